This is an optimization exercise on Yosys and OpenROAD, whose aim is small area, not a production implementation. Where RTL was checked, it was by simulation tests only, not by an equivalence proof against the original. The runs stand in the order in which they began. Some may have run side by side, so a run need not build on the results above it, and the first need not be the original design. Not every run is shown, and edits may drop behaviour that the tests do not exercise. Function not checked in runs 7 and 8: the RTL went through the layout flow alone. No driver is modelled on the clock port, so clock power and skew are understated where the tree is cut down; a real chip needs a root buffer or a tree.

===== flow/config.mk =====
export PLATFORM = sky130hd
export DESIGN_NAME = filt_ppd
export DESIGN_NICKNAME = filt_ppd
export VERILOG_FILES = /design/flow/design.v
export SDC_FILE = /design/flow/constraint.sdc
export NUM_CORES = 4
export LEC_CHECK = 0
export CAP_MARGIN = 20
export CORE_MARGIN = 2
export CORE_UTILIZATION = 40
export SLEW_MARGIN = 20

===== flow/run.sh =====
#!/bin/bash
# synth_recipe.tcl (not shown) runs the flow's synth.tcl, then flattens the netlist and writes it again
# the make line also repeats each setting of config.mk as NAME=value (left out here)
make -C /OpenROAD-flow-scripts/flow DESIGN_CONFIG=/design/flow/config.mk WORK_HOME=/design/flow/orfs CLKGATE_MAP_FILE= SYNTH_SCRIPT=/design/flow/synth_recipe.tcl finish

===== flow/constraint.sdc =====
create_clock -name core_clock -period 25.0 [get_ports {i_clk}]
set_input_delay 5.0000 -clock core_clock [delete_from_list [all_inputs] [get_ports {i_clk}]]
set_output_delay 5.0000 -clock core_clock [all_outputs]
set_load 0.01 [all_outputs]

===== flow/design.v =====
module dff #(
  parameter gp_data_width = 8                   
) 
(
  input  wire                     i_rst_an,     
  input  wire                     i_ena,        
  input  wire                     i_clk,        
  input  wire [gp_data_width-1:0] i_data,       
  output wire [gp_data_width-1:0] o_data        
);
  reg [gp_data_width-1:0] r_data;
  always @(posedge i_clk or negedge i_rst_an)
    begin: p_dff
      if (!i_rst_an)
        r_data <= 'd0;
      else if (i_ena)
        r_data <= i_data;  
    end
  assign o_data = r_data;
endmodule
module commutator #(
  parameter gp_ccw               = 1,                                      
  parameter gp_idata_width       = 8,                                      
  parameter gp_decimation_factor = 4,                                      
  parameter gp_reg_oup           = 1,                                      
  parameter gp_phase             = 0                                       
  )                              
(
  input  wire                                                  i_rst_an,   
  input  wire                                                  i_ena,      
  input  wire                                                  i_clk,      
  input  wire signed [gp_idata_width-1:0]                      i_data,     
  output wire signed [gp_decimation_factor*gp_idata_width-1:0] o_data,     
  output wire                                                  o_clk       
);
  localparam c_cnt_width = gp_decimation_factor;
  reg  [c_cnt_width-1:0]                         r_ring_cnt;
  reg                                            r_done;    
  wire [c_cnt_width-1:0]                         w_phase_to_idx;  
  wire [gp_decimation_factor*gp_idata_width-1:0] w_data; 
  wire                                           w_ena; 
  wire                                           w_done;
  wire signed [gp_idata_width-1:0]               d_data;
  genvar x;
  generate
    if (!gp_ccw)
      begin: g_commutator_cw
        always @(posedge i_clk or negedge i_rst_an)
          begin: p_ring_counter_cw
            if (!i_rst_an)
              begin
                r_ring_cnt <= 'd0;
		r_done     <= 1'b0;
              end
            else if (i_ena)
              begin
                if (r_ring_cnt == 'd0)
                  begin
                    r_ring_cnt[c_cnt_width-1] <= 1'b1;
                  end
                else
                  begin
                    r_ring_cnt[c_cnt_width-1]   <= r_ring_cnt[0];
                    r_ring_cnt[c_cnt_width-2:0] <= r_ring_cnt[c_cnt_width-1:1];  
                  end
		r_done <= w_done;
              end
          end 
	if (gp_phase==0)
	  begin: SR_PHASE_EQ_0
	    assign d_data = i_data;
	  end
	else	  
	  begin: g_phase_alignment
            shift_register #(
	      .gp_data_width (gp_idata_width),
	      .gp_nr_stages  (gp_phase)
	    ) SR_PHASE_LT_0 (
	      .i_rst_an (i_rst_an),
	      .i_ena    (i_ena),  
	      .i_clk    (i_clk),  
	      .i_data   (i_data), 
	      .o_data   (d_data),
	      .o_shift_done (w_ena)  
	    );
	  end
        for (x=gp_decimation_factor; x>0; x=x-1)
          begin: g_reg_comm_inp
            dff #(
              .gp_data_width (gp_idata_width)
              ) REG_COMMUTATOR_INP_DATA  (
              .i_rst_an (i_rst_an),
              .i_ena    (i_ena & r_ring_cnt[x-1]),
              .i_clk    (i_clk),
              .i_data   (d_data),
              .o_data   (w_data[x*gp_idata_width-1 -: gp_idata_width])
            );
          end
	if (gp_reg_oup)
	  begin: g_reg_comm_oup
            for (x=gp_decimation_factor; x>0; x=x-1)
              begin: g_dff
                dff #(
                  .gp_data_width (gp_idata_width)
                  ) REG_COMMUTATOR_OUP_DATA  (
                  .i_rst_an (i_rst_an),
                  .i_ena    (i_ena & r_done),
                  .i_clk    (i_clk),
                  .i_data   (w_data[x*gp_idata_width-1 -: gp_idata_width]),
                  .o_data   (o_data[x*gp_idata_width-1 -: gp_idata_width])
                );
              end	  
	  end
	else
	  begin
	    assign o_data = w_data;
	  end
        assign w_done = (r_ring_cnt[0]) ? 1'b1 : 1'b0;
      end 
    else
      begin: g_commutator_ccw
        always @(posedge i_clk or negedge i_rst_an)
          begin: p_ring_counter_ccw
            if (!i_rst_an)
              begin
                r_ring_cnt <= 'd0;
		r_done     <= 1'b0;
              end
            else if (i_ena)
              begin
                if (r_ring_cnt == 'd0)
                  begin
                    r_ring_cnt[0] <= 1'b1;
                  end
                else
                  begin
                    r_ring_cnt[0]               <= r_ring_cnt[c_cnt_width-1];
                    r_ring_cnt[c_cnt_width-1:1] <= r_ring_cnt[c_cnt_width-2:0];
                  end
		r_done     <= w_done;
              end
          end 
	if (gp_phase==0)
	  begin: SR_PHASE_EQ_0
	    assign d_data = i_data;
	  end
	else	  
	  begin: g_phase_alignment
            shift_register #(
	      .gp_data_width (gp_idata_width),
	      .gp_nr_stages  (gp_phase)
	    ) SR_PHASE_LT_0 (
	      .i_rst_an (i_rst_an),
	      .i_ena    (i_ena),  
	      .i_clk    (i_clk),  
	      .i_data   (i_data), 
	      .o_data   (d_data),
	      .o_shift_done (w_ena)  
	    );
	  end
        for (x=0; x<gp_decimation_factor; x=x+1)
          begin: g_reg_comm_inp
            dff #(
              .gp_data_width (gp_idata_width)
              ) REG_COMMUTATOR_INP_DATA  (
              .i_rst_an (i_rst_an),
              .i_ena    (i_ena & r_ring_cnt[x]),
              .i_clk    (i_clk),
              .i_data   (d_data),
              .o_data   (w_data[(x+1)*gp_idata_width-1:x*gp_idata_width])
            );
          end
	if (gp_reg_oup)
	  begin: g_reg_comm_oup
            for (x=0; x<gp_decimation_factor; x=x+1)
              begin: g_dff
                dff #(
                  .gp_data_width (gp_idata_width)
                  ) REG_COMMUTATOR_OUP_DATA  (
                  .i_rst_an (i_rst_an),
                  .i_ena    (i_ena & r_done),
                  .i_clk    (i_clk),
                  .i_data   (w_data[(x+1)*gp_idata_width-1:x*gp_idata_width]),
                  .o_data   (o_data[(x+1)*gp_idata_width-1:x*gp_idata_width])
                );
              end	  
	  end
	else
	  begin
	    assign o_data = w_data;
	  end
        assign w_done = (r_ring_cnt[c_cnt_width-1]) ? 1'b1 : 1'b0;
      end 
  endgenerate
assign o_clk  = i_ena & r_done;                  
endmodule
module mul_add #(
  parameter gp_idata_width       = 6,                                     
  parameter gp_decimation_factor = 31,                                     
  parameter gp_coeff_length      = 53,                                    
  parameter gp_coeff_width       = 16,                                    
  parameter gp_tf_df             = 1,                                     
  parameter gp_ccw               = 1,                                     
  parameter gp_odata_width       = gp_idata_width+gp_coeff_width+$clog2(gp_decimation_factor)+$clog2((gp_coeff_length%gp_decimation_factor==0) ? (gp_coeff_length/gp_decimation_factor) : (gp_coeff_length/gp_decimation_factor+1))
) (
  input  wire                                                  i_rst_an,  
  input  wire                                                  i_ena,	  
  input  wire                                                  i_clk,	  
  input  wire signed [gp_decimation_factor*gp_idata_width-1:0] i_data,	  
  output wire signed [gp_odata_width-1:0]                      o_data	  
);
  localparam c_coeff_2          = (gp_coeff_length%2==0) ? (gp_coeff_length/2) : (gp_coeff_length/2+1);
  localparam c_col              = (gp_coeff_length%gp_decimation_factor==0) ? (gp_coeff_length/gp_decimation_factor) : (gp_coeff_length/gp_decimation_factor+1);
  localparam c_row_x_col        = gp_decimation_factor * c_col;
  localparam c_mul_out_width    = gp_idata_width       + gp_coeff_width;
  localparam c_add_out_width    = $clog2(gp_decimation_factor) + c_mul_out_width;
  localparam c_sum_out_width    = c_add_out_width      + $clog2(c_col);
  localparam c_commutator_width = gp_decimation_factor * gp_idata_width;
  localparam c_msb_filler_width = c_sum_out_width      - c_add_out_width;
  wire signed [gp_coeff_width-1:0]                      c_coeff [0:c_coeff_2-1]; 
  wire signed [c_mul_out_width*c_row_x_col-1:0]         w_mul;
  wire signed [c_add_out_width*(c_row_x_col-c_col)-1:0] w_add_tree;
  wire signed [c_row_x_col*gp_idata_width-1:0]          w_mul_inp_tf;
  wire signed [c_row_x_col*gp_idata_width-1:0]          w_mul_inp_df;
  wire signed [c_row_x_col*gp_idata_width-1:0]          w_mul_inp;
  wire signed [c_sum_out_width*c_col-1:0]               w_sum;
  wire signed [c_sum_out_width*(c_col-1)-1:0]           d_sum;
  wire signed [gp_decimation_factor*gp_idata_width-1:0] w_byte_reverse;
  genvar i, j, k, l, m, n, o;
  assign c_coeff[0] =  16'sd483;
  assign c_coeff[1] =  16'sd616;
  assign c_coeff[2] =  16'sd819;
  assign c_coeff[3] =  16'sd1120;
  assign c_coeff[4] =  16'sd1542;
  assign c_coeff[5] =  16'sd2109;
  assign c_coeff[6] =  16'sd2840;
  assign c_coeff[7] =  16'sd3750;
  assign c_coeff[8] =  16'sd4846;
  assign c_coeff[9] =  16'sd6133;
  assign c_coeff[10] =  16'sd7606;
  assign c_coeff[11] =  16'sd9255;
  assign c_coeff[12] =  16'sd11062;
  assign c_coeff[13] =  16'sd13002;
  assign c_coeff[14] =  16'sd15045;
  assign c_coeff[15] =  16'sd17156;
  assign c_coeff[16] =  16'sd19293;
  assign c_coeff[17] =  16'sd21414;
  assign c_coeff[18] =  16'sd23473;
  assign c_coeff[19] =  16'sd25425;
  assign c_coeff[20] =  16'sd27224;
  assign c_coeff[21] =  16'sd28827;
  assign c_coeff[22] =  16'sd30197;
  assign c_coeff[23] =  16'sd31300;
  assign c_coeff[24] =  16'sd32108;
  assign c_coeff[25] =  16'sd32601;
  assign c_coeff[26] =  16'sd32767;
  generate
    if (gp_tf_df)
      begin: g_mul_tf
	if (gp_ccw)
	  begin: g_mul_tf_ccw
	    for (i=0; i<c_row_x_col; i=i+1)
	      begin: g_mul_coeff
	        if (i<c_coeff_2)
                  assign w_mul[(i+1)*c_mul_out_width-1 -: c_mul_out_width] = $signed(w_mul_inp[(i+1)*gp_idata_width-1 -: gp_idata_width]) * c_coeff[i];
                else if (i<gp_coeff_length)
                  assign w_mul[(i+1)*c_mul_out_width-1 -: c_mul_out_width] = $signed(w_mul_inp[(i+1)*gp_idata_width-1 -: gp_idata_width]) * c_coeff[gp_coeff_length-i-1];
                else
                  assign w_mul[(i+1)*c_mul_out_width-1 -: c_mul_out_width] = 'd0;
	      end
	  end
	else
	  begin: g_mul_tf_cw
	    for (i=0; i<c_row_x_col; i=i+1)
	      begin: g_mul_coeff
	        if (i<c_coeff_2)
                  assign w_mul[(i+1)*c_mul_out_width-1 -: c_mul_out_width] = $signed(w_mul_inp[(c_row_x_col-i)*gp_idata_width-1 -: gp_idata_width]) * c_coeff[i];
                else if (i<gp_coeff_length)
                  assign w_mul[(i+1)*c_mul_out_width-1 -: c_mul_out_width] = $signed(w_mul_inp[(c_row_x_col-i)*gp_idata_width-1 -: gp_idata_width]) * c_coeff[gp_coeff_length-i-1];
                else
                  assign w_mul[(i+1)*c_mul_out_width-1 -: c_mul_out_width] = 'd0;
	      end	  
	  end
      end
    else
      begin: g_mul_df
	if (gp_ccw)
	  begin: g_mul_df_ccw
	    for (i=0; i<c_row_x_col; i=i+1)
	      begin: g_mul_coeff
	        if (i<c_coeff_2)
                  assign w_mul[(i+1)*c_mul_out_width-1 -: c_mul_out_width] = $signed(w_mul_inp[ (c_row_x_col-(gp_decimation_factor-1-i%gp_decimation_factor)-((i/gp_decimation_factor)*gp_decimation_factor))*gp_idata_width-1 -: gp_idata_width]) * c_coeff[i];
                else if (i<gp_coeff_length)
                  assign w_mul[(i+1)*c_mul_out_width-1 -: c_mul_out_width] = $signed(w_mul_inp[ (c_row_x_col-(gp_decimation_factor-1-i%gp_decimation_factor)-((i/gp_decimation_factor)*gp_decimation_factor))*gp_idata_width-1 -: gp_idata_width]) * c_coeff[gp_coeff_length-i-1];
                else
                  assign w_mul[(i+1)*c_mul_out_width-1 -: c_mul_out_width] = 'd0;	      
	      end
	  end
	else
	  begin: g_mul_df_cw
	    for (i=0; i<c_row_x_col; i=i+1)
	      begin: g_mul_coeff
	        if (i<c_coeff_2)
                  assign w_mul[(c_row_x_col-i)*c_mul_out_width-1 -: c_mul_out_width] = $signed(w_mul_inp[(c_row_x_col-i)*gp_idata_width-1 -: gp_idata_width]) * c_coeff[i];
                else if (i<gp_coeff_length)
                  assign w_mul[(c_row_x_col-i)*c_mul_out_width-1 -: c_mul_out_width] = $signed(w_mul_inp[(c_row_x_col-i)*gp_idata_width-1 -: gp_idata_width]) * c_coeff[gp_coeff_length-i-1];
                else
                  assign w_mul[(c_row_x_col-i)*c_mul_out_width-1 -: c_mul_out_width] = 'd0;
	      end	  
	  end
      end
  endgenerate
  generate
    for (j=0; j<(c_row_x_col-c_col); j=j+1)
      begin: g_add_tree
        if (j%(gp_decimation_factor-1)==0)
          assign w_add_tree[(j+1)*c_add_out_width-1:j*c_add_out_width] = $signed(w_mul[(j+1+j/(gp_decimation_factor-1))*c_mul_out_width-1:(j+j/(gp_decimation_factor-1))*c_mul_out_width]) + $signed(w_mul[(j+2+j/(gp_decimation_factor-1))*c_mul_out_width-1:(j+1+j/(gp_decimation_factor-1))*c_mul_out_width]);
        else
          assign w_add_tree[(j+1)*c_add_out_width-1:j*c_add_out_width] = $signed(w_add_tree[j*c_add_out_width-1:(j-1)*c_add_out_width])                                                  + $signed(w_mul[(j+2+j/(gp_decimation_factor-1))*c_mul_out_width-1:(j+1+j/(gp_decimation_factor-1))*c_mul_out_width]);
      end
  endgenerate
  generate
    if (gp_tf_df)
      begin: g_mul_inp_tf
        for (k=0; k<c_col; k=k+1)
          begin: g_mul_inp_tf_loop
            assign w_mul_inp_tf[(1+k)*gp_decimation_factor*gp_idata_width-1 -: gp_decimation_factor*gp_idata_width] = i_data;
          end 
      end
    else
      begin: g_mul_inp_df
        for (k=c_row_x_col-1; k>=0; k=k-1)
	  begin: g_mul_inp_df_loop
	    if (k/gp_decimation_factor==c_col-1)
	      begin: g_mul_inp_df_inp_col
	        assign w_mul_inp_df[(k+1)*gp_idata_width-1 -: gp_idata_width] = i_data[((k%gp_decimation_factor)+1)*gp_idata_width-1 -: gp_idata_width];
	      end
	    else
	      begin: g_mul_inp_df_remain_cols
	        dff #(
                  .gp_data_width (gp_idata_width)
                ) CCW_DF_DFF (
                  .i_rst_an (i_rst_an),
		  .i_ena    (i_ena),
		  .i_clk    (i_clk),
                  .i_data   (w_mul_inp_df[(k+gp_decimation_factor+1)*gp_idata_width-1 -: gp_idata_width]),
                  .o_data   (w_mul_inp_df[(k+1)*gp_idata_width-1 -: gp_idata_width])
                );
	      end
	  end
      end
  endgenerate
  generate
    if (gp_tf_df)
      begin: g_sel_inp_tf
        assign w_mul_inp = w_mul_inp_tf;
      end
    else
      begin: g_sel_inp_df
        assign w_mul_inp = w_mul_inp_df;
      end
  endgenerate
  generate
    if (gp_tf_df)
      begin: g_dly_line_tf
        for (n=c_col; n>0; n=n-1)
          begin: g_dly_line_tf_loop
            if (n==c_col)
              begin: g_sum_tf_col_n               
                assign w_sum[n*c_sum_out_width-1-:c_sum_out_width] = $signed(w_add_tree[(gp_decimation_factor-1)*(n)*c_add_out_width-1-:c_add_out_width]);
              end 
            else
              begin: g_sum_tf_col_n_0                
                dff #(
                  .gp_data_width (c_sum_out_width)
                ) SUM_TF_DFF (
                  .i_rst_an (i_rst_an),
		  .i_ena    (i_ena),
		  .i_clk    (i_clk),
                  .i_data   (w_sum[(n+1)*c_sum_out_width-1 -: c_sum_out_width]),
                  .o_data   (d_sum[(n)*c_sum_out_width-1 -: c_sum_out_width])
                );
		assign w_sum[n*c_sum_out_width-1-:c_sum_out_width] = $signed(w_add_tree[(gp_decimation_factor-1)*(n)*c_add_out_width-1-:c_add_out_width]) + $signed(d_sum[n*c_sum_out_width-1 -: c_sum_out_width]);
              end 
          end 
      end 
    else
      begin: g_dly_line_df
        for (n=0; n<c_col; n=n+1)
          begin: g_dly_line_df_loop
            if (n == 0)
              assign w_sum[(n+1)*c_sum_out_width-1-:c_sum_out_width] = $signed(w_add_tree[(gp_decimation_factor-1)*(n+1)*c_add_out_width-1-:c_add_out_width]);
	    else
	      assign w_sum[(n+1)*c_sum_out_width-1-:c_sum_out_width] = $signed(w_add_tree[(gp_decimation_factor-1)*(n+1)*c_add_out_width-1-:c_add_out_width]) + $signed(w_sum[n*c_sum_out_width-1-:c_sum_out_width]);
          end
      end
  endgenerate
  generate
    if (gp_tf_df)
      begin: g_oup_assignment_tf
        assign o_data = w_sum[c_sum_out_width-1:0]; 
      end
    else
      begin: g_oup_assignment_df
        assign o_data = w_sum[c_sum_out_width*c_col-1 -: c_sum_out_width]; 
      end
  endgenerate
endmodule
module filt_ppd #(  
  parameter gp_idata_width       = 6,                               
  parameter gp_decimation_factor = 31,                               
  parameter gp_coeff_length      = 53,                              
  parameter gp_coeff_width       = 16,                               
  parameter gp_tf_df             = 0,                               
  parameter gp_comm_reg_oup      = 1,                               
  parameter gp_comm_ccw          = 1,                               
  parameter gp_mul_ccw           = 0,                               
  parameter gp_comm_phase        = 0,                               
  parameter gp_odata_width       = gp_idata_width+gp_coeff_width+$clog2(gp_decimation_factor)+$clog2((gp_coeff_length%gp_decimation_factor==0) ? (gp_coeff_length/gp_decimation_factor) : (gp_coeff_length/gp_decimation_factor+1))
) (
  input  wire                             i_rst_an,                 
  input  wire                             i_ena,                    
  input  wire                             i_clk,                    
  input  wire signed [gp_idata_width-1:0] i_data,                   
  output wire signed [gp_odata_width-1:0] o_data,                   
  output wire                             o_sclk                    
);
  wire                                           s_clk;
  wire [gp_decimation_factor*gp_idata_width-1:0] comm_data;
  commutator #(
    .gp_ccw               (gp_comm_ccw         ),
    .gp_idata_width       (gp_idata_width      ),
    .gp_decimation_factor (gp_decimation_factor),
    .gp_reg_oup           (gp_comm_reg_oup     ),                     
    .gp_phase             (gp_comm_phase       )
  ) ppd_commutator                             
  (
    .i_rst_an (i_rst_an ),
    .i_ena    (i_ena    ),
    .i_clk    (i_clk    ),
    .i_data   (i_data   ),
    .o_data   (comm_data),     
    .o_clk    (s_clk    ) 
  );
  mul_add #(
    .gp_idata_width       (gp_idata_width      ),   
    .gp_decimation_factor (gp_decimation_factor),
    .gp_coeff_length      (gp_coeff_length     ),
    .gp_coeff_width       (gp_coeff_width      ),
    .gp_tf_df	          (gp_tf_df            ),
    .gp_ccw	          (gp_mul_ccw          ),
    .gp_odata_width       (gp_odata_width      )
  ) ppd_mul_add (
    .i_rst_an (i_rst_an ),
    .i_ena    (s_clk    ),
    .i_clk    (i_clk    ),
    .i_data   (comm_data),
    .o_data   (o_data   )
  );
  reg r_sclk;
  always @(posedge i_clk or negedge i_rst_an)
    begin: p_sclk
      if (!i_rst_an)
        r_sclk <= 1'b0;
      else
        r_sclk <= s_clk;
    end
  assign o_sclk = r_sclk;
endmodule

==> notes.md, run 1 <==
- Clock buffer depth: 3
- CP Launch Type: register
- Yosys warning count: 4
- Area leader, netlist: fa_1
- Final period util: 0.898
- Worst slew pin tran: 1.08 ns
- Synth Flop Type: dfrtp_1
- Nets: 14,459
- Setup Buffers After CTS: 0
- Skew-Pair Late Insertion Delay: 0.72 ns
- Vias: 69,903
- Post-Synth Simple-Gate Area: 0.0455
- Post-synth top area share: 0.358
- Detailed Route Iter0 Violations: 4,447
- TritonRoute pass-1 iters: 5
- Resize count post-CTS: 0
- GR Layer Usage met2: 0.406
- Instance count of the mapped netlist: 10,276
- Clk sinks: 537
- Fmax: 44.5 MHz
- Critical path arrival: 17.45 ns
- Reg clk slew, reported paths: 0.06 ns
- DP HPWL: 285 mm
- Layout cells sized above 1: 0.0476
- Worst path most repeated cell: fa_1
- Combinational family with the most area after synthesis: adder cells
- Grt total ovfl: 0
- GRT Overall Usage: 0.241
- Syn avg cell area: 10.5 um^2
- XOR/XNOR Fraction of Synth Area: 0.0345
- Synthesized area: 108,000 um^2
- Seq cells post-synth: 537
- Delay of the slowest critical-path stage: 0.75 ns
- CP max FO: 7
- Setup violators final: 0
- Outcome: complete, no violations
- Vias/cell: 5.02
- ANT nets after route: 0
- CTS tree: built
- Fill cell count: 25,503
- Max-cap violations: 0
- Post-synth EDFFs: 0
- Async set-reset flop share out of synthesis: 1.00
- Worst clock skew: 0.0391 ns
- Slew margin rel.: 0.272
- Core area: 268,000 um^2
- Initial antenna violation count: 22
- HP Class: reg2reg
- Ranking of synthesized cells by area: fa_1, ha_1, dfrtp_1
- Post-Synth Adder-Cell Area: 0.613
- I/O pin cnt: 38
- CP required: 20.00 ns
- Drt drc: 0
- Pin count of the biggest net entering global routing: 152
- Compound-gate portion of the synthesized area: 0.0540
- Die width: 524 um
- Routed wire length: 321 mm
- Final worst path period need: 22.45 ns
- Number of CTS-inserted buffers: 73
- Input/output buffers: 37
- FP Rows: 190
- Area Overhead vs Synth: 6.65%
- Syn_nets: 14,418
- CP max-delay cell: xor2_1
- CP Capture Type: output pin
- H-tree depth: 3
- Finished Layout Cells: 13,935
- GRT Max-Usage Layer: met2
- Initial Utilization: 0.403
- Hold-fix buffers, CTS: 0
- Setup TNS: 0 ns
- Critical path class: reg2out
- Dpl cells: 13,794
- Met1 usage in global routing: 0.319
- Die extent in y: 524 um
- R2r setup slk: 20.90 ns
- DR WL/cell: 23.0 um
- Post-synthesis mux area share: 0.0284
- Max Transition Viols Final: 0
- CTS Root Cell: clkbuf_16
- RSZ-0062 raised after global routing: false
- Sequential-to-total area share from yosys stat: 0.124
- Die area: 274,000 um^2
- Distinct cells, synth: 70
- Met3 usage: 0.0278
- First-pass GRT wire length: 487 mm
- Routability congestion estimate: 0.983
- Fin. Hold Viols: 0
- Number of global-route vias before repair: 76,835
==> cells by family after synthesis <==
| group | Yosys count |
|---|---|
| muxes | 273 |
| AOI/OAI and AO/OA | 943 |
| adders and majority gates | 4133 |
| buffers and inverters | 2899 |
| xor gates and xnor gates | 426 |
| and+or+nand+nor | 1065 |
| DFF | 537 |
==> stage by stage <==
| step | util | hold WS (ns) | cell area (um^2) | worst slack (ns) |
|---|---|---|---|---|
| floorplan | - | 0.433 | 108000 | 5.40 |
| finish | 0.430 | 0.453 | 115000 | 2.55 |
| detailed placement | 0.420 | 0.461 | 113000 | 3.40 |
| global route | 0.429 | 0.486 | 115000 | 1.81 |
| CTS | 0.429 | 0.454 | 115000 | 2.59 |
| global placement | 0.420 | 0.453 | 113000 | 3.54 |
==> worst paths after layout <==
kind | startpoint | to | depth (start not counted)
max in group asynchronous | i_rst_an | async pin | 4
min | register | register | 2
min reg2reg | register | register | 2
max | register | o_data[27] | 60
max reg2reg | ppd_commutator.r_done | register | 6
min in group asynchronous | i_rst_an | async pin | 1
==> critical path: cells and delay by family, from the launching register on <==
| kind | cells | cell delay, ns |
|---|---|---|
| adders and majority gates | 24 | 9.92 |
| AOI/OAI and AO/OA | 14 | 3.08 |
| buffers and inverters | 11 | 1.30 |
| xor gates and xnor gates | 3 | 0.99 |
| and+or+nand+nor | 8 | 0.93 |
| DFF | 1 | 0.54 |
==> cells in the mapped netlist (7+ instances only) <==
| cell | instances |
|---|---|
| o31ai_1 | 18 |
| ha_1 | 2201 |
| a21boi_0 | 17 |
| mux2_2 | 271 |
| o2111ai_1 | 16 |
| a31o_2 | 9 |
| o31a_1 | 7 |
| nor3_1 | 67 |
| a211oi_1 | 16 |
| and2_1 | 16 |
| nand2_1 | 458 |
| nand3_1 | 86 |
| or4_1 | 8 |
| o21ai_1 | 9 |
| o21bai_1 | 51 |
| a21oi_1 | 224 |
| inv_1 | 2809 |
| dfrtp_1 | 537 |
| or2_2 | 44 |
| nand2b_1 | 32 |
| o21a_1 | 32 |
| nor2b_1 | 47 |
| nor4_1 | 11 |
| a211o_1 | 9 |
| and3_1 | 42 |
| fa_1 | 1932 |
| o21ai_0 | 336 |
| or3_1 | 29 |
| nor2_1 | 192 |
| clkbuf_1 | 86 |
| nand4_1 | 11 |
| xnor2_1 | 298 |
| o311ai_0 | 8 |
| a21o_1 | 88 |
| a31oi_1 | 41 |
| xor2_1 | 128 |
| o41ai_2 | 7 |
==> routing by layer <==
layer | up-vias | routed length, um
li1 | 32134 | -
met1 | 35906 | 139000
met2 | 1518 | 154000
met3 | 339 | 15200
met4 | 6 | 13200
met5 | - | 40
==> layout make-up <==
| cell class | count | area [um^2] | share of cell area |
|---|---|---|---|
| diodes | 11 | 27.5 | 0.000239 |
| clock buffers | 93 | 2050 | 0.0177 |
| clock inverters | 37 | 467 | 0.00405 |
| inverters | 2810 | 10600 | 0.0916 |
| multi-input cells | 6840 | 83800 | 0.727 |
| flip-flops and latches | 537 | 13400 | 0.117 |
| well taps | 3552 | 4440 | 0.0385 |
| repair buffers | 55 | 518 | 0.00449 |
==> cells in the final DEF, fill, tap and decap left out, types with 128 or more instances in the layout <==
cell type     n
nand2_1     457
mux2_2      271
fa_1       1932
nor2_1      192
o21ai_0     335
xor2_1      128
xnor2_1     298
ha_1       2201
a21oi_1     224
inv_1      2809
dfrtp_1     537
Power of run 1 is not shown: default switching activity piles up to over one toggle a cycle in this logic, so the estimate is an artifact.
==> run 2: changes to the inputs <==
==> flow/design.v (replaced) <==
module mac_a (
  input  wire [4:0]  i_k,
  input  wire [2:0]  i_one,
  input  wire [2:0]  i_two,
  input  wire [2:0]  i_neg,
  input  wire [2:0]  i_nneg,
  input  wire [25:0] i_base,
  output wire [25:0] o_acc
);
  reg [14:0] h;
  always @(*)
    case (i_k)
      5'd0: h = 15'd483;
      5'd1: h = 15'd616;
      5'd2: h = 15'd819;
      5'd3: h = 15'd1120;
      5'd4: h = 15'd1542;
      5'd5: h = 15'd2109;
      5'd6: h = 15'd2840;
      5'd7: h = 15'd3750;
      5'd8: h = 15'd4846;
      5'd9: h = 15'd6133;
      5'd10: h = 15'd7606;
      5'd11: h = 15'd9255;
      5'd12: h = 15'd11062;
      5'd13: h = 15'd13002;
      5'd14: h = 15'd15045;
      5'd15: h = 15'd17156;
      5'd16: h = 15'd19293;
      5'd17: h = 15'd21414;
      5'd18: h = 15'd23473;
      5'd19: h = 15'd25425;
      5'd20: h = 15'd27224;
      5'd21: h = 15'd28827;
      5'd22: h = 15'd30197;
      5'd23: h = 15'd31300;
      5'd24: h = 15'd32108;
      5'd25: h = 15'd32601;
      5'd26: h = 15'd32767;
      5'd27: h = 15'd32601;
      5'd28: h = 15'd32108;
      5'd29: h = 15'd31300;
      5'd30: h = 15'd30197;
      5'd31: h = 15'd0;
    endcase
  wire pp0_0 = ((i_one[0] & h[0])) ^ i_neg[0];
  wire pp0_1 = ((i_one[0] & h[1]) | (i_two[0] & h[0])) ^ i_neg[0];
  wire pp0_2 = ((i_one[0] & h[2]) | (i_two[0] & h[1])) ^ i_neg[0];
  wire pp0_3 = ((i_one[0] & h[3]) | (i_two[0] & h[2])) ^ i_neg[0];
  wire pp0_4 = ((i_one[0] & h[4]) | (i_two[0] & h[3])) ^ i_neg[0];
  wire pp0_5 = ((i_one[0] & h[5]) | (i_two[0] & h[4])) ^ i_neg[0];
  wire pp0_6 = ((i_one[0] & h[6]) | (i_two[0] & h[5])) ^ i_neg[0];
  wire pp0_7 = ((i_one[0] & h[7]) | (i_two[0] & h[6])) ^ i_neg[0];
  wire pp0_8 = ((i_one[0] & h[8]) | (i_two[0] & h[7])) ^ i_neg[0];
  wire pp0_9 = ((i_one[0] & h[9]) | (i_two[0] & h[8])) ^ i_neg[0];
  wire pp0_10 = ((i_one[0] & h[10]) | (i_two[0] & h[9])) ^ i_neg[0];
  wire pp0_11 = ((i_one[0] & h[11]) | (i_two[0] & h[10])) ^ i_neg[0];
  wire pp0_12 = ((i_one[0] & h[12]) | (i_two[0] & h[11])) ^ i_neg[0];
  wire pp0_13 = ((i_one[0] & h[13]) | (i_two[0] & h[12])) ^ i_neg[0];
  wire pp0_14 = ((i_one[0] & h[14]) | (i_two[0] & h[13])) ^ i_neg[0];
  wire pp0_15 = ((i_two[0] & h[14])) ^ i_neg[0];
  wire pp1_0 = ((i_one[1] & h[0])) ^ i_neg[1];
  wire pp1_1 = ((i_one[1] & h[1]) | (i_two[1] & h[0])) ^ i_neg[1];
  wire pp1_2 = ((i_one[1] & h[2]) | (i_two[1] & h[1])) ^ i_neg[1];
  wire pp1_3 = ((i_one[1] & h[3]) | (i_two[1] & h[2])) ^ i_neg[1];
  wire pp1_4 = ((i_one[1] & h[4]) | (i_two[1] & h[3])) ^ i_neg[1];
  wire pp1_5 = ((i_one[1] & h[5]) | (i_two[1] & h[4])) ^ i_neg[1];
  wire pp1_6 = ((i_one[1] & h[6]) | (i_two[1] & h[5])) ^ i_neg[1];
  wire pp1_7 = ((i_one[1] & h[7]) | (i_two[1] & h[6])) ^ i_neg[1];
  wire pp1_8 = ((i_one[1] & h[8]) | (i_two[1] & h[7])) ^ i_neg[1];
  wire pp1_9 = ((i_one[1] & h[9]) | (i_two[1] & h[8])) ^ i_neg[1];
  wire pp1_10 = ((i_one[1] & h[10]) | (i_two[1] & h[9])) ^ i_neg[1];
  wire pp1_11 = ((i_one[1] & h[11]) | (i_two[1] & h[10])) ^ i_neg[1];
  wire pp1_12 = ((i_one[1] & h[12]) | (i_two[1] & h[11])) ^ i_neg[1];
  wire pp1_13 = ((i_one[1] & h[13]) | (i_two[1] & h[12])) ^ i_neg[1];
  wire pp1_14 = ((i_one[1] & h[14]) | (i_two[1] & h[13])) ^ i_neg[1];
  wire pp1_15 = ((i_two[1] & h[14])) ^ i_neg[1];
  wire pp2_0 = ((i_one[2] & h[0])) ^ i_neg[2];
  wire pp2_1 = ((i_one[2] & h[1]) | (i_two[2] & h[0])) ^ i_neg[2];
  wire pp2_2 = ((i_one[2] & h[2]) | (i_two[2] & h[1])) ^ i_neg[2];
  wire pp2_3 = ((i_one[2] & h[3]) | (i_two[2] & h[2])) ^ i_neg[2];
  wire pp2_4 = ((i_one[2] & h[4]) | (i_two[2] & h[3])) ^ i_neg[2];
  wire pp2_5 = ((i_one[2] & h[5]) | (i_two[2] & h[4])) ^ i_neg[2];
  wire pp2_6 = ((i_one[2] & h[6]) | (i_two[2] & h[5])) ^ i_neg[2];
  wire pp2_7 = ((i_one[2] & h[7]) | (i_two[2] & h[6])) ^ i_neg[2];
  wire pp2_8 = ((i_one[2] & h[8]) | (i_two[2] & h[7])) ^ i_neg[2];
  wire pp2_9 = ((i_one[2] & h[9]) | (i_two[2] & h[8])) ^ i_neg[2];
  wire pp2_10 = ((i_one[2] & h[10]) | (i_two[2] & h[9])) ^ i_neg[2];
  wire pp2_11 = ((i_one[2] & h[11]) | (i_two[2] & h[10])) ^ i_neg[2];
  wire pp2_12 = ((i_one[2] & h[12]) | (i_two[2] & h[11])) ^ i_neg[2];
  wire pp2_13 = ((i_one[2] & h[13]) | (i_two[2] & h[12])) ^ i_neg[2];
  wire pp2_14 = ((i_one[2] & h[14]) | (i_two[2] & h[13])) ^ i_neg[2];
  wire pp2_15 = ((i_two[2] & h[14])) ^ i_neg[2];
  wire mac_a_w1 = i_base[0] ^ i_neg[0] ^ pp0_0;
  wire mac_a_w2 = (i_base[0] & i_neg[0]) | (pp0_0 & (i_base[0] ^ i_neg[0]));
  wire mac_a_w3 = i_base[1] ^ pp0_1 ^ mac_a_w2;
  wire mac_a_w4 = (i_base[1] & pp0_1) | (mac_a_w2 & (i_base[1] ^ pp0_1));
  wire mac_a_w5 = i_base[2] ^ i_neg[1] ^ pp0_2;
  wire mac_a_w6 = (i_base[2] & i_neg[1]) | (pp0_2 & (i_base[2] ^ i_neg[1]));
  wire mac_a_w7 = pp1_0 ^ mac_a_w5 ^ mac_a_w4;
  wire mac_a_w8 = (pp1_0 & mac_a_w5) | (mac_a_w4 & (pp1_0 ^ mac_a_w5));
  wire mac_a_w9 = i_base[3] ^ pp0_3 ^ pp1_1;
  wire mac_a_w10 = (i_base[3] & pp0_3) | (pp1_1 & (i_base[3] ^ pp0_3));
  wire mac_a_w11 = mac_a_w6 ^ mac_a_w9 ^ mac_a_w8;
  wire mac_a_w12 = (mac_a_w6 & mac_a_w9) | (mac_a_w8 & (mac_a_w6 ^ mac_a_w9));
  wire mac_a_w13 = i_base[4] ^ i_neg[2] ^ pp0_4;
  wire mac_a_w14 = (i_base[4] & i_neg[2]) | (pp0_4 & (i_base[4] ^ i_neg[2]));
  wire mac_a_w15 = pp1_2 ^ pp2_0 ^ mac_a_w10;
  wire mac_a_w16 = (pp1_2 & pp2_0) | (mac_a_w10 & (pp1_2 ^ pp2_0));
  wire mac_a_w17 = mac_a_w13 ^ mac_a_w15 ^ mac_a_w12;
  wire mac_a_w18 = (mac_a_w13 & mac_a_w15) | (mac_a_w12 & (mac_a_w13 ^ mac_a_w15));
  wire mac_a_w19 = i_base[5] ^ pp0_5 ^ pp1_3;
  wire mac_a_w20 = (i_base[5] & pp0_5) | (pp1_3 & (i_base[5] ^ pp0_5));
  wire mac_a_w21 = pp2_1 ^ mac_a_w14 ^ mac_a_w19;
  wire mac_a_w22 = (pp2_1 & mac_a_w14) | (mac_a_w19 & (pp2_1 ^ mac_a_w14));
  wire mac_a_w23 = mac_a_w16 ^ mac_a_w21 ^ mac_a_w18;
  wire mac_a_w24 = (mac_a_w16 & mac_a_w21) | (mac_a_w18 & (mac_a_w16 ^ mac_a_w21));
  wire mac_a_w25 = i_base[6] ^ pp0_6 ^ pp1_4;
  wire mac_a_w26 = (i_base[6] & pp0_6) | (pp1_4 & (i_base[6] ^ pp0_6));
  wire mac_a_w27 = pp2_2 ^ mac_a_w20 ^ mac_a_w25;
  wire mac_a_w28 = (pp2_2 & mac_a_w20) | (mac_a_w25 & (pp2_2 ^ mac_a_w20));
  wire mac_a_w29 = mac_a_w22 ^ mac_a_w27 ^ mac_a_w24;
  wire mac_a_w30 = (mac_a_w22 & mac_a_w27) | (mac_a_w24 & (mac_a_w22 ^ mac_a_w27));
  wire mac_a_w31 = i_base[7] ^ pp0_7 ^ pp1_5;
  wire mac_a_w32 = (i_base[7] & pp0_7) | (pp1_5 & (i_base[7] ^ pp0_7));
  wire mac_a_w33 = pp2_3 ^ mac_a_w26 ^ mac_a_w31;
  wire mac_a_w34 = (pp2_3 & mac_a_w26) | (mac_a_w31 & (pp2_3 ^ mac_a_w26));
  wire mac_a_w35 = mac_a_w28 ^ mac_a_w33 ^ mac_a_w30;
  wire mac_a_w36 = (mac_a_w28 & mac_a_w33) | (mac_a_w30 & (mac_a_w28 ^ mac_a_w33));
  wire mac_a_w37 = i_base[8] ^ pp0_8 ^ pp1_6;
  wire mac_a_w38 = (i_base[8] & pp0_8) | (pp1_6 & (i_base[8] ^ pp0_8));
  wire mac_a_w39 = pp2_4 ^ mac_a_w32 ^ mac_a_w37;
  wire mac_a_w40 = (pp2_4 & mac_a_w32) | (mac_a_w37 & (pp2_4 ^ mac_a_w32));
  wire mac_a_w41 = mac_a_w34 ^ mac_a_w39 ^ mac_a_w36;
  wire mac_a_w42 = (mac_a_w34 & mac_a_w39) | (mac_a_w36 & (mac_a_w34 ^ mac_a_w39));
  wire mac_a_w43 = i_base[9] ^ pp0_9 ^ pp1_7;
  wire mac_a_w44 = (i_base[9] & pp0_9) | (pp1_7 & (i_base[9] ^ pp0_9));
  wire mac_a_w45 = pp2_5 ^ mac_a_w38 ^ mac_a_w43;
  wire mac_a_w46 = (pp2_5 & mac_a_w38) | (mac_a_w43 & (pp2_5 ^ mac_a_w38));
  wire mac_a_w47 = mac_a_w40 ^ mac_a_w45 ^ mac_a_w42;
  wire mac_a_w48 = (mac_a_w40 & mac_a_w45) | (mac_a_w42 & (mac_a_w40 ^ mac_a_w45));
  wire mac_a_w49 = i_base[10] ^ pp0_10 ^ pp1_8;
  wire mac_a_w50 = (i_base[10] & pp0_10) | (pp1_8 & (i_base[10] ^ pp0_10));
  wire mac_a_w51 = pp2_6 ^ mac_a_w44 ^ mac_a_w49;
  wire mac_a_w52 = (pp2_6 & mac_a_w44) | (mac_a_w49 & (pp2_6 ^ mac_a_w44));
  wire mac_a_w53 = mac_a_w46 ^ mac_a_w51 ^ mac_a_w48;
  wire mac_a_w54 = (mac_a_w46 & mac_a_w51) | (mac_a_w48 & (mac_a_w46 ^ mac_a_w51));
  wire mac_a_w55 = i_base[11] ^ pp0_11 ^ pp1_9;
  wire mac_a_w56 = (i_base[11] & pp0_11) | (pp1_9 & (i_base[11] ^ pp0_11));
  wire mac_a_w57 = pp2_7 ^ mac_a_w50 ^ mac_a_w55;
  wire mac_a_w58 = (pp2_7 & mac_a_w50) | (mac_a_w55 & (pp2_7 ^ mac_a_w50));
  wire mac_a_w59 = mac_a_w52 ^ mac_a_w57 ^ mac_a_w54;
  wire mac_a_w60 = (mac_a_w52 & mac_a_w57) | (mac_a_w54 & (mac_a_w52 ^ mac_a_w57));
  wire mac_a_w61 = i_base[12] ^ pp0_12 ^ pp1_10;
  wire mac_a_w62 = (i_base[12] & pp0_12) | (pp1_10 & (i_base[12] ^ pp0_12));
  wire mac_a_w63 = pp2_8 ^ mac_a_w56 ^ mac_a_w61;
  wire mac_a_w64 = (pp2_8 & mac_a_w56) | (mac_a_w61 & (pp2_8 ^ mac_a_w56));
  wire mac_a_w65 = mac_a_w58 ^ mac_a_w63 ^ mac_a_w60;
  wire mac_a_w66 = (mac_a_w58 & mac_a_w63) | (mac_a_w60 & (mac_a_w58 ^ mac_a_w63));
  wire mac_a_w67 = i_base[13] ^ pp0_13 ^ pp1_11;
  wire mac_a_w68 = (i_base[13] & pp0_13) | (pp1_11 & (i_base[13] ^ pp0_13));
  wire mac_a_w69 = pp2_9 ^ mac_a_w62 ^ mac_a_w67;
  wire mac_a_w70 = (pp2_9 & mac_a_w62) | (mac_a_w67 & (pp2_9 ^ mac_a_w62));
  wire mac_a_w71 = mac_a_w64 ^ mac_a_w69 ^ mac_a_w66;
  wire mac_a_w72 = (mac_a_w64 & mac_a_w69) | (mac_a_w66 & (mac_a_w64 ^ mac_a_w69));
  wire mac_a_w73 = i_base[14] ^ pp0_14 ^ pp1_12;
  wire mac_a_w74 = (i_base[14] & pp0_14) | (pp1_12 & (i_base[14] ^ pp0_14));
  wire mac_a_w75 = pp2_10 ^ mac_a_w68 ^ mac_a_w73;
  wire mac_a_w76 = (pp2_10 & mac_a_w68) | (mac_a_w73 & (pp2_10 ^ mac_a_w68));
  wire mac_a_w77 = mac_a_w70 ^ mac_a_w75 ^ mac_a_w72;
  wire mac_a_w78 = (mac_a_w70 & mac_a_w75) | (mac_a_w72 & (mac_a_w70 ^ mac_a_w75));
  wire mac_a_w79 = i_base[15] ^ pp0_15 ^ pp1_13;
  wire mac_a_w80 = (i_base[15] & pp0_15) | (pp1_13 & (i_base[15] ^ pp0_15));
  wire mac_a_w81 = pp2_11 ^ mac_a_w74 ^ mac_a_w79;
  wire mac_a_w82 = (pp2_11 & mac_a_w74) | (mac_a_w79 & (pp2_11 ^ mac_a_w74));
  wire mac_a_w83 = mac_a_w76 ^ mac_a_w81 ^ mac_a_w78;
  wire mac_a_w84 = (mac_a_w76 & mac_a_w81) | (mac_a_w78 & (mac_a_w76 ^ mac_a_w81));
  wire mac_a_w85 = i_base[16] ^ i_nneg[0] ^ pp1_14;
  wire mac_a_w86 = (i_base[16] & i_nneg[0]) | (pp1_14 & (i_base[16] ^ i_nneg[0]));
  wire mac_a_w87 = pp2_12 ^ mac_a_w80 ^ mac_a_w85;
  wire mac_a_w88 = (pp2_12 & mac_a_w80) | (mac_a_w85 & (pp2_12 ^ mac_a_w80));
  wire mac_a_w89 = mac_a_w82 ^ mac_a_w87 ^ mac_a_w84;
  wire mac_a_w90 = (mac_a_w82 & mac_a_w87) | (mac_a_w84 & (mac_a_w82 ^ mac_a_w87));
  wire mac_a_w91 = i_base[17] ^ pp1_15 ^ pp2_13;
  wire mac_a_w92 = (i_base[17] & pp1_15) | (pp2_13 & (i_base[17] ^ pp1_15));
  wire mac_a_w93 = mac_a_w86 ^ mac_a_w91 ^ mac_a_w88;
  wire mac_a_w94 = (mac_a_w86 & mac_a_w91) | (mac_a_w88 & (mac_a_w86 ^ mac_a_w91));
  wire mac_a_w95 = mac_a_w93 ^ mac_a_w90;
  wire mac_a_w96 = mac_a_w93 & mac_a_w90;
  wire mac_a_w97 = i_base[18] ^ i_nneg[1] ^ pp2_14;
  wire mac_a_w98 = (i_base[18] & i_nneg[1]) | (pp2_14 & (i_base[18] ^ i_nneg[1]));
  wire mac_a_w99 = mac_a_w92 ^ mac_a_w97 ^ mac_a_w94;
  wire mac_a_w100 = (mac_a_w92 & mac_a_w97) | (mac_a_w94 & (mac_a_w92 ^ mac_a_w97));
  wire mac_a_w101 = mac_a_w99 ^ mac_a_w96;
  wire mac_a_w102 = mac_a_w99 & mac_a_w96;
  wire mac_a_w103 = i_base[19] ^ pp2_15 ^ mac_a_w98;
  wire mac_a_w104 = (i_base[19] & pp2_15) | (mac_a_w98 & (i_base[19] ^ pp2_15));
  wire mac_a_w105 = mac_a_w103 ^ mac_a_w100 ^ mac_a_w102;
  wire mac_a_w106 = (mac_a_w103 & mac_a_w100) | (mac_a_w102 & (mac_a_w103 ^ mac_a_w100));
  wire mac_a_w107 = i_base[20] ^ i_nneg[2] ^ mac_a_w104;
  wire mac_a_w108 = (i_base[20] & i_nneg[2]) | (mac_a_w104 & (i_base[20] ^ i_nneg[2]));
  wire mac_a_w109 = mac_a_w107 ^ mac_a_w106;
  wire mac_a_w110 = mac_a_w107 & mac_a_w106;
  wire mac_a_w111 = i_base[21] ^ mac_a_w108 ^ mac_a_w110;
  wire mac_a_w112 = (i_base[21] & mac_a_w108) | (mac_a_w110 & (i_base[21] ^ mac_a_w108));
  wire mac_a_w113 = i_base[22] ^ mac_a_w112;
  wire mac_a_w114 = i_base[22] & mac_a_w112;
  wire mac_a_w115 = i_base[23] ^ mac_a_w114;
  wire mac_a_w116 = i_base[23] & mac_a_w114;
  wire mac_a_w117 = i_base[24] ^ mac_a_w116;
  wire mac_a_w118 = i_base[24] & mac_a_w116;
  wire mac_a_w119 = i_base[25] ^ mac_a_w118;
  assign o_acc = {mac_a_w119, mac_a_w117, mac_a_w115, mac_a_w113, mac_a_w111, mac_a_w109, mac_a_w105, mac_a_w101, mac_a_w95, mac_a_w89, mac_a_w83, mac_a_w77, mac_a_w71, mac_a_w65, mac_a_w59, mac_a_w53, mac_a_w47, mac_a_w41, mac_a_w35, mac_a_w29, mac_a_w23, mac_a_w17, mac_a_w11, mac_a_w7, mac_a_w3, mac_a_w1};
endmodule
module mac_b (
  input  wire [4:0]  i_k,
  input  wire [2:0]  i_one,
  input  wire [2:0]  i_two,
  input  wire [2:0]  i_neg,
  input  wire [2:0]  i_nneg,
  input  wire [25:0] i_base,
  output wire [25:0] o_acc
);
  reg [14:0] h;
  always @(*)
    case (i_k)
      5'd0: h = 15'd28827;
      5'd1: h = 15'd27224;
      5'd2: h = 15'd25425;
      5'd3: h = 15'd23473;
      5'd4: h = 15'd21414;
      5'd5: h = 15'd19293;
      5'd6: h = 15'd17156;
      5'd7: h = 15'd15045;
      5'd8: h = 15'd13002;
      5'd9: h = 15'd11062;
      5'd10: h = 15'd9255;
      5'd11: h = 15'd7606;
      5'd12: h = 15'd6133;
      5'd13: h = 15'd4846;
      5'd14: h = 15'd3750;
      5'd15: h = 15'd2840;
      5'd16: h = 15'd2109;
      5'd17: h = 15'd1542;
      5'd18: h = 15'd1120;
      5'd19: h = 15'd819;
      5'd20: h = 15'd616;
      5'd21: h = 15'd483;
      5'd22: h = 15'd0;
      5'd23: h = 15'd0;
      5'd24: h = 15'd0;
      5'd25: h = 15'd0;
      5'd26: h = 15'd0;
      5'd27: h = 15'd0;
      5'd28: h = 15'd0;
      5'd29: h = 15'd0;
      5'd30: h = 15'd0;
      5'd31: h = 15'd0;
    endcase
  wire pp0_0 = ((i_one[0] & h[0])) ^ i_neg[0];
  wire pp0_1 = ((i_one[0] & h[1]) | (i_two[0] & h[0])) ^ i_neg[0];
  wire pp0_2 = ((i_one[0] & h[2]) | (i_two[0] & h[1])) ^ i_neg[0];
  wire pp0_3 = ((i_one[0] & h[3]) | (i_two[0] & h[2])) ^ i_neg[0];
  wire pp0_4 = ((i_one[0] & h[4]) | (i_two[0] & h[3])) ^ i_neg[0];
  wire pp0_5 = ((i_one[0] & h[5]) | (i_two[0] & h[4])) ^ i_neg[0];
  wire pp0_6 = ((i_one[0] & h[6]) | (i_two[0] & h[5])) ^ i_neg[0];
  wire pp0_7 = ((i_one[0] & h[7]) | (i_two[0] & h[6])) ^ i_neg[0];
  wire pp0_8 = ((i_one[0] & h[8]) | (i_two[0] & h[7])) ^ i_neg[0];
  wire pp0_9 = ((i_one[0] & h[9]) | (i_two[0] & h[8])) ^ i_neg[0];
  wire pp0_10 = ((i_one[0] & h[10]) | (i_two[0] & h[9])) ^ i_neg[0];
  wire pp0_11 = ((i_one[0] & h[11]) | (i_two[0] & h[10])) ^ i_neg[0];
  wire pp0_12 = ((i_one[0] & h[12]) | (i_two[0] & h[11])) ^ i_neg[0];
  wire pp0_13 = ((i_one[0] & h[13]) | (i_two[0] & h[12])) ^ i_neg[0];
  wire pp0_14 = ((i_one[0] & h[14]) | (i_two[0] & h[13])) ^ i_neg[0];
  wire pp0_15 = ((i_two[0] & h[14])) ^ i_neg[0];
  wire pp1_0 = ((i_one[1] & h[0])) ^ i_neg[1];
  wire pp1_1 = ((i_one[1] & h[1]) | (i_two[1] & h[0])) ^ i_neg[1];
  wire pp1_2 = ((i_one[1] & h[2]) | (i_two[1] & h[1])) ^ i_neg[1];
  wire pp1_3 = ((i_one[1] & h[3]) | (i_two[1] & h[2])) ^ i_neg[1];
  wire pp1_4 = ((i_one[1] & h[4]) | (i_two[1] & h[3])) ^ i_neg[1];
  wire pp1_5 = ((i_one[1] & h[5]) | (i_two[1] & h[4])) ^ i_neg[1];
  wire pp1_6 = ((i_one[1] & h[6]) | (i_two[1] & h[5])) ^ i_neg[1];
  wire pp1_7 = ((i_one[1] & h[7]) | (i_two[1] & h[6])) ^ i_neg[1];
  wire pp1_8 = ((i_one[1] & h[8]) | (i_two[1] & h[7])) ^ i_neg[1];
  wire pp1_9 = ((i_one[1] & h[9]) | (i_two[1] & h[8])) ^ i_neg[1];
  wire pp1_10 = ((i_one[1] & h[10]) | (i_two[1] & h[9])) ^ i_neg[1];
  wire pp1_11 = ((i_one[1] & h[11]) | (i_two[1] & h[10])) ^ i_neg[1];
  wire pp1_12 = ((i_one[1] & h[12]) | (i_two[1] & h[11])) ^ i_neg[1];
  wire pp1_13 = ((i_one[1] & h[13]) | (i_two[1] & h[12])) ^ i_neg[1];
  wire pp1_14 = ((i_one[1] & h[14]) | (i_two[1] & h[13])) ^ i_neg[1];
  wire pp1_15 = ((i_two[1] & h[14])) ^ i_neg[1];
  wire pp2_0 = ((i_one[2] & h[0])) ^ i_neg[2];
  wire pp2_1 = ((i_one[2] & h[1]) | (i_two[2] & h[0])) ^ i_neg[2];
  wire pp2_2 = ((i_one[2] & h[2]) | (i_two[2] & h[1])) ^ i_neg[2];
  wire pp2_3 = ((i_one[2] & h[3]) | (i_two[2] & h[2])) ^ i_neg[2];
  wire pp2_4 = ((i_one[2] & h[4]) | (i_two[2] & h[3])) ^ i_neg[2];
  wire pp2_5 = ((i_one[2] & h[5]) | (i_two[2] & h[4])) ^ i_neg[2];
  wire pp2_6 = ((i_one[2] & h[6]) | (i_two[2] & h[5])) ^ i_neg[2];
  wire pp2_7 = ((i_one[2] & h[7]) | (i_two[2] & h[6])) ^ i_neg[2];
  wire pp2_8 = ((i_one[2] & h[8]) | (i_two[2] & h[7])) ^ i_neg[2];
  wire pp2_9 = ((i_one[2] & h[9]) | (i_two[2] & h[8])) ^ i_neg[2];
  wire pp2_10 = ((i_one[2] & h[10]) | (i_two[2] & h[9])) ^ i_neg[2];
  wire pp2_11 = ((i_one[2] & h[11]) | (i_two[2] & h[10])) ^ i_neg[2];
  wire pp2_12 = ((i_one[2] & h[12]) | (i_two[2] & h[11])) ^ i_neg[2];
  wire pp2_13 = ((i_one[2] & h[13]) | (i_two[2] & h[12])) ^ i_neg[2];
  wire pp2_14 = ((i_one[2] & h[14]) | (i_two[2] & h[13])) ^ i_neg[2];
  wire pp2_15 = ((i_two[2] & h[14])) ^ i_neg[2];
  wire mac_b_w1 = i_base[0] ^ i_neg[0] ^ pp0_0;
  wire mac_b_w2 = (i_base[0] & i_neg[0]) | (pp0_0 & (i_base[0] ^ i_neg[0]));
  wire mac_b_w3 = i_base[1] ^ pp0_1 ^ mac_b_w2;
  wire mac_b_w4 = (i_base[1] & pp0_1) | (mac_b_w2 & (i_base[1] ^ pp0_1));
  wire mac_b_w5 = i_base[2] ^ i_neg[1] ^ pp0_2;
  wire mac_b_w6 = (i_base[2] & i_neg[1]) | (pp0_2 & (i_base[2] ^ i_neg[1]));
  wire mac_b_w7 = pp1_0 ^ mac_b_w5 ^ mac_b_w4;
  wire mac_b_w8 = (pp1_0 & mac_b_w5) | (mac_b_w4 & (pp1_0 ^ mac_b_w5));
  wire mac_b_w9 = i_base[3] ^ pp0_3 ^ pp1_1;
  wire mac_b_w10 = (i_base[3] & pp0_3) | (pp1_1 & (i_base[3] ^ pp0_3));
  wire mac_b_w11 = mac_b_w6 ^ mac_b_w9 ^ mac_b_w8;
  wire mac_b_w12 = (mac_b_w6 & mac_b_w9) | (mac_b_w8 & (mac_b_w6 ^ mac_b_w9));
  wire mac_b_w13 = i_base[4] ^ i_neg[2] ^ pp0_4;
  wire mac_b_w14 = (i_base[4] & i_neg[2]) | (pp0_4 & (i_base[4] ^ i_neg[2]));
  wire mac_b_w15 = pp1_2 ^ pp2_0 ^ mac_b_w10;
  wire mac_b_w16 = (pp1_2 & pp2_0) | (mac_b_w10 & (pp1_2 ^ pp2_0));
  wire mac_b_w17 = mac_b_w13 ^ mac_b_w15 ^ mac_b_w12;
  wire mac_b_w18 = (mac_b_w13 & mac_b_w15) | (mac_b_w12 & (mac_b_w13 ^ mac_b_w15));
  wire mac_b_w19 = i_base[5] ^ pp0_5 ^ pp1_3;
  wire mac_b_w20 = (i_base[5] & pp0_5) | (pp1_3 & (i_base[5] ^ pp0_5));
  wire mac_b_w21 = pp2_1 ^ mac_b_w14 ^ mac_b_w19;
  wire mac_b_w22 = (pp2_1 & mac_b_w14) | (mac_b_w19 & (pp2_1 ^ mac_b_w14));
  wire mac_b_w23 = mac_b_w16 ^ mac_b_w21 ^ mac_b_w18;
  wire mac_b_w24 = (mac_b_w16 & mac_b_w21) | (mac_b_w18 & (mac_b_w16 ^ mac_b_w21));
  wire mac_b_w25 = i_base[6] ^ pp0_6 ^ pp1_4;
  wire mac_b_w26 = (i_base[6] & pp0_6) | (pp1_4 & (i_base[6] ^ pp0_6));
  wire mac_b_w27 = pp2_2 ^ mac_b_w20 ^ mac_b_w25;
  wire mac_b_w28 = (pp2_2 & mac_b_w20) | (mac_b_w25 & (pp2_2 ^ mac_b_w20));
  wire mac_b_w29 = mac_b_w22 ^ mac_b_w27 ^ mac_b_w24;
  wire mac_b_w30 = (mac_b_w22 & mac_b_w27) | (mac_b_w24 & (mac_b_w22 ^ mac_b_w27));
  wire mac_b_w31 = i_base[7] ^ pp0_7 ^ pp1_5;
  wire mac_b_w32 = (i_base[7] & pp0_7) | (pp1_5 & (i_base[7] ^ pp0_7));
  wire mac_b_w33 = pp2_3 ^ mac_b_w26 ^ mac_b_w31;
  wire mac_b_w34 = (pp2_3 & mac_b_w26) | (mac_b_w31 & (pp2_3 ^ mac_b_w26));
  wire mac_b_w35 = mac_b_w28 ^ mac_b_w33 ^ mac_b_w30;
  wire mac_b_w36 = (mac_b_w28 & mac_b_w33) | (mac_b_w30 & (mac_b_w28 ^ mac_b_w33));
  wire mac_b_w37 = i_base[8] ^ pp0_8 ^ pp1_6;
  wire mac_b_w38 = (i_base[8] & pp0_8) | (pp1_6 & (i_base[8] ^ pp0_8));
  wire mac_b_w39 = pp2_4 ^ mac_b_w32 ^ mac_b_w37;
  wire mac_b_w40 = (pp2_4 & mac_b_w32) | (mac_b_w37 & (pp2_4 ^ mac_b_w32));
  wire mac_b_w41 = mac_b_w34 ^ mac_b_w39 ^ mac_b_w36;
  wire mac_b_w42 = (mac_b_w34 & mac_b_w39) | (mac_b_w36 & (mac_b_w34 ^ mac_b_w39));
  wire mac_b_w43 = i_base[9] ^ pp0_9 ^ pp1_7;
  wire mac_b_w44 = (i_base[9] & pp0_9) | (pp1_7 & (i_base[9] ^ pp0_9));
  wire mac_b_w45 = pp2_5 ^ mac_b_w38 ^ mac_b_w43;
  wire mac_b_w46 = (pp2_5 & mac_b_w38) | (mac_b_w43 & (pp2_5 ^ mac_b_w38));
  wire mac_b_w47 = mac_b_w40 ^ mac_b_w45 ^ mac_b_w42;
  wire mac_b_w48 = (mac_b_w40 & mac_b_w45) | (mac_b_w42 & (mac_b_w40 ^ mac_b_w45));
  wire mac_b_w49 = i_base[10] ^ pp0_10 ^ pp1_8;
  wire mac_b_w50 = (i_base[10] & pp0_10) | (pp1_8 & (i_base[10] ^ pp0_10));
  wire mac_b_w51 = pp2_6 ^ mac_b_w44 ^ mac_b_w49;
  wire mac_b_w52 = (pp2_6 & mac_b_w44) | (mac_b_w49 & (pp2_6 ^ mac_b_w44));
  wire mac_b_w53 = mac_b_w46 ^ mac_b_w51 ^ mac_b_w48;
  wire mac_b_w54 = (mac_b_w46 & mac_b_w51) | (mac_b_w48 & (mac_b_w46 ^ mac_b_w51));
  wire mac_b_w55 = i_base[11] ^ pp0_11 ^ pp1_9;
  wire mac_b_w56 = (i_base[11] & pp0_11) | (pp1_9 & (i_base[11] ^ pp0_11));
  wire mac_b_w57 = pp2_7 ^ mac_b_w50 ^ mac_b_w55;
  wire mac_b_w58 = (pp2_7 & mac_b_w50) | (mac_b_w55 & (pp2_7 ^ mac_b_w50));
  wire mac_b_w59 = mac_b_w52 ^ mac_b_w57 ^ mac_b_w54;
  wire mac_b_w60 = (mac_b_w52 & mac_b_w57) | (mac_b_w54 & (mac_b_w52 ^ mac_b_w57));
  wire mac_b_w61 = i_base[12] ^ pp0_12 ^ pp1_10;
  wire mac_b_w62 = (i_base[12] & pp0_12) | (pp1_10 & (i_base[12] ^ pp0_12));
  wire mac_b_w63 = pp2_8 ^ mac_b_w56 ^ mac_b_w61;
  wire mac_b_w64 = (pp2_8 & mac_b_w56) | (mac_b_w61 & (pp2_8 ^ mac_b_w56));
  wire mac_b_w65 = mac_b_w58 ^ mac_b_w63 ^ mac_b_w60;
  wire mac_b_w66 = (mac_b_w58 & mac_b_w63) | (mac_b_w60 & (mac_b_w58 ^ mac_b_w63));
  wire mac_b_w67 = i_base[13] ^ pp0_13 ^ pp1_11;
  wire mac_b_w68 = (i_base[13] & pp0_13) | (pp1_11 & (i_base[13] ^ pp0_13));
  wire mac_b_w69 = pp2_9 ^ mac_b_w62 ^ mac_b_w67;
  wire mac_b_w70 = (pp2_9 & mac_b_w62) | (mac_b_w67 & (pp2_9 ^ mac_b_w62));
  wire mac_b_w71 = mac_b_w64 ^ mac_b_w69 ^ mac_b_w66;
  wire mac_b_w72 = (mac_b_w64 & mac_b_w69) | (mac_b_w66 & (mac_b_w64 ^ mac_b_w69));
  wire mac_b_w73 = i_base[14] ^ pp0_14 ^ pp1_12;
  wire mac_b_w74 = (i_base[14] & pp0_14) | (pp1_12 & (i_base[14] ^ pp0_14));
  wire mac_b_w75 = pp2_10 ^ mac_b_w68 ^ mac_b_w73;
  wire mac_b_w76 = (pp2_10 & mac_b_w68) | (mac_b_w73 & (pp2_10 ^ mac_b_w68));
  wire mac_b_w77 = mac_b_w70 ^ mac_b_w75 ^ mac_b_w72;
  wire mac_b_w78 = (mac_b_w70 & mac_b_w75) | (mac_b_w72 & (mac_b_w70 ^ mac_b_w75));
  wire mac_b_w79 = i_base[15] ^ pp0_15 ^ pp1_13;
  wire mac_b_w80 = (i_base[15] & pp0_15) | (pp1_13 & (i_base[15] ^ pp0_15));
  wire mac_b_w81 = pp2_11 ^ mac_b_w74 ^ mac_b_w79;
  wire mac_b_w82 = (pp2_11 & mac_b_w74) | (mac_b_w79 & (pp2_11 ^ mac_b_w74));
  wire mac_b_w83 = mac_b_w76 ^ mac_b_w81 ^ mac_b_w78;
  wire mac_b_w84 = (mac_b_w76 & mac_b_w81) | (mac_b_w78 & (mac_b_w76 ^ mac_b_w81));
  wire mac_b_w85 = i_base[16] ^ i_nneg[0] ^ pp1_14;
  wire mac_b_w86 = (i_base[16] & i_nneg[0]) | (pp1_14 & (i_base[16] ^ i_nneg[0]));
  wire mac_b_w87 = pp2_12 ^ mac_b_w80 ^ mac_b_w85;
  wire mac_b_w88 = (pp2_12 & mac_b_w80) | (mac_b_w85 & (pp2_12 ^ mac_b_w80));
  wire mac_b_w89 = mac_b_w82 ^ mac_b_w87 ^ mac_b_w84;
  wire mac_b_w90 = (mac_b_w82 & mac_b_w87) | (mac_b_w84 & (mac_b_w82 ^ mac_b_w87));
  wire mac_b_w91 = i_base[17] ^ pp1_15 ^ pp2_13;
  wire mac_b_w92 = (i_base[17] & pp1_15) | (pp2_13 & (i_base[17] ^ pp1_15));
  wire mac_b_w93 = mac_b_w86 ^ mac_b_w91 ^ mac_b_w88;
  wire mac_b_w94 = (mac_b_w86 & mac_b_w91) | (mac_b_w88 & (mac_b_w86 ^ mac_b_w91));
  wire mac_b_w95 = mac_b_w93 ^ mac_b_w90;
  wire mac_b_w96 = mac_b_w93 & mac_b_w90;
  wire mac_b_w97 = i_base[18] ^ i_nneg[1] ^ pp2_14;
  wire mac_b_w98 = (i_base[18] & i_nneg[1]) | (pp2_14 & (i_base[18] ^ i_nneg[1]));
  wire mac_b_w99 = mac_b_w92 ^ mac_b_w97 ^ mac_b_w94;
  wire mac_b_w100 = (mac_b_w92 & mac_b_w97) | (mac_b_w94 & (mac_b_w92 ^ mac_b_w97));
  wire mac_b_w101 = mac_b_w99 ^ mac_b_w96;
  wire mac_b_w102 = mac_b_w99 & mac_b_w96;
  wire mac_b_w103 = i_base[19] ^ pp2_15 ^ mac_b_w98;
  wire mac_b_w104 = (i_base[19] & pp2_15) | (mac_b_w98 & (i_base[19] ^ pp2_15));
  wire mac_b_w105 = mac_b_w103 ^ mac_b_w100 ^ mac_b_w102;
  wire mac_b_w106 = (mac_b_w103 & mac_b_w100) | (mac_b_w102 & (mac_b_w103 ^ mac_b_w100));
  wire mac_b_w107 = i_base[20] ^ i_nneg[2] ^ mac_b_w104;
  wire mac_b_w108 = (i_base[20] & i_nneg[2]) | (mac_b_w104 & (i_base[20] ^ i_nneg[2]));
  wire mac_b_w109 = mac_b_w107 ^ mac_b_w106;
  wire mac_b_w110 = mac_b_w107 & mac_b_w106;
  wire mac_b_w111 = i_base[21] ^ mac_b_w108 ^ mac_b_w110;
  wire mac_b_w112 = (i_base[21] & mac_b_w108) | (mac_b_w110 & (i_base[21] ^ mac_b_w108));
  wire mac_b_w113 = i_base[22] ^ mac_b_w112;
  wire mac_b_w114 = i_base[22] & mac_b_w112;
  wire mac_b_w115 = i_base[23] ^ mac_b_w114;
  wire mac_b_w116 = i_base[23] & mac_b_w114;
  wire mac_b_w117 = i_base[24] ^ mac_b_w116;
  wire mac_b_w118 = i_base[24] & mac_b_w116;
  wire mac_b_w119 = i_base[25] ^ mac_b_w118;
  assign o_acc = {mac_b_w119, mac_b_w117, mac_b_w115, mac_b_w113, mac_b_w111, mac_b_w109, mac_b_w105, mac_b_w101, mac_b_w95, mac_b_w89, mac_b_w83, mac_b_w77, mac_b_w71, mac_b_w65, mac_b_w59, mac_b_w53, mac_b_w47, mac_b_w41, mac_b_w35, mac_b_w29, mac_b_w23, mac_b_w17, mac_b_w11, mac_b_w7, mac_b_w3, mac_b_w1};
endmodule
module filt_ppd (
  input  wire               i_rst_an,    
  input  wire               i_ena,       
  input  wire               i_clk,       
  input  wire signed [5:0]  i_data,      
  output wire signed [27:0] o_data,      
  output wire               o_sclk       
);
  localparam [25:0] c_k30 = 26'h2ea0000;
  localparam [25:0] c_k31 = 26'h1600000;
  reg  [4:0]  r_k;
  reg         r_sclk;
  reg  [25:0] r_acc_a;
  reg  [25:0] r_acc_b;
  wire [5:0] w_x = i_data & {6{i_ena}};
  wire [6:0] w_xe = {w_x, 1'b0};
  wire [2:0] w_one, w_two, w_neg, w_nneg;
  genvar i;
  generate
    for (i = 0; i < 3; i = i + 1) begin: g_booth
      assign w_one[i]  = w_xe[2*i+1] ^ w_xe[2*i];
      assign w_two[i]  = (w_xe[2*i+2] & ~w_xe[2*i+1] & ~w_xe[2*i]) |
                         (~w_xe[2*i+2] & w_xe[2*i+1] & w_xe[2*i]);
      assign w_neg[i]  = w_xe[2*i+2];
      assign w_nneg[i] = i_ena & ~w_xe[2*i+2];
    end
  endgenerate
  wire        w_sel    = i_ena & (&r_k[4:1]);
  wire [25:0] w_base_a = w_sel ? r_acc_b : r_acc_a;
  wire [25:0] w_base_b = w_sel ? (r_k[0] ? c_k31 : c_k30) : r_acc_b;
  wire [25:0] w_acc_a, w_acc_b;
  mac_a u_mac_a (.i_k(r_k), .i_one(w_one), .i_two(w_two), .i_neg(w_neg), .i_nneg(w_nneg),
                 .i_base(w_base_a), .o_acc(w_acc_a));
  mac_b u_mac_b (.i_k(r_k), .i_one(w_one), .i_two(w_two), .i_neg(w_neg), .i_nneg(w_nneg),
                 .i_base(w_base_b), .o_acc(w_acc_b));
  always @(posedge i_clk or negedge i_rst_an)
    if (!i_rst_an) begin
      r_k    <= 5'd31;
      r_sclk <= 1'b0;
    end else begin
      if (i_ena)
        r_k <= (r_k == 5'd0) ? 5'd30 : r_k - 5'd1;
      r_sclk <= i_ena & (r_k == 5'd0);
    end
  always @(posedge i_clk) begin
    r_acc_a <= w_acc_a;
    r_acc_b <= w_acc_b;
  end
  assign o_data = {{2{r_acc_a[25]}}, r_acc_a};
  assign o_sclk = r_sclk;
endmodule
==> run 2 against run 1 <==
  * Die area shrank 92%
  * Still clean
  * Wire length is 94% lower
  * Utilization up 1.5 points
  * Non-clock buffer count down 8
  * Largest cell class unchanged
  * Worst setup slack gained 7.1 ns
  * First-iteration DRC count shrank 87%
  * Critical path depth down 28
  * Cell count decreased by 92%
  * Highest routed layer is now met4
  * Via count shrank 91%
  * Register-to-register slack worse by 7.8 ns
  * Synthesized cell count is 92% lower
==> notes.md, run 2 <==
- Initial antenna violation count: 1
- CP Launch Type: primary input
- ANT nets after route: 0
- Syn_nets: 957
- H-tree depth: 3
- Pin count of the biggest net entering global routing: 66
- Slew margin rel.: 0.381
- Fill cell count: 1,867
- R2R Path Start: r_k[1]
- CP max-delay cell: nor2_1
- Resize count post-CTS: 0
- Fmax: 64.9 MHz
- Outcome: complete, no violations
- Setup Buffers After CTS: 0
- Post-synth EDFFs: 0
- Worst slew pin tran: 0.925 ns
- Clock buffer depth: 2
- Most common cell in the netlist: fa_1
- TritonRoute pass-1 iters: 6
- Dpl cells: 1,066
- Finished Layout Cells: 1,083
- Critical path class: in2reg
- Area leader, netlist: fa_1
- Vias: 5,993
- HP Class: reg2reg
- Fin. Hold Viols: 0
- Final worst path period need: 15.40 ns
- DP HPWL: 15.2 mm
- I/O pin cnt: 38
- Clk sinks: 58
- Ranking of synthesized cells by area: fa_1, dfxtp_1, xnor2_1
- Hold path start: r_acc_b[0]
- Detailed Route Iter0 Violations: 595
- FP Rows: 51
- Setup violators final: 0
- Sequential-to-total area share from yosys stat: 0.153
- Largest registers: r_acc_a x26, r_acc_b x26, r_k x5
- Yosys warning count: 3
- Async set-reset flop share out of synthesis: 0.103
- Distinct cells, synth: 88
- Worst Hold End: r_acc_b[0]
- Hold-fix buffers, CTS: 0
- GRT Overall Usage: 0.210
- Hold Path Cell Cnt: 2
- Die area: 20,700 um^2
- DR WL/cell: 18.9 um
- R2R cell count: 32
- Syn avg cell area: 9.59 um^2
- Max Transition Viols Final: 0
- Routability congestion estimate: 0.909
- Die width: 144 um
- Skew-Pair Late Insertion Delay: 0.35 ns
- Instance count of the mapped netlist: 816
- Most frequent cells in the layout: fa_1, inv_1, dfxtp_1
- Number of global-route vias before repair: 5,826
- RSZ-0062 raised after global routing: false
- Critical path arrival: 15.63 ns
- Max-cap violations: 0
- Reg clk slew, reported paths: 0.06 ns
- Synth cell count leaders: fa_1, inv_1, dfxtp_1
- CP Capture Type: register
- R2r setup slk: 13.14 ns
- Core area: 19,300 um^2
- Post-synth top area share: 0.266
- Number of CTS-inserted buffers: 9
- Routed wire length: 20.5 mm
- Grt total ovfl: 0
- Worst clock skew: 0.00680 ns
- Vias/cell: 5.53
- Input/output buffers: 37
- Final period util: 0.616
- CP required: 25.23 ns
- First-pass GRT wire length: 33.2 mm
- CP max FO: 37
- Worst path most repeated cell: fa_1
- Nets: 953
- Layout cells sized above 1: 0.0967
- Setup TNS: 0 ns
- Seq cells post-synth: 58
- Delay of the slowest critical-path stage: 0.74 ns
- Reg2reg end: r_acc_a[25]
- CTS Root Cell: clkbuf_16
- Drt drc: 0
- Synthesized area: 7830 um^2
- Initial Utilization: 0.405
- Commonest non-fill, non-tap cell in the layout: fa_1
- Die extent in y: 144 um
- Area Overhead vs Synth: 9.72%
- Synth Flop Type: dfxtp_1
- CTS tree: built
## run 2: cell count changes after synthesis, moves of 69 or more
cell,previous run,this run
fa_1,1932,104
nand3_1,86,11
ha_1,2201,28
xnor2_1,298,49
o21ai_0,336,21
nor2_1,192,37
dfrtp_1,537,1
xor2_1,128,19
clkbuf_1,86,17
a21oi_1,224,18
mux2_2,271,9
nand2_1,458,51
inv_1,2809,78
a21o_1,88,5
## run 2: how the worst max path moves through the flow
stage	slack [ns]	from	endpoint	depth (start not counted)
2_1_floorplan	10.73	i_data[0]	r_acc_b[25]	30
3_3_place_gp	9.42	i_ena	r_acc_a[25]	32
3_5_place_dp	9.24	i_ena	r_acc_b[25]	32
4_1_cts	9.63	i_ena	r_acc_b[25]	32
5_1_grt	9.13	i_ena	r_acc_b[25]	32
6_report	9.60	i_ena	r_acc_b[25]	32
## run 2: metal layers
metal | wire length [um] | GRT usage | share of wire | up-vias
met5 | 0 | 0 | 0 | -
met4 | 522 | 0.0635 | 0.026 | 0
met3 | 1030 | 0.0357 | 0.050 | 26
met2 | 9720 | 0.339 | 0.47 | 181
met1 | 9190 | 0.289 | 0.45 | 2978
li1 | - | - | - | 2808
## run 2: area by class of cell
| type | instances | area (um^2) | share of cell area |
|---|---|---|---|
| flip-flops and latches | 58 | 1200 | 0.139 |
| inverters | 82 | 308 | 0.0358 |
| clock buffers | 9 | 225 | 0.0262 |
| clock inverters | 7 | 101 | 0.0118 |
| multi-input cells | 614 | 5980 | 0.696 |
| repair buffers | 47 | 445 | 0.0519 |
| well taps | 265 | 332 | 0.0386 |
| diodes | 1 | 2.50 | 0.000291 |
## run 2: cells by family (layout without fill, tap and decap cells)
logic type               after synthesis  after routing  synth area share
XOR/XNOR                              68             68            0.0761
AO/OA/AOI/OAI                        203            203             0.205
multiplexers                          49             49            0.0681
other                                  0              1                 0
flip-flops                            58             58             0.153
buffers and inverters                144            145            0.0838
adder cells (fa/ha/maj)              132            132             0.311
AND/OR/NAND/NOR                      162            162             0.103
## run 2: through the flow
step | instance area (um^2) | setup slack (ns) | util | hold slack, ns
finish | 8590 | 9.60 | 0.444 | 0.508
floorplan | 7830 | 10.73 | - | 0.471
CTS | 8580 | 9.63 | 0.444 | 0.508
global placement | 8260 | 9.42 | 0.427 | 0.501
global route | 8590 | 9.13 | 0.444 | 0.568
detailed placement | 8260 | 9.24 | 0.427 | 0.500
## run 2: worst max-delay path: cells and delay by family
kind	cells	cell delay, ns
AO/OA/AOI/OAI	3	0.76
XOR/XNOR	1	0.13
adder cells (fa/ha/maj)	23	7.99
buffers and inverters	4	1.02
AND/OR/NAND/NOR	1	0.74
Power of run 2 is not shown: the default activity estimate is doubtful for this run.
==> run 3: changes to the inputs <==
==> flow/design.v (replaced) <==
module add_fa (input wire i_a, input wire i_b, input wire i_c, output wire o_s, output wire o_c);
  assign o_s = i_a ^ i_b ^ i_c;
  assign o_c = (i_a & i_b) | (i_c & (i_a ^ i_b));
endmodule
module add_ha (input wire i_a, input wire i_b, output wire o_s, output wire o_c);
  assign o_s = i_a ^ i_b;
  assign o_c = i_a & i_b;
endmodule
module filt_ppd (
  input  wire               i_rst_an,    
  input  wire               i_ena,       
  input  wire               i_clk,       
  input  wire signed [5:0]  i_data,      
  output wire signed [27:0] o_data,      
  output wire               o_sclk       
);
  localparam [25:0] c_k30 = 26'h2ea0000;
  localparam [25:0] c_k31 = 26'h1600000;
  reg  [4:0]  r_k;
  reg         r_sclk;
  reg  [25:0] r_acc_a;
  reg  [25:0] r_acc_b;
  wire [5:0] w_x = i_data & {6{i_ena}};
  wire [6:0] w_xe = {w_x, 1'b0};
  wire [2:0] w_one, w_two, w_neg, w_nneg;
  genvar i;
  generate
    for (i = 0; i < 3; i = i + 1) begin: g_booth
      assign w_one[i]  = w_xe[2*i+1] ^ w_xe[2*i];
      assign w_two[i]  = (w_xe[2*i+2] & ~w_xe[2*i+1] & ~w_xe[2*i]) |
                         (~w_xe[2*i+2] & w_xe[2*i+1] & w_xe[2*i]);
      assign w_neg[i]  = w_xe[2*i+2];
      assign w_nneg[i] = i_ena & ~w_xe[2*i+2];
    end
  endgenerate
  reg  [4:0] w_k_nxt;
  reg        w_first, w_last, w_rst_st;
  always @(*) begin
    w_k_nxt  = 5'd0;
    w_first  = 1'b0;    
    w_last   = 1'b0;    
    w_rst_st = 1'b0;    
    case (r_k)
      5'd0: begin w_k_nxt = 5'd30; w_last = 1'b1; end
      5'd1: begin w_k_nxt = 5'd0; end
      5'd2: begin w_k_nxt = 5'd1; end
      5'd3: begin w_k_nxt = 5'd2; end
      5'd4: begin w_k_nxt = 5'd3; end
      5'd5: begin w_k_nxt = 5'd4; end
      5'd6: begin w_k_nxt = 5'd5; end
      5'd7: begin w_k_nxt = 5'd6; end
      5'd8: begin w_k_nxt = 5'd7; end
      5'd9: begin w_k_nxt = 5'd8; end
      5'd10: begin w_k_nxt = 5'd9; end
      5'd11: begin w_k_nxt = 5'd10; end
      5'd12: begin w_k_nxt = 5'd11; end
      5'd13: begin w_k_nxt = 5'd12; end
      5'd14: begin w_k_nxt = 5'd13; end
      5'd15: begin w_k_nxt = 5'd14; end
      5'd16: begin w_k_nxt = 5'd15; end
      5'd17: begin w_k_nxt = 5'd16; end
      5'd18: begin w_k_nxt = 5'd17; end
      5'd19: begin w_k_nxt = 5'd18; end
      5'd20: begin w_k_nxt = 5'd19; end
      5'd21: begin w_k_nxt = 5'd20; end
      5'd22: begin w_k_nxt = 5'd21; end
      5'd23: begin w_k_nxt = 5'd22; end
      5'd24: begin w_k_nxt = 5'd23; end
      5'd25: begin w_k_nxt = 5'd24; end
      5'd26: begin w_k_nxt = 5'd25; end
      5'd27: begin w_k_nxt = 5'd26; end
      5'd28: begin w_k_nxt = 5'd27; end
      5'd29: begin w_k_nxt = 5'd28; end
      5'd30: begin w_k_nxt = 5'd29; w_first = 1'b1; end
      5'd31: begin w_k_nxt = 5'd30; w_first = 1'b1; w_rst_st = 1'b1; end
      default: ;
    endcase
  end
  wire        w_sel    = i_ena & w_first;
  wire [25:0] w_base_a = w_sel ? r_acc_b : r_acc_a;
  wire [25:0] w_base_b = w_sel ? (w_rst_st ? c_k31 : c_k30) : r_acc_b;
  wire [25:0] w_acc_a, w_acc_b;
  reg [14:0] ma_h;
  always @(*)
    case (r_k)
      5'd0: ma_h = 15'd483;
      5'd1: ma_h = 15'd616;
      5'd2: ma_h = 15'd819;
      5'd3: ma_h = 15'd1120;
      5'd4: ma_h = 15'd1542;
      5'd5: ma_h = 15'd2109;
      5'd6: ma_h = 15'd2840;
      5'd7: ma_h = 15'd3750;
      5'd8: ma_h = 15'd4846;
      5'd9: ma_h = 15'd6133;
      5'd10: ma_h = 15'd7606;
      5'd11: ma_h = 15'd9255;
      5'd12: ma_h = 15'd11062;
      5'd13: ma_h = 15'd13002;
      5'd14: ma_h = 15'd15045;
      5'd15: ma_h = 15'd17156;
      5'd16: ma_h = 15'd19293;
      5'd17: ma_h = 15'd21414;
      5'd18: ma_h = 15'd23473;
      5'd19: ma_h = 15'd25425;
      5'd20: ma_h = 15'd27224;
      5'd21: ma_h = 15'd28827;
      5'd22: ma_h = 15'd30197;
      5'd23: ma_h = 15'd31300;
      5'd24: ma_h = 15'd32108;
      5'd25: ma_h = 15'd32601;
      5'd26: ma_h = 15'd32767;
      5'd27: ma_h = 15'd32601;
      5'd28: ma_h = 15'd32108;
      5'd29: ma_h = 15'd31300;
      5'd30: ma_h = 15'd30197;
      5'd31: ma_h = 15'd0;
      default: ma_h = 15'd0;
    endcase
  wire ma_pp0_0 = ((w_one[0] & ma_h[0])) ^ w_neg[0];
  wire ma_pp0_1 = ((w_one[0] & ma_h[1]) | (w_two[0] & ma_h[0])) ^ w_neg[0];
  wire ma_pp0_2 = ((w_one[0] & ma_h[2]) | (w_two[0] & ma_h[1])) ^ w_neg[0];
  wire ma_pp0_3 = ((w_one[0] & ma_h[3]) | (w_two[0] & ma_h[2])) ^ w_neg[0];
  wire ma_pp0_4 = ((w_one[0] & ma_h[4]) | (w_two[0] & ma_h[3])) ^ w_neg[0];
  wire ma_pp0_5 = ((w_one[0] & ma_h[5]) | (w_two[0] & ma_h[4])) ^ w_neg[0];
  wire ma_pp0_6 = ((w_one[0] & ma_h[6]) | (w_two[0] & ma_h[5])) ^ w_neg[0];
  wire ma_pp0_7 = ((w_one[0] & ma_h[7]) | (w_two[0] & ma_h[6])) ^ w_neg[0];
  wire ma_pp0_8 = ((w_one[0] & ma_h[8]) | (w_two[0] & ma_h[7])) ^ w_neg[0];
  wire ma_pp0_9 = ((w_one[0] & ma_h[9]) | (w_two[0] & ma_h[8])) ^ w_neg[0];
  wire ma_pp0_10 = ((w_one[0] & ma_h[10]) | (w_two[0] & ma_h[9])) ^ w_neg[0];
  wire ma_pp0_11 = ((w_one[0] & ma_h[11]) | (w_two[0] & ma_h[10])) ^ w_neg[0];
  wire ma_pp0_12 = ((w_one[0] & ma_h[12]) | (w_two[0] & ma_h[11])) ^ w_neg[0];
  wire ma_pp0_13 = ((w_one[0] & ma_h[13]) | (w_two[0] & ma_h[12])) ^ w_neg[0];
  wire ma_pp0_14 = ((w_one[0] & ma_h[14]) | (w_two[0] & ma_h[13])) ^ w_neg[0];
  wire ma_pp0_15 = ((w_two[0] & ma_h[14])) ^ w_neg[0];
  wire ma_pp1_0 = ((w_one[1] & ma_h[0])) ^ w_neg[1];
  wire ma_pp1_1 = ((w_one[1] & ma_h[1]) | (w_two[1] & ma_h[0])) ^ w_neg[1];
  wire ma_pp1_2 = ((w_one[1] & ma_h[2]) | (w_two[1] & ma_h[1])) ^ w_neg[1];
  wire ma_pp1_3 = ((w_one[1] & ma_h[3]) | (w_two[1] & ma_h[2])) ^ w_neg[1];
  wire ma_pp1_4 = ((w_one[1] & ma_h[4]) | (w_two[1] & ma_h[3])) ^ w_neg[1];
  wire ma_pp1_5 = ((w_one[1] & ma_h[5]) | (w_two[1] & ma_h[4])) ^ w_neg[1];
  wire ma_pp1_6 = ((w_one[1] & ma_h[6]) | (w_two[1] & ma_h[5])) ^ w_neg[1];
  wire ma_pp1_7 = ((w_one[1] & ma_h[7]) | (w_two[1] & ma_h[6])) ^ w_neg[1];
  wire ma_pp1_8 = ((w_one[1] & ma_h[8]) | (w_two[1] & ma_h[7])) ^ w_neg[1];
  wire ma_pp1_9 = ((w_one[1] & ma_h[9]) | (w_two[1] & ma_h[8])) ^ w_neg[1];
  wire ma_pp1_10 = ((w_one[1] & ma_h[10]) | (w_two[1] & ma_h[9])) ^ w_neg[1];
  wire ma_pp1_11 = ((w_one[1] & ma_h[11]) | (w_two[1] & ma_h[10])) ^ w_neg[1];
  wire ma_pp1_12 = ((w_one[1] & ma_h[12]) | (w_two[1] & ma_h[11])) ^ w_neg[1];
  wire ma_pp1_13 = ((w_one[1] & ma_h[13]) | (w_two[1] & ma_h[12])) ^ w_neg[1];
  wire ma_pp1_14 = ((w_one[1] & ma_h[14]) | (w_two[1] & ma_h[13])) ^ w_neg[1];
  wire ma_pp1_15 = ((w_two[1] & ma_h[14])) ^ w_neg[1];
  wire ma_pp2_0 = ((w_one[2] & ma_h[0])) ^ w_neg[2];
  wire ma_pp2_1 = ((w_one[2] & ma_h[1]) | (w_two[2] & ma_h[0])) ^ w_neg[2];
  wire ma_pp2_2 = ((w_one[2] & ma_h[2]) | (w_two[2] & ma_h[1])) ^ w_neg[2];
  wire ma_pp2_3 = ((w_one[2] & ma_h[3]) | (w_two[2] & ma_h[2])) ^ w_neg[2];
  wire ma_pp2_4 = ((w_one[2] & ma_h[4]) | (w_two[2] & ma_h[3])) ^ w_neg[2];
  wire ma_pp2_5 = ((w_one[2] & ma_h[5]) | (w_two[2] & ma_h[4])) ^ w_neg[2];
  wire ma_pp2_6 = ((w_one[2] & ma_h[6]) | (w_two[2] & ma_h[5])) ^ w_neg[2];
  wire ma_pp2_7 = ((w_one[2] & ma_h[7]) | (w_two[2] & ma_h[6])) ^ w_neg[2];
  wire ma_pp2_8 = ((w_one[2] & ma_h[8]) | (w_two[2] & ma_h[7])) ^ w_neg[2];
  wire ma_pp2_9 = ((w_one[2] & ma_h[9]) | (w_two[2] & ma_h[8])) ^ w_neg[2];
  wire ma_pp2_10 = ((w_one[2] & ma_h[10]) | (w_two[2] & ma_h[9])) ^ w_neg[2];
  wire ma_pp2_11 = ((w_one[2] & ma_h[11]) | (w_two[2] & ma_h[10])) ^ w_neg[2];
  wire ma_pp2_12 = ((w_one[2] & ma_h[12]) | (w_two[2] & ma_h[11])) ^ w_neg[2];
  wire ma_pp2_13 = ((w_one[2] & ma_h[13]) | (w_two[2] & ma_h[12])) ^ w_neg[2];
  wire ma_pp2_14 = ((w_one[2] & ma_h[14]) | (w_two[2] & ma_h[13])) ^ w_neg[2];
  wire ma_pp2_15 = ((w_two[2] & ma_h[14])) ^ w_neg[2];
  wire ma_w1, ma_w2;
  add_fa u_ma_w1 (.i_a(w_base_a[0]), .i_b(w_neg[0]), .i_c(ma_pp0_0), .o_s(ma_w1), .o_c(ma_w2));
  wire ma_w3, ma_w4;
  add_fa u_ma_w3 (.i_a(w_base_a[1]), .i_b(ma_pp0_1), .i_c(ma_w2), .o_s(ma_w3), .o_c(ma_w4));
  wire ma_w5, ma_w6;
  add_fa u_ma_w5 (.i_a(w_base_a[2]), .i_b(w_neg[1]), .i_c(ma_pp0_2), .o_s(ma_w5), .o_c(ma_w6));
  wire ma_w7, ma_w8;
  add_fa u_ma_w7 (.i_a(ma_pp1_0), .i_b(ma_w5), .i_c(ma_w4), .o_s(ma_w7), .o_c(ma_w8));
  wire ma_w9, ma_w10;
  add_fa u_ma_w9 (.i_a(w_base_a[3]), .i_b(ma_pp0_3), .i_c(ma_pp1_1), .o_s(ma_w9), .o_c(ma_w10));
  wire ma_w11, ma_w12;
  add_fa u_ma_w11 (.i_a(ma_w6), .i_b(ma_w9), .i_c(ma_w8), .o_s(ma_w11), .o_c(ma_w12));
  wire ma_w13, ma_w14;
  add_fa u_ma_w13 (.i_a(w_base_a[4]), .i_b(w_neg[2]), .i_c(ma_pp0_4), .o_s(ma_w13), .o_c(ma_w14));
  wire ma_w15, ma_w16;
  add_fa u_ma_w15 (.i_a(ma_pp1_2), .i_b(ma_pp2_0), .i_c(ma_w10), .o_s(ma_w15), .o_c(ma_w16));
  wire ma_w17, ma_w18;
  add_fa u_ma_w17 (.i_a(ma_w13), .i_b(ma_w15), .i_c(ma_w12), .o_s(ma_w17), .o_c(ma_w18));
  wire ma_w19, ma_w20;
  add_fa u_ma_w19 (.i_a(w_base_a[5]), .i_b(ma_pp0_5), .i_c(ma_pp1_3), .o_s(ma_w19), .o_c(ma_w20));
  wire ma_w21, ma_w22;
  add_fa u_ma_w21 (.i_a(ma_pp2_1), .i_b(ma_w14), .i_c(ma_w19), .o_s(ma_w21), .o_c(ma_w22));
  wire ma_w23, ma_w24;
  add_fa u_ma_w23 (.i_a(ma_w16), .i_b(ma_w21), .i_c(ma_w18), .o_s(ma_w23), .o_c(ma_w24));
  wire ma_w25, ma_w26;
  add_fa u_ma_w25 (.i_a(w_base_a[6]), .i_b(ma_pp0_6), .i_c(ma_pp1_4), .o_s(ma_w25), .o_c(ma_w26));
  wire ma_w27, ma_w28;
  add_fa u_ma_w27 (.i_a(ma_pp2_2), .i_b(ma_w20), .i_c(ma_w25), .o_s(ma_w27), .o_c(ma_w28));
  wire ma_w29, ma_w30;
  add_fa u_ma_w29 (.i_a(ma_w22), .i_b(ma_w27), .i_c(ma_w24), .o_s(ma_w29), .o_c(ma_w30));
  wire ma_w31, ma_w32;
  add_fa u_ma_w31 (.i_a(w_base_a[7]), .i_b(ma_pp0_7), .i_c(ma_pp1_5), .o_s(ma_w31), .o_c(ma_w32));
  wire ma_w33, ma_w34;
  add_fa u_ma_w33 (.i_a(ma_pp2_3), .i_b(ma_w26), .i_c(ma_w31), .o_s(ma_w33), .o_c(ma_w34));
  wire ma_w35, ma_w36;
  add_fa u_ma_w35 (.i_a(ma_w28), .i_b(ma_w33), .i_c(ma_w30), .o_s(ma_w35), .o_c(ma_w36));
  wire ma_w37, ma_w38;
  add_fa u_ma_w37 (.i_a(w_base_a[8]), .i_b(ma_pp0_8), .i_c(ma_pp1_6), .o_s(ma_w37), .o_c(ma_w38));
  wire ma_w39, ma_w40;
  add_fa u_ma_w39 (.i_a(ma_pp2_4), .i_b(ma_w32), .i_c(ma_w37), .o_s(ma_w39), .o_c(ma_w40));
  wire ma_w41, ma_w42;
  add_fa u_ma_w41 (.i_a(ma_w34), .i_b(ma_w39), .i_c(ma_w36), .o_s(ma_w41), .o_c(ma_w42));
  wire ma_w43, ma_w44;
  add_fa u_ma_w43 (.i_a(w_base_a[9]), .i_b(ma_pp0_9), .i_c(ma_pp1_7), .o_s(ma_w43), .o_c(ma_w44));
  wire ma_w45, ma_w46;
  add_fa u_ma_w45 (.i_a(ma_pp2_5), .i_b(ma_w38), .i_c(ma_w43), .o_s(ma_w45), .o_c(ma_w46));
  wire ma_w47, ma_w48;
  add_fa u_ma_w47 (.i_a(ma_w40), .i_b(ma_w45), .i_c(ma_w42), .o_s(ma_w47), .o_c(ma_w48));
  wire ma_w49, ma_w50;
  add_fa u_ma_w49 (.i_a(w_base_a[10]), .i_b(ma_pp0_10), .i_c(ma_pp1_8), .o_s(ma_w49), .o_c(ma_w50));
  wire ma_w51, ma_w52;
  add_fa u_ma_w51 (.i_a(ma_pp2_6), .i_b(ma_w44), .i_c(ma_w49), .o_s(ma_w51), .o_c(ma_w52));
  wire ma_w53, ma_w54;
  add_fa u_ma_w53 (.i_a(ma_w46), .i_b(ma_w51), .i_c(ma_w48), .o_s(ma_w53), .o_c(ma_w54));
  wire ma_w55, ma_w56;
  add_fa u_ma_w55 (.i_a(w_base_a[11]), .i_b(ma_pp0_11), .i_c(ma_pp1_9), .o_s(ma_w55), .o_c(ma_w56));
  wire ma_w57, ma_w58;
  add_fa u_ma_w57 (.i_a(ma_pp2_7), .i_b(ma_w50), .i_c(ma_w55), .o_s(ma_w57), .o_c(ma_w58));
  wire ma_w59, ma_w60;
  add_fa u_ma_w59 (.i_a(ma_w52), .i_b(ma_w57), .i_c(ma_w54), .o_s(ma_w59), .o_c(ma_w60));
  wire ma_w61, ma_w62;
  add_fa u_ma_w61 (.i_a(w_base_a[12]), .i_b(ma_pp0_12), .i_c(ma_pp1_10), .o_s(ma_w61), .o_c(ma_w62));
  wire ma_w63, ma_w64;
  add_fa u_ma_w63 (.i_a(ma_pp2_8), .i_b(ma_w56), .i_c(ma_w61), .o_s(ma_w63), .o_c(ma_w64));
  wire ma_w65, ma_w66;
  add_fa u_ma_w65 (.i_a(ma_w58), .i_b(ma_w63), .i_c(ma_w60), .o_s(ma_w65), .o_c(ma_w66));
  wire ma_w67, ma_w68;
  add_fa u_ma_w67 (.i_a(w_base_a[13]), .i_b(ma_pp0_13), .i_c(ma_pp1_11), .o_s(ma_w67), .o_c(ma_w68));
  wire ma_w69, ma_w70;
  add_fa u_ma_w69 (.i_a(ma_pp2_9), .i_b(ma_w62), .i_c(ma_w67), .o_s(ma_w69), .o_c(ma_w70));
  wire ma_w71, ma_w72;
  add_fa u_ma_w71 (.i_a(ma_w64), .i_b(ma_w69), .i_c(ma_w66), .o_s(ma_w71), .o_c(ma_w72));
  wire ma_w73, ma_w74;
  add_fa u_ma_w73 (.i_a(w_base_a[14]), .i_b(ma_pp0_14), .i_c(ma_pp1_12), .o_s(ma_w73), .o_c(ma_w74));
  wire ma_w75, ma_w76;
  add_fa u_ma_w75 (.i_a(ma_pp2_10), .i_b(ma_w68), .i_c(ma_w73), .o_s(ma_w75), .o_c(ma_w76));
  wire ma_w77, ma_w78;
  add_fa u_ma_w77 (.i_a(ma_w70), .i_b(ma_w75), .i_c(ma_w72), .o_s(ma_w77), .o_c(ma_w78));
  wire ma_w79, ma_w80;
  add_fa u_ma_w79 (.i_a(w_base_a[15]), .i_b(ma_pp0_15), .i_c(ma_pp1_13), .o_s(ma_w79), .o_c(ma_w80));
  wire ma_w81, ma_w82;
  add_fa u_ma_w81 (.i_a(ma_pp2_11), .i_b(ma_w74), .i_c(ma_w79), .o_s(ma_w81), .o_c(ma_w82));
  wire ma_w83, ma_w84;
  add_fa u_ma_w83 (.i_a(ma_w76), .i_b(ma_w81), .i_c(ma_w78), .o_s(ma_w83), .o_c(ma_w84));
  wire ma_w85, ma_w86;
  add_fa u_ma_w85 (.i_a(w_base_a[16]), .i_b(w_nneg[0]), .i_c(ma_pp1_14), .o_s(ma_w85), .o_c(ma_w86));
  wire ma_w87, ma_w88;
  add_fa u_ma_w87 (.i_a(ma_pp2_12), .i_b(ma_w80), .i_c(ma_w85), .o_s(ma_w87), .o_c(ma_w88));
  wire ma_w89, ma_w90;
  add_fa u_ma_w89 (.i_a(ma_w82), .i_b(ma_w87), .i_c(ma_w84), .o_s(ma_w89), .o_c(ma_w90));
  wire ma_w91, ma_w92;
  add_fa u_ma_w91 (.i_a(w_base_a[17]), .i_b(ma_pp1_15), .i_c(ma_pp2_13), .o_s(ma_w91), .o_c(ma_w92));
  wire ma_w93, ma_w94;
  add_fa u_ma_w93 (.i_a(ma_w86), .i_b(ma_w91), .i_c(ma_w88), .o_s(ma_w93), .o_c(ma_w94));
  wire ma_w95, ma_w96;
  add_ha u_ma_w95 (.i_a(ma_w93), .i_b(ma_w90), .o_s(ma_w95), .o_c(ma_w96));
  wire ma_w97, ma_w98;
  add_fa u_ma_w97 (.i_a(w_base_a[18]), .i_b(w_nneg[1]), .i_c(ma_pp2_14), .o_s(ma_w97), .o_c(ma_w98));
  wire ma_w99, ma_w100;
  add_fa u_ma_w99 (.i_a(ma_w92), .i_b(ma_w97), .i_c(ma_w94), .o_s(ma_w99), .o_c(ma_w100));
  wire ma_w101, ma_w102;
  add_ha u_ma_w101 (.i_a(ma_w99), .i_b(ma_w96), .o_s(ma_w101), .o_c(ma_w102));
  wire ma_w103, ma_w104;
  add_fa u_ma_w103 (.i_a(w_base_a[19]), .i_b(ma_pp2_15), .i_c(ma_w98), .o_s(ma_w103), .o_c(ma_w104));
  wire ma_w105, ma_w106;
  add_fa u_ma_w105 (.i_a(ma_w103), .i_b(ma_w100), .i_c(ma_w102), .o_s(ma_w105), .o_c(ma_w106));
  wire ma_w107, ma_w108;
  add_fa u_ma_w107 (.i_a(w_base_a[20]), .i_b(w_nneg[2]), .i_c(ma_w104), .o_s(ma_w107), .o_c(ma_w108));
  wire ma_w109, ma_w110;
  add_ha u_ma_w109 (.i_a(ma_w107), .i_b(ma_w106), .o_s(ma_w109), .o_c(ma_w110));
  wire ma_w111, ma_w112;
  add_fa u_ma_w111 (.i_a(w_base_a[21]), .i_b(ma_w108), .i_c(ma_w110), .o_s(ma_w111), .o_c(ma_w112));
  wire ma_w113, ma_w114;
  add_ha u_ma_w113 (.i_a(w_base_a[22]), .i_b(ma_w112), .o_s(ma_w113), .o_c(ma_w114));
  wire ma_w115, ma_w116;
  add_ha u_ma_w115 (.i_a(w_base_a[23]), .i_b(ma_w114), .o_s(ma_w115), .o_c(ma_w116));
  wire ma_w117, ma_w118;
  add_ha u_ma_w117 (.i_a(w_base_a[24]), .i_b(ma_w116), .o_s(ma_w117), .o_c(ma_w118));
  wire ma_w119 = w_base_a[25] ^ ma_w118;
  assign w_acc_a = {ma_w119, ma_w117, ma_w115, ma_w113, ma_w111, ma_w109, ma_w105, ma_w101, ma_w95, ma_w89, ma_w83, ma_w77, ma_w71, ma_w65, ma_w59, ma_w53, ma_w47, ma_w41, ma_w35, ma_w29, ma_w23, ma_w17, ma_w11, ma_w7, ma_w3, ma_w1};
  reg [14:0] mb_h;
  always @(*)
    case (r_k)
      5'd0: mb_h = 15'd28827;
      5'd1: mb_h = 15'd27224;
      5'd2: mb_h = 15'd25425;
      5'd3: mb_h = 15'd23473;
      5'd4: mb_h = 15'd21414;
      5'd5: mb_h = 15'd19293;
      5'd6: mb_h = 15'd17156;
      5'd7: mb_h = 15'd15045;
      5'd8: mb_h = 15'd13002;
      5'd9: mb_h = 15'd11062;
      5'd10: mb_h = 15'd9255;
      5'd11: mb_h = 15'd7606;
      5'd12: mb_h = 15'd6133;
      5'd13: mb_h = 15'd4846;
      5'd14: mb_h = 15'd3750;
      5'd15: mb_h = 15'd2840;
      5'd16: mb_h = 15'd2109;
      5'd17: mb_h = 15'd1542;
      5'd18: mb_h = 15'd1120;
      5'd19: mb_h = 15'd819;
      5'd20: mb_h = 15'd616;
      5'd21: mb_h = 15'd483;
      5'd22: mb_h = 15'd0;
      5'd23: mb_h = 15'd0;
      5'd24: mb_h = 15'd0;
      5'd25: mb_h = 15'd0;
      5'd26: mb_h = 15'd0;
      5'd27: mb_h = 15'd0;
      5'd28: mb_h = 15'd0;
      5'd29: mb_h = 15'd0;
      5'd30: mb_h = 15'd0;
      5'd31: mb_h = 15'd0;
      default: mb_h = 15'd0;
    endcase
  wire mb_pp0_0 = ((w_one[0] & mb_h[0])) ^ w_neg[0];
  wire mb_pp0_1 = ((w_one[0] & mb_h[1]) | (w_two[0] & mb_h[0])) ^ w_neg[0];
  wire mb_pp0_2 = ((w_one[0] & mb_h[2]) | (w_two[0] & mb_h[1])) ^ w_neg[0];
  wire mb_pp0_3 = ((w_one[0] & mb_h[3]) | (w_two[0] & mb_h[2])) ^ w_neg[0];
  wire mb_pp0_4 = ((w_one[0] & mb_h[4]) | (w_two[0] & mb_h[3])) ^ w_neg[0];
  wire mb_pp0_5 = ((w_one[0] & mb_h[5]) | (w_two[0] & mb_h[4])) ^ w_neg[0];
  wire mb_pp0_6 = ((w_one[0] & mb_h[6]) | (w_two[0] & mb_h[5])) ^ w_neg[0];
  wire mb_pp0_7 = ((w_one[0] & mb_h[7]) | (w_two[0] & mb_h[6])) ^ w_neg[0];
  wire mb_pp0_8 = ((w_one[0] & mb_h[8]) | (w_two[0] & mb_h[7])) ^ w_neg[0];
  wire mb_pp0_9 = ((w_one[0] & mb_h[9]) | (w_two[0] & mb_h[8])) ^ w_neg[0];
  wire mb_pp0_10 = ((w_one[0] & mb_h[10]) | (w_two[0] & mb_h[9])) ^ w_neg[0];
  wire mb_pp0_11 = ((w_one[0] & mb_h[11]) | (w_two[0] & mb_h[10])) ^ w_neg[0];
  wire mb_pp0_12 = ((w_one[0] & mb_h[12]) | (w_two[0] & mb_h[11])) ^ w_neg[0];
  wire mb_pp0_13 = ((w_one[0] & mb_h[13]) | (w_two[0] & mb_h[12])) ^ w_neg[0];
  wire mb_pp0_14 = ((w_one[0] & mb_h[14]) | (w_two[0] & mb_h[13])) ^ w_neg[0];
  wire mb_pp0_15 = ((w_two[0] & mb_h[14])) ^ w_neg[0];
  wire mb_pp1_0 = ((w_one[1] & mb_h[0])) ^ w_neg[1];
  wire mb_pp1_1 = ((w_one[1] & mb_h[1]) | (w_two[1] & mb_h[0])) ^ w_neg[1];
  wire mb_pp1_2 = ((w_one[1] & mb_h[2]) | (w_two[1] & mb_h[1])) ^ w_neg[1];
  wire mb_pp1_3 = ((w_one[1] & mb_h[3]) | (w_two[1] & mb_h[2])) ^ w_neg[1];
  wire mb_pp1_4 = ((w_one[1] & mb_h[4]) | (w_two[1] & mb_h[3])) ^ w_neg[1];
  wire mb_pp1_5 = ((w_one[1] & mb_h[5]) | (w_two[1] & mb_h[4])) ^ w_neg[1];
  wire mb_pp1_6 = ((w_one[1] & mb_h[6]) | (w_two[1] & mb_h[5])) ^ w_neg[1];
  wire mb_pp1_7 = ((w_one[1] & mb_h[7]) | (w_two[1] & mb_h[6])) ^ w_neg[1];
  wire mb_pp1_8 = ((w_one[1] & mb_h[8]) | (w_two[1] & mb_h[7])) ^ w_neg[1];
  wire mb_pp1_9 = ((w_one[1] & mb_h[9]) | (w_two[1] & mb_h[8])) ^ w_neg[1];
  wire mb_pp1_10 = ((w_one[1] & mb_h[10]) | (w_two[1] & mb_h[9])) ^ w_neg[1];
  wire mb_pp1_11 = ((w_one[1] & mb_h[11]) | (w_two[1] & mb_h[10])) ^ w_neg[1];
  wire mb_pp1_12 = ((w_one[1] & mb_h[12]) | (w_two[1] & mb_h[11])) ^ w_neg[1];
  wire mb_pp1_13 = ((w_one[1] & mb_h[13]) | (w_two[1] & mb_h[12])) ^ w_neg[1];
  wire mb_pp1_14 = ((w_one[1] & mb_h[14]) | (w_two[1] & mb_h[13])) ^ w_neg[1];
  wire mb_pp1_15 = ((w_two[1] & mb_h[14])) ^ w_neg[1];
  wire mb_pp2_0 = ((w_one[2] & mb_h[0])) ^ w_neg[2];
  wire mb_pp2_1 = ((w_one[2] & mb_h[1]) | (w_two[2] & mb_h[0])) ^ w_neg[2];
  wire mb_pp2_2 = ((w_one[2] & mb_h[2]) | (w_two[2] & mb_h[1])) ^ w_neg[2];
  wire mb_pp2_3 = ((w_one[2] & mb_h[3]) | (w_two[2] & mb_h[2])) ^ w_neg[2];
  wire mb_pp2_4 = ((w_one[2] & mb_h[4]) | (w_two[2] & mb_h[3])) ^ w_neg[2];
  wire mb_pp2_5 = ((w_one[2] & mb_h[5]) | (w_two[2] & mb_h[4])) ^ w_neg[2];
  wire mb_pp2_6 = ((w_one[2] & mb_h[6]) | (w_two[2] & mb_h[5])) ^ w_neg[2];
  wire mb_pp2_7 = ((w_one[2] & mb_h[7]) | (w_two[2] & mb_h[6])) ^ w_neg[2];
  wire mb_pp2_8 = ((w_one[2] & mb_h[8]) | (w_two[2] & mb_h[7])) ^ w_neg[2];
  wire mb_pp2_9 = ((w_one[2] & mb_h[9]) | (w_two[2] & mb_h[8])) ^ w_neg[2];
  wire mb_pp2_10 = ((w_one[2] & mb_h[10]) | (w_two[2] & mb_h[9])) ^ w_neg[2];
  wire mb_pp2_11 = ((w_one[2] & mb_h[11]) | (w_two[2] & mb_h[10])) ^ w_neg[2];
  wire mb_pp2_12 = ((w_one[2] & mb_h[12]) | (w_two[2] & mb_h[11])) ^ w_neg[2];
  wire mb_pp2_13 = ((w_one[2] & mb_h[13]) | (w_two[2] & mb_h[12])) ^ w_neg[2];
  wire mb_pp2_14 = ((w_one[2] & mb_h[14]) | (w_two[2] & mb_h[13])) ^ w_neg[2];
  wire mb_pp2_15 = ((w_two[2] & mb_h[14])) ^ w_neg[2];
  wire mb_w1, mb_w2;
  add_fa u_mb_w1 (.i_a(w_base_b[0]), .i_b(w_neg[0]), .i_c(mb_pp0_0), .o_s(mb_w1), .o_c(mb_w2));
  wire mb_w3, mb_w4;
  add_fa u_mb_w3 (.i_a(w_base_b[1]), .i_b(mb_pp0_1), .i_c(mb_w2), .o_s(mb_w3), .o_c(mb_w4));
  wire mb_w5, mb_w6;
  add_fa u_mb_w5 (.i_a(w_base_b[2]), .i_b(w_neg[1]), .i_c(mb_pp0_2), .o_s(mb_w5), .o_c(mb_w6));
  wire mb_w7, mb_w8;
  add_fa u_mb_w7 (.i_a(mb_pp1_0), .i_b(mb_w5), .i_c(mb_w4), .o_s(mb_w7), .o_c(mb_w8));
  wire mb_w9, mb_w10;
  add_fa u_mb_w9 (.i_a(w_base_b[3]), .i_b(mb_pp0_3), .i_c(mb_pp1_1), .o_s(mb_w9), .o_c(mb_w10));
  wire mb_w11, mb_w12;
  add_fa u_mb_w11 (.i_a(mb_w6), .i_b(mb_w9), .i_c(mb_w8), .o_s(mb_w11), .o_c(mb_w12));
  wire mb_w13, mb_w14;
  add_fa u_mb_w13 (.i_a(w_base_b[4]), .i_b(w_neg[2]), .i_c(mb_pp0_4), .o_s(mb_w13), .o_c(mb_w14));
  wire mb_w15, mb_w16;
  add_fa u_mb_w15 (.i_a(mb_pp1_2), .i_b(mb_pp2_0), .i_c(mb_w10), .o_s(mb_w15), .o_c(mb_w16));
  wire mb_w17, mb_w18;
  add_fa u_mb_w17 (.i_a(mb_w13), .i_b(mb_w15), .i_c(mb_w12), .o_s(mb_w17), .o_c(mb_w18));
  wire mb_w19, mb_w20;
  add_fa u_mb_w19 (.i_a(w_base_b[5]), .i_b(mb_pp0_5), .i_c(mb_pp1_3), .o_s(mb_w19), .o_c(mb_w20));
  wire mb_w21, mb_w22;
  add_fa u_mb_w21 (.i_a(mb_pp2_1), .i_b(mb_w14), .i_c(mb_w19), .o_s(mb_w21), .o_c(mb_w22));
  wire mb_w23, mb_w24;
  add_fa u_mb_w23 (.i_a(mb_w16), .i_b(mb_w21), .i_c(mb_w18), .o_s(mb_w23), .o_c(mb_w24));
  wire mb_w25, mb_w26;
  add_fa u_mb_w25 (.i_a(w_base_b[6]), .i_b(mb_pp0_6), .i_c(mb_pp1_4), .o_s(mb_w25), .o_c(mb_w26));
  wire mb_w27, mb_w28;
  add_fa u_mb_w27 (.i_a(mb_pp2_2), .i_b(mb_w20), .i_c(mb_w25), .o_s(mb_w27), .o_c(mb_w28));
  wire mb_w29, mb_w30;
  add_fa u_mb_w29 (.i_a(mb_w22), .i_b(mb_w27), .i_c(mb_w24), .o_s(mb_w29), .o_c(mb_w30));
  wire mb_w31, mb_w32;
  add_fa u_mb_w31 (.i_a(w_base_b[7]), .i_b(mb_pp0_7), .i_c(mb_pp1_5), .o_s(mb_w31), .o_c(mb_w32));
  wire mb_w33, mb_w34;
  add_fa u_mb_w33 (.i_a(mb_pp2_3), .i_b(mb_w26), .i_c(mb_w31), .o_s(mb_w33), .o_c(mb_w34));
  wire mb_w35, mb_w36;
  add_fa u_mb_w35 (.i_a(mb_w28), .i_b(mb_w33), .i_c(mb_w30), .o_s(mb_w35), .o_c(mb_w36));
  wire mb_w37, mb_w38;
  add_fa u_mb_w37 (.i_a(w_base_b[8]), .i_b(mb_pp0_8), .i_c(mb_pp1_6), .o_s(mb_w37), .o_c(mb_w38));
  wire mb_w39, mb_w40;
  add_fa u_mb_w39 (.i_a(mb_pp2_4), .i_b(mb_w32), .i_c(mb_w37), .o_s(mb_w39), .o_c(mb_w40));
  wire mb_w41, mb_w42;
  add_fa u_mb_w41 (.i_a(mb_w34), .i_b(mb_w39), .i_c(mb_w36), .o_s(mb_w41), .o_c(mb_w42));
  wire mb_w43, mb_w44;
  add_fa u_mb_w43 (.i_a(w_base_b[9]), .i_b(mb_pp0_9), .i_c(mb_pp1_7), .o_s(mb_w43), .o_c(mb_w44));
  wire mb_w45, mb_w46;
  add_fa u_mb_w45 (.i_a(mb_pp2_5), .i_b(mb_w38), .i_c(mb_w43), .o_s(mb_w45), .o_c(mb_w46));
  wire mb_w47, mb_w48;
  add_fa u_mb_w47 (.i_a(mb_w40), .i_b(mb_w45), .i_c(mb_w42), .o_s(mb_w47), .o_c(mb_w48));
  wire mb_w49, mb_w50;
  add_fa u_mb_w49 (.i_a(w_base_b[10]), .i_b(mb_pp0_10), .i_c(mb_pp1_8), .o_s(mb_w49), .o_c(mb_w50));
  wire mb_w51, mb_w52;
  add_fa u_mb_w51 (.i_a(mb_pp2_6), .i_b(mb_w44), .i_c(mb_w49), .o_s(mb_w51), .o_c(mb_w52));
  wire mb_w53, mb_w54;
  add_fa u_mb_w53 (.i_a(mb_w46), .i_b(mb_w51), .i_c(mb_w48), .o_s(mb_w53), .o_c(mb_w54));
  wire mb_w55, mb_w56;
  add_fa u_mb_w55 (.i_a(w_base_b[11]), .i_b(mb_pp0_11), .i_c(mb_pp1_9), .o_s(mb_w55), .o_c(mb_w56));
  wire mb_w57, mb_w58;
  add_fa u_mb_w57 (.i_a(mb_pp2_7), .i_b(mb_w50), .i_c(mb_w55), .o_s(mb_w57), .o_c(mb_w58));
  wire mb_w59, mb_w60;
  add_fa u_mb_w59 (.i_a(mb_w52), .i_b(mb_w57), .i_c(mb_w54), .o_s(mb_w59), .o_c(mb_w60));
  wire mb_w61, mb_w62;
  add_fa u_mb_w61 (.i_a(w_base_b[12]), .i_b(mb_pp0_12), .i_c(mb_pp1_10), .o_s(mb_w61), .o_c(mb_w62));
  wire mb_w63, mb_w64;
  add_fa u_mb_w63 (.i_a(mb_pp2_8), .i_b(mb_w56), .i_c(mb_w61), .o_s(mb_w63), .o_c(mb_w64));
  wire mb_w65, mb_w66;
  add_fa u_mb_w65 (.i_a(mb_w58), .i_b(mb_w63), .i_c(mb_w60), .o_s(mb_w65), .o_c(mb_w66));
  wire mb_w67, mb_w68;
  add_fa u_mb_w67 (.i_a(w_base_b[13]), .i_b(mb_pp0_13), .i_c(mb_pp1_11), .o_s(mb_w67), .o_c(mb_w68));
  wire mb_w69, mb_w70;
  add_fa u_mb_w69 (.i_a(mb_pp2_9), .i_b(mb_w62), .i_c(mb_w67), .o_s(mb_w69), .o_c(mb_w70));
  wire mb_w71, mb_w72;
  add_fa u_mb_w71 (.i_a(mb_w64), .i_b(mb_w69), .i_c(mb_w66), .o_s(mb_w71), .o_c(mb_w72));
  wire mb_w73, mb_w74;
  add_fa u_mb_w73 (.i_a(w_base_b[14]), .i_b(mb_pp0_14), .i_c(mb_pp1_12), .o_s(mb_w73), .o_c(mb_w74));
  wire mb_w75, mb_w76;
  add_fa u_mb_w75 (.i_a(mb_pp2_10), .i_b(mb_w68), .i_c(mb_w73), .o_s(mb_w75), .o_c(mb_w76));
  wire mb_w77, mb_w78;
  add_fa u_mb_w77 (.i_a(mb_w70), .i_b(mb_w75), .i_c(mb_w72), .o_s(mb_w77), .o_c(mb_w78));
  wire mb_w79, mb_w80;
  add_fa u_mb_w79 (.i_a(w_base_b[15]), .i_b(mb_pp0_15), .i_c(mb_pp1_13), .o_s(mb_w79), .o_c(mb_w80));
  wire mb_w81, mb_w82;
  add_fa u_mb_w81 (.i_a(mb_pp2_11), .i_b(mb_w74), .i_c(mb_w79), .o_s(mb_w81), .o_c(mb_w82));
  wire mb_w83, mb_w84;
  add_fa u_mb_w83 (.i_a(mb_w76), .i_b(mb_w81), .i_c(mb_w78), .o_s(mb_w83), .o_c(mb_w84));
  wire mb_w85, mb_w86;
  add_fa u_mb_w85 (.i_a(w_base_b[16]), .i_b(w_nneg[0]), .i_c(mb_pp1_14), .o_s(mb_w85), .o_c(mb_w86));
  wire mb_w87, mb_w88;
  add_fa u_mb_w87 (.i_a(mb_pp2_12), .i_b(mb_w80), .i_c(mb_w85), .o_s(mb_w87), .o_c(mb_w88));
  wire mb_w89, mb_w90;
  add_fa u_mb_w89 (.i_a(mb_w82), .i_b(mb_w87), .i_c(mb_w84), .o_s(mb_w89), .o_c(mb_w90));
  wire mb_w91, mb_w92;
  add_fa u_mb_w91 (.i_a(w_base_b[17]), .i_b(mb_pp1_15), .i_c(mb_pp2_13), .o_s(mb_w91), .o_c(mb_w92));
  wire mb_w93, mb_w94;
  add_fa u_mb_w93 (.i_a(mb_w86), .i_b(mb_w91), .i_c(mb_w88), .o_s(mb_w93), .o_c(mb_w94));
  wire mb_w95, mb_w96;
  add_ha u_mb_w95 (.i_a(mb_w93), .i_b(mb_w90), .o_s(mb_w95), .o_c(mb_w96));
  wire mb_w97, mb_w98;
  add_fa u_mb_w97 (.i_a(w_base_b[18]), .i_b(w_nneg[1]), .i_c(mb_pp2_14), .o_s(mb_w97), .o_c(mb_w98));
  wire mb_w99, mb_w100;
  add_fa u_mb_w99 (.i_a(mb_w92), .i_b(mb_w97), .i_c(mb_w94), .o_s(mb_w99), .o_c(mb_w100));
  wire mb_w101, mb_w102;
  add_ha u_mb_w101 (.i_a(mb_w99), .i_b(mb_w96), .o_s(mb_w101), .o_c(mb_w102));
  wire mb_w103, mb_w104;
  add_fa u_mb_w103 (.i_a(w_base_b[19]), .i_b(mb_pp2_15), .i_c(mb_w98), .o_s(mb_w103), .o_c(mb_w104));
  wire mb_w105, mb_w106;
  add_fa u_mb_w105 (.i_a(mb_w103), .i_b(mb_w100), .i_c(mb_w102), .o_s(mb_w105), .o_c(mb_w106));
  wire mb_w107, mb_w108;
  add_fa u_mb_w107 (.i_a(w_base_b[20]), .i_b(w_nneg[2]), .i_c(mb_w104), .o_s(mb_w107), .o_c(mb_w108));
  wire mb_w109, mb_w110;
  add_ha u_mb_w109 (.i_a(mb_w107), .i_b(mb_w106), .o_s(mb_w109), .o_c(mb_w110));
  wire mb_w111, mb_w112;
  add_fa u_mb_w111 (.i_a(w_base_b[21]), .i_b(mb_w108), .i_c(mb_w110), .o_s(mb_w111), .o_c(mb_w112));
  wire mb_w113, mb_w114;
  add_ha u_mb_w113 (.i_a(w_base_b[22]), .i_b(mb_w112), .o_s(mb_w113), .o_c(mb_w114));
  wire mb_w115, mb_w116;
  add_ha u_mb_w115 (.i_a(w_base_b[23]), .i_b(mb_w114), .o_s(mb_w115), .o_c(mb_w116));
  wire mb_w117, mb_w118;
  add_ha u_mb_w117 (.i_a(w_base_b[24]), .i_b(mb_w116), .o_s(mb_w117), .o_c(mb_w118));
  wire mb_w119 = w_base_b[25] ^ mb_w118;
  assign w_acc_b = {mb_w119, mb_w117, mb_w115, mb_w113, mb_w111, mb_w109, mb_w105, mb_w101, mb_w95, mb_w89, mb_w83, mb_w77, mb_w71, mb_w65, mb_w59, mb_w53, mb_w47, mb_w41, mb_w35, mb_w29, mb_w23, mb_w17, mb_w11, mb_w7, mb_w3, mb_w1};
  always @(posedge i_clk or negedge i_rst_an)
    if (!i_rst_an) begin
      r_k    <= 5'd31;
      r_sclk <= 1'b0;
    end else begin
      if (i_ena)
        r_k <= w_k_nxt;
      r_sclk <= i_ena & w_last;
    end
  always @(posedge i_clk) begin
    r_acc_a <= w_acc_a;
    r_acc_b <= w_acc_b;
  end
  assign o_data = {{2{r_acc_a[25]}}, r_acc_a};
  assign o_sclk = r_sclk;
endmodule
--- a/flow/config.mk
+++ b/flow/config.mk
@@ -11 +11,3 @@
 export SLEW_MARGIN = 20
+export SYNTH_HIERARCHICAL = 1
+export SYNTH_MINIMUM_KEEP_SIZE = 0
==> run 3 against run 2 <==
  * Still clean
  * Non-clock buffer count is 3 higher
  * Worst hold slack better by 0.078 ns
  * Via count is 2.3% lower
  * Critical path type unchanged
  * Highest routed layer unchanged
==> notes.md, run 3 <==
- Syn avg cell area: 9.23 um^2
- FP Rows: 49
- Placed cell area: 7760 um^2
- Clk sinks: 58
- Instance count of the mapped netlist: 792
- RSZ-0062 raised after global routing: false
- Initial antenna violation count: 0
- Sequential-to-total area share from yosys stat: 0.164
- Final worst path period need: 15.37 ns
- I/O pin cnt: 38
- Top delay family on crit path: adder cells
- Core area: 18,000 um^2
- Delay of the slowest critical-path stage: 0.49 ns
- Vias/cell: 5.69
- DR WL/cell: 19.9 um
- Antenna fix cells: 0
- Input/output buffers: 37
- Area leader, netlist: fa_1
- Hold path start: r_acc_b[22]
- TritonRoute pass-1 iters: 6
- Number of CTS-inserted buffers: 9
- Routability congestion estimate: 0.926
- Clock buffer depth: 2
- Resize count post-CTS: 0
- Slew margin rel.: 0.435
- Commonest non-fill, non-tap cell in the layout: nand2_1
- CP Launch Type: primary input
- Setup Buffers After CTS: 0
- CP Capture Type: register
- Post-synth top area share: 0.290
- Synth cell count leaders: nand2_1, fa_1, xnor2_1
- Area Overhead vs Synth: 10.5%
- Distinct cells, synth: 69
- Async set-reset flop share out of synthesis: 0.103
- First-pass GRT wire length: 33.5 mm
- CP Launch Point: i_data[0]
- Fmax: 65.1 MHz
- Yosys warning count: 7
- Pin count of the biggest net entering global routing: 67
- Vias: 5,855
- Largest registers: r_acc_a x26, r_acc_b x26, r_k x5
- Max Transition Viols Final: 0
- Outcome: complete, no violations
- CTS tree: built
- Max-cap violations: 0
- Most common cell in the netlist: nand2_1
- WP depth: 31
- Die width: 139 um
- Detailed Route Iter0 Violations: 508
- Hold-fix buffers, CTS: 0
- Drt drc: 0
- DP HPWL: 15.4 mm
- Number of global-route vias before repair: 6,012
- Synth Flop Type: dfxtp_1
- Fin. Hold Viols: 0
- Critical path arrival: 15.61 ns
- Worst clock skew: 0.00439 ns
- Die area: 19,400 um^2
- CP max FO: 28
- Worst slew pin tran: 0.847 ns
- R2R Path Start: r_k[0]
- ANT nets after route: 0
- R2R cell count: 32
- Final period util: 0.615
- Routed wire length: 20.5 mm
- CP required: 25.24 ns
- Die extent in y: 139 um
- Critical path class: in2reg
- Syn_nets: 931
- CP Buf/Inv Count: 3
- Setup TNS: 0 ns
- CP max-delay cell: fa_1
- Nets: 934
- Setup violators final: 0
- Most frequent cells in the layout: nand2_1, fa_1, xnor2_1
- CTS Root Cell: clkbuf_16
- HP Class: reg2reg
- Initial Utilization: 0.407
- Post-synth EDFFs: 0
- Synthesized area: 7310 um^2
- H-tree depth: 3
- Layout cells sized above 1: 0.0750
- Grt total ovfl: 0
- Hold Path Cell Cnt: 2
- GRT Overall Usage: 0.221
- Seq cells post-synth: 58
- Post-route design area: 8080 um^2
- Skew-Pair Late Insertion Delay: 0.35 ns
- Reg clk slew, reported paths: 0.06 ns
- Ranking of synthesized cells by area: fa_1, dfxtp_1, xnor2_1
- Worst path most repeated cell: fa_1
[run 3: Yosys stat by module, one instance, submodules excluded]
module / cells inside / flops+latches / times used / cell area [um^2]
add_fa: 1 / 0 / 106 / 20.0
add_ha: 1 / 0 / 12 / 12.5
filt_ppd: 674 / 58 / 1 / 5040
[run 3: cells by family (layout without fill, tap and decap cells)]
kind of cell               count (synthesis)  in the layout  synth area share
xor gates and xnor gates                  69             69            0.0826
buffers and inverters                     73             81            0.0493
muxes                                     18             18            0.0318
and+or+nand+nor                          254            254             0.167
adders and majority gates                130            130             0.331
DFF                                       58             58             0.164
AOI/OAI and AO/OA                        190            190             0.174
[run 3: worst paths after layout]
kind | to | slack, ns
max in group asynchronous | r_k[4] | 19.80
setup / recovery | r_acc_b[25] | 9.63
hold / removal | r_acc_b[22] | 0.59
setup reg to reg | r_acc_b[25] | 13.30
hold reg to reg | r_acc_b[22] | 0.59
min in group asynchronous | r_sclk | 4.91
[run 3: area by class of cell]
class	instances	area, um^2
Fill cell	1756	9880
Multi-Input combinational cell	661	5760
Sequential cell	58	1200
Timing Repair Buffer	50	465
Tap cell	229	287
Clock buffer	9	225
Clock inverter	7	93.8
Inverter	15	56.3
[run 3: tightest hold or removal path, stage by stage, from the launching register on]
cell and delay, ns:
dfxtp_1 0.33, nand2b_1 0.11, ha_1 0.12
[run 3: routing by layer]
metal | share of wire | GRT usage | up-vias
li1 | - | - | 2744
met1 | 0.43 | 0.294 | 2879
met2 | 0.49 | 0.361 | 193
met3 | 0.052 | 0.0414 | 39
met4 | 0.031 | 0.0845 | 0
met5 | 0 | 0 | -
[run 3: per-stage QoR]
| step | std cells | util | hold slack, ns | worst slack, ns |
|---|---|---|---|---|
| 2_1_floorplan | 792 | - | 0.511 | 10.59 |
| 3_3_place_gp | 1012 | 0.432 | 0.565 | 9.41 |
| 3_5_place_dp | 1013 | 0.432 | 0.576 | 9.20 |
| 4_1_cts | 1029 | 0.450 | 0.592 | 9.60 |
| 5_1_grt | 1029 | 0.450 | 0.604 | 9.15 |
| 6_report | 1029 | 0.450 | 0.586 | 9.63 |
Power of run 3 is not shown: the default activity estimate is doubtful for this run.
==> run 4: changes to the inputs <==
--- a/flow/config.mk
+++ b/flow/config.mk
@@ -10,2 +10,5 @@
 export CORE_UTILIZATION = 40
+export CTS_BUF_LIST = sky130_fd_sc_hd__clkbuf_4
+export CTS_CLUSTER_DIAMETER = 100
+export CTS_CLUSTER_SIZE = 30
 export SLEW_MARGIN = 20
==> run 4 against run 3 <==
  * Critical endpoint unchanged
  * Wire length shrank 0.53%
  * Utilization is 0.88 points lower
  * First-iteration DRC count fell by 1.6%
  * Clock skew grew 0.013 ns
  * Largest cell class unchanged
  * Critical path type unchanged
  * Maximum frequency up 0.58%
  * Highest routed layer unchanged
==> notes.md, run 4 <==
- Final WS setup: 9.72 ns
- Reg clk slew, reported paths: 0.12 ns
- Most frequent cells in the layout: nand2_1, fa_1, xnor2_1
- Die area: 19,400 um^2
- Yosys warning count: 7
- Initial Utilization: 0.407
- TritonRoute pass-1 iters: 6
- Async set-reset flop share out of synthesis: 0.103
- Routability congestion estimate: 0.926
- Worst path most repeated cell: fa_1
- Seq cells post-synth: 58
- Pin count of the biggest net entering global routing: 67
- Routed wire length: 20.4 mm
- Sequential-to-total area share from yosys stat: 0.164
- Delay of the slowest critical-path stage: 0.49 ns
- Number of CTS-inserted buffers: 9
- R2R cell count: 32
- FP Rows: 49
- Outcome: complete, no violations
- Skew-Pair Late Insertion Delay: 0.44 ns
- Hold-fix buffers, CTS: 0
- CP Launch Type: primary input
- Final worst path period need: 15.28 ns
- Max-cap violations: 0
- Worst clock skew: 0.0172 ns
- CP Capture Type: register
- Largest registers: r_acc_a x26, r_acc_b x26, r_k x5
- Synth Flop Type: dfxtp_1
- Util after Layout: 0.441
- Drt drc: 0
- WHS: 0.604 ns
- H-tree depth: 3
- Area leader, netlist: fa_1
- Syn_nets: 931
- DR WL/cell: 19.8 um
- Detailed Route Iter0 Violations: 500
- CP required: 25.35 ns
- Setup TNS: 0 ns
- Die width: 139 um
- Reg2reg end: r_acc_b[25]
- HP Class: reg2reg
- DP HPWL: 15.4 mm
- GRT Overall Usage: 0.219
- Die extent in y: 139 um
- Final period util: 0.611
- Antenna fix cells: 0
- R2r setup slk: 13.29 ns
- Instance count of the mapped netlist: 792
- Worst slew pin tran: 0.839 ns
- Max Transition Viols Final: 0
- ANT nets after route: 0
- Core area: 18,000 um^2
- Commonest non-fill, non-tap cell in the layout: nand2_1
- First-pass GRT wire length: 33.3 mm
- Clock buffer depth: 2
- Slew margin rel.: 0.438
- Synthesized area: 7310 um^2
- Area Overhead vs Synth: 8.37%
- Grt total ovfl: 0
- Layout cells sized above 1: 0.0750
- Fin. Hold Viols: 0
- Hold Path Cell Cnt: 2
- Setup violators final: 0
- Synth cell count leaders: nand2_1, fa_1, xnor2_1
- Most common cell in the netlist: nand2_1
- Ranking of synthesized cells by area: fa_1, dfxtp_1, xnor2_1
- CP max-delay cell: fa_1
- Distinct cells, synth: 69
- Pre-CTS setup slack: 9.20 ns
- Fmax: 65.4 MHz
- CP max FO: 28
- Hold path start: r_acc_b[22]
- R2R Path Start: r_k[0]
- Initial antenna violation count: 0
- Vias: 5,895
- CTS tree: built
- Vias/cell: 5.73
- Setup Buffers After CTS: 0
- I/O pin cnt: 38
- Critical path class: in2reg
- CTS Root Cell: clkbuf_4
- Syn avg cell area: 9.23 um^2
- Post-synth top area share: 0.290
- Worst Hold End: r_acc_b[22]
- Number of global-route vias before repair: 5,962
- Resize count post-CTS: 0
- Fill cell count: 1,778
- Input/output buffers: 37
- Critical path arrival: 15.63 ns
- Nets: 934
- RSZ-0062 raised after global routing: false
- Post-synth EDFFs: 0
- Clk sinks: 58
## run 4: how the worst max path moves through the flow
stage	end	cells past startpoint	slack, ns	startpoint
after floorplan	r_acc_b[25]	31	10.59	i_ena
after global placement	r_acc_b[25]	31	9.41	i_data[0]
after detailed placement	r_acc_b[25]	31	9.20	i_data[0]
after CTS	r_acc_b[25]	31	9.74	i_data[0]
after global routing	r_acc_b[25]	31	9.28	i_data[0]
final	r_acc_b[25]	31	9.72	i_data[0]
## run 4: layout make-up
class / instances / area, um^2 / area share
inverter: 15 / 56.3 / 0.00711
clock buffer: 9 / 67.6 / 0.00853
tap: 229 / 287 / 0.0362
sequential: 58 / 1200 / 0.151
multi-input combinational: 661 / 5760 / 0.727
clock inverter: 7 / 93.8 / 0.0118
timing repair buffer: 50 / 465 / 0.0587
## run 4: stage by stage
stage	cell area, um^2	std cells
after floorplan	7310	792
after global placement	7760	1012
after detailed placement	7760	1013
after CTS	7920	1029
after global routing	7920	1029
final	7920	1029
## run 4: critical path: cells and delay by family
family	cells	cell delay, ns
fa+ha+maj	24	8.28
compound gates	1	0.37
simple gates	2	0.74
buf+inv	3	1.07
xor+xnor	1	0.12
## run 4: cell families after synthesis
group,Yosys count,share of synthesized area
AO/OA/AOI/OAI,190,0.174
XOR/XNOR,69,0.0826
adder cells (fa/ha/maj),130,0.331
buffers and inverters,73,0.0493
flip-flops,58,0.164
multiplexers,18,0.0318
AND/OR/NAND/NOR,254,0.167
## run 4: modules after synthesis, one instance, submodules excluded
module	cell area [um^2]	flip-flops and latches	cells inside	times used
add_ha	12.5	0	1	12
filt_ppd	5040	58	674	1
add_fa	20.0	0	1	106
## run 4: metal layers
metal / track usage / vias up / share of wire
li1: - / 2750 / -
met1: 0.295 / 2912 / 0.43
met2: 0.355 / 195 / 0.49
met3: 0.0387 / 38 / 0.054
met4: 0.0824 / 0 / 0.030
met5: 0 / - / 0
Power of run 4 is not shown: the default activity estimate is doubtful for this run.
==> run 5: changes to the inputs <==
--- a/flow/config.mk
+++ b/flow/config.mk
@@ -10,5 +10,5 @@
 export CORE_UTILIZATION = 40
-export CTS_BUF_LIST = sky130_fd_sc_hd__clkbuf_4
-export CTS_CLUSTER_DIAMETER = 100
-export CTS_CLUSTER_SIZE = 30
+export CTS_BUF_LIST = sky130_fd_sc_hd__clkbuf_8
+export CTS_CLUSTER_DIAMETER = 200
+export CTS_CLUSTER_SIZE = 60
 export SLEW_MARGIN = 20
==> run 5 against run 4 <==
  * Worst setup slack worse by 0.083 ns
  * Via count grew 0.14%
  * Sequential cell count is the same
  * Sequential share of layout area decreased by 0.11 points
  * Cell count is the same
  * Critical path depth stayed put
  * Synthesized area is the same
  * Wire length grew 0.46%
  * Synthesized cell count stayed put
  * Final area rose by 0.71%
  * Worst hold slack got worse by 0.013 ns
  * Clock-buffer cell count stayed put
  * Largest cell class unchanged
==> notes.md, run 5 <==
- Placed cell area: 7760 um^2
- CP required: 25.26 ns
- Worst clock skew: 0.00820 ns
- Post-Synth Simple-Gate Area: 0.167
- Nets: 934
- GRT Max-Usage Layer: met2
- CTS tree: built
- ANT nets after route: 0
- Setup violators final: 0
- Fin. Hold Viols: 0
- HP Class: reg2reg
- Final worst path period need: 15.36 ns
- TritonRoute pass-1 iters: 5
- CP max FO: 28
- I/O pin cnt: 38
- RSZ-0062 raised after global routing: false
- Final period util: 0.615
- Slew margin rel.: 0.423
- Number of global-route vias before repair: 5,985
- CP Buf/Inv Count: 3
- Most common cell in the netlist: nand2_1
- Seq cells post-synth: 58
- XOR/XNOR Fraction of Synth Area: 0.0826
- GRT Overall Usage: 0.220
- Ranking of synthesized cells by area: fa_1, dfxtp_1, xnor2_1
- Area Overhead vs Synth: 9.14%
- Commonest non-fill, non-tap cell in the layout: nand2_1
- CTS Root Cell: clkbuf_8
- Largest registers: r_acc_a x26, r_acc_b x26, r_k x5
- Routed wire length: 20.5 mm
- Routability congestion estimate: 0.926
- Synthesized area: 7310 um^2
- Setup TNS: 0 ns
- Post-synth EDFFs: 0
- Syn avg cell area: 9.23 um^2
- Synth cell count leaders: nand2_1, fa_1, xnor2_1
- Worst slew pin tran: 0.862 ns
- Hold-fix buffers, CTS: 0
- Grt total ovfl: 0
- Combinational family with the most area after synthesis: adder cells
- CP max-delay cell: fa_1
- Top delay family on crit path: adder cells
- Async set-reset flop share out of synthesis: 0.103
- Reg clk slew, reported paths: 0.07 ns
- Outcome: complete, no violations
- Resize count post-CTS: 0
- Die extent in y: 139 um
- Compound-gate portion of the synthesized area: 0.174
- Post-route design area: 7980 um^2
- Initial antenna violation count: 0
- Sequential-to-total area share from yosys stat: 0.164
- Critical path arrival: 15.62 ns
- Drt drc: 0
- DR WL/cell: 19.9 um
- Initial Utilization: 0.407
- Die area: 19,400 um^2
- Fmax: 65.1 MHz
- Max-cap violations: 0
- Core area: 18,000 um^2
- Die width: 139 um
- Post-synthesis mux area share: 0.0318
- Antenna fix cells: 0
- Pin count of the biggest net entering global routing: 67
- Post-synth top area share: 0.290
- Vias: 5,903
- Setup Buffers After CTS: 0
- GR Layer Usage met2: 0.359
- Instance count of the mapped netlist: 792
- Max Transition Viols Final: 0
- DP HPWL: 15.4 mm
- Fill cell count: 1,766
- Worst path most repeated cell: fa_1
- CP Launch Type: primary input
- Skew-Pair Late Insertion Delay: 0.37 ns
- FP Rows: 49
- Syn_nets: 931
- Number of CTS-inserted buffers: 9
- Clk sinks: 58
- Critical path class: in2reg
- Layout cells sized above 1: 0.0750
- Post-Synth Adder-Cell Area: 0.331
- H-tree depth: 3
- Clock buffer depth: 2
- Most frequent cells in the layout: nand2_1, fa_1, xnor2_1
- Met1 usage in global routing: 0.294
- Area leader, netlist: fa_1
- Input/output buffers: 37
- CP Capture Type: register
- First-pass GRT wire length: 33.4 mm
- Delay of the slowest critical-path stage: 0.49 ns
- Yosys warning count: 7
- Met3 usage: 0.0432
- Synth Flop Type: dfxtp_1
- Distinct cells, synth: 69
- Detailed Route Iter0 Violations: 539
- Vias/cell: 5.74
## run 5: cell count changes in the layout (fill, tap and decap cells not counted)
cell,change
clkbuf_4,-9
clkbuf_8,+9
## run 5: cells by family after synthesis
logic type,after synthesis
AOI/OAI and AO/OA,190
xor gates and xnor gates,69
adders and majority gates,130
buffers and inverters,73
DFF,58
muxes,18
and+or+nand+nor,254
## run 5: worst paths after layout
path                       depth (start not counted)   startpoint           to  slack (ns)
setup / recovery                                  31    i_data[0]  r_acc_b[25]        9.64
hold / removal                                     2  r_acc_b[22]  r_acc_b[22]        0.59
setup reg to reg                                  33       r_k[0]  r_acc_a[25]       13.26
hold reg to reg                                    2  r_acc_b[22]  r_acc_b[22]        0.59
max in group asynchronous                          1     i_rst_an       r_k[2]       19.83
min in group asynchronous                          1     i_rst_an       r_sclk        4.89
## run 5: layout make-up
type / instances / area (um^2) / share of cell area
timing repair buffer: 50 / 465 / 0.0583
tap: 229 / 287 / 0.0359
clock inverter: 7 / 93.8 / 0.0118
clock buffer: 9 / 124 / 0.0155
inverter: 15 / 56.3 / 0.00706
multi-input combinational: 661 / 5760 / 0.721
sequential: 58 / 1200 / 0.150
## run 5: Yosys stat by module, one instance, submodules excluded
module,cells,times used
add_fa,1,106
add_ha,1,12
filt_ppd,674,1
## run 5: worst register-to-register path, delay by kind of cell, from the launching register on
family / cells / cell delay [ns]
AOI/OAI and AO/OA: 1 / 0.14
xor gates and xnor gates: 1 / 0.13
adders and majority gates: 26 / 9.21
buffers and inverters: 1 / 0.21
DFF: 1 / 0.73
and+or+nand+nor: 4 / 1.20
## run 5: per-stage QoR
step | cells | hold WS [ns] | utilization | setup slack [ns]
3_3_place_gp | 1012 | 0.565 | 0.432 | 9.41
3_5_place_dp | 1013 | 0.576 | 0.432 | 9.20
6_report | 1029 | 0.591 | 0.444 | 9.64
4_1_cts | 1029 | 0.597 | 0.444 | 9.63
2_1_floorplan | 792 | 0.511 | - | 10.59
5_1_grt | 1029 | 0.609 | 0.444 | 9.18
## run 5: metal layers
layer | vias to the layer above | share of wire
met5 | - | 0
met4 | 0 | 0.029
met3 | 40 | 0.049
met2 | 182 | 0.49
met1 | 2934 | 0.43
li1 | 2747 | -
Power of run 5 is not shown: the default activity estimate is doubtful for this run.
==> run 6: changes to the inputs <==
==> flow/flow/run.sh (new file) <==
#!/bin/bash
# Own layout flow: the standard synthesis, then an area re-mapping of the
# combinational logic between the registers and adder cells (registers, full
# and half adders are kept as they are, with their names), then the standard flow's
# standard layout with smaller port buffers and a clock tree without dummy loads.
# Each tool's full output goes to a log file of its own in this folder.
set -euo pipefail
W=$(pwd)
export PLATFORM_LIB=$FLOW_HOME/platforms/$FLOW_PLATFORM/lib/sky130_fd_sc_hd__tt_025C_1v80.lib
R=$W/orfs/results/$FLOW_PLATFORM/filt_ppd/base
L=$W/orfs/logs/$FLOW_PLATFORM/filt_ppd/base

# 1. standard synthesis
bash standard.sh synth > $W/log_1_synth.log 2>&1

# 2. re-map the combinational logic for area
cp $R/1_2_yosys.v $W/synth_standard.v
DONT_USE=$(grep -o -- '-dont_use [^ ]*' $L/1_2_yosys.log | sort -u | tr '\n' ' ')
export REOPT_IN=$W/synth_standard.v
export REOPT_OUT=$W/synth_reopt.v
export REOPT_DONT_USE="$DONT_USE"
export REOPT_SCRIPT=$W/flow/abc_area.script
yosys -c $W/flow/reopt.tcl > $W/log_2_reopt.log 2>&1
cp $W/synth_reopt.v $R/1_2_yosys.v
rm -f $R/1_synth.odb $R/1_synth.sdc

# 3. layout
bash standard.sh finish \
  "BUFFER_PORTS_ARGS=-buffer_cell sky130_fd_sc_hd__buf_1" \
  "CTS_ARGS=-sink_clustering_enable -repair_clock_nets -dont_use_dummy_load -buf_list sky130_fd_sc_hd__clkbuf_8 -sink_clustering_size 30 -sink_clustering_max_diameter 150" \
  > $W/log_3_layout.log 2>&1
==> flow/flow/abc_area.script (new file) <==
strash
dch -f
amap
topo
==> flow/flow/reopt.tcl (new file) <==
# Re-map the combinational logic of the standard synthesis netlist for area.
# Registers, full and half adders stay as they are (blackboxes, same instance names).
yosys -import
set lib $::env(PLATFORM_LIB)
read_liberty -ignore_miss_func $lib
read_verilog $::env(REOPT_IN)
hierarchy -top $::env(FLOW_TOP)
setattr -mod -set blackbox 1 sky130_fd_sc_hd__fa_* sky130_fd_sc_hd__ha_* sky130_fd_sc_hd__df*
tee -o $::env(REOPT_OUT).before.stat stat -liberty $lib
flatten
yosys rename -hide w:*.*
hierarchy -top $::env(FLOW_TOP)
opt_clean -purge
abc -liberty $lib {*}$::env(REOPT_DONT_USE) -script $::env(REOPT_SCRIPT)
read_liberty -lib -ignore_redef $lib
setundef -zero
splitnets
opt_clean -purge
hilomap -singleton -hicell sky130_fd_sc_hd__conb_1 HI -locell sky130_fd_sc_hd__conb_1 LO
insbuf -buf sky130_fd_sc_hd__buf_1 A X
opt_clean -purge
check -assert
tee -o $::env(REOPT_OUT).after.stat stat -liberty $lib
write_verilog -noattr -nohex -nodec $::env(REOPT_OUT)
==> flow/standard.sh (new file) <==
#!/bin/bash
# synth_recipe.tcl (not shown) runs the flow's synth.tcl, then flattens the netlist and writes it again
# the make line also repeats each setting of config.mk as NAME=value (left out here)
make -C /OpenROAD-flow-scripts/flow DESIGN_CONFIG=/design/flow/config.mk WORK_HOME=/design/flow/orfs CLKGATE_MAP_FILE= SYNTH_SCRIPT=/design/flow/synth_recipe.tcl "${@:-finish}"
--- a/flow/config.mk
+++ b/flow/config.mk
@@ -10,5 +10,2 @@
 export CORE_UTILIZATION = 40
-export CTS_BUF_LIST = sky130_fd_sc_hd__clkbuf_8
-export CTS_CLUSTER_DIAMETER = 200
-export CTS_CLUSTER_SIZE = 60
 export SLEW_MARGIN = 20
removed: flow/run.sh
==> run 6 against run 5 <==
  * Synthesized cell count is 1.3% higher
  * Wire length shrank 4.6%
  * Critical path depth up 2
  * First-iteration DRC count is 6.1% higher
  * Cell count rose by 4.3%
  * Via count is 4.7% higher
  * Clock-buffer cell count unchanged
  * Final area decreased by 9.4%
  * Maximum frequency fell by 5.9%
  * Critical path type unchanged
  * Critical endpoint unchanged
  * Highest routed layer unchanged
==> notes.md, run 6 <==
- RSZ-0062 raised after global routing: false
- Syn avg cell area: 8.23 um^2
- Initial antenna violation count: 0
- DR WL/cell: 18.2 um
- CTS Root Cell: clkbuf_8
- TritonRoute pass-1 iters: 5
- Skew-Pair Late Insertion Delay: 0.36 ns
- Most frequent cells in the layout: nor2_1, fa_1, a21oi_1
- Routability congestion estimate: 0.953
- Setup violators final: 0
- FP Rows: 46
- Die extent in y: 132 um
- CP required: 25.25 ns
- Worst path most repeated cell: fa_1
- CP Buf/Inv Count: 4
- Number of global-route vias before repair: 5,988
- Number of CTS-inserted buffers: 9
- Clk sinks: 58
- Worst slew pin tran: 1.14 ns
- GRT Overall Usage: 0.236
- H-tree depth: 3
- Outcome: complete, no violations
- Top delay family on crit path: adder cells
- Area Overhead vs Synth: 9.60%
- Routed wire length: 19.5 mm
- I/O pin cnt: 38
- Critical path class: in2reg
- Setup Buffers After CTS: 0
- Syn_nets: 941
- Nets: 998
- Initial Utilization: 0.412
- CP max FO: 17
- Layout cells sized above 1: 0.0350
- First-pass GRT wire length: 32.6 mm
- Yosys warning count: 7
- Commonest non-fill, non-tap cell in the layout: nor2_1
- CP Capture Type: register
- Die width: 132 um
- Sequential cell area: 1200 um^2
- Core area: 16,000 um^2
- HP Class: reg2reg
- R2r setup slk: 12.70 ns
- Pin count of the biggest net entering global routing: 57
- Input/output buffers: 37
- CTS tree: built
- Max Transition Viols Final: 0
- Drt drc: 0
- ANT nets after route: 0
- Instance count of the mapped netlist: 802
- CP max-delay cell: clkinv_1
- Die area: 17,500 um^2
- Critical path arrival: 16.57 ns
- Antenna fix cells: 0
- Max-cap violations: 0
- Grt total ovfl: 0
- Synthesized area: 6600 um^2
- Final worst path period need: 16.32 ns
- Hold-fix buffers, CTS: 0
- Fmax: 61.3 MHz
- Detailed Route Iter0 Violations: 572
- DP HPWL: 14.7 mm
- Clock buffer depth: 2
- Multi-input gate area: 5130 um^2
- Setup TNS: 0 ns
- Fin. Hold Viols: 0
- Vias: 6,181
- Resize count post-CTS: 0
- Fill cell count: 1,644
- Delay of the slowest critical-path stage: 0.62 ns
- CP Launch Type: primary input
- Vias/cell: 5.76
- Largest registers: r_acc_a x26, r_acc_b x26, r_k x5
- Worst clock skew: 0.0170 ns
- Reg clk slew, reported paths: 0.07 ns
- Final period util: 0.653
- Slew margin rel.: 0.229
[run 6: path summary, 6_finish.rpt]
kind / from / cells after the start / endpoint
setup / recovery: i_ena / 33 / r_acc_b[25]
hold / removal: r_acc_b[22] / 2 / r_acc_b[22]
setup reg to reg: r_k[4] / 33 / r_acc_a[25]
min in group asynchronous: i_rst_an / 1 / r_sclk
max in group asynchronous: i_rst_an / 1 / r_k[1]
hold reg to reg: r_acc_b[22] / 2 / r_acc_b[22]
[run 6: tightest hold or removal path: stages, from the launching register on]
cell and delay, ns:
dfxtp_1 0.33, or2_0 0.12, ha_1 0.13
[run 6: through the flow]
step,cells,hold slack [ns],setup slack [ns],area (um^2),utilization
2_1_floorplan,802,0.531,7.60,6600,-
3_3_place_gp,1063,0.578,8.62,7100,0.444
3_5_place_dp,1064,0.581,8.32,7110,0.444
4_1_cts,1073,0.608,8.76,7230,0.452
5_1_grt,1073,0.640,8.04,7230,0.452
6_report,1073,0.608,8.68,7230,0.452
[run 6: area by class of cell]
type,count,area share
Timing Repair Buffer,48,0.0303
Tap cell,216,0.0374
Multi-Input combinational cell,666,0.710
Sequential cell,58,0.166
Inverter,76,0.0395
Clock buffer,9,0.0171
[run 6: per-layer routing]
layer	track usage	routed length, um	vias to the layer above
met5	0	0	-
met4	0.0992	754	0
met3	0.0437	1470	43
met2	0.351	8610	309
met1	0.337	8690	2865
li1	-	-	2964
Power of run 6 is not shown: default switching activity piles up to over one toggle a cycle in this logic, so the estimate is an artifact.
==> run 7: changes to the inputs <==
==> flow/design.v (replaced) <==
module add_fa (input wire i_a, input wire i_b, input wire i_c, output wire o_s, output wire o_c);
  assign o_s = i_a ^ i_b ^ i_c;
  assign o_c = (i_a & i_b) | (i_c & (i_a ^ i_b));
endmodule
module add_ha (input wire i_a, input wire i_b, output wire o_s, output wire o_c);
  assign o_s = i_a ^ i_b;
  assign o_c = i_a & i_b;
endmodule
module filt_ppd (
  input  wire               i_rst_an,    
  input  wire               i_ena,       
  input  wire               i_clk,       
  input  wire signed [5:0]  i_data,      
  output wire signed [27:0] o_data,      
  output wire               o_sclk       
);
  localparam [25:0] c_k30 = 26'h2ea0000;
  localparam [25:0] c_k31 = 26'h1600000;
  reg  [4:0]  r_k;       
  reg         r_sclk;
  reg         r_ph;      
  reg         r_phn;     
  reg  [5:0]  r_x;       
  reg         r_v;       
  reg         r_f31;     
  reg  [25:0] r_acc_a;
  reg  [25:0] r_acc_b;
  wire       w_ph = r_ph ^ r_phn;
  reg  [4:0] w_k_nxt;
  reg        w_first, w_last, w_s29, w_s30, w_s31;
  always @(*) begin
    w_k_nxt = 5'd0;
    w_first = 1'b0;    
    w_last  = 1'b0;    
    w_s29   = 1'b0;
    w_s30   = 1'b0;
    w_s31   = 1'b0;
    case (r_k)
      5'd0: begin w_k_nxt = 5'd30; w_last = 1'b1; end
      5'd1: begin w_k_nxt = 5'd0; end
      5'd2: begin w_k_nxt = 5'd1; end
      5'd3: begin w_k_nxt = 5'd2; end
      5'd4: begin w_k_nxt = 5'd3; end
      5'd5: begin w_k_nxt = 5'd4; end
      5'd6: begin w_k_nxt = 5'd5; end
      5'd7: begin w_k_nxt = 5'd6; end
      5'd8: begin w_k_nxt = 5'd7; end
      5'd9: begin w_k_nxt = 5'd8; end
      5'd10: begin w_k_nxt = 5'd9; end
      5'd11: begin w_k_nxt = 5'd10; end
      5'd12: begin w_k_nxt = 5'd11; end
      5'd13: begin w_k_nxt = 5'd12; end
      5'd14: begin w_k_nxt = 5'd13; end
      5'd15: begin w_k_nxt = 5'd14; end
      5'd16: begin w_k_nxt = 5'd15; end
      5'd17: begin w_k_nxt = 5'd16; end
      5'd18: begin w_k_nxt = 5'd17; end
      5'd19: begin w_k_nxt = 5'd18; end
      5'd20: begin w_k_nxt = 5'd19; end
      5'd21: begin w_k_nxt = 5'd20; end
      5'd22: begin w_k_nxt = 5'd21; end
      5'd23: begin w_k_nxt = 5'd22; end
      5'd24: begin w_k_nxt = 5'd23; end
      5'd25: begin w_k_nxt = 5'd24; end
      5'd26: begin w_k_nxt = 5'd25; end
      5'd27: begin w_k_nxt = 5'd26; end
      5'd28: begin w_k_nxt = 5'd27; end
      5'd29: begin w_k_nxt = 5'd28; w_s29 = 1'b1; end
      5'd30: begin w_k_nxt = 5'd29; w_first = 1'b1; w_s30 = 1'b1; end
      5'd31: begin w_k_nxt = 5'd30; w_first = 1'b1; w_s31 = 1'b1; end
      default: ;
    endcase
  end
  wire [5:0] w_x    = w_ph ? r_x : (i_data & {6{i_ena}});
  wire       w_en   = w_ph ? r_v : i_ena;
  wire       w_clr  = r_v & (w_s29 | (w_s30 & r_f31));
  wire       w_ld   = i_ena & w_first;
  wire [25:0] w_base = w_ph ? (w_clr ? ((w_s30 & r_f31) ? c_k31 : c_k30) : r_acc_b)
                            : (w_ld ? r_acc_b : r_acc_a);
  wire [25:0] w_acc;
  wire [6:0] w_xe = {w_x, 1'b0};
  wire [2:0] w_one, w_two, w_neg, w_nneg;
  genvar i;
  generate
    for (i = 0; i < 3; i = i + 1) begin: g_booth
      assign w_one[i]  = w_xe[2*i+1] ^ w_xe[2*i];
      assign w_two[i]  = (w_xe[2*i+2] & ~w_xe[2*i+1] & ~w_xe[2*i]) |
                         (~w_xe[2*i+2] & w_xe[2*i+1] & w_xe[2*i]);
      assign w_neg[i]  = w_xe[2*i+2];
      assign w_nneg[i] = w_en & ~w_xe[2*i+2];
    end
  endgenerate
  reg [14:0] w_h;
  always @(*)
    case ({w_ph, r_k})
      6'd0: w_h = 15'd483;
      6'd1: w_h = 15'd616;
      6'd2: w_h = 15'd819;
      6'd3: w_h = 15'd1120;
      6'd4: w_h = 15'd1542;
      6'd5: w_h = 15'd2109;
      6'd6: w_h = 15'd2840;
      6'd7: w_h = 15'd3750;
      6'd8: w_h = 15'd4846;
      6'd9: w_h = 15'd6133;
      6'd10: w_h = 15'd7606;
      6'd11: w_h = 15'd9255;
      6'd12: w_h = 15'd11062;
      6'd13: w_h = 15'd13002;
      6'd14: w_h = 15'd15045;
      6'd15: w_h = 15'd17156;
      6'd16: w_h = 15'd19293;
      6'd17: w_h = 15'd21414;
      6'd18: w_h = 15'd23473;
      6'd19: w_h = 15'd25425;
      6'd20: w_h = 15'd27224;
      6'd21: w_h = 15'd28827;
      6'd22: w_h = 15'd30197;
      6'd23: w_h = 15'd31300;
      6'd24: w_h = 15'd32108;
      6'd25: w_h = 15'd32601;
      6'd26: w_h = 15'd32767;
      6'd27: w_h = 15'd32601;
      6'd28: w_h = 15'd32108;
      6'd29: w_h = 15'd31300;
      6'd30: w_h = 15'd30197;
      6'd31: w_h = 15'd0;
      6'd32: w_h = 15'd27224;
      6'd33: w_h = 15'd25425;
      6'd34: w_h = 15'd23473;
      6'd35: w_h = 15'd21414;
      6'd36: w_h = 15'd19293;
      6'd37: w_h = 15'd17156;
      6'd38: w_h = 15'd15045;
      6'd39: w_h = 15'd13002;
      6'd40: w_h = 15'd11062;
      6'd41: w_h = 15'd9255;
      6'd42: w_h = 15'd7606;
      6'd43: w_h = 15'd6133;
      6'd44: w_h = 15'd4846;
      6'd45: w_h = 15'd3750;
      6'd46: w_h = 15'd2840;
      6'd47: w_h = 15'd2109;
      6'd48: w_h = 15'd1542;
      6'd49: w_h = 15'd1120;
      6'd50: w_h = 15'd819;
      6'd51: w_h = 15'd616;
      6'd52: w_h = 15'd483;
      6'd53: w_h = 15'd0;
      6'd54: w_h = 15'd0;
      6'd55: w_h = 15'd0;
      6'd56: w_h = 15'd0;
      6'd57: w_h = 15'd0;
      6'd58: w_h = 15'd0;
      6'd59: w_h = 15'd0;
      6'd60: w_h = 15'd0;
      6'd61: w_h = 15'd0;
      6'd62: w_h = r_f31 ? 15'd0 : 15'd28827;
      6'd63: w_h = 15'd0;
      default: w_h = 15'd0;
    endcase
  wire m_pp0_0 = ((w_one[0] & w_h[0])) ^ w_neg[0];
  wire m_pp0_1 = ((w_one[0] & w_h[1]) | (w_two[0] & w_h[0])) ^ w_neg[0];
  wire m_pp0_2 = ((w_one[0] & w_h[2]) | (w_two[0] & w_h[1])) ^ w_neg[0];
  wire m_pp0_3 = ((w_one[0] & w_h[3]) | (w_two[0] & w_h[2])) ^ w_neg[0];
  wire m_pp0_4 = ((w_one[0] & w_h[4]) | (w_two[0] & w_h[3])) ^ w_neg[0];
  wire m_pp0_5 = ((w_one[0] & w_h[5]) | (w_two[0] & w_h[4])) ^ w_neg[0];
  wire m_pp0_6 = ((w_one[0] & w_h[6]) | (w_two[0] & w_h[5])) ^ w_neg[0];
  wire m_pp0_7 = ((w_one[0] & w_h[7]) | (w_two[0] & w_h[6])) ^ w_neg[0];
  wire m_pp0_8 = ((w_one[0] & w_h[8]) | (w_two[0] & w_h[7])) ^ w_neg[0];
  wire m_pp0_9 = ((w_one[0] & w_h[9]) | (w_two[0] & w_h[8])) ^ w_neg[0];
  wire m_pp0_10 = ((w_one[0] & w_h[10]) | (w_two[0] & w_h[9])) ^ w_neg[0];
  wire m_pp0_11 = ((w_one[0] & w_h[11]) | (w_two[0] & w_h[10])) ^ w_neg[0];
  wire m_pp0_12 = ((w_one[0] & w_h[12]) | (w_two[0] & w_h[11])) ^ w_neg[0];
  wire m_pp0_13 = ((w_one[0] & w_h[13]) | (w_two[0] & w_h[12])) ^ w_neg[0];
  wire m_pp0_14 = ((w_one[0] & w_h[14]) | (w_two[0] & w_h[13])) ^ w_neg[0];
  wire m_pp0_15 = ((w_two[0] & w_h[14])) ^ w_neg[0];
  wire m_pp1_0 = ((w_one[1] & w_h[0])) ^ w_neg[1];
  wire m_pp1_1 = ((w_one[1] & w_h[1]) | (w_two[1] & w_h[0])) ^ w_neg[1];
  wire m_pp1_2 = ((w_one[1] & w_h[2]) | (w_two[1] & w_h[1])) ^ w_neg[1];
  wire m_pp1_3 = ((w_one[1] & w_h[3]) | (w_two[1] & w_h[2])) ^ w_neg[1];
  wire m_pp1_4 = ((w_one[1] & w_h[4]) | (w_two[1] & w_h[3])) ^ w_neg[1];
  wire m_pp1_5 = ((w_one[1] & w_h[5]) | (w_two[1] & w_h[4])) ^ w_neg[1];
  wire m_pp1_6 = ((w_one[1] & w_h[6]) | (w_two[1] & w_h[5])) ^ w_neg[1];
  wire m_pp1_7 = ((w_one[1] & w_h[7]) | (w_two[1] & w_h[6])) ^ w_neg[1];
  wire m_pp1_8 = ((w_one[1] & w_h[8]) | (w_two[1] & w_h[7])) ^ w_neg[1];
  wire m_pp1_9 = ((w_one[1] & w_h[9]) | (w_two[1] & w_h[8])) ^ w_neg[1];
  wire m_pp1_10 = ((w_one[1] & w_h[10]) | (w_two[1] & w_h[9])) ^ w_neg[1];
  wire m_pp1_11 = ((w_one[1] & w_h[11]) | (w_two[1] & w_h[10])) ^ w_neg[1];
  wire m_pp1_12 = ((w_one[1] & w_h[12]) | (w_two[1] & w_h[11])) ^ w_neg[1];
  wire m_pp1_13 = ((w_one[1] & w_h[13]) | (w_two[1] & w_h[12])) ^ w_neg[1];
  wire m_pp1_14 = ((w_one[1] & w_h[14]) | (w_two[1] & w_h[13])) ^ w_neg[1];
  wire m_pp1_15 = ((w_two[1] & w_h[14])) ^ w_neg[1];
  wire m_pp2_0 = ((w_one[2] & w_h[0])) ^ w_neg[2];
  wire m_pp2_1 = ((w_one[2] & w_h[1]) | (w_two[2] & w_h[0])) ^ w_neg[2];
  wire m_pp2_2 = ((w_one[2] & w_h[2]) | (w_two[2] & w_h[1])) ^ w_neg[2];
  wire m_pp2_3 = ((w_one[2] & w_h[3]) | (w_two[2] & w_h[2])) ^ w_neg[2];
  wire m_pp2_4 = ((w_one[2] & w_h[4]) | (w_two[2] & w_h[3])) ^ w_neg[2];
  wire m_pp2_5 = ((w_one[2] & w_h[5]) | (w_two[2] & w_h[4])) ^ w_neg[2];
  wire m_pp2_6 = ((w_one[2] & w_h[6]) | (w_two[2] & w_h[5])) ^ w_neg[2];
  wire m_pp2_7 = ((w_one[2] & w_h[7]) | (w_two[2] & w_h[6])) ^ w_neg[2];
  wire m_pp2_8 = ((w_one[2] & w_h[8]) | (w_two[2] & w_h[7])) ^ w_neg[2];
  wire m_pp2_9 = ((w_one[2] & w_h[9]) | (w_two[2] & w_h[8])) ^ w_neg[2];
  wire m_pp2_10 = ((w_one[2] & w_h[10]) | (w_two[2] & w_h[9])) ^ w_neg[2];
  wire m_pp2_11 = ((w_one[2] & w_h[11]) | (w_two[2] & w_h[10])) ^ w_neg[2];
  wire m_pp2_12 = ((w_one[2] & w_h[12]) | (w_two[2] & w_h[11])) ^ w_neg[2];
  wire m_pp2_13 = ((w_one[2] & w_h[13]) | (w_two[2] & w_h[12])) ^ w_neg[2];
  wire m_pp2_14 = ((w_one[2] & w_h[14]) | (w_two[2] & w_h[13])) ^ w_neg[2];
  wire m_pp2_15 = ((w_two[2] & w_h[14])) ^ w_neg[2];
  wire m_w1, m_w2;
  add_fa u_m_w1 (.i_a(w_base[0]), .i_b(w_neg[0]), .i_c(m_pp0_0), .o_s(m_w1), .o_c(m_w2));
  wire m_w3, m_w4;
  add_fa u_m_w3 (.i_a(w_base[1]), .i_b(m_pp0_1), .i_c(m_w2), .o_s(m_w3), .o_c(m_w4));
  wire m_w5, m_w6;
  add_fa u_m_w5 (.i_a(w_base[2]), .i_b(w_neg[1]), .i_c(m_pp0_2), .o_s(m_w5), .o_c(m_w6));
  wire m_w7, m_w8;
  add_fa u_m_w7 (.i_a(m_pp1_0), .i_b(m_w5), .i_c(m_w4), .o_s(m_w7), .o_c(m_w8));
  wire m_w9, m_w10;
  add_fa u_m_w9 (.i_a(w_base[3]), .i_b(m_pp0_3), .i_c(m_pp1_1), .o_s(m_w9), .o_c(m_w10));
  wire m_w11, m_w12;
  add_fa u_m_w11 (.i_a(m_w6), .i_b(m_w9), .i_c(m_w8), .o_s(m_w11), .o_c(m_w12));
  wire m_w13, m_w14;
  add_fa u_m_w13 (.i_a(w_base[4]), .i_b(w_neg[2]), .i_c(m_pp0_4), .o_s(m_w13), .o_c(m_w14));
  wire m_w15, m_w16;
  add_fa u_m_w15 (.i_a(m_pp1_2), .i_b(m_pp2_0), .i_c(m_w10), .o_s(m_w15), .o_c(m_w16));
  wire m_w17, m_w18;
  add_fa u_m_w17 (.i_a(m_w13), .i_b(m_w15), .i_c(m_w12), .o_s(m_w17), .o_c(m_w18));
  wire m_w19, m_w20;
  add_fa u_m_w19 (.i_a(w_base[5]), .i_b(m_pp0_5), .i_c(m_pp1_3), .o_s(m_w19), .o_c(m_w20));
  wire m_w21, m_w22;
  add_fa u_m_w21 (.i_a(m_pp2_1), .i_b(m_w14), .i_c(m_w19), .o_s(m_w21), .o_c(m_w22));
  wire m_w23, m_w24;
  add_fa u_m_w23 (.i_a(m_w16), .i_b(m_w21), .i_c(m_w18), .o_s(m_w23), .o_c(m_w24));
  wire m_w25, m_w26;
  add_fa u_m_w25 (.i_a(w_base[6]), .i_b(m_pp0_6), .i_c(m_pp1_4), .o_s(m_w25), .o_c(m_w26));
  wire m_w27, m_w28;
  add_fa u_m_w27 (.i_a(m_pp2_2), .i_b(m_w20), .i_c(m_w25), .o_s(m_w27), .o_c(m_w28));
  wire m_w29, m_w30;
  add_fa u_m_w29 (.i_a(m_w22), .i_b(m_w27), .i_c(m_w24), .o_s(m_w29), .o_c(m_w30));
  wire m_w31, m_w32;
  add_fa u_m_w31 (.i_a(w_base[7]), .i_b(m_pp0_7), .i_c(m_pp1_5), .o_s(m_w31), .o_c(m_w32));
  wire m_w33, m_w34;
  add_fa u_m_w33 (.i_a(m_pp2_3), .i_b(m_w26), .i_c(m_w31), .o_s(m_w33), .o_c(m_w34));
  wire m_w35, m_w36;
  add_fa u_m_w35 (.i_a(m_w28), .i_b(m_w33), .i_c(m_w30), .o_s(m_w35), .o_c(m_w36));
  wire m_w37, m_w38;
  add_fa u_m_w37 (.i_a(w_base[8]), .i_b(m_pp0_8), .i_c(m_pp1_6), .o_s(m_w37), .o_c(m_w38));
  wire m_w39, m_w40;
  add_fa u_m_w39 (.i_a(m_pp2_4), .i_b(m_w32), .i_c(m_w37), .o_s(m_w39), .o_c(m_w40));
  wire m_w41, m_w42;
  add_fa u_m_w41 (.i_a(m_w34), .i_b(m_w39), .i_c(m_w36), .o_s(m_w41), .o_c(m_w42));
  wire m_w43, m_w44;
  add_fa u_m_w43 (.i_a(w_base[9]), .i_b(m_pp0_9), .i_c(m_pp1_7), .o_s(m_w43), .o_c(m_w44));
  wire m_w45, m_w46;
  add_fa u_m_w45 (.i_a(m_pp2_5), .i_b(m_w38), .i_c(m_w43), .o_s(m_w45), .o_c(m_w46));
  wire m_w47, m_w48;
  add_fa u_m_w47 (.i_a(m_w40), .i_b(m_w45), .i_c(m_w42), .o_s(m_w47), .o_c(m_w48));
  wire m_w49, m_w50;
  add_fa u_m_w49 (.i_a(w_base[10]), .i_b(m_pp0_10), .i_c(m_pp1_8), .o_s(m_w49), .o_c(m_w50));
  wire m_w51, m_w52;
  add_fa u_m_w51 (.i_a(m_pp2_6), .i_b(m_w44), .i_c(m_w49), .o_s(m_w51), .o_c(m_w52));
  wire m_w53, m_w54;
  add_fa u_m_w53 (.i_a(m_w46), .i_b(m_w51), .i_c(m_w48), .o_s(m_w53), .o_c(m_w54));
  wire m_w55, m_w56;
  add_fa u_m_w55 (.i_a(w_base[11]), .i_b(m_pp0_11), .i_c(m_pp1_9), .o_s(m_w55), .o_c(m_w56));
  wire m_w57, m_w58;
  add_fa u_m_w57 (.i_a(m_pp2_7), .i_b(m_w50), .i_c(m_w55), .o_s(m_w57), .o_c(m_w58));
  wire m_w59, m_w60;
  add_fa u_m_w59 (.i_a(m_w52), .i_b(m_w57), .i_c(m_w54), .o_s(m_w59), .o_c(m_w60));
  wire m_w61, m_w62;
  add_fa u_m_w61 (.i_a(w_base[12]), .i_b(m_pp0_12), .i_c(m_pp1_10), .o_s(m_w61), .o_c(m_w62));
  wire m_w63, m_w64;
  add_fa u_m_w63 (.i_a(m_pp2_8), .i_b(m_w56), .i_c(m_w61), .o_s(m_w63), .o_c(m_w64));
  wire m_w65, m_w66;
  add_fa u_m_w65 (.i_a(m_w58), .i_b(m_w63), .i_c(m_w60), .o_s(m_w65), .o_c(m_w66));
  wire m_w67, m_w68;
  add_fa u_m_w67 (.i_a(w_base[13]), .i_b(m_pp0_13), .i_c(m_pp1_11), .o_s(m_w67), .o_c(m_w68));
  wire m_w69, m_w70;
  add_fa u_m_w69 (.i_a(m_pp2_9), .i_b(m_w62), .i_c(m_w67), .o_s(m_w69), .o_c(m_w70));
  wire m_w71, m_w72;
  add_fa u_m_w71 (.i_a(m_w64), .i_b(m_w69), .i_c(m_w66), .o_s(m_w71), .o_c(m_w72));
  wire m_w73, m_w74;
  add_fa u_m_w73 (.i_a(w_base[14]), .i_b(m_pp0_14), .i_c(m_pp1_12), .o_s(m_w73), .o_c(m_w74));
  wire m_w75, m_w76;
  add_fa u_m_w75 (.i_a(m_pp2_10), .i_b(m_w68), .i_c(m_w73), .o_s(m_w75), .o_c(m_w76));
  wire m_w77, m_w78;
  add_fa u_m_w77 (.i_a(m_w70), .i_b(m_w75), .i_c(m_w72), .o_s(m_w77), .o_c(m_w78));
  wire m_w79, m_w80;
  add_fa u_m_w79 (.i_a(w_base[15]), .i_b(m_pp0_15), .i_c(m_pp1_13), .o_s(m_w79), .o_c(m_w80));
  wire m_w81, m_w82;
  add_fa u_m_w81 (.i_a(m_pp2_11), .i_b(m_w74), .i_c(m_w79), .o_s(m_w81), .o_c(m_w82));
  wire m_w83, m_w84;
  add_fa u_m_w83 (.i_a(m_w76), .i_b(m_w81), .i_c(m_w78), .o_s(m_w83), .o_c(m_w84));
  wire m_w85, m_w86;
  add_fa u_m_w85 (.i_a(w_base[16]), .i_b(w_nneg[0]), .i_c(m_pp1_14), .o_s(m_w85), .o_c(m_w86));
  wire m_w87, m_w88;
  add_fa u_m_w87 (.i_a(m_pp2_12), .i_b(m_w80), .i_c(m_w85), .o_s(m_w87), .o_c(m_w88));
  wire m_w89, m_w90;
  add_fa u_m_w89 (.i_a(m_w82), .i_b(m_w87), .i_c(m_w84), .o_s(m_w89), .o_c(m_w90));
  wire m_w91, m_w92;
  add_fa u_m_w91 (.i_a(w_base[17]), .i_b(m_pp1_15), .i_c(m_pp2_13), .o_s(m_w91), .o_c(m_w92));
  wire m_w93, m_w94;
  add_fa u_m_w93 (.i_a(m_w86), .i_b(m_w91), .i_c(m_w88), .o_s(m_w93), .o_c(m_w94));
  wire m_w95, m_w96;
  add_ha u_m_w95 (.i_a(m_w93), .i_b(m_w90), .o_s(m_w95), .o_c(m_w96));
  wire m_w97, m_w98;
  add_fa u_m_w97 (.i_a(w_base[18]), .i_b(w_nneg[1]), .i_c(m_pp2_14), .o_s(m_w97), .o_c(m_w98));
  wire m_w99, m_w100;
  add_fa u_m_w99 (.i_a(m_w92), .i_b(m_w97), .i_c(m_w94), .o_s(m_w99), .o_c(m_w100));
  wire m_w101, m_w102;
  add_ha u_m_w101 (.i_a(m_w99), .i_b(m_w96), .o_s(m_w101), .o_c(m_w102));
  wire m_w103, m_w104;
  add_fa u_m_w103 (.i_a(w_base[19]), .i_b(m_pp2_15), .i_c(m_w98), .o_s(m_w103), .o_c(m_w104));
  wire m_w105, m_w106;
  add_fa u_m_w105 (.i_a(m_w103), .i_b(m_w100), .i_c(m_w102), .o_s(m_w105), .o_c(m_w106));
  wire m_w107, m_w108;
  add_fa u_m_w107 (.i_a(w_base[20]), .i_b(w_nneg[2]), .i_c(m_w104), .o_s(m_w107), .o_c(m_w108));
  wire m_w109, m_w110;
  add_ha u_m_w109 (.i_a(m_w107), .i_b(m_w106), .o_s(m_w109), .o_c(m_w110));
  wire m_w111, m_w112;
  add_fa u_m_w111 (.i_a(w_base[21]), .i_b(m_w108), .i_c(m_w110), .o_s(m_w111), .o_c(m_w112));
  wire m_w113, m_w114;
  add_ha u_m_w113 (.i_a(w_base[22]), .i_b(m_w112), .o_s(m_w113), .o_c(m_w114));
  wire m_w115, m_w116;
  add_ha u_m_w115 (.i_a(w_base[23]), .i_b(m_w114), .o_s(m_w115), .o_c(m_w116));
  wire m_w117, m_w118;
  add_ha u_m_w117 (.i_a(w_base[24]), .i_b(m_w116), .o_s(m_w117), .o_c(m_w118));
  wire m_w119 = w_base[25] ^ m_w118;
  assign w_acc = {m_w119, m_w117, m_w115, m_w113, m_w111, m_w109, m_w105, m_w101, m_w95, m_w89, m_w83, m_w77, m_w71, m_w65, m_w59, m_w53, m_w47, m_w41, m_w35, m_w29, m_w23, m_w17, m_w11, m_w7, m_w3, m_w1};
  always @(posedge i_clk or negedge i_rst_an)
    if (!i_rst_an) begin
      r_k    <= 5'd31;
      r_sclk <= 1'b0;
      r_ph   <= 1'b0;
    end else begin
      if (i_ena)
        r_k <= w_k_nxt;
      r_sclk <= i_ena & w_last;
      r_ph   <= ~r_ph;
    end
  always @(negedge i_clk or negedge i_rst_an)
    if (!i_rst_an)
      r_phn <= 1'b0;
    else
      r_phn <= r_ph;
  always @(posedge i_clk) begin
    r_x     <= i_data & {6{i_ena}};
    r_v     <= i_ena;
    r_f31   <= i_ena & w_s31;
    r_acc_a <= w_acc;
  end
  always @(negedge i_clk or negedge i_rst_an)
    if (!i_rst_an)
      r_acc_b <= 26'd0;
    else
      r_acc_b <= w_acc;
  assign o_data = {{2{r_acc_a[25]}}, r_acc_a};
  assign o_sclk = r_sclk;
endmodule
==> run 7 against run 6 <==
  * The layout now fails its checks (setup timing)
  * Critical endpoint is now r_acc_b[25]
  * Wire length decreased by 6.2%
  * Utilization up 6.9 points
  * Register-to-register slack got worse by 12 ns
  * Synthesized area decreased by 20%
  * Synthesized cell count shrank 23%
  * Cell count shrank 14%
  * Worst setup slack worse by 9.6 ns
  * First-iteration DRC count decreased by 29%
  * Critical path depth grew 1
  * Non-clock buffer count is 80 higher
  * Critical path type unchanged
==> notes.md, run 7 <==
- Outcome: complete, but fails checks
- SO Viols: setup timing
- Routability congestion estimate: 0.996
- Number of CTS-inserted buffers: 9
- GRT Overall Usage: 0.270
- Finished Layout Cells: 926
- Critical path class: in2reg
- Instance count of the mapped netlist: 615
- Commonest non-fill, non-tap cell in the layout: nor2_1
- CTS Root Cell: clkbuf_8
- CP max-delay cell: fa_2
- Initial Utilization: 0.405
- Antenna fix cells: 0
- RSZ-0062 raised after global routing: true
- Layout cells sized above 1: 0.217
- Worst slew pin tran: 0.965 ns
- Most frequent cells in the layout: nor2_1, buf_4, clkinv_1
- Nets: 825
- HP Class: reg2reg
- Max Transition Viols Final: 0
- FP Rows: 42
- Vias/cell: 6.12
- Hold-fix buffers, CTS: 0
- Drt drc: 0
- Area Overhead vs Synth: 28.7%
- TritonRoute pass-1 iters: 5
- Largest registers: r_acc_a x26, r_acc_b x26, r_x x6
- CP Capture Type: register
- Detailed Route Iter0 Violations: 406
- Delay of the slowest critical-path stage: 0.40 ns
- R2r setup slk: 0.76 ns
- ANT nets after route: 0
- CP required: 12.70 ns
- Setup violators final: 5
- First-pass GRT wire length: 29.8 mm
- Critical path arrival: 13.60 ns
- Yosys warning count: 7
- CP max FO: 5
- Core area: 13,100 um^2
- CP Launch Type: primary input
- Worst clock skew: 0.0325 ns
- Setup TNS: -3.29 ns
- Number of global-route vias before repair: 5,697
- Clk sinks: 68
- Final WS setup: -0.907 ns
- Max-cap violations: 0
- Initial antenna violation count: 0
- Input/output buffers: 37
- Vias: 5,669
- Die width: 119 um
- DP HPWL: 14.3 mm
- WHS: 0.496 ns
- Fin. Hold Viols: 0
- DR WL/cell: 19.8 um
- Worst path most repeated cell: fa_2
- H-tree depth: 3
- Syn avg cell area: 8.61 um^2
- Clock buffer depth: 2
- CTS tree: built
- I/O pin cnt: 38
- Skew-Pair Late Insertion Delay: 0.37 ns
- Routed wire length: 18.3 mm
- Die area: 14,200 um^2
- Slew margin rel.: 0.350
- Reg clk slew, reported paths: 0.06 ns
- Dpl cells: 909
- Pin count of the biggest net entering global routing: 35
- Die extent in y: 119 um
- Synthesized area: 5300 um^2
- Grt total ovfl: 0
- Syn_nets: 688
==> run 7: critical path: cells and delay by family <==
family	cells	cell delay, ns
buffers and inverters	5	0.45
AOI/OAI and AO/OA	2	0.30
and+or+nand+nor	2	0.09
adders and majority gates	25	7.77
==> run 7: layout make-up <==
cell class | count | area [um^2]
repair buffers | 128 | 861
multi-input cells | 488 | 3840
inverters | 57 | 233
well taps | 176 | 220
fillers | 1290 | 6270
clock buffers | 9 | 124
flip-flops and latches | 68 | 1540
==> run 7: worst paths after layout <==
kind	startpoint	depth (start not counted)	endpoint
max in group asynchronous	i_rst_an	1	r_phn
max	i_ena	34	r_acc_b[25]
min	r_ph	1	r_ph
min in group asynchronous	i_rst_an	1	r_ph
min reg2reg	r_ph	1	r_ph
max reg2reg	r_k[0]	41	r_acc_b[25]
==> run 7: what timing repair did <==
item,4_1_cts,5_1_grt
endpoints found under the setup margin,7,7
resized for setup,14,20
hold endpoints to repair,0,0
pin swaps,6,6
buffers inserted,4,4
==> run 7: stage by stage <==
stage | area (um^2) | util | worst slack [ns]
global route | 6810 | 0.521 | -1.08
detailed placement | 6500 | 0.497 | -1.61
finish | 6810 | 0.521 | -0.907
CTS | 6700 | 0.512 | -0.937
floorplan | 5520 | - | -1.33
global placement | 6500 | 0.497 | -1.49
==> run 7: metal layers <==
metal	GRT usage	wire length [um]
met1	0.342	7520
met2	0.440	8850
met4	0.132	841
met5	0	0
met3	0.0527	1090
Power of run 7 is left out for the same reason.
==> run 8: changes to the inputs <==
--- a/flow/design.v
+++ b/flow/design.v
@@ -16,4 +16,4 @@
 );
-  localparam [25:0] c_k30 = 26'h2ea0000;
-  localparam [25:0] c_k31 = 26'h1600000;
+  localparam [25:0] c_k29 = 26'h2ea0000;
+  localparam [25:0] c_k31 = 26'h14b0000;
   reg  [4:0]  r_k;       
@@ -29,12 +29,11 @@
   reg  [4:0] w_k_nxt;
-  reg        w_first, w_last, w_s29, w_s30, w_s31;
+  reg        w_p0or31, w_p29, w_p30, w_s31;
   always @(*) begin
-    w_k_nxt = 5'd0;
-    w_first = 1'b0;    
-    w_last  = 1'b0;    
-    w_s29   = 1'b0;
-    w_s30   = 1'b0;
-    w_s31   = 1'b0;
+    w_k_nxt  = 5'd0;
+    w_p0or31 = 1'b0;
+    w_p29    = 1'b0;
+    w_p30    = 1'b0;
+    w_s31    = 1'b0;
     case (r_k)
-      5'd0: begin w_k_nxt = 5'd30; w_last = 1'b1; end
+      5'd0: begin w_k_nxt = 5'd30; end
       5'd1: begin w_k_nxt = 5'd0; end
@@ -66,6 +65,6 @@
       5'd27: begin w_k_nxt = 5'd26; end
-      5'd28: begin w_k_nxt = 5'd27; end
-      5'd29: begin w_k_nxt = 5'd28; w_s29 = 1'b1; end
-      5'd30: begin w_k_nxt = 5'd29; w_first = 1'b1; w_s30 = 1'b1; end
-      5'd31: begin w_k_nxt = 5'd30; w_first = 1'b1; w_s31 = 1'b1; end
+      5'd28: begin w_k_nxt = 5'd27; w_p29 = 1'b1; end
+      5'd29: begin w_k_nxt = 5'd28; w_p30 = 1'b1; end
+      5'd30: begin w_k_nxt = 5'd29; w_p0or31 = 1'b1; end
+      5'd31: begin w_k_nxt = 5'd30; w_s31 = 1'b1; end
       default: ;
@@ -73,10 +72,10 @@
   end
-  wire [5:0] w_x    = w_ph ? r_x : (i_data & {6{i_ena}});
-  wire       w_en   = w_ph ? r_v : i_ena;
-  wire       w_clr  = r_v & (w_s29 | (w_s30 & r_f31));
-  wire       w_ld   = i_ena & w_first;
-  wire [25:0] w_base = w_ph ? (w_clr ? ((w_s30 & r_f31) ? c_k31 : c_k30) : r_acc_b)
+  wire        w_p31  = w_p0or31 & r_f31;
+  wire        w_p0   = w_p0or31 & ~r_f31;
+  wire        w_clr  = r_v & (w_p29 | w_p31);
+  wire        w_ld   = r_v & w_p30;
+  wire [25:0] w_base = w_ph ? (w_clr ? (w_p31 ? c_k31 : c_k29) : r_acc_b)
                             : (w_ld ? r_acc_b : r_acc_a);
   wire [25:0] w_acc;
-  wire [6:0] w_xe = {w_x, 1'b0};
+  wire [6:0] w_xe = {r_x, 1'b0};
   wire [2:0] w_one, w_two, w_neg, w_nneg;
@@ -89,3 +88,3 @@
       assign w_neg[i]  = w_xe[2*i+2];
-      assign w_nneg[i] = w_en & ~w_xe[2*i+2];
+      assign w_nneg[i] = r_v & ~w_xe[2*i+2];
     end
@@ -95,33 +94,33 @@
     case ({w_ph, r_k})
-      6'd0: w_h = 15'd483;
-      6'd1: w_h = 15'd616;
-      6'd2: w_h = 15'd819;
-      6'd3: w_h = 15'd1120;
-      6'd4: w_h = 15'd1542;
-      6'd5: w_h = 15'd2109;
-      6'd6: w_h = 15'd2840;
-      6'd7: w_h = 15'd3750;
-      6'd8: w_h = 15'd4846;
-      6'd9: w_h = 15'd6133;
-      6'd10: w_h = 15'd7606;
-      6'd11: w_h = 15'd9255;
-      6'd12: w_h = 15'd11062;
-      6'd13: w_h = 15'd13002;
-      6'd14: w_h = 15'd15045;
-      6'd15: w_h = 15'd17156;
-      6'd16: w_h = 15'd19293;
-      6'd17: w_h = 15'd21414;
-      6'd18: w_h = 15'd23473;
-      6'd19: w_h = 15'd25425;
-      6'd20: w_h = 15'd27224;
-      6'd21: w_h = 15'd28827;
-      6'd22: w_h = 15'd30197;
-      6'd23: w_h = 15'd31300;
-      6'd24: w_h = 15'd32108;
-      6'd25: w_h = 15'd32601;
-      6'd26: w_h = 15'd32767;
-      6'd27: w_h = 15'd32601;
-      6'd28: w_h = 15'd32108;
-      6'd29: w_h = 15'd31300;
-      6'd30: w_h = 15'd30197;
+      6'd0: w_h = 15'd616;
+      6'd1: w_h = 15'd819;
+      6'd2: w_h = 15'd1120;
+      6'd3: w_h = 15'd1542;
+      6'd4: w_h = 15'd2109;
+      6'd5: w_h = 15'd2840;
+      6'd6: w_h = 15'd3750;
+      6'd7: w_h = 15'd4846;
+      6'd8: w_h = 15'd6133;
+      6'd9: w_h = 15'd7606;
+      6'd10: w_h = 15'd9255;
+      6'd11: w_h = 15'd11062;
+      6'd12: w_h = 15'd13002;
+      6'd13: w_h = 15'd15045;
+      6'd14: w_h = 15'd17156;
+      6'd15: w_h = 15'd19293;
+      6'd16: w_h = 15'd21414;
+      6'd17: w_h = 15'd23473;
+      6'd18: w_h = 15'd25425;
+      6'd19: w_h = 15'd27224;
+      6'd20: w_h = 15'd28827;
+      6'd21: w_h = 15'd30197;
+      6'd22: w_h = 15'd31300;
+      6'd23: w_h = 15'd32108;
+      6'd24: w_h = 15'd32601;
+      6'd25: w_h = 15'd32767;
+      6'd26: w_h = 15'd32601;
+      6'd27: w_h = 15'd32108;
+      6'd28: w_h = 15'd31300;
+      6'd29: w_h = 15'd30197;
+      6'd30: w_h = 15'd483;
       6'd31: w_h = 15'd0;
@@ -337,3 +336,3 @@
         r_k <= w_k_nxt;
-      r_sclk <= i_ena & w_last;
+      r_sclk <= r_v & w_p0;
       r_ph   <= ~r_ph;
==> run 8 against run 7 <==
  * The run now finishes clean
  * Die area fell by 0.23%
  * Sequential cell count did not move
  * First-iteration DRC count rose by 53%
  * Cell count fell by 5.6%
  * Synthesized cell count fell by 2.3%
  * Clock-buffer cell count did not move
  * Register-to-register slack got worse by 0.27 ns
  * Critical path type is now reg2reg
  * Largest cell class unchanged
==> notes.md, run 8 <==
- Grt total ovfl: 0
- Most frequent cells in the layout: nor2_1, clkinv_1, buf_4
- Clk sinks: 68
- Antenna fix cells: 0
- Hold path start: r_ph
- DR WL/cell: 21.6 um
- RSZ-0062 raised after global routing: false
- Slew margin rel.: 0.362
- DP HPWL: 14.6 mm
- Placed cell area: 6060 um^2
- Initial Utilization: 0.414
- Yosys warning count: 7
- Fin. Hold Viols: 0
- Final WS setup: 0.494 ns
- Delay of the slowest critical-path stage: 0.56 ns
- Setup violators final: 0
- I/O pin cnt: 38
- First-pass GRT wire length: 30.0 mm
- Synthesized area: 5280 um^2
- Outcome: complete, no violations
- Number of global-route vias before repair: 5,343
- Pin count of the biggest net entering global routing: 35
- Max Transition Viols Final: 0
- Instance count of the mapped netlist: 601
- Core area: 12,800 um^2
- Layout cells sized above 1: 0.108
- TritonRoute pass-1 iters: 8
- CP max-delay cell: dfstp_2
- CP max FO: 5
- Resize count post-CTS: 0
- H-tree depth: 3
- Die area: 14,100 um^2
- Vias: 5,365
- CP Launch Point: r_k[0]
- Util after Layout: 0.486
- ANT nets after route: 0
- Worst path most repeated cell: fa_1
- Die extent in y: 119 um
- Setup Buffers After CTS: 0
- Number of CTS-inserted buffers: 9
- HP Class: reg2reg
- Clock buffer depth: 2
- Syn avg cell area: 8.79 um^2
- Routed wire length: 18.8 mm
- Commonest non-fill, non-tap cell in the layout: nor2_1
- GRT Overall Usage: 0.276
- Pre-CTS setup slack: 0.437 ns
- CP Capture Type: register
- Worst clock skew: 0.0363 ns
- Hold-fix buffers, CTS: 0
- Input/output buffers: 37
- Nets: 777
- Detailed Route Iter0 Violations: 620
- Setup TNS: 0 ns
- Vias/cell: 6.14
- Critical path class: reg2reg
- Die width: 119 um
- Skew-Pair Late Insertion Delay: 0.37 ns
- Initial antenna violation count: 0
- CP required: 12.67 ns
- FP Rows: 41
- Worst slew pin tran: 0.934 ns
- Drt drc: 0
- Routability congestion estimate: 1.05
- Syn_nets: 674
- Area Overhead vs Synth: 17.5%
- CP Launch Type: register
- Reg clk slew, reported paths: 0.09 ns
- R2R Path Start: r_k[0]
- Critical path arrival: 12.18 ns
- Largest registers: r_acc_a x26, r_acc_b x26, r_x x6
- CTS Root Cell: clkbuf_8
- Max-cap violations: 0
- CTS tree: built
- Post-route design area: 6210 um^2
## run 8: worst paths after layout
kind                                to  slack [ns]  cells after the start
max in group asynchronous  r_acc_b[13]        7.51                      2
min                               r_ph        0.50                      1
max                        r_acc_b[25]        0.49                     39
max reg2reg                r_acc_b[25]        0.49                     39
min reg2reg                       r_ph        0.50                      1
min in group asynchronous         r_ph        4.68                      2
## run 8: layout make-up
| type | instances | area (um^2) |
|---|---|---|
| inverters | 63 | 236 |
| clock buffers | 9 | 124 |
| multi-input cells | 468 | 3520 |
| well taps | 172 | 215 |
| repair buffers | 94 | 568 |
| flip-flops and latches | 68 | 1540 |
| fillers | 1266 | 6570 |
## run 8: critical path, delay by kind of cell (launching register included)
kind / cells / cell delay, ns
compound gates: 1 / 0.09
fa+ha+maj: 26 / 8.94
simple gates: 7 / 1.49
xor+xnor: 1 / 0.17
flops: 1 / 0.56
buf+inv: 4 / 0.54
## run 8: per-stage QoR
stage / hold WS, ns / instances
after floorplan: 0.408 / 601
after global placement: 0.465 / 865
after detailed placement: 0.475 / 865
after CTS: 0.495 / 874
after global routing: 0.524 / 874
final: 0.498 / 874
## run 8: per-layer routing
layer | share of wire | track usage
met4 | 0.021 | 0.0960
met3 | 0.094 | 0.0656
met1 | 0.45 | 0.402
met2 | 0.43 | 0.398
met5 | 0 | 0
Power of run 8 is left out for the same reason.
==> run 9: changes to the inputs <==
==> flow/design.v: back to that of run 3 <==
--- a/flow/flow/run.sh
+++ b/flow/flow/run.sh
@@ -29,3 +29,3 @@
   "BUFFER_PORTS_ARGS=-buffer_cell sky130_fd_sc_hd__buf_1" \
-  "CTS_ARGS=-sink_clustering_enable -repair_clock_nets -dont_use_dummy_load -buf_list sky130_fd_sc_hd__clkbuf_8 -sink_clustering_size 30 -sink_clustering_max_diameter 150" \
+  "CTS_ARGS=-sink_clustering_enable -repair_clock_nets -dont_use_dummy_load -buf_list sky130_fd_sc_hd__clkbuf_8 -sink_clustering_size 64 -sink_clustering_max_diameter 400" \
   > $W/log_3_layout.log 2>&1
==> run 9 against run 8 <==
  * Synthesized cell count up 33%
  * Still clean
  * First-iteration DRC count fell by 7.7%
  * Via count is 15% higher
  * Clock skew down 0.019 ns
==> notes.md, run 9 <==
- Outcome: complete, no violations
- Routability congestion estimate: 0.953
- Skew-Pair Late Insertion Delay: 0.36 ns
- Routed wire length: 19.5 mm
- Area Overhead vs Synth: 9.60%
- Antenna fix cells: 0
- CP required: 25.25 ns
- R2r setup slk: 12.70 ns
- Sequential cell area: 1200 um^2
- TritonRoute pass-1 iters: 5
- Resize count post-CTS: 0
- Final period util: 0.653
- Fill cell count: 1,644
- First-pass GRT wire length: 32.6 mm
- Most frequent cells in the layout: nor2_1, fa_1, a21oi_1
- RSZ-0062 raised after global routing: false
- Slew margin rel.: 0.229
- ANT nets after route: 0
- WP depth: 33
- Syn_nets: 941
- Commonest non-fill, non-tap cell in the layout: nor2_1
- Setup Buffers After CTS: 0
- Pin count of the biggest net entering global routing: 57
- Post-route design area: 7230 um^2
- Max Transition Viols Final: 0
- Reg clk slew, reported paths: 0.07 ns
- CTS Root Cell: clkbuf_8
- Critical path class: in2reg
- CP Buf/Inv Count: 4
- FP Rows: 46
- Layout cells sized above 1: 0.0350
- CP max-delay cell: clkinv_1
- Max-cap violations: 0
- Number of global-route vias before repair: 5,988
- Hold-fix buffers, CTS: 0
- CP Launch Type: primary input
- H-tree depth: 3
- CTS tree: built
- Number of CTS-inserted buffers: 9
- Worst clock skew: 0.0170 ns
- CP Capture Type: register
- DR WL/cell: 18.2 um
- Synthesized area: 6600 um^2
- Final WS setup: 8.68 ns
- Setup TNS: 0 ns
- CP Launch Point: i_ena
- Vias: 6,181
- Critical path arrival: 16.57 ns
- Final worst path period need: 16.32 ns
- GRT Overall Usage: 0.236
- Die area: 17,500 um^2
- Nets: 998
- Setup violators final: 0
- Initial Utilization: 0.412
- Die width: 132 um
- CP endpoint: r_acc_b[25]
- DP HPWL: 14.7 mm
- Core area: 16,000 um^2
- R2R cell count: 33
- HP Class: reg2reg
- R2R Path Start: r_k[4]
- WHS: 0.608 ns
- Worst path most repeated cell: fa_1
- Clk sinks: 58
- Top delay family on crit path: adder cells
- Input/output buffers: 37
- Placed cell area: 7110 um^2
- Fmax: 61.3 MHz
- Fin. Hold Viols: 0
- Yosys warning count: 7
- Vias/cell: 5.76
- Multi-input gate area: 5130 um^2
- Detailed Route Iter0 Violations: 572
- CP max FO: 17
- Largest registers: r_acc_a x26, r_acc_b x26, r_k x5
- Worst slew pin tran: 1.14 ns
- Reg2reg end: r_acc_a[25]
- Instance count of the mapped netlist: 802
- Die extent in y: 132 um
- Pre-CTS setup slack: 8.32 ns
- Syn avg cell area: 8.23 um^2
- Grt total ovfl: 0
- Initial antenna violation count: 0
- Clock buffer depth: 2
- Drt drc: 0
- I/O pin cnt: 38
- Delay of the slowest critical-path stage: 0.62 ns
-- run 9: layout make-up --
type	count	share of cell area
repair buffers	48	0.0303
multi-input cells	666	0.710
clock buffers	9	0.0171
well taps	216	0.0374
inverters	76	0.0395
flip-flops and latches	58	0.166
-- run 9: how the worst min path moves through the flow --
stage | cells after the start | slack [ns] | end | start
2_1_floorplan | 2 | 0.53 | r_acc_b[25] | r_acc_b[25]
3_3_place_gp | 2 | 0.58 | r_acc_b[25] | r_acc_b[25]
3_5_place_dp | 2 | 0.58 | r_acc_b[22] | r_acc_b[22]
4_1_cts | 2 | 0.61 | r_acc_b[25] | r_acc_b[25]
5_1_grt | 2 | 0.64 | r_acc_b[25] | r_acc_b[25]
6_report | 2 | 0.61 | r_acc_b[22] | r_acc_b[22]
-- run 9: tightest hold or removal path, cell delays in order, from the launching register on --
cell     delay [ns]
dfxtp_1        0.33
or2_0          0.12
ha_1           0.13
-- run 9: per-stage QoR --
step	utilization	instances
finish	0.452	1073
global route	0.452	1073
CTS	0.452	1073
detailed placement	0.444	1064
global placement	0.444	1063
floorplan	-	802
-- run 9: metal layers --
| layer | track usage | routed length (um) |
|---|---|---|
| met3 | 0.0437 | 1470 |
| met5 | 0 | 0 |
| met4 | 0.0992 | 754 |
| met2 | 0.351 | 8610 |
| met1 | 0.337 | 8690 |
Power of run 9 is left out for the same reason.
==> run 10: changes to the inputs <==
--- a/flow/flow/run.sh
+++ b/flow/flow/run.sh
@@ -29,3 +29,3 @@
   "BUFFER_PORTS_ARGS=-buffer_cell sky130_fd_sc_hd__buf_1" \
-  "CTS_ARGS=-sink_clustering_enable -repair_clock_nets -dont_use_dummy_load -buf_list sky130_fd_sc_hd__clkbuf_8 -sink_clustering_size 64 -sink_clustering_max_diameter 400" \
+  "CTS_ARGS=-repair_clock_nets -dont_use_dummy_load -buf_list sky130_fd_sc_hd__clkbuf_16 -root_buf sky130_fd_sc_hd__clkbuf_16" \
   > $W/log_3_layout.log 2>&1
==> run 10 against run 9 <==
  * Still clean on timing, DRC and antenna
  * Utilization up 0.63 points
  * Worst hold slack worse by 0.0045 ns
  * First-iteration DRC count up 12%
  * Highest routed layer unchanged
==> notes.md, run 10 <==
- Initial antenna violation count: 0
- Instance count of the mapped netlist: 802
- Worst path most repeated cell: fa_1
- GRT Overall Usage: 0.237
- Worst clock skew: 0.0156 ns
- Final period util: 0.653
- Nets: 998
- Syn_nets: 941
- TritonRoute pass-1 iters: 6
- Outcome: complete, no violations
- Hold-fix buffers, CTS: 0
- ANT nets after route: 0
- CTS Root Cell: clkbuf_16
- CP required: 25.23 ns
- Largest registers: r_acc_a x26, r_acc_b x26, r_k x5
- Critical path arrival: 16.55 ns
- Layout cells sized above 1: 0.0350
- CP Capture Type: register
- Reg2reg end: r_acc_a[25]
- Finished Layout Cells: 1,073
- Syn avg cell area: 8.23 um^2
- CTS tree: built
- Drt drc: 0
- Die area: 17,500 um^2
- Grt total ovfl: 0
- Max Transition Viols Final: 0
- Final WS setup: 8.68 ns
- CP max FO: 17
- Core area: 16,000 um^2
- Resize count post-CTS: 0
- Detailed Route Iter0 Violations: 639
- Dpl cells: 1,064
- Reg clk slew, reported paths: 0.06 ns
- Vias/cell: 5.82
- H-tree depth: 3
- HP Class: reg2reg
- R2R cell count: 33
- Die width: 132 um
- I/O pin cnt: 38
- Fill cell count: 1,629
- Number of global-route vias before repair: 6,059
- Fmax: 61.3 MHz
- Skew-Pair Late Insertion Delay: 0.34 ns
- CP Launch Point: i_ena
- Area Overhead vs Synth: 11.1%
- Setup Buffers After CTS: 0
- FP Rows: 46
- Die extent in y: 132 um
- Setup TNS: 0 ns
- Max-cap violations: 0
- Slew margin rel.: 0.185
- Routed wire length: 19.5 mm
- Worst slew pin tran: 1.21 ns
- Fin. Hold Viols: 0
- DR WL/cell: 18.1 um
- Clk sinks: 58
- CP max-delay cell: clkinv_1
- Delay of the slowest critical-path stage: 0.62 ns
- R2R Path Start: r_k[4]
- Most frequent cells in the layout: nor2_1, fa_1, a21oi_1
- Setup violators final: 0
- R2r setup slk: 12.71 ns
- Final worst path period need: 16.32 ns
- CP endpoint: r_acc_b[25]
- First-pass GRT wire length: 32.8 mm
- Input/output buffers: 37
- Routability congestion estimate: 0.953
- Antenna fix cells: 0
- Initial Utilization: 0.412
- Number of CTS-inserted buffers: 9
- Vias: 6,246
- RSZ-0062 raised after global routing: false
- Critical path class: in2reg
- Pin count of the biggest net entering global routing: 57
- DP HPWL: 14.7 mm
- Pre-CTS setup slack: 8.32 ns
- WHS: 0.604 ns
- Clock buffer depth: 2
- Commonest non-fill, non-tap cell in the layout: nor2_1
- Yosys warning count: 7
- CP Launch Type: primary input
- Synthesized area: 6600 um^2
## run 10: critical path, delay by kind of cell
family | cells | cell delay [ns]
compound gates | 2 | 0.51
fa+ha+maj | 24 | 8.27
simple gates | 3 | 1.16
buf+inv | 4 | 1.59
## run 10: per-layer routing
layer	share of wire	track usage	vias to the layer above
li1	-	-	2972
met4	0.036	0.0842	0
met5	0	0	-
met3	0.080	0.0467	52
met1	0.44	0.337	2890
met2	0.45	0.360	332
## run 10: through the flow
| stage | instance area (um^2) | utilization |
|---|---|---|
| floorplan | 6600 | - |
| global placement | 7100 | 0.444 |
| detailed placement | 7110 | 0.444 |
| CTS | 7330 | 0.458 |
| global route | 7330 | 0.458 |
| finish | 7330 | 0.458 |
## run 10: worst min path at each step
stage | start | endpoint | slack [ns] | depth (start not counted)
detailed placement | r_acc_b[22] | r_acc_b[22] | 0.58 | 2
global placement | r_acc_b[25] | r_acc_b[25] | 0.58 | 2
CTS | r_acc_b[25] | r_acc_b[25] | 0.60 | 2
floorplan | r_acc_b[25] | r_acc_b[25] | 0.53 | 2
global route | r_acc_b[25] | r_acc_b[25] | 0.64 | 2
finish | r_acc_b[25] | r_acc_b[25] | 0.60 | 2
## run 10: cell type report
| class | count | area [um^2] | share of cell area |
|---|---|---|---|
| clock buffers | 9 | 225 | 0.0307 |
| well taps | 216 | 270 | 0.0369 |
| flip-flops and latches | 58 | 1200 | 0.163 |
| multi-input cells | 666 | 5130 | 0.700 |
| inverters | 76 | 285 | 0.0389 |
| repair buffers | 48 | 219 | 0.0299 |
Power of run 10 is left out for the same reason.
==> run 11: changes to the inputs <==
--- a/flow/flow/run.sh
+++ b/flow/flow/run.sh
@@ -29,3 +29,3 @@
   "BUFFER_PORTS_ARGS=-buffer_cell sky130_fd_sc_hd__buf_1" \
-  "CTS_ARGS=-repair_clock_nets -dont_use_dummy_load -buf_list sky130_fd_sc_hd__clkbuf_16 -root_buf sky130_fd_sc_hd__clkbuf_16" \
+  "CTS_ARGS=-sink_clustering_enable -repair_clock_nets -dont_use_dummy_load -root_buf sky130_fd_sc_hd__clkbuf_8 -buf_list sky130_fd_sc_hd__clkbuf_4" \
   > $W/log_3_layout.log 2>&1
==> run 11 against run 10 <==
  * Still clean on timing, DRC and antenna
  * Sequential share of layout area is 0.23 points higher
  * Register-to-register slack hardly changed
  * Sequential cell count stayed put
  * Final area is 1.4% lower
  * Worst hold slack better by 0.0045 ns
  * Die area stayed put
  * Clock-buffer cell count stayed put
  * Non-clock buffer count stayed put
  * Utilization is 0.63 points lower
  * Clock skew is 0.0014 ns higher
  * Worst setup slack better by 0.0014 ns
  * Wire length is 0.39% higher
  * Critical endpoint unchanged
  * Highest routed layer unchanged
==> notes.md, run 11 <==
- Outcome: complete, no violations
- Grt total ovfl: 0
- Die extent in y: 132 um
- CTS Root Cell: clkbuf_8
- Pin count of the biggest net entering global routing: 57
- Hold-fix buffers, CTS: 0
- Fin. Hold Viols: 0
- Resize count post-CTS: 0
- Most frequent cells in the layout: nor2_1, fa_1, a21oi_1
- Setup TNS: 0 ns
- Die area: 17,500 um^2
- Critical path class: in2reg
- Detailed Route Iter0 Violations: 572
- Initial antenna violation count: 0
- Area Overhead vs Synth: 9.60%
- Syn avg cell area: 8.23 um^2
- CP max-delay cell: clkinv_1
- Layout cells sized above 1: 0.0350
- Worst path most repeated cell: fa_1
- Setup Buffers After CTS: 0
- CP Capture Type: register
- Clk sinks: 58
- Vias/cell: 5.76
- DP HPWL: 14.7 mm
- Final period util: 0.653
- I/O pin cnt: 38
- Skew-Pair Late Insertion Delay: 0.36 ns
- Largest registers: r_acc_a x26, r_acc_b x26, r_k x5
- HP Class: reg2reg
- CP Launch Type: primary input
- Input/output buffers: 37
- CP max FO: 17
- Synthesized area: 6600 um^2
- CP required: 25.25 ns
- Drt drc: 0
- TritonRoute pass-1 iters: 5
- Commonest non-fill, non-tap cell in the layout: nor2_1
- Number of CTS-inserted buffers: 9
- Syn_nets: 941
- Instance count of the mapped netlist: 802
- Clock buffer depth: 2
- Yosys warning count: 7
- ANT nets after route: 0
- Core area: 16,000 um^2
- DR WL/cell: 18.2 um
- First-pass GRT wire length: 32.6 mm
- Antenna fix cells: 0
- Worst clock skew: 0.0170 ns
- Number of global-route vias before repair: 5,988
- Die width: 132 um
- Fmax: 61.3 MHz
- Final worst path period need: 16.32 ns
- H-tree depth: 3
- Routed wire length: 19.5 mm
- Max Transition Viols Final: 0
- CTS tree: built
- Reg clk slew, reported paths: 0.07 ns
- Initial Utilization: 0.412
- Setup violators final: 0
- Delay of the slowest critical-path stage: 0.62 ns
- Slew margin rel.: 0.229
- Vias: 6,181
- Nets: 998
- Critical path arrival: 16.57 ns
- Routability congestion estimate: 0.953
- Worst slew pin tran: 1.14 ns
- RSZ-0062 raised after global routing: false
- Max-cap violations: 0
- FP Rows: 46
- GRT Overall Usage: 0.236
[run 11: final timing paths]
path	from	to	cells past startpoint	slack, ns
min reg2reg	r_acc_b[22]	r_acc_b[22]	2	0.61
max reg2reg	r_k[4]	r_acc_a[25]	33	12.70
max in group asynchronous	i_rst_an	r_k[1]	1	20.22
max	i_ena	r_acc_b[25]	33	8.68
min in group asynchronous	i_rst_an	r_sclk	1	4.50
min	r_acc_b[22]	r_acc_b[22]	2	0.61
[run 11: layout make-up]
cell class	instances	area (um^2)
fillers	1644	8770
repair buffers	48	219
clock buffers	9	124
inverters	76	285
well taps	216	270
flip-flops and latches	58	1200
multi-input cells	666	5130
[run 11: critical path, delay by kind of cell]
family / cells / cell delay [ns]
adders and majority gates: 24 / 8.28
buffers and inverters: 4 / 1.59
and+or+nand+nor: 3 / 1.18
AOI/OAI and AO/OA: 2 / 0.50
[run 11: stage by stage]
stage / hold slack (ns) / setup WS, ns / instance area (um^2) / cells / util
floorplan: 0.531 / 7.60 / 6600 / 802 / -
global placement: 0.578 / 8.62 / 7100 / 1063 / 0.444
detailed placement: 0.581 / 8.32 / 7110 / 1064 / 0.444
CTS: 0.608 / 8.76 / 7230 / 1073 / 0.452
global route: 0.640 / 8.04 / 7230 / 1073 / 0.452
finish: 0.608 / 8.68 / 7230 / 1073 / 0.452
[run 11: layer usage]
| layer | GRT usage | vias up | share of wire |
|---|---|---|---|
| li1 | - | 2964 | - |
| met1 | 0.337 | 2865 | 0.45 |
| met2 | 0.351 | 309 | 0.44 |
| met3 | 0.0437 | 43 | 0.075 |
| met4 | 0.0992 | 0 | 0.039 |
| met5 | 0 | - | 0 |
Power of run 11 is left out for the same reason.
==> run 12: changes to the inputs <==
--- a/flow/flow/run.sh
+++ b/flow/flow/run.sh
@@ -29,3 +29,3 @@
   "BUFFER_PORTS_ARGS=-buffer_cell sky130_fd_sc_hd__buf_1" \
-  "CTS_ARGS=-sink_clustering_enable -repair_clock_nets -dont_use_dummy_load -root_buf sky130_fd_sc_hd__clkbuf_8 -buf_list sky130_fd_sc_hd__clkbuf_4" \
+  "CTS_ARGS=-sink_clustering_enable -repair_clock_nets -dont_use_dummy_load -buf_list sky130_fd_sc_hd__clkbuf_8 -sink_clustering_size 30 -sink_clustering_max_diameter 150" \
   > $W/log_3_layout.log 2>&1
==> flow/flow/abc_area.script (replaced) <==
strash
&get -n
&deepsyn -T 30
&put
dch -f
amap
topo
==> run 12 against run 11 <==
  * Global-route usage is 0.45 points lower
  * Wire length is 3.1% lower
  * Cell count decreased by 2.1%
  * Worst setup slack gained 0.45 ns
  * Maximum frequency increased by 2.8%
  * Via count shrank 3.0%
  * Clock skew is 0.00081 ns higher
  * Register-to-register slack worse by 0.19 ns
  * Worst hold slack worse by 0.028 ns
  * Sequential share of layout area rose by 0.23 points
==> notes.md, run 12 <==
- Outcome: complete, no violations
- DP HPWL: 14.3 mm
- RSZ-0062 raised after global routing: false
- Fin. Hold Viols: 0
- CP max-delay cell: nor2_1
- Drt drc: 0
- CTS tree: built
- Antenna fix cells: 0
- R2r setup slk: 12.51 ns
- Pre-CTS setup slack: 8.64 ns
- CP Capture Type: register
- Resize count post-CTS: 0
- CP Launch Point: i_ena
- Worst clock skew: 0.0178 ns
- CP max FO: 14
- Skew-Pair Late Insertion Delay: 0.38 ns
- Layout cells sized above 1: 0.0372
- Initial Utilization: 0.408
- Clk sinks: 58
- I/O pin cnt: 38
- Grt total ovfl: 0
- CP required: 25.26 ns
- Nets: 975
- WL met3: 1.36 mm
- Detailed Route Iter0 Violations: 597
- Pin count of the biggest net entering global routing: 68
- DR WL/cell: 18.0 um
- R2R cell count: 32
- Fill cell count: 1,620
- CTS Root Cell: clkbuf_8
- Routability congestion estimate: 0.965
- Number of CTS-inserted buffers: 9
- FP Rows: 46
- Commonest non-fill, non-tap cell in the layout: nor2_1
- Initial antenna violation count: 0
- R2R Path Start: r_k[2]
- Multi-input gate area: 5070 um^2
- Vias: 5,995
- Core area: 15,900 um^2
- Die extent in y: 131 um
- Die width: 131 um
- Final worst path period need: 15.88 ns
- Die area: 17,200 um^2
- Reg clk slew, reported paths: 0.06 ns
- Reg2reg end: r_acc_a[25]
- Setup TNS: 0 ns
- Finished Layout Cells: 1,050
- Routed length on met1: 8.30 mm
- Yosys warning count: 7
- Critical path class: in2reg
- Util after Layout: 0.449
- First-pass GRT wire length: 31.5 mm
- Largest registers: r_acc_a x26, r_acc_b x26, r_k x5
- Slew margin rel.: 0.278
- Critical path arrival: 16.13 ns
- Syn_nets: 917
- H-tree depth: 3
- Number of global-route vias before repair: 5,844
- HP Class: reg2reg
- CP endpoint: r_acc_b[25]
- Setup violators final: 0
- GRT Overall Usage: 0.231
- Area Overhead vs Synth: 9.96%
- Routed wl met2: 8.47 mm
- Routed wire length: 18.9 mm
- Dpl cells: 1,041
- Vias/cell: 5.71
- Fmax: 63.0 MHz
- Input/output buffers: 37
- Synthesized area: 6480 um^2
- CP Launch Type: primary input
- Setup Buffers After CTS: 0
- Sequential cell area: 1200 um^2
- Max Used Layer: met4
- Delay of the slowest critical-path stage: 0.76 ns
- Hold-fix buffers, CTS: 0
- Instance count of the mapped netlist: 778
- Syn avg cell area: 8.34 um^2
- Max-cap violations: 0
- ANT nets after route: 0
- Most frequent cells in the layout: nor2_1, fa_1, a21oi_1
- Clock buffer depth: 2
- Worst path most repeated cell: fa_1
- TritonRoute pass-1 iters: 8
- Final period util: 0.635
- Final WS setup: 9.12 ns
- Max Transition Viols Final: 0
- Worst slew pin tran: 1.08 ns
## run 12: critical path, delay by kind of cell
family          cells  cell delay (ns)
fa+ha+maj          24             8.21
simple gates        3             1.43
buf+inv             3             1.09
compound gates      2             0.37
## run 12: worst min-delay path by stage
stage | start | endpoint | slack [ns] | cells after the start
finish | r_acc_b[25] | r_acc_b[25] | 0.58 | 2
floorplan | r_acc_b[25] | r_acc_b[25] | 0.53 | 2
global route | r_acc_b[25] | r_acc_b[25] | 0.62 | 2
CTS | r_acc_b[25] | r_acc_a[25] | 0.58 | 2
detailed placement | r_acc_b[25] | r_acc_b[25] | 0.57 | 2
global placement | r_acc_b[25] | r_acc_b[25] | 0.58 | 2
## run 12: metrics by stage
step | hold slack, ns | area [um^2]
6_report | 0.580 | 7130
5_1_grt | 0.617 | 7130
4_1_cts | 0.580 | 7130
3_5_place_dp | 0.574 | 7010
3_3_place_gp | 0.575 | 7010
2_1_floorplan | 0.531 | 6480
## run 12: per-layer routing
metal | vias to the layer above | global-route usage
li1 | 2869 | -
met1 | 2830 | 0.324
met2 | 245 | 0.347
met3 | 51 | 0.0428
met4 | 0 | 0.110
met5 | - | 0
## run 12: final cells by class
type / instances / area share
Multi-Input combinational cell: 654 / 0.711
Sequential cell: 58 / 0.168
Tap cell: 216 / 0.0379
Inverter: 64 / 0.0337
Timing Repair Buffer: 49 / 0.0321
Clock buffer: 9 / 0.0174
Power of run 12 is left out for the same reason.
==> run 13: changes to the inputs <==
--- a/flow/flow/run.sh
+++ b/flow/flow/run.sh
@@ -18,3 +18,4 @@
 DONT_USE=$(grep -o -- '-dont_use [^ ]*' $L/1_2_yosys.log | sort -u | tr '\n' ' ')
-export REOPT_IN=$W/synth_standard.v
+python3 $W/flow/prep.py $W/synth_standard.v $W/synth_prep.v > $W/log_2_prep.log 2>&1
+export REOPT_IN=$W/synth_prep.v
 export REOPT_OUT=$W/synth_reopt.v
==> flow/flow/prep.py (new file) <==
#!/usr/bin/env python3
"""Turn adder cells of the standard synthesis netlist that have an unused output
into the plain gate they reduce to, so that the re-mapping can optimise them:
half adder without SUM -> and2, half adder without COUT -> xor2,
full adder without SUM -> maj3, full adder without COUT -> xor3.
Usage: prep.py IN.v OUT.v"""
import re, sys
from collections import Counter

src = open(sys.argv[1]).read()
inst_re = re.compile(r'(sky130_fd_sc_hd__(?:ha|fa)_\d)\s+(\S+)\s*\((.*?)\);', re.S)
pin_re = re.compile(r'\.(\w+)\(\s*([^()]*?)\s*\)')

# every net reference: pin connections, assigns and port declarations
refs = Counter(n for _, n in pin_re.findall(src))
for m in re.finditer(r'^\s*(?:output|assign)\b(.*?);', src, re.S | re.M):
    for tok in re.findall(r'\\\S+|[A-Za-z_][\w$]*(?:\s*\[\d+\])?', m.group(1)):
        refs[tok.strip()] += 1
outputs = set()
for m in re.finditer(r'^\s*output\b(.*?);', src, re.S | re.M):
    outputs.update(t.strip() for t in re.findall(r'\\\S+|[A-Za-z_][\w$]*', m.group(1)))

changed = Counter()
def repl(m):
    typ, name, body = m.groups()
    pins = dict(pin_re.findall(body))
    used = lambda p: p in pins and pins[p] != '' and (refs[pins[p]] > 1 or pins[p] in outputs)
    ins = [pins[p] for p in ('A', 'B', 'CIN') if p in pins]
    if 'ha_' in typ:
        if not used('SUM') and used('COUT'):
            new, out = 'sky130_fd_sc_hd__and2_1', pins['COUT']
        elif not used('COUT') and used('SUM'):
            new, out = 'sky130_fd_sc_hd__xor2_1', pins['SUM']
        else:
            return m.group(0)
        conn = [f".A({ins[0]} )", f".B({ins[1]} )", f".X({out} )"]
    else:
        if not used('SUM') and used('COUT'):
            new, out, o = 'sky130_fd_sc_hd__maj3_1', pins['COUT'], 'X'
        elif not used('COUT') and used('SUM'):
            new, out, o = 'sky130_fd_sc_hd__xor3_1', pins['SUM'], 'X'
        else:
            return m.group(0)
        conn = [f".A({ins[0]} )", f".B({ins[1]} )", f".C({ins[2]} )", f".{o}({out} )"]
    changed[new] += 1
    return f"{new} {name} (\n    " + ",\n    ".join(conn) + "\n  );"

out = inst_re.sub(repl, src)
open(sys.argv[2], 'w').write(out)
print("prep:", dict(changed))
==> run 13 against run 12 <==
  * Maximum frequency up 3.6%
  * Critical path depth up 1
  * Non-clock buffer count up 4
  * Cell count down 2.1%
  * Global-route usage up 0.80 points
  * Worst setup slack better by 0.55 ns
  * Final area down 2.3%
  * Still clean
  * Die area down 2.9%
  * Largest cell class unchanged
  * First-iteration DRC count down 26%
  * Synthesized cell count down 2.7%
  * Wire length down 1.8%
  * Via count down 2.8%
==> notes.md, run 13 <==
- Detailed Route Iter0 Violations: 439
- Most frequent cells in the layout: nor2_1, fa_1, a21oi_1
- Worst slew pin tran: 0.908 ns
- DR WL/cell: 18.1 um
- CP required: 25.26 ns
- Drt drc: 0
- Hold path start: r_acc_b[25]
- Fill cell count: 1,541
- Setup violators final: 0
- Clk sinks: 58
- Instance count of the mapped netlist: 757
- DP HPWL: 14.3 mm
- Setup Buffers After CTS: 0
- CTS Root Cell: clkbuf_8
- Antenna fix cells: 0
- R2r setup slk: 13.11 ns
- CP max FO: 30
- CP Launch Type: primary input
- CP max-delay cell: nor2_1
- HP Class: reg2reg
- Synthesized area: 6290 um^2
- CTS tree: built
- Initial antenna violation count: 0
- Clock buffer depth: 2
- Max Transition Viols Final: 0
- R2R cell count: 32
- Pin count of the biggest net entering global routing: 68
- Slew margin rel.: 0.391
- Fmax: 65.2 MHz
- Max-cap violations: 0
- Syn_nets: 886
- Util after Layout: 0.455
- Die width: 129 um
- Commonest non-fill, non-tap cell in the layout: nor2_1
- GRT Overall Usage: 0.239
- R2R Path Start: r_k[2]
- Vias: 5,829
- Setup TNS: 0 ns
- First-pass GRT wire length: 31.0 mm
- Critical path arrival: 15.58 ns
- FP Rows: 45
- Core area: 15,300 um^2
- Routability congestion estimate: 1.02
- RSZ-0062 raised after global routing: false
- Largest registers: r_acc_a x26, r_acc_b x26, r_k x5
- Reg clk slew, reported paths: 0.08 ns
- Syn avg cell area: 8.32 um^2
- Grt total ovfl: 0
- Final period util: 0.613
- Final worst path period need: 15.33 ns
- CP endpoint: r_acc_a[25]
- Fin. Hold Viols: 0
- Number of CTS-inserted buffers: 9
- Area Overhead vs Synth: 10.7%
- CP Launch Point: i_ena
- Number of global-route vias before repair: 5,787
- Routed wire length: 18.6 mm
- Delay of the slowest critical-path stage: 0.78 ns
- H-tree depth: 3
- ANT nets after route: 0
- I/O pin cnt: 38
- Reg2reg end: r_acc_a[25]
- Yosys warning count: 7
- Outcome: complete, no violations
- Input/output buffers: 37
- Die area: 16,800 um^2
- Resize count post-CTS: 0
- CP Capture Type: register
- Critical path class: in2reg
- Initial Utilization: 0.411
- Skew-Pair Late Insertion Delay: 0.36 ns
- Die extent in y: 129 um
- Vias/cell: 5.67
- Worst path most repeated cell: fa_1
- Layout cells sized above 1: 0.0428
- Worst clock skew: 0.0216 ns
- TritonRoute pass-1 iters: 6
- Nets: 948
- Hold-fix buffers, CTS: 0
==> run 13: layout make-up <==
cell class / count / area, um^2 / share of cell area
inverters: 60 / 225 / 0.0323
well taps: 211 / 264 / 0.0379
multi-input cells: 637 / 4900 / 0.703
flip-flops and latches: 58 / 1200 / 0.172
clock buffers: 9 / 124 / 0.0178
repair buffers: 53 / 259 / 0.0372
==> run 13: worst min path at each step <==
stage / to / slack (ns) / depth (start not counted)
final: r_acc_a[25] / 0.58 / 2
after global routing: r_acc_b[25] / 0.64 / 2
after CTS: r_acc_a[25] / 0.58 / 2
after detailed placement: r_acc_b[25] / 0.57 / 2
after global placement: r_acc_b[25] / 0.54 / 2
after floorplan: r_acc_b[25] / 0.52 / 2
==> run 13: per-stage QoR <==
stage                     cells  instance area, um^2  hold slack [ns]  setup slack [ns]
after global placement     1019                 6840            0.539              9.43
after CTS                  1028                 6970            0.580              9.60
final                      1028                 6970            0.579              9.67
after global routing       1028                 6970            0.645              9.17
after floorplan             757                 6290            0.521              6.71
after detailed placement   1019                 6840            0.572              9.17
==> run 13: critical path: cells and delay by family <==
kind	cells	cell delay [ns]
AOI/OAI and AO/OA	4	0.62
adders and majority gates	23	7.94
buffers and inverters	3	1.09
and+or+nand+nor	3	0.90
==> run 13: per-layer routing <==
metal,track usage,share of wire,up-vias
li1,-,-,2804
met1,0.326,0.43,2764
met2,0.374,0.46,220
met3,0.0520,0.067,41
met4,0.0942,0.035,0
met5,0,0,-
Power of run 13 is left out for the same reason.
==> run 14: changes to the inputs <==
--- a/flow/flow/run.sh
+++ b/flow/flow/run.sh
@@ -3,4 +3,6 @@
 # combinational logic between the registers and adder cells (registers, full
-# and half adders are kept as they are, with their names), then the standard flow's
-# standard layout with smaller port buffers and a clock tree without dummy loads.
+# and half adders are kept as they are, with their names; adder cells with an
+# unused output become the plain gate they reduce to), then the standard
+# layout with smaller port buffers, a clock tree without dummy loads, and
+# smaller leaf clock buffers where the clock slew allows.
 # Each tool's full output goes to a log file of its own in this folder.
@@ -27,6 +29,11 @@
 
-# 3. layout
-bash standard.sh finish \
-  "BUFFER_PORTS_ARGS=-buffer_cell sky130_fd_sc_hd__buf_1" \
-  "CTS_ARGS=-sink_clustering_enable -repair_clock_nets -dont_use_dummy_load -buf_list sky130_fd_sc_hd__clkbuf_8 -sink_clustering_size 30 -sink_clustering_max_diameter 150" \
-  > $W/log_3_layout.log 2>&1
+# 3. layout up to the clock tree
+ARGS=("BUFFER_PORTS_ARGS=-buffer_cell sky130_fd_sc_hd__buf_1"
+      "CTS_ARGS=-sink_clustering_enable -repair_clock_nets -dont_use_dummy_load -buf_list sky130_fd_sc_hd__clkbuf_8 -sink_clustering_size 30 -sink_clustering_max_diameter 150")
+bash standard.sh "${ARGS[@]}" cts > $W/log_3_layout_cts.log 2>&1
+
+# 4. smaller leaf clock buffers where the clock pins they drive keep a low slew
+RESULTS=$R CLK_SLEW_LIMIT=0.095 openroad -no_init -exit $W/flow/clk_resize.tcl > $W/log_4_clk_resize.log 2>&1
+
+# 5. rest of the layout
+bash standard.sh "${ARGS[@]}" finish > $W/log_5_layout.log 2>&1
==> flow/flow/clk_resize.tcl (new file) <==
# Downsize leaf clock buffers of the clock tree where the flip-flop clock pins
# they drive keep a small slew (placement parasitics), then save the database.
set r $::env(RESULTS)
read_db $r/4_cts.odb
read_liberty $::env(PLATFORM_LIB)
read_sdc $r/4_cts.sdc
source $::env(FLOW_HOME)/platforms/$::env(FLOW_PLATFORM)/setRC.tcl
set_propagated_clock [all_clocks]
set limit $::env(CLK_SLEW_LIMIT)
proc sink_slew {inst} {
  set mx 0
  set out [get_pins -of_objects [get_cells $inst] -filter "direction == output"]
  foreach p [get_pins -of_objects [get_nets -of_objects $out] -filter "direction == input"] {
    set s [get_property $p slew_max]
    if {$s > $mx} { set mx $s }
  }
  return $mx
}
estimate_parasitics -placement
foreach inst [get_cells clkbuf_*] {
  set name [get_full_name $inst]
  set old [get_property $inst ref_name]
  # leaves only: buffers that drive no other clock buffer
  set out [get_pins -of_objects $inst -filter "direction == output"]
  set drives_buf 0
  foreach p [get_pins -of_objects [get_nets -of_objects $out] -filter "direction == input"] {
    if {[string match "clkbuf_*" [get_full_name [get_cells -of_objects $p]]]} { set drives_buf 1 }
  }
  if {$drives_buf} { continue }
  foreach cand {sky130_fd_sc_hd__clkbuf_2 sky130_fd_sc_hd__clkbuf_4} {
    if {$cand == $old} { break }
    replace_cell $name $cand
    estimate_parasitics -placement
    set s [sink_slew $name]
    if {$s <= $limit} {
      puts "clk_resize: $name $old -> $cand (sink slew [format %.3f $s])"
      break
    }
    replace_cell $name $old
    estimate_parasitics -placement
  }
}
set mx 0
foreach p [get_pins -hierarchical */CLK*] { set s [get_property $p slew_max]; if {$s > $mx} {set mx $s} }
puts "clk_resize: max flip-flop clock slew [format %.3f $mx]"
write_db $r/4_cts.odb
==> run 14 against run 13 <==
  * Clock skew grew 0.00065 ns
  * Synthesized area unchanged
  * Register-to-register slack worse by 0.02 ns
  * Clock-buffer cell count unchanged
  * Largest cell class unchanged
==> notes.md, run 14 <==
- CP Launch Type: primary input
- DR WL/cell: 18.0 um
- Most frequent cells in the layout: nor2_1, fa_1, a21oi_1
- Syn_nets: 886
- Area Overhead vs Synth: 10.3%
- Final worst path period need: 15.40 ns
- Vias: 5,812
- First-pass GRT wire length: 30.9 mm
- Setup Buffers After CTS: 0
- Max-cap violations: 0
- Initial Utilization: 0.411
- Worst clock skew: 0.0223 ns
- Syn avg cell area: 8.32 um^2
- Critical path arrival: 15.64 ns
- Hold-fix buffers, CTS: 0
- Skew-Pair Late Insertion Delay: 0.36 ns
- Antenna fix cells: 0
- Die width: 129 um
- Util after Layout: 0.453
- Delay of the slowest critical-path stage: 0.84 ns
- Sequential cell area: 1200 um^2
- Routability congestion estimate: 1.02
- Routed wl met2: 8.58 mm
- ANT nets after route: 0
- RSZ-0062 raised after global routing: false
- GRT Overall Usage: 0.239
- Setup violators final: 0
- DP HPWL: 14.3 mm
- Fmax: 65.0 MHz
- Grt total ovfl: 0
- Commonest non-fill, non-tap cell in the layout: nor2_1
- CP max-delay cell: nor2_1
- Max Transition Viols Final: 0
- Vias/cell: 5.65
- Clock buffer depth: 2
- Core area: 15,300 um^2
- I/O pin cnt: 38
- Outcome: complete, no violations
- Worst path most repeated cell: fa_1
- Resize count post-CTS: 0
- Detailed Route Iter0 Violations: 372
- Critical path class: in2reg
- HP Class: reg2reg
- Clk sinks: 58
- WL met3: 1.42 mm
- Yosys warning count: 7
- Fin. Hold Viols: 0
- Multi-input gate area: 4900 um^2
- Instance count of the mapped netlist: 757
- CP Capture Type: register
- Initial antenna violation count: 0
- Max Used Layer: met4
- Largest registers: r_acc_a x26, r_acc_b x26, r_k x5
- Routed length on met1: 7.88 mm
- Fill cell count: 1,543
- Input/output buffers: 37
- Drt drc: 0
- Pin count of the biggest net entering global routing: 68
- FP Rows: 45
- Layout cells sized above 1: 0.0428
- CP max FO: 30
- Worst slew pin tran: 0.917 ns
- Number of CTS-inserted buffers: 9
- CTS Root Cell: clkbuf_8
- Routed wire length: 18.5 mm
- TritonRoute pass-1 iters: 6
- Setup TNS: 0 ns
- CTS tree: built
- Slew margin rel.: 0.383
- H-tree depth: 3
- Die extent in y: 129 um
- Nets: 948
- Reg clk slew, reported paths: 0.08 ns
- CP required: 25.24 ns
- Final period util: 0.616
- Die area: 16,800 um^2
- Synthesized area: 6290 um^2
- Number of global-route vias before repair: 5,786
[run 14: layout make-up]
class | instances | share of cell area
Multi-Input combinational cell | 637 | 0.705
Timing Repair Buffer | 53 | 0.0373
Tap cell | 211 | 0.0380
Sequential cell | 58 | 0.173
Clock buffer | 9 | 0.0142
Inverter | 60 | 0.0324
[run 14: layer usage]
| metal | global-route usage | vias to the layer above |
|---|---|---|
| met5 | 0 | - |
| met4 | 0.0942 | 0 |
| met3 | 0.0520 | 38 |
| met2 | 0.374 | 241 |
| met1 | 0.325 | 2723 |
| li1 | - | 2810 |
[run 14: stage by stage]
stage / hold WS (ns) / std cells / setup slack (ns) / area (um^2)
finish: 0.594 / 1028 / 9.60 / 6940
global route: 0.652 / 1028 / 9.15 / 6940
CTS: 0.580 / 1028 / 9.60 / 6970
detailed placement: 0.572 / 1019 / 9.17 / 6840
global placement: 0.539 / 1019 / 9.43 / 6840
floorplan: 0.521 / 757 / 6.71 / 6290
[run 14: worst paths after layout]
path / from / end / slack (ns) / cells past startpoint
setup / recovery: i_ena / r_acc_a[25] / 9.60 / 33
hold / removal: r_acc_b[25] / r_acc_b[25] / 0.59 / 2
setup reg to reg: r_k[0] / r_acc_a[25] / 13.09 / 33
hold reg to reg: r_acc_b[25] / r_acc_b[25] / 0.59 / 2
max in group asynchronous: i_rst_an / r_k[2] / 20.19 / 1
min in group asynchronous: i_rst_an / r_sclk / 4.50 / 1
[run 14: critical path: cells and delay by family]
family / cells / cell delay, ns
AOI/OAI and AO/OA: 4 / 0.62
and+or+nand+nor: 3 / 0.96
adders and majority gates: 23 / 7.96
buffers and inverters: 3 / 1.08
Power of run 14 is left out for the same reason.
==> run 15: changes to the inputs <==
--- a/flow/config.mk
+++ b/flow/config.mk
@@ -7,6 +7,7 @@
 export LEC_CHECK = 0
-export CAP_MARGIN = 20
+export CAP_MARGIN = 0
 export CORE_MARGIN = 2
 export CORE_UTILIZATION = 40
-export SLEW_MARGIN = 20
+export GPL_TIMING_DRIVEN = 0
+export SLEW_MARGIN = 0
 export SYNTH_HIERARCHICAL = 1
==> run 15 against run 14 <==
  * Register-to-register slack worse by 0.29 ns
  * Worst hold slack better by 0.0042 ns
  * Clock skew is 0.00051 ns lower
  * Critical path depth stayed put
  * Synthesized area stayed put
  * Die area stayed put
  * Cell count is 0.29% lower
  * Worst setup slack worse by 0.36 ns
  * Maximum frequency is 2.3% lower
  * Utilization is 0.20 points higher
==> notes.md, run 15 <==
- Routed length on met1: 8.30 mm
- CP max FO: 18
- CP Capture Type: register
- Commonest non-fill, non-tap cell in the layout: nor2_1
- Outcome: complete, no violations
- Vias/cell: 5.67
- WP depth: 33
- Pin count of the biggest net entering global routing: 59
- Clock buffer depth: 2
- Routability congestion estimate: 0.962
- Syn_nets: 886
- Fin. Hold Viols: 0
- Worst path most repeated cell: fa_1
- TritonRoute pass-1 iters: 6
- Core area: 15,300 um^2
- Critical path class: in2reg
- Number of global-route vias before repair: 5,678
- GRT Overall Usage: 0.237
- R2R cell count: 32
- DP HPWL: 14.6 mm
- Die area: 16,800 um^2
- RSZ-0062 raised after global routing: false
- Vias: 5,815
- Setup violators final: 0
- Fmax: 63.5 MHz
- CP max-delay cell: nor2_1
- Resize count post-CTS: 0
- CTS Root Cell: clkbuf_8
- FP Rows: 45
- Die width: 129 um
- Delay of the slowest critical-path stage: 0.82 ns
- Detailed Route Iter0 Violations: 483
- Max Used Layer: met4
- Input/output buffers: 37
- Hold-fix buffers, CTS: 0
- Area Overhead vs Synth: 10.8%
- Number of CTS-inserted buffers: 9
- Max-cap violations: 0
- Setup Buffers After CTS: 0
- Top delay family on crit path: adder cells
- Worst slew pin tran: 1.25 ns
- WL met3: 1.25 mm
- Setup TNS: 0 ns
- Antenna fix cells: 0
- Grt total ovfl: 0
- Syn avg cell area: 8.32 um^2
- Critical path arrival: 15.98 ns
- Instance count of the mapped netlist: 757
- Drt drc: 0
- HP Class: reg2reg
- Max Transition Viols Final: 0
- Synthesized area: 6290 um^2
- Slew margin rel.: 0.160
- CTS tree: built
- Nets: 945
- CP required: 25.22 ns
- Die extent in y: 129 um
- Largest registers: r_acc_a x26, r_acc_b x26, r_k x5
- Initial antenna violation count: 0
- CP Launch Type: primary input
- H-tree depth: 3
- Initial Utilization: 0.411
- Layout cells sized above 1: 0.0405
- First-pass GRT wire length: 30.7 mm
- Final period util: 0.630
- Routed wire length: 18.6 mm
- Final worst path period need: 15.76 ns
- I/O pin cnt: 38
- DR WL/cell: 18.1 um
- Clk sinks: 58
- Worst clock skew: 0.0218 ns
- Yosys warning count: 7
- Hold Path Cell Cnt: 2
- CP Buf/Inv Count: 3
- Skew-Pair Late Insertion Delay: 0.36 ns
- Reg clk slew, reported paths: 0.07 ns
- ANT nets after route: 0
- Routed wl met2: 8.65 mm
- Most frequent cells in the layout: nor2_1, fa_1, a21oi_1
## run 15: worst paths after layout
check	to	start	slack, ns
min in group asynchronous	r_sclk	i_rst_an	4.50
worst max-delay path	r_acc_b[25]	i_ena	9.24
max in group asynchronous	r_k[3]	i_rst_an	20.22
worst min register to register	r_acc_b[24]	r_acc_b[24]	0.60
worst max register to register	r_acc_a[25]	r_k[2]	12.80
worst min-delay path	r_acc_b[24]	r_acc_b[24]	0.60
## run 15: tightest hold or removal path, cell delays in order, from the launching register on
cell,delay (ns)
dfxtp_1,0.33
o21a_1,0.13
ha_1,0.12
## run 15: through the flow
stage	std cells	hold WS (ns)	instance area, um^2	utilization	setup WS (ns)
3_5_place_dp	1016	0.587	6880	0.449	8.77
3_3_place_gp	1005	0.548	6700	0.437	3.01
4_1_cts	1025	0.604	7000	0.457	9.18
6_report	1025	0.598	6970	0.455	9.24
2_1_floorplan	757	0.521	6290	-	6.71
5_1_grt	1025	0.644	6970	0.455	8.69
## run 15: layout make-up
cell class	count	area [um^2]
plain buffers	2	7.51
inverters	60	226
repair buffers	48	280
fillers	1579	8340
well taps	211	264
flip-flops and latches	58	1200
clock buffers	9	92.6
multi-input cells	637	4900
## run 15: metal layers
metal	global-route usage	vias up
met1	0.339	2745
li1	-	2802
met2	0.374	248
met3	0.0376	20
met4	0.0702	0
met5	0	-
Power of run 15 is left out for the same reason.
==> run 16: changes to the inputs <==
--- a/flow/flow/run.sh
+++ b/flow/flow/run.sh
@@ -5,4 +5,4 @@
 # unused output become the plain gate they reduce to), then the standard
-# layout with smaller port buffers, a clock tree without dummy loads, and
-# smaller leaf clock buffers where the clock slew allows.
+# layout with smaller port buffers and a clock tree with fewer and smaller
+# buffers where the clock slew allows.
 # Each tool's full output goes to a log file of its own in this folder.
@@ -34,3 +34,7 @@
 
-# 4. smaller leaf clock buffers where the clock pins they drive keep a low slew
+# 4. a clock tree with fewer buffers (the clock port drives 4 leaf buffers), if
+#    the clock slew at the flip-flops stays low; then smaller leaf buffers where
+#    the clock pins they drive keep a low slew
+RESULTS=$R CLK_SLEW_LIMIT=0.118 CLK_LEAVES=4 CLK_PORT=i_clk CLK_LEAF_CELL=sky130_fd_sc_hd__clkbuf_8 \
+  openroad -no_init -exit $W/flow/clk_tree.tcl > $W/log_4_clk_tree.log 2>&1
 RESULTS=$R CLK_SLEW_LIMIT=0.095 openroad -no_init -exit $W/flow/clk_resize.tcl > $W/log_4_clk_resize.log 2>&1
==> flow/flow/clk_tree.tcl (new file) <==
set r $::env(RESULTS)
read_db $r/4_cts.odb
read_liberty $::env(PLATFORM_LIB)
read_sdc $r/4_cts.sdc
source $::env(FLOW_HOME)/platforms/$::env(FLOW_PLATFORM)/setRC.tcl
set_propagated_clock [all_clocks]
set limit $::env(CLK_SLEW_LIMIT)
set nleaf $::env(CLK_LEAVES)
set db [ord::get_db]
set block [ord::get_db_block]

proc max_clk_slew {} {
  set mx 0
  foreach p [get_pins -hierarchical */CLK*] { set s [get_property $p slew_max]; if {$s > $mx} { set mx $s } }
  return $mx
}
proc center {inst} {
  set b [$inst getBBox]
  return [list [expr {([$b xMin] + [$b xMax]) / 2}] [expr {([$b yMin] + [$b yMax]) / 2}]]
}

estimate_parasitics -placement
puts "clk_tree: CTS tree: [llength [get_cells clkbuf_*]] buffers, max clock slew [format %.3f [max_clk_slew]]"

set clk [$block findNet $::env(CLK_PORT)]
# the root: buffers driven by the clock port; leaves: buffers driven by the root
set roots {}
foreach it [$clk getITerms] {
  if {[string match "clkbuf_*" [[$it getInst] getName]]} { lappend roots [$it getInst] }
}
if {[llength $roots] != 1} { puts "clk_tree: unexpected tree, kept"; write_db $r/4_cts.odb; exit }
set root [lindex $roots 0]
set rnet [[$root findITerm X] getNet]
set leaves {}
foreach it [$rnet getITerms] {
  if {[$it isInputSignal] || [$it getMTerm] != "" } {
    set i [$it getInst]
    if {$i != $root && [string match "clkbuf_*" [$i getName]]} { lappend leaves $i }
  }
}
puts "clk_tree: root [$root getName], [llength $leaves] leaves"
if {[llength $leaves] <= $nleaf} { puts "clk_tree: nothing to merge, kept"; write_db $r/4_cts.odb; exit }

# greedy merge of the closest pair of groups until nleaf groups remain
set groups {}
foreach l $leaves { lappend groups [list $l] }
proc gcenter {g} {
  set x 0; set y 0
  foreach i $g { lassign [center $i] a b; set x [expr {$x + $a}]; set y [expr {$y + $b}] }
  return [list [expr {$x / [llength $g]}] [expr {$y / [llength $g]}]]
}
while {[llength $groups] > $nleaf} {
  set best ""; set bd 1e18
  for {set i 0} {$i < [llength $groups]} {incr i} {
    for {set j [expr {$i + 1}]} {$j < [llength $groups]} {incr j} {
      lassign [gcenter [lindex $groups $i]] x1 y1
      lassign [gcenter [lindex $groups $j]] x2 y2
      set d [expr {abs($x1 - $x2) + abs($y1 - $y2)}]
      if {$d < $bd} { set bd $d; set best [list $i $j] }
    }
  }
  lassign $best i j
  set merged [concat [lindex $groups $i] [lindex $groups $j]]
  set groups [lreplace $groups $j $j]
  set groups [lreplace $groups $i $i $merged]
}

set master [$db findMaster $::env(CLK_LEAF_CELL)]
foreach g $groups {
  set keep [lindex $g 0]
  set knet [[$keep findITerm X] getNet]
  foreach other [lrange $g 1 end] {
    set onet [[$other findITerm X] getNet]
    foreach it [$onet getITerms] {
      if {[$it getInst] != $other} { $it disconnect; $it connect $knet }
    }
    [$other findITerm A] disconnect
    [$other findITerm X] disconnect
    odb::dbInst_destroy $other
    odb::dbNet_destroy $onet
  }
  $keep swapMaster $master
  # move the kept buffer to the middle of its flip-flops
  set x 0; set y 0; set n 0
  foreach it [$knet getITerms] {
    if {[$it getInst] != $keep} { lassign [center [$it getInst]] a b; set x [expr {$x + $a}]; set y [expr {$y + $b}]; incr n }
  }
  $keep setLocation [expr {$x / $n}] [expr {$y / $n}]
  [$keep findITerm A] disconnect
  [$keep findITerm A] connect $clk
}
[$root findITerm A] disconnect
[$root findITerm X] disconnect
odb::dbInst_destroy $root
odb::dbNet_destroy $rnet

detailed_placement
estimate_parasitics -placement
set s [max_clk_slew]
puts "clk_tree: rebuilt tree: [llength [get_cells clkbuf_*]] buffers, max clock slew [format %.3f $s]"
if {$s > $limit} { puts "clk_tree: slew over [format %.3f $limit], CTS tree kept"; exit }
check_placement
write_db $r/4_cts.odb
puts "clk_tree: written"
--- a/flow/config.mk
+++ b/flow/config.mk
@@ -7,7 +7,6 @@
 export LEC_CHECK = 0
-export CAP_MARGIN = 0
+export CAP_MARGIN = 20
 export CORE_MARGIN = 2
 export CORE_UTILIZATION = 40
-export GPL_TIMING_DRIVEN = 0
-export SLEW_MARGIN = 0
+export SLEW_MARGIN = 20
 export SYNTH_HIERARCHICAL = 1
==> run 16 against run 15 <==
  * Still clean on timing, DRC and antenna
  * Cell count shrank 0.20%
  * Critical endpoint is now r_acc_a[25]
  * Synthesized cell count did not move
  * Worst hold slack worse by 0.011 ns
  * Maximum frequency rose by 1.3%
==> notes.md, run 16 <==
- FP Rows: 45
- Reg clk slew, reported paths: 0.10 ns
- Final period util: 0.622
- Core area: 15,300 um^2
- Number of global-route vias before repair: 5,731
- ANT nets after route: 0
- I/O pin cnt: 38
- R2r setup slk: 13.11 ns
- Placed cell area: 6840 um^2
- Clk sinks: 58
- CP required: 25.06 ns
- Worst clock skew: 0.0128 ns
- Die area: 16,800 um^2
- Critical path class: in2reg
- Input/output buffers: 37
- Most frequent cells in the layout: nor2_1, fa_1, a21oi_1
- HP Class: reg2reg
- DP HPWL: 14.3 mm
- Layout cells sized above 1: 0.0369
- Area Overhead vs Synth: 9.56%
- CP Launch Type: primary input
- TritonRoute pass-1 iters: 6
- DR WL/cell: 18.0 um
- Setup violators final: 0
- Max-cap violations: 0
- Post-route design area: 6900 um^2
- Setup Buffers After CTS: 0
- Worst slew pin tran: 0.892 ns
- CP max FO: 30
- GRT Overall Usage: 0.235
- Vias/cell: 5.68
- CP max-delay cell: nor2_1
- Outcome: complete, no violations
- Largest registers: r_acc_a x26, r_acc_b x26, r_k x5
- Hold-fix buffers, CTS: 0
- Yosys warning count: 7
- Syn_nets: 886
- Critical path arrival: 15.61 ns
- Fmax: 64.3 MHz
- Max Transition Viols Final: 0
- Grt total ovfl: 0
- RSZ-0062 raised after global routing: false
- First-pass GRT wire length: 30.8 mm
- Nets: 943
- Synthesized area: 6290 um^2
- Util after Layout: 0.450
- Routability congestion estimate: 1.02
- CP Capture Type: register
- Detailed Route Iter0 Violations: 427
- Die width: 129 um
- Slew margin rel.: 0.401
- Syn avg cell area: 8.32 um^2
- Routed wire length: 18.4 mm
- Final worst path period need: 15.55 ns
- Pin count of the biggest net entering global routing: 68
- Fin. Hold Viols: 0
- Die extent in y: 129 um
- Commonest non-fill, non-tap cell in the layout: nor2_1
- Initial Utilization: 0.411
- Worst path most repeated cell: fa_1
- Setup TNS: 0 ns
- Instance count of the mapped netlist: 757
- Fill cell count: 1,542
- Skew-Pair Late Insertion Delay: 0.16 ns
- Delay of the slowest critical-path stage: 0.82 ns
- Initial antenna violation count: 0
- Vias: 5,811
- Resize count post-CTS: 0
- Antenna fix cells: 0
- Drt drc: 0
[run 16: final timing paths]
kind,startpoint,endpoint,cells after the start
setup / recovery,i_ena,r_acc_a[25],33
setup reg to reg,r_k[2],r_acc_a[25],32
max in group asynchronous,i_rst_an,r_k[1],1
hold reg to reg,r_acc_b[25],r_acc_b[25],2
min in group asynchronous,i_rst_an,r_sclk,1
hold / removal,r_acc_b[25],r_acc_b[25],2
[run 16: routing by layer]
| metal | part of all wire | GRT usage |
|---|---|---|
| met1 | 0.43 | 0.325 |
| met2 | 0.47 | 0.375 |
| met3 | 0.071 | 0.0487 |
| met4 | 0.031 | 0.0708 |
| met5 | 0 | 0 |
[run 16: worst max-delay path: cells and delay by family]
kind | cells | cell delay (ns)
simple gates | 3 | 0.94
fa+ha+maj | 23 | 7.94
compound gates | 4 | 0.62
buf+inv | 3 | 1.08
[run 16: area by class of cell]
type                    instances  area (um^2)  share of cell area
multi-input cells             637         4900               0.710
flip-flops and latches         58         1200               0.174
well taps                     211          264              0.0383
repair buffers                 53          259              0.0376
inverters                      60          225              0.0327
clock buffers                   4         55.1             0.00798
[run 16: stage by stage]
step / std cells / setup WS [ns] / hold slack (ns)
3_5_place_dp: 1019 / 9.17 / 0.572
6_report: 1023 / 9.45 / 0.587
3_3_place_gp: 1019 / 9.43 / 0.539
4_1_cts: 1028 / 9.60 / 0.580
2_1_floorplan: 757 / 6.71 / 0.521
5_1_grt: 1023 / 8.96 / 0.653
Power of run 16 is left out for the same reason.
==> run 17: changes to the inputs <==
--- a/flow/design.v
+++ b/flow/design.v
@@ -36,3 +36,3 @@
   reg  [4:0] w_k_nxt;
-  reg        w_first, w_last, w_rst_st;
+  reg        w_first, w_last, w_rst_st, w_clr;
   always @(*) begin
@@ -42,2 +42,3 @@
     w_rst_st = 1'b0;    
+    w_clr    = 1'b0;    
     case (r_k)
@@ -73,4 +74,4 @@
       5'd29: begin w_k_nxt = 5'd28; end
-      5'd30: begin w_k_nxt = 5'd29; w_first = 1'b1; end
-      5'd31: begin w_k_nxt = 5'd30; w_first = 1'b1; w_rst_st = 1'b1; end
+      5'd30: begin w_k_nxt = 5'd29; w_first = 1'b1; w_clr = 1'b1; end
+      5'd31: begin w_k_nxt = 5'd30; w_first = 1'b1; w_rst_st = 1'b1; w_clr = 1'b1; end
       default: ;
@@ -80,3 +81,4 @@
   wire [25:0] w_base_a = w_sel ? r_acc_b : r_acc_a;
-  wire [25:0] w_base_b = w_sel ? (w_rst_st ? c_k31 : c_k30) : r_acc_b;
+  wire        w_selb   = i_ena & w_clr;
+  wire [25:0] w_base_b = w_selb ? (w_rst_st ? c_k31 : c_k30) : r_acc_b;
   wire [25:0] w_acc_a, w_acc_b;
@@ -116,3 +118,3 @@
       5'd30: ma_h = 15'd30197;
-      5'd31: ma_h = 15'd0;
+      5'd31: ma_h = 15'd30197;
       default: ma_h = 15'd0;
--- a/flow/flow/run.sh
+++ b/flow/flow/run.sh
@@ -5,4 +5,5 @@
 # unused output become the plain gate they reduce to), then the standard
-# layout with smaller port buffers and a clock tree with fewer and smaller
-# buffers where the clock slew allows.
+# layout with smaller port buffers, a clock tree with fewer and smaller
+# buffers where the clock slew allows, and smaller cells where slew, load and
+# timing keep a margin.
 # Each tool's full output goes to a log file of its own in this folder.
@@ -40,2 +41,4 @@
 RESULTS=$R CLK_SLEW_LIMIT=0.095 openroad -no_init -exit $W/flow/clk_resize.tcl > $W/log_4_clk_resize.log 2>&1
+# smaller logic cells and repair buffers where slew, capacitance and timing keep a margin
+RESULTS=$R DS_MARGIN=0.2 openroad -no_init -exit $W/flow/downsize.tcl > $W/log_4_downsize.log 2>&1
 
==> flow/flow/downsize.tcl (new file) <==
# Replace upsized logic cells and repair buffers by smaller cells of the same
# function where the design keeps a margin on max slew and max capacitance and
# its setup and hold slack stay positive (placement parasitics).
set r $::env(RESULTS)
read_db $r/4_cts.odb
read_liberty $::env(PLATFORM_LIB)
read_sdc $r/4_cts.sdc
source $::env(FLOW_HOME)/platforms/$::env(FLOW_PLATFORM)/setRC.tcl
set_propagated_clock [all_clocks]
set margin $::env(DS_MARGIN)
set db [ord::get_db]
set block [ord::get_db_block]
proc ok {margin} {
  estimate_parasitics -placement
  if {[sta::max_slew_violation_count] > 0 || [sta::max_capacitance_violation_count] > 0} { return 0 }
  if {[sta::max_slew_check_slack_limit] < $margin} { return 0 }
  if {[sta::max_capacitance_check_slack_limit] < $margin} { return 0 }
  if {[sta::worst_slack_cmd max] < 1e-9 || [sta::worst_slack_cmd min] < 0.1e-9} { return 0 }
  return 1
}
if {![ok $margin]} { puts "downsize: design already below margin, nothing done"; exit }
set saved 0.0
foreach inst [$block getInsts] {
  set m [$inst getMaster]
  set mn [$m getName]
  if {![regexp {^(sky130_fd_sc_hd__[a-z0-9]+)_([0-9]+)$} $mn -> fam sz]} { continue }
  if {[string match "*__df*" $fam] || [string match "*__clk*" $fam] || [string match "*__fa" $fam] || [string match "*__ha" $fam]} { continue }
  if {[string match "*tap*" $fam] || [string match "*fill*" $fam] || [string match "*decap*" $fam] || [string match "*conb*" $fam]} { continue }
  set area [expr {[$m getWidth] * [$m getHeight]}]
  set cands {}
  foreach s {0 1 2 4} {
    set c [$db findMaster ${fam}_$s]
    if {$c == "NULL" || $c == ""} { continue }
    set ca [expr {[$c getWidth] * [$c getHeight]}]
    if {$ca < $area} { lappend cands [list $ca $c] }
  }
  foreach cc [lsort -real -index 0 $cands] {
    set c [lindex $cc 1]
    $inst swapMaster $c
    if {[ok $margin]} {
      puts "downsize: [$inst getName] $mn -> [$c getName]"
      set saved [expr {$saved + ($area - [lindex $cc 0]) / 1e6}]
      set m $c
      break
    }
    $inst swapMaster $m
  }
}
estimate_parasitics -placement
puts "downsize: saved [format %.2f $saved] um2; slew margin [format %.3f [sta::max_slew_check_slack_limit]], cap margin [format %.3f [sta::max_capacitance_check_slack_limit]]"
detailed_placement
check_placement
write_db $r/4_cts.odb
==> run 17 against run 16 <==
  * Critical path type unchanged
  * Global-route usage increased by 1.1 points
  * Synthesized cell count grew 0.79%
  * Clock skew increased by 0.019 ns
  * Clock-buffer cell count up 5
  * Utilization fell by 0.16 points
  * Die area grew 0.10%
  * Final area decreased by 0.34%
==> notes.md, run 17 <==
- Outcome: complete, no violations
- Detailed Route Iter0 Violations: 487
- Routed wl met2: 8.92 mm
- Synthesized area: 6300 um^2
- Routed length on met1: 8.39 mm
- Die extent in y: 130 um
- Hold Path Cell Cnt: 2
- Worst clock skew: 0.0317 ns
- Syn avg cell area: 8.26 um^2
- CP max-delay cell: buf_1
- H-tree depth: 3
- Initial Utilization: 0.411
- Pin count of the biggest net entering global routing: 68
- Antenna fix cells: 0
- Layout cells sized above 1: 0.0293
- CTS tree: built
- DR WL/cell: 18.7 um
- Syn_nets: 892
- Reg clk slew, reported paths: 0.08 ns
- Slew margin rel.: 0.269
- Die width: 130 um
- Skew-Pair Late Insertion Delay: 0.38 ns
- Area Overhead vs Synth: 9.07%
- DP HPWL: 14.7 mm
- Grt total ovfl: 0
- Reg2reg end: r_acc_a[25]
- Vias: 5,881
- Initial antenna violation count: 0
- First-pass GRT wire length: 31.6 mm
- Setup violators final: 0
- FP Rows: 45
- Setup TNS: 0 ns
- CP Launch Type: primary input
- Clock buffer depth: 2
- R2R cell count: 35
- Core area: 15,300 um^2
- Resize count post-CTS: 0
- GRT Overall Usage: 0.246
- Die area: 16,800 um^2
- R2R Path Start: r_k[0]
- Max Used Layer: met4
- CP required: 25.25 ns
- CP Capture Type: register
- Drt drc: 0
- Number of CTS-inserted buffers: 9
- Number of global-route vias before repair: 5,880
- CTS Root Cell: clkbuf_8
- Fmax: 61.6 MHz
- TritonRoute pass-1 iters: 6
- Routability congestion estimate: 0.954
- Max-cap violations: 0
- Final period util: 0.649
- Hold path start: r_acc_b[25]
- CP Buf/Inv Count: 5
- Nets: 949
- Clk sinks: 58
- Routed wire length: 19.2 mm
- Final worst path period need: 16.23 ns
- Most frequent cells in the layout: nor2_1, fa_1, a21oi_1
- Worst path most repeated cell: fa_1
- Setup Buffers After CTS: 0
- WL met3: 1.32 mm
- R2r setup slk: 12.79 ns
- Critical path class: in2reg
- Delay of the slowest critical-path stage: 0.63 ns
- Fin. Hold Viols: 0
- Yosys warning count: 7
- Instance count of the mapped netlist: 763
- WP depth: 34
- Hold-fix buffers, CTS: 0
- CP max FO: 19
- Worst Hold End: r_acc_b[25]
- Critical path arrival: 16.48 ns
- Input/output buffers: 37
- RSZ-0062 raised after global routing: false
- I/O pin cnt: 38
- Vias/cell: 5.72
- ANT nets after route: 0
- Commonest non-fill, non-tap cell in the layout: nor2_1
- Largest registers: r_acc_a x26, r_acc_b x26, r_k x5
- Max Transition Viols Final: 0
- Top delay family on crit path: adder cells
- HP Class: reg2reg
- Worst slew pin tran: 1.09 ns
[run 17: cell count changes in the layout (fill, tap and decap cells not counted), sizes merged, moves of 5 or more]
cell and delta:
a22oi -6, buf -5, clkbuf +5, nor2 -7
clkinv +15, a21oi +9
[run 17: layout make-up]
| cell class | count | area (um^2) |
|---|---|---|
| Sequential cell | 58 | 1200 |
| Inverter | 75 | 282 |
| Clock buffer | 9 | 105 |
| Multi-Input combinational cell | 628 | 4830 |
| Timing Repair Buffer | 48 | 194 |
| Fill cell | 1584 | 8440 |
| Tap cell | 211 | 264 |
[run 17: worst reg2reg max path, delay by kind of cell (launching register included)]
kind            cells  cell delay [ns]
simple gates        4             1.22
compound gates      3             0.54
flops               1             0.59
fa+ha+maj          26             9.22
buf+inv             2             0.51
[run 17: worst max path at each step]
stage	slack (ns)	start	end
after floorplan	6.79	i_ena	r_acc_a[25]
after global placement	9.20	i_ena	r_acc_b[25]
after detailed placement	8.87	i_ena	r_acc_b[25]
after CTS	9.28	i_ena	r_acc_b[25]
after global routing	8.04	i_ena	r_acc_b[25]
final	8.77	i_ena	r_acc_b[25]
[run 17: stage by stage]
| step | cells | cell area, um^2 | setup WS, ns | hold WS [ns] | util |
|---|---|---|---|---|---|
| floorplan | 763 | 6300 | 6.79 | 0.521 | - |
| global placement | 1020 | 6800 | 9.20 | 0.571 | 0.444 |
| detailed placement | 1020 | 6800 | 8.87 | 0.560 | 0.444 |
| CTS | 1029 | 6920 | 9.28 | 0.580 | 0.452 |
| global route | 1029 | 6870 | 8.04 | 0.649 | 0.449 |
| finish | 1029 | 6870 | 8.77 | 0.572 | 0.449 |
[run 17: per-layer routing]
layer | up-vias | track usage
met1 | 2811 | 0.339
met3 | 41 | 0.0508
li1 | 2802 | -
met2 | 227 | 0.380
met5 | - | 0
met4 | 0 | 0.104
Power of run 17 is left out for the same reason.
==> run 18: changes to the inputs <==
--- a/flow/flow/run.sh
+++ b/flow/flow/run.sh
@@ -38,3 +38,3 @@
 #    the clock pins they drive keep a low slew
-RESULTS=$R CLK_SLEW_LIMIT=0.118 CLK_LEAVES=4 CLK_PORT=i_clk CLK_LEAF_CELL=sky130_fd_sc_hd__clkbuf_8 \
+RESULTS=$R CLK_SLEW_LIMIT=0.112 CLK_LEAVES=4 CLK_PORT=i_clk CLK_LEAF_CELL=sky130_fd_sc_hd__clkbuf_8 CLK_BIG_CELL=sky130_fd_sc_hd__clkbuf_16 \
   openroad -no_init -exit $W/flow/clk_tree.tcl > $W/log_4_clk_tree.log 2>&1
--- a/flow/flow/clk_tree.tcl
+++ b/flow/flow/clk_tree.tcl
@@ -22,3 +22,14 @@
 estimate_parasitics -placement
-puts "clk_tree: CTS tree: [llength [get_cells clkbuf_*]] buffers, max clock slew [format %.3f [max_clk_slew]]"
+proc tree_area {} {
+  set a 0.0
+  foreach i [[ord::get_db_block] getInsts] {
+    if {[string match "clkbuf_*" [$i getName]]} {
+      set m [$i getMaster]
+      set a [expr {$a + [$m getWidth] * [$m getHeight] / 1e6}]
+    }
+  }
+  return $a
+}
+set cts_area [tree_area]
+puts "clk_tree: CTS tree: [llength [get_cells clkbuf_*]] buffers, [format %.2f $cts_area] um2, max clock slew [format %.3f [max_clk_slew]]"
 
@@ -96,7 +107,35 @@
 
+proc leaf_slew {inst} {
+  set mx 0
+  foreach it [[[$inst findITerm X] getNet] getITerms] {
+    if {[$it getInst] == $inst} { continue }
+    set p [get_pins [[$it getInst] getName]/[[$it getMTerm] getName]]
+    set s [get_property $p slew_max]
+    if {$s > $mx} { set mx $s }
+  }
+  return $mx
+}
+
+set big [$db findMaster $::env(CLK_BIG_CELL)]
 detailed_placement
 estimate_parasitics -placement
-set s [max_clk_slew]
-puts "clk_tree: rebuilt tree: [llength [get_cells clkbuf_*]] buffers, max clock slew [format %.3f $s]"
-if {$s > $limit} { puts "clk_tree: slew over [format %.3f $limit], CTS tree kept"; exit }
+while {1} {
+  set s [max_clk_slew]
+  set a [tree_area]
+  puts "clk_tree: rebuilt tree: [llength [get_cells clkbuf_*]] buffers, [format %.2f $a] um2, max clock slew [format %.3f $s]"
+  if {$a >= $cts_area} { puts "clk_tree: no smaller than the CTS tree, CTS tree kept"; exit }
+  if {$s <= $limit} { break }
+  # upsize the leaf with the worst slew
+  set worst ""; set ws 0
+  foreach g $groups {
+    set l [lindex $g 0]
+    if {[[$l getMaster] getName] == [$big getName]} { continue }
+    set ls [leaf_slew $l]
+    if {$ls > $ws} { set ws $ls; set worst $l }
+  }
+  if {$worst == ""} { puts "clk_tree: slew over [format %.3f $limit], CTS tree kept"; exit }
+  $worst swapMaster $big
+  detailed_placement
+  estimate_parasitics -placement
+}
 check_placement
==> run 18 against run 17 <==
  * Still clean
  * Global-route usage decreased by 0.28 points
  * Synthesized cell count unchanged
  * Worst hold slack barely moved
  * Clock-buffer cell count is 5 lower
  * Synthesized area did not move
  * Sequential share of layout area increased by 0.099 points
  * Register-to-register slack gained 0.05 ns
  * Sequential cell count unchanged
  * Non-clock buffer count unchanged
  * Maximum frequency down 1.9%
  * First-iteration DRC count is the same
  * Critical path depth unchanged
  * Largest cell class unchanged
  * Highest routed layer unchanged
==> notes.md, run 18 <==
- Syn_nets: 892
- Commonest non-fill, non-tap cell in the layout: nor2_1
- TritonRoute pass-1 iters: 6
- Syn avg cell area: 8.26 um^2
- Resize count post-CTS: 0
- Max-cap violations: 0
- Clk sinks: 58
- GRT Overall Usage: 0.243
- DR WL/cell: 18.6 um
- ANT nets after route: 0
- Largest registers: r_acc_a x26, r_acc_b x26, r_k x5
- Layout cells sized above 1: 0.0234
- Most frequent cells in the layout: nor2_1, fa_1, a21oi_1
- Instance count of the mapped netlist: 763
- CP required: 25.04 ns
- GR Layer Usage met2: 0.383
- Worst clock skew: 0.0197 ns
- CP max FO: 19
- Worst slew pin tran: 1.14 ns
- Fin. Hold Viols: 0
- Detailed Route Iter0 Violations: 487
- Vias: 5,847
- Yosys warning count: 7
- Slew margin rel.: 0.235
- Core area: 15,300 um^2
- Routability congestion estimate: 0.954
- Die extent in y: 130 um
- Initial antenna violation count: 0
- Drt drc: 0
- Max Transition Viols Final: 0
- R2R cell count: 35
- Nets: 944
- Skew-Pair Late Insertion Delay: 0.16 ns
- Setup TNS: 0 ns
- Hold Path Cell Cnt: 2
- Synthesized area: 6300 um^2
- Routed wire length: 19.1 mm
- Grt total ovfl: 0
- CP Capture Type: register
- Reg clk slew, reported paths: 0.08 ns
- Critical path class: in2reg
- Final worst path period need: 16.55 ns
- Pin count of the biggest net entering global routing: 68
- Die area: 16,800 um^2
- CP Launch Type: primary input
- Met1 usage in global routing: 0.339
- Vias/cell: 5.71
- Number of global-route vias before repair: 5,834
- Worst path most repeated cell: fa_1
- Input/output buffers: 37
- Die width: 130 um
- Initial Utilization: 0.411
- HP Class: reg2reg
- First-pass GRT wire length: 31.5 mm
- Setup violators final: 0
- FP Rows: 45
- Delay of the slowest critical-path stage: 0.64 ns
- I/O pin cnt: 38
- Outcome: complete, no violations
- Critical path arrival: 16.59 ns
- CP max-delay cell: buf_1
- RSZ-0062 raised after global routing: false
- Final period util: 0.662
- DP HPWL: 14.7 mm
- Antenna fix cells: 0
- Fmax: 60.4 MHz
- Hold-fix buffers, CTS: 0
- GRT Max-Usage Layer: met2
- Area Overhead vs Synth: 8.46%
- Setup Buffers After CTS: 0
- Met3 usage: 0.0454
==> run 18: path summary, 6_finish.rpt <==
path,start,end,slack [ns]
min reg2reg,r_acc_b[25],r_acc_b[25],0.57
min in group asynchronous,i_rst_an,r_sclk,4.70
min,r_acc_b[25],r_acc_b[25],0.57
max,i_ena,r_acc_b[25],8.45
max reg2reg,r_k[0],r_acc_a[25],12.84
max in group asynchronous,i_rst_an,r_k[4],20.00
==> run 18: cell type report <==
cell class,count,area (um^2)
timing repair buffer,48,194
sequential,58,1200
multi-input combinational,628,4830
tap,211,264
clock buffer,4,66.3
inverter,75,282
fill,1590,8480
==> run 18: layer usage <==
layer | vias to the layer above | share of wire
met5 | - | 0
met4 | 0 | 0.031
met3 | 36 | 0.071
met2 | 238 | 0.47
met1 | 2778 | 0.43
li1 | 2795 | -
==> run 18: worst max-delay path, delay by kind of cell <==
kind	cells	cell delay, ns
adders and majority gates	24	8.29
buffers and inverters	5	2.10
and+or+nand+nor	3	0.77
AOI/OAI and AO/OA	2	0.43
==> run 18: per-stage QoR <==
step / instances / util / hold WS (ns) / setup WS, ns / area [um^2]
2_1_floorplan: 763 / - / 0.521 / 6.79 / 6300
3_3_place_gp: 1020 / 0.444 / 0.571 / 9.20 / 6800
3_5_place_dp: 1020 / 0.444 / 0.560 / 8.87 / 6800
4_1_cts: 1029 / 0.452 / 0.580 / 9.28 / 6920
5_1_grt: 1024 / 0.446 / 0.649 / 7.81 / 6830
6_report: 1024 / 0.446 / 0.572 / 8.45 / 6830
Power of run 18 is left out for the same reason.
==> run 19: changes to the inputs <==
--- a/flow/flow/clk_tree.tcl
+++ b/flow/flow/clk_tree.tcl
@@ -1 +1,6 @@
+# Rebuild the clock tree with fewer buffers: the clock port drives up to
+# CLK_LEAVES leaf buffers directly (no root buffer), each driving the
+# flip-flops of the nearest CTS leaves merged into it. The leaf with the worst
+# clock slew is upsized until the slew at the flip-flops is under the limit;
+# the CTS tree is kept if that does not give a smaller tree.
 set r $::env(RESULTS)
==> run 19 against run 18 <==
  * Cell count unchanged
  * Register-to-register slack about the same
  * Highest routed layer unchanged
  * Critical endpoint unchanged
  * Clock skew unchanged
  * First-iteration DRC count unchanged
  * Final area unchanged
  * Clock-buffer cell count unchanged
  * Largest cell class unchanged
  * Worst setup slack unchanged
  * Global-route usage unchanged
  * Critical path depth unchanged
==> notes.md, run 19 <==
- Max-cap violations: 0
- Die width: 130 um
- Pre-CTS setup slack: 8.87 ns
- CP Launch Point: i_ena
- Util after Layout: 0.446
- Critical path class: in2reg
- CP max-delay cell: buf_1
- Fmax: 60.4 MHz
- Detailed Route Iter0 Violations: 487
- Placed cell area: 6800 um^2
- CP Launch Type: primary input
- Area Overhead vs Synth: 8.46%
- Setup TNS: 0 ns
- Worst slew pin tran: 1.14 ns
- Most frequent cells in the layout: nor2_1, fa_1, a21oi_1
- DP HPWL: 14.7 mm
- Worst clock skew: 0.0197 ns
- Post-route design area: 6830 um^2
- Drt drc: 0
- Routability congestion estimate: 0.954
- Resize count post-CTS: 0
- Vias: 5,847
- Input/output buffers: 37
- Routed wire length: 19.1 mm
- Syn_nets: 892
- Instance count of the mapped netlist: 763
- Hold-fix buffers, CTS: 0
- Largest registers: r_acc_a x26, r_acc_b x26, r_k x5
- Final WS setup: 8.45 ns
- CP endpoint: r_acc_b[25]
- Antenna fix cells: 0
- Critical path arrival: 16.59 ns
- Outcome: complete, no violations
- Vias/cell: 5.71
- DR WL/cell: 18.6 um
- GRT Overall Usage: 0.243
- Synthesized area: 6300 um^2
- Commonest non-fill, non-tap cell in the layout: nor2_1
- Reg clk slew, reported paths: 0.08 ns
- Slew margin rel.: 0.235
- FP Rows: 45
- CP required: 25.04 ns
- Initial antenna violation count: 0
- R2R Path Start: r_k[0]
- Final period util: 0.662
- Number of global-route vias before repair: 5,834
- HP Class: reg2reg
- Die area: 16,800 um^2
- First-pass GRT wire length: 31.5 mm
- ANT nets after route: 0
- I/O pin cnt: 38
- Reg2reg end: r_acc_a[25]
- Setup violators final: 0
- Core area: 15,300 um^2
- Grt total ovfl: 0
- Die extent in y: 130 um
- RSZ-0062 raised after global routing: false
- Pin count of the biggest net entering global routing: 68
- Clk sinks: 58
- Layout cells sized above 1: 0.0234
- Fill cell count: 1,590
- R2R cell count: 35
- Setup Buffers After CTS: 0
- CP max FO: 19
- Syn avg cell area: 8.26 um^2
- Final worst path period need: 16.55 ns
- CP Capture Type: register
- Initial Utilization: 0.411
- Nets: 944
- Delay of the slowest critical-path stage: 0.64 ns
- R2r setup slk: 12.84 ns
- Worst path most repeated cell: fa_1
- Yosys warning count: 7
- TritonRoute pass-1 iters: 6
- Fin. Hold Viols: 0
- Skew-Pair Late Insertion Delay: 0.16 ns
- Max Transition Viols Final: 0
-- run 19: worst min path at each step --
stage               slack (ns)  cells after the start           to         from
floorplan                 0.52                      2  r_acc_b[25]  r_acc_b[25]
CTS                       0.58                      2  r_acc_b[25]  r_acc_b[25]
global placement          0.57                      2  r_acc_b[25]  r_acc_b[25]
finish                    0.57                      2  r_acc_b[25]  r_acc_b[25]
global route              0.65                      2  r_acc_b[25]  r_acc_b[25]
detailed placement        0.56                      2  r_acc_b[25]  r_acc_b[25]
-- run 19: metal layers --
metal,up-vias,GRT usage,share of wire
li1,2795,-,-
met1,2778,0.339,0.43
met2,238,0.383,0.47
met3,36,0.0454,0.071
met4,0,0.0873,0.031
met5,-,0,0
-- run 19: worst max-delay path, delay by kind of cell --
family                     cells  cell delay [ns]
AOI/OAI and AO/OA              2             0.43
adders and majority gates     24             8.29
and+or+nand+nor                3             0.77
buffers and inverters          5             2.10
-- run 19: area by class of cell --
class                      count  area [um^2]  area share
clock buffer                   4         66.3     0.00970
inverter                      75          282      0.0412
multi-input combinational    628         4830       0.707
sequential                    58         1200       0.175
tap                          211          264      0.0386
timing repair buffer          48          194      0.0284
-- run 19: metrics by stage --
step / hold WS (ns) / cells
after floorplan: 0.521 / 763
after global placement: 0.571 / 1020
after detailed placement: 0.560 / 1020
after CTS: 0.580 / 1029
after global routing: 0.649 / 1024
final: 0.572 / 1024
Power of run 19 is left out for the same reason.
==> run 20: changes to the inputs <==
--- a/flow/flow/run.sh
+++ b/flow/flow/run.sh
@@ -42,3 +42,3 @@
 # smaller logic cells and repair buffers where slew, capacitance and timing keep a margin
-RESULTS=$R DS_MARGIN=0.2 openroad -no_init -exit $W/flow/downsize.tcl > $W/log_4_downsize.log 2>&1
+RESULTS=$R DS_MARGIN=0.1 openroad -no_init -exit $W/flow/downsize.tcl > $W/log_4_downsize.log 2>&1
 
==> run 20 against run 19 <==
  * Still clean on timing, DRC and antenna
  * Sequential share of layout area stayed put
  * Cell count unchanged
  * Final area stayed put
  * Utilization stayed put
  * Clock-buffer cell count unchanged
  * Sequential cell count unchanged
  * Maximum frequency stayed put
  * Register-to-register slack is essentially flat
  * Critical path depth stayed put
  * Wire length unchanged
  * Critical path type unchanged
  * Largest cell class unchanged
==> notes.md, run 20 <==
- Slew margin rel.: 0.235
- RSZ-0062 raised after global routing: false
- Routed wire length: 19.1 mm
- Reg clk slew, reported paths: 0.08 ns
- Outcome: complete, no violations
- Sequential cell area: 1200 um^2
- Initial Utilization: 0.411
- Critical path class: in2reg
- Util after Layout: 0.446
- Setup violators final: 0
- Final period util: 0.662
- Final worst path period need: 16.55 ns
- Hold-fix buffers, CTS: 0
- R2R cell count: 35
- Reg2reg end: r_acc_a[25]
- HP Class: reg2reg
- Max-cap violations: 0
- Die extent in y: 130 um
- Number of global-route vias before repair: 5,834
- Delay of the slowest critical-path stage: 0.64 ns
- FP Rows: 45
- CP required: 25.04 ns
- CP max-delay cell: buf_1
- Initial antenna violation count: 0
- Instance count of the mapped netlist: 763
- Worst clock skew: 0.0197 ns
- Nets: 944
- R2R Path Start: r_k[0]
- Routability congestion estimate: 0.954
- Worst path most repeated cell: fa_1
- GRT Overall Usage: 0.243
- Fmax: 60.4 MHz
- CP Buf/Inv Count: 5
- Multi-input gate area: 4830 um^2
- Top delay family on crit path: adder cells
- DR WL/cell: 18.6 um
- Core area: 15,300 um^2
- I/O pin cnt: 38
- Critical path arrival: 16.59 ns
- Input/output buffers: 37
- Setup Buffers After CTS: 0
- Grt total ovfl: 0
- Fill cell count: 1,590
- Vias/cell: 5.71
- CP max FO: 19
- Resize count post-CTS: 0
- Commonest non-fill, non-tap cell in the layout: nor2_1
- Drt drc: 0
- First-pass GRT wire length: 31.5 mm
- Detailed Route Iter0 Violations: 487
- R2r setup slk: 12.84 ns
- Hold path start: r_acc_b[25]
- Syn_nets: 892
- Vias: 5,847
- Dpl cells: 1,020
- Yosys warning count: 7
- ANT nets after route: 0
- CP Capture Type: register
- Hold Path Cell Cnt: 2
- Synthesized area: 6300 um^2
- Syn avg cell area: 8.26 um^2
- Max Transition Viols Final: 0
- Worst slew pin tran: 1.14 ns
- CP Launch Type: primary input
- Pin count of the biggest net entering global routing: 68
- Most frequent cells in the layout: nor2_1, fa_1, a21oi_1
- Setup TNS: 0 ns
- WHS: 0.572 ns
- Finished Layout Cells: 1,024
- Worst Hold End: r_acc_b[25]
- DP HPWL: 14.7 mm
- Clk sinks: 58
- Die width: 130 um
- Skew-Pair Late Insertion Delay: 0.16 ns
- Antenna fix cells: 0
- Largest registers: r_acc_a x26, r_acc_b x26, r_k x5
- Layout cells sized above 1: 0.0234
- Die area: 16,800 um^2
- TritonRoute pass-1 iters: 6
- Area Overhead vs Synth: 8.46%
- Fin. Hold Viols: 0
-- run 20: cell counts in the layout (fill, tap and decap cells not counted) --
No cell type changed its count.
-- run 20: routing by layer --
layer | wire length, um | vias up | global-route usage | share of wire
li1 | - | 2795 | - | -
met1 | 8200 | 2778 | 0.339 | 0.43
met2 | 8940 | 238 | 0.383 | 0.47
met3 | 1350 | 36 | 0.0454 | 0.071
met4 | 597 | 0 | 0.0873 | 0.031
met5 | 0 | - | 0 | 0
-- run 20: worst max path at each step --
stage | startpoint | endpoint | slack [ns] | cells past startpoint
finish | i_ena | r_acc_b[25] | 8.45 | 34
global route | i_ena | r_acc_b[25] | 7.81 | 34
CTS | i_ena | r_acc_b[25] | 9.28 | 34
detailed placement | i_ena | r_acc_b[25] | 8.87 | 34
global placement | i_ena | r_acc_b[25] | 9.20 | 34
floorplan | i_ena | r_acc_a[25] | 6.79 | 30
-- run 20: per-stage QoR --
stage | worst slack, ns | instance area, um^2
floorplan | 6.79 | 6300
global placement | 9.20 | 6800
detailed placement | 8.87 | 6800
CTS | 9.28 | 6920
global route | 7.81 | 6830
finish | 8.45 | 6830
-- run 20: final cells by class --
cell class,count,share of cell area
inverter,75,0.0412
clock buffer,4,0.00970
multi-input combinational,628,0.707
timing repair buffer,48,0.0284
tap,211,0.0386
sequential,58,0.175
-- run 20: worst register-to-register path, delay by kind of cell (launching register included) --
family / cells / cell delay (ns)
AND/OR/NAND/NOR: 4 / 1.21
AO/OA/AOI/OAI: 3 / 0.55
buffers and inverters: 2 / 0.51
adder cells (fa/ha/maj): 26 / 9.20
flip-flops: 1 / 0.59
Power of run 20 is left out for the same reason.
==> run 21: changes to the inputs <==
--- a/flow/flow/run.sh
+++ b/flow/flow/run.sh
@@ -42,3 +42,3 @@
 # smaller logic cells and repair buffers where slew, capacitance and timing keep a margin
-RESULTS=$R DS_MARGIN=0.1 openroad -no_init -exit $W/flow/downsize.tcl > $W/log_4_downsize.log 2>&1
+RESULTS=$R DS_MARGIN=0.2 openroad -no_init -exit $W/flow/downsize.tcl > $W/log_4_downsize.log 2>&1
 
==> flow/flow/abc_area.script (replaced) <==
strash
&get -n
&deepsyn -T 30
&put
dch -f
amap
strash
&get -n
&deepsyn -T 30
&put
dch -f
amap
topo
==> run 21 against run 20 <==
  * Still clean
  * First-iteration DRC count fell by 8.0%
  * Die area fell by 0.18%
  * Worst setup slack improved by 0.32 ns
  * Worst hold slack improved by 0.016 ns
  * Cell count fell by 0.68%
  * Maximum frequency rose by 2.0%
  * Utilization barely moved
  * Non-clock buffer count rose by 1
  * Via count fell by 0.51%
  * Sequential share of layout area rose by 0.068 points
==> notes.md, run 21 <==
- Worst Hold End: r_acc_b[25]
- WL met3: 1.30 mm
- Fmax: 61.6 MHz
- Delay of the slowest critical-path stage: 0.56 ns
- Setup Buffers After CTS: 0
- Dpl cells: 1,013
- HP Class: reg2reg
- I/O pin cnt: 38
- Die extent in y: 129 um
- Routed wl met2: 9.11 mm
- Instance count of the mapped netlist: 755
- CP Capture Type: register
- Pin count of the biggest net entering global routing: 68
- Input/output buffers: 37
- Grt total ovfl: 0
- Initial antenna violation count: 0
- FP Rows: 45
- Antenna fix cells: 0
- Synthesized area: 6290 um^2
- DR WL/cell: 18.4 um
- Skew-Pair Late Insertion Delay: 0.16 ns
- Max Transition Viols Final: 0
- Detailed Route Iter0 Violations: 448
- Hold Path Cell Cnt: 2
- Initial Utilization: 0.412
- Die width: 129 um
- Setup TNS: 0 ns
- Routed length on met1: 7.91 mm
- Multi-input gate area: 4800 um^2
- Fill cell count: 1,578
- WP depth: 34
- Hold path start: r_acc_b[25]
- Finished Layout Cells: 1,017
- Core area: 15,300 um^2
- Reg2reg end: r_acc_b[25]
- Setup violators final: 0
- Critical path arrival: 16.26 ns
- Routability congestion estimate: 1.01
- Nets: 937
- DP HPWL: 14.8 mm
- Die area: 16,700 um^2
- Number of global-route vias before repair: 5,842
- Clk sinks: 58
- Most frequent cells in the layout: nor2_1, fa_1, a21oi_1
- Slew margin rel.: 0.314
- Final period util: 0.649
- Syn_nets: 884
- Drt drc: 0
- Vias/cell: 5.72
- Outcome: complete, no violations
- R2R cell count: 36
- Max-cap violations: 0
- Largest registers: r_acc_a x26, r_acc_b x26, r_k x5
- CP required: 25.03 ns
- CP Launch Type: primary input
- Resize count post-CTS: 0
- Fin. Hold Viols: 0
- Routed wire length: 18.7 mm
- Area Overhead vs Synth: 8.24%
- Worst clock skew: 0.0215 ns
- CP max-delay cell: buf_1
- RSZ-0062 raised after global routing: false
- Worst path most repeated cell: fa_1
- Top delay family on crit path: adder cells
- Yosys warning count: 7
- TritonRoute pass-1 iters: 6
- Commonest non-fill, non-tap cell in the layout: nor2_1
- CP max FO: 17
- Sequential cell area: 1200 um^2
- ANT nets after route: 0
- R2R Path Start: r_k[4]
- Vias: 5,817
- Hold-fix buffers, CTS: 0
- Critical path class: in2reg
- GRT Overall Usage: 0.240
- Max Used Layer: met4
- First-pass GRT wire length: 31.2 mm
- Syn avg cell area: 8.33 um^2
- CP Buf/Inv Count: 5
- Post-route design area: 6810 um^2
- Placed cell area: 6810 um^2
- R2r setup slk: 12.31 ns
- Layout cells sized above 1: 0.0211
- Worst slew pin tran: 1.03 ns
- Final worst path period need: 16.23 ns
- Util after Layout: 0.446
- Reg clk slew, reported paths: 0.08 ns
==> run 21: how the worst max path moves through the flow <==
| stage | start | to | slack [ns] |
|---|---|---|---|
| floorplan | i_ena | r_acc_a[25] | 7.76 |
| global placement | i_ena | r_acc_b[25] | 9.23 |
| detailed placement | i_ena | r_acc_b[25] | 8.93 |
| CTS | i_ena | r_acc_b[25] | 9.32 |
| global route | i_ena | r_acc_b[25] | 8.26 |
| finish | i_ena | r_acc_b[25] | 8.77 |
==> run 21: cell type report <==
type,instances,share of cell area
sequential,58,0.176
timing repair buffer,49,0.0287
multi-input combinational,619,0.705
clock buffer,4,0.00974
tap,211,0.0388
inverter,76,0.0419
==> run 21: routing by layer <==
metal / up-vias / global-route usage
met5: - / 0
met4: 0 / 0.0601
met3: 31 / 0.0417
met2: 219 / 0.401
met1: 2779 / 0.326
li1: 2788 / -
==> run 21: metrics by stage <==
stage / hold slack, ns / setup slack [ns]
after floorplan: 0.521 / 7.76
after global placement: 0.573 / 9.23
after detailed placement: 0.558 / 8.93
after CTS: 0.585 / 9.32
after global routing: 0.643 / 8.26
final: 0.588 / 8.77
==> run 21: tightest hold or removal path, cell delays in order, from the launching register on <==
cell and delay, ns:
dfxtp_1 0.34, a22oi_1 0.07, o21ai_0 0.14
Power of run 21 is left out for the same reason.

-- separate check: timing with driven ports --
How much do the figures lean on ideal ports? The routed layouts below were timed once more, with nothing changed but the port constraints.
Step 1 sets driving cells, clkbuf_16 on the clock port and buf_2 on the other inputs (assumed; they add their load-dependent delay and slew).
Step 2 times the ports against the registers' clock, not the clock port: input delays grow and output delays shrink by t, the midpoint of the rising clock arrivals with the driver on.
Three values: ideal ports, drivers, drivers and shift; two values: the first two.
run | shift t [ns] | setup slack, ns | hold slack, ns | worst setup path after step 2
run 1 | 0.778 | 2.547 / 2.466 / 3.245 | 0.453 / 0.453 / 0.453 | register to output
run 2 | 0.389 | 9.597 / 9.620 / 9.231 | 0.508 / 0.508 / 0.508 | input to register
run 3 | 0.385 | 9.630 / 9.648 / 9.263 | 0.586 / 0.586 / 0.586 | input to register
run 4 | 0.468 | 9.719 / 9.730 / 9.263 | 0.604 / 0.604 / 0.604 | input to register
run 5 | 0.399 | 9.637 / 9.650 / 9.252 | 0.591 / 0.591 / 0.591 | input to register
run 6 | 0.395 | 8.678 / 8.691 / 8.297 | 0.608 / 0.608 / 0.608 | input to register
run 9 | 0.395 | 8.678 / 8.691 / 8.297 | 0.608 / 0.608 / 0.608 | input to register
run 10 | 0.380 | 8.676 / 8.696 / 8.317 | 0.604 / 0.604 / 0.604 | input to register
run 11 | 0.395 | 8.678 / 8.691 / 8.297 | 0.608 / 0.608 / 0.608 | input to register
run 12 | 0.408 | 9.123 / 9.139 / 8.731 | 0.580 / 0.580 / 0.580 | input to register
run 13 | 0.389 | 9.672 / 9.682 / 9.293 | 0.579 / 0.579 / 0.579 | input to register
run 14 | 0.386 | 9.604 / 9.615 / 9.229 | 0.594 / 0.594 / 0.594 | input to register
run 15 | 0.383 | 9.241 / 9.252 / 8.869 | 0.598 / 0.598 / 0.598 | input to register
run 16 | 0.232 | 9.449 / 9.498 / 9.266 | 0.587 / 0.587 / 0.587 | input to register
run 17 | 0.400 | 8.769 / 8.784 / 8.384 | 0.572 / 0.572 / 0.572 | input to register
run 18 | 0.235 | 8.450 / 8.509 / 8.274 | 0.572 / 0.572 / 0.572 | input to register
run 19 | 0.235 | 8.450 / 8.509 / 8.274 | 0.572 / 0.572 / 0.572 | input to register
run 20 | 0.235 | 8.450 / 8.509 / 8.274 | 0.572 / 0.572 / 0.572 | input to register
run 21 | 0.229 | 8.773 / 8.828 / 8.599 | 0.588 / 0.588 / 0.588 | input to register
After both steps setup and hold are still met in every run listed. The setup slack of run 4, which loses most, moves by +0.011 ns with the drivers and by -0.456 ns with both steps.
